This design comes from an exercise in tuning for small area, a short achievable clock period and few clock cycles per item on the open sky130 flow, not from production work. RTL that was checked went through simulation tests only; none was proved equivalent to the original. Runs are listed by start time; runs that overlapped did not see each other's results, and the first one shown may already differ from the original design. The series may have gaps, and a smaller design here may also do less where the tests do not look. No functional check of the RTL was part of runs 2 to 6, 9, 10, 12 to 14, 17 to 19, 21, 22 and 31 to 33.

<file path="flow/design.v">
module basc_element
	(
		input wire aj,
		input wire bj,
		input wire t_i1_j1,
		input wire t_i1_m1,
		input wire b_m1,
		input wire gj,
		output wire out_t_i1_m1,
		output wire out_b_m1,
		output wire out_aj,
		output wire out_bj,
	 	output wire t_i_j
		);
assign out_aj = aj;
assign out_bj = bj;
assign out_t_i1_m1 = t_i1_m1;
assign out_b_m1 = b_m1;
assign t_i_j = (b_m1&aj)^(t_i1_m1&gj)^t_i1_j1;
endmodule  
module one_bit
#(
	parameter DATA_WIDTH = 163
)(
	input wire b,
	input wire [DATA_WIDTH - 1 : 0] a,
	input wire [DATA_WIDTH - 1 : 0] g,
	input wire t_i1_m1,
	input wire [DATA_WIDTH - 1 : 0] t_i1_j1,
	output wire [DATA_WIDTH - 1 : 0] t_i_j,
	output wire [DATA_WIDTH - 1 : 0] out_a,
	output wire [DATA_WIDTH - 1 : 0] out_b
);
generate
	genvar i;
	for(i = DATA_WIDTH - 1; i >= 0; i = i - 1)
	begin: basic
		basc_element inst(
			.aj(a[i]),
			.bj(b),
			.t_i1_j1(t_i1_j1[i]),
			.t_i1_m1(t_i1_m1),
			.b_m1(b),
			.gj(g[i]),
			.out_t_i1_m1(),
			.out_b_m1(),
			.out_aj(out_a[i]),
			.out_bj(out_b[i]),
	 		.t_i_j(t_i_j[i])
			);
	end
endgenerate
endmodule
module serial
#(
    parameter DATA_WIDTH = 163,
	parameter DIGITAL = 32
)(
	input wire [DIGITAL - 1:0] b,
	input wire [DATA_WIDTH - 1 : 0] a,
	input wire [DATA_WIDTH - 1 : 0] g,
	input wire [DATA_WIDTH - 1 : 0] t_i1_j1,
	output wire [DATA_WIDTH - 1 : 0] t_i_j
);
generate
	genvar j;
	for(j = 0; j< DIGITAL + 1; j = j + 1)
	begin : inter_wire
		wire [DATA_WIDTH - 1 : 0] t_wire_i_j;
	end
endgenerate
assign t_i_j = inter_wire[DIGITAL].t_wire_i_j;
assign inter_wire[0].t_wire_i_j = t_i1_j1;
generate
	genvar i;
	for(i = 0; i < DIGITAL; i = i + 1)
	begin: array
		one_bit
		#(
		  .DATA_WIDTH(DATA_WIDTH)
		) instone_bit(
			.b(b[DIGITAL - i - 1]),
			.a(a),
			.g(g),
			.t_i1_m1(inter_wire[i].t_wire_i_j[DATA_WIDTH - 1]),
			.t_i1_j1({inter_wire[i].t_wire_i_j[DATA_WIDTH - 2:0], 1'b0}),
			.t_i_j(inter_wire[i + 1].t_wire_i_j)
			);
	end
endgenerate
endmodule  
module gf2m
#(
	parameter DIGITAL = 32,
	parameter DATA_WIDTH = 163
)(
	input wire rst,
	input wire clk,
	input wire start,
	input wire [DATA_WIDTH - 1 : 0] a,
	input wire [DATA_WIDTH - 1 : 0] g,
	input wire [DIGITAL - 1:0] b,
	output reg [DATA_WIDTH - 1 : 0] t_i_j,
	output reg done
);
parameter ITERATION_NUMBER = DATA_WIDTH / DIGITAL;
parameter IDLE = 1'b0;
parameter CAL  = 1'b1;
reg state;
reg [12:0] counter;
wire [DATA_WIDTH - 1 : 0] wire_t_i_j;
serial #(
    .DATA_WIDTH(DATA_WIDTH),
    .DIGITAL(DIGITAL)
)serial_8_bit(
	.b(b),
	.a(a),
	.g(g),
	.t_i1_j1(t_i_j),
	.t_i_j(wire_t_i_j)
);
always @(posedge clk or negedge rst) begin : proc_counter
	if(~rst) begin
		counter <= 0;
	end else begin
		case (state)
			IDLE: begin  
				counter <= 6'd0;
			end
			CAL: begin 
				if( counter < ITERATION_NUMBER) 
					counter <= counter + 1;
				else 
					counter <= 6'd0;
			end
			default :  ;
		endcase
	end
end
always @(posedge clk or negedge rst) begin : proc_t_i_j
	if(~rst) begin
		t_i_j <= 0;
	end else begin
		case (state)
			IDLE : t_i_j <= 0;
			CAL : t_i_j <= wire_t_i_j;
			default : t_i_j <= 0;
		endcase
	end
end
always @(posedge clk or negedge rst) begin : proc_done
	if(~rst) begin
		done <= 0;
	end else begin
		case (state)
			IDLE : done <= 0;
			CAL : begin 
				if( counter < ITERATION_NUMBER) 
					done <= 0;
				else 
					done <= 1'b1;
			end	
			default : done <= 0;
		endcase
	end
end
always @(posedge clk or negedge rst) begin : proc_state
	if(~rst) begin
		state <= IDLE;
	end else begin
		case (state)
			IDLE: begin : IDLE_STATE
				if (start)
					state <= CAL;
				else
					state <= state;
			end
			CAL: begin  : CAL_STATE
				if ( counter < ITERATION_NUMBER)
					state <= CAL;
				else
					state <= IDLE;
			end
			default : state <= IDLE;
		endcase
	end
end
endmodule
module fpga_gf2m
#(
	parameter DIGITAL = 32,
	parameter DATA_WIDTH = 163
)(
	input clk,     
	input rst,   
	input wire start,
	input wire [DATA_WIDTH - 1 : 0] a,
	input wire [DATA_WIDTH - 1 : 0] g,
	input wire [BWIDTH - 1:0] b,
	output reg [DATA_WIDTH - 1 : 0] t_i_j,
	output reg done
);
parameter ITERATION_NUMBER = DATA_WIDTH / DIGITAL;
parameter BWIDTH = (ITERATION_NUMBER + 1)*DIGITAL;
parameter IDLE = 2'b00;
parameter CAL  = 2'b01;
parameter DONE = 2'b10;
reg state;
reg [12:0] counter;
reg [DATA_WIDTH - 1 : 0] reg_a;
reg [DATA_WIDTH - 1 : 0] reg_g;
reg [BWIDTH - 1:0] reg_b;
wire [DIGITAL - 1:0] b_in;
wire [DATA_WIDTH - 1 : 0] out_t_i_j;
wire wire_done;
gf2m #(
    .DATA_WIDTH(DATA_WIDTH),
    .DIGITAL(DIGITAL)
)fpgainst(
	.rst(rst),
	.clk(clk),
	.start(start),
	.a(reg_a),
	.g(reg_g),
	.b(b_in),
	.t_i_j(out_t_i_j),
	.done(wire_done)
);
always @(posedge clk or negedge rst) begin : proc_done
	if(~rst) begin
		done <= 0;
	end else begin
		case (wire_done)
			1'b0: done <= (start && state == IDLE) ? 1'b0 : done;
			1'b1: done <= 1'b1;	
			default : done <= done;
		endcase
	end
end
always @(posedge clk or negedge rst) begin : proc_t_i_j
	if(~rst) begin
		t_i_j <= 0;
	end else begin
		case (wire_done)
			1'b0: t_i_j <= t_i_j;
			1'b1: t_i_j <= out_t_i_j;
			default : t_i_j <= t_i_j;
		endcase
	end
end
always @(posedge clk or negedge rst) begin : proc_counter
	if(~rst) begin
		counter <= 0;
	end else begin
		case (state)
			IDLE: begin 
				counter <= 12'd0;
			end
			CAL: begin 
				if(counter < ITERATION_NUMBER)
					counter <= counter + 1;
				else
					counter <= 12'd0;
			end
			default : counter <= 12'd0;
		endcase
	end
end
assign b_in = reg_b[(ITERATION_NUMBER + 1)*DIGITAL - 1  : (ITERATION_NUMBER )*DIGITAL];
always @(posedge clk or negedge rst) begin : reg_a34
	if(~rst) begin
		reg_a <= 0;
	end else begin
		case (state)
			IDLE: begin 
				if(start)
					reg_a <= a;
				else
					reg_a <= 0;
			end		
			default : reg_a <= reg_a;
		endcase
	end
end
always @(posedge clk or negedge rst) begin : reg_b24
	if(~rst) begin
		reg_b <= 0;
	end else begin
		case (state)
			IDLE: begin 
				if(start)
					reg_b <= b;
				else
					reg_b <= 0;
			end
			CAL:begin
			     reg_b <= reg_b <<< DIGITAL;
			end
			default : reg_b <= reg_b;
		endcase
	end
end
always @(posedge clk or negedge rst) begin : proc_reg_g32
	if(~rst) begin
		reg_g <= 0;
	end else begin
		case (state)
			IDLE: begin 
				if(start)
					reg_g <= g;
				else
					reg_g <= 0;
			end	 
		 	default : reg_g <= reg_g;
		 endcase 
	end
end
always @(posedge clk or negedge rst) begin : proc_state_machine
	if(~rst) begin
		state <= IDLE;
	end else begin
		 case (state)
		 	IDLE: begin 
		 		if(start) begin
		 			state <= CAL;
		 		end
		 		else begin 
		 			state <= state;
		 		end
		 	end
		 	CAL: begin 
		 		if (counter < ITERATION_NUMBER)
		 			state <= CAL;
		 		else 
		 			state <= DONE;
		 	end
		 	DONE: begin
		 		state <= DONE;
		 	end 
		 	default : state <= IDLE;
		 endcase
	end
end
endmodule
</file>
<file path="flow/run.sh">
#!/bin/bash
# synth_recipe.tcl (not shown) runs the flow's synth.tcl, then flattens the netlist and writes it again
# the make line also repeats each setting of config.mk as NAME=value (left out here)
make -C /OpenROAD-flow-scripts/flow DESIGN_CONFIG=/design/flow/config.mk WORK_HOME=/design/flow/orfs CLKGATE_MAP_FILE= SYNTH_SCRIPT=/design/flow/synth_recipe.tcl finish
</file>
<file path="flow/config.mk">
export PLATFORM = sky130hd
export DESIGN_NAME = fpga_gf2m
export DESIGN_NICKNAME = fpga_gf2m
export VERILOG_FILES = /design/flow/design.v
export SDC_FILE = /design/flow/constraint.sdc
export NUM_CORES = 8
export LEC_CHECK = 0
export CAP_MARGIN = 20
export CORE_MARGIN = 2
export CORE_UTILIZATION = 40
export SLEW_MARGIN = 20
</file>
<file path="flow/constraint.sdc">
create_clock -name core_clock -period 14.5 [get_ports {clk}]
set_input_delay 2.9000 -clock core_clock [delete_from_list [all_inputs] [get_ports {clk}]]
set_output_delay 2.9000 -clock core_clock [all_outputs]
set_load 0.01 [all_outputs]
</file>
==> results.txt, run 1 <==
- Fillers: 45150
- Setup crit end kind: flip-flop
- Worst path most repeated cell: buf_4
- Pin count of the biggest net entering global routing: 155
- Final setup viols: 0
- Clk sinks: 874
- Hold WS: 0.4583 ns
- Final Max Slew Viols: 0
- Max-cap violations: 0
- Final Cycle Share: 97.30%
- Slew Limit Headroom: 8.199%
- Synth Area per Inst: 6.806 um2
- Die footprint: 0.4509 mm2
- Slowest Stage Delay on Critical Path: 0.55 ns
- Root Driver: clkbuf_16
- Initial antenna violation count: 108
- Fin. Hold Viols: 0
- Crit Path Class: flip-flop to flip-flop
- Required time of the critical path: 15.37 ns
- Final nets: 25777
- Ys flop type: dfrtp_1
- Cts bufs inserted: 121
- Number of global-route vias before repair: 168321
- Via density per instance: 5.779
- Global-route wire length before repair: 1274 mm
- P&R area growth vs syn: 9.434%
- Area of the mapped netlist: 0.1782 mm2
- Post-Synthesis Cells: 26186
- Worst-Margin Slew: 1.377 ns
- Routability congestion estimate from global placement: 1.033
- Part of the Yosys area used for sequential elements: 12.27%
- Hold/Removal Path Class: flip-flop to flip-flop
- Asr flop ratio synth: 100.0%
- Most common cell after layout, fill and taps aside: nand2_1
- R2R setup slack: 0.39 ns
- DRC errors left: 0
- Core Footprint: 0.4445 mm2
- Clock Skews: 0.1264 ns
- Yosys cell types: 102
- Buffers on Ports: 684
- Fin cells: 31324
- Most frequent cells in the layout: nand2_1, xnor2_1, xor2_1
- Congestion Overflow GR: 0
- CTS H-tree depth: 3
- Max frequency: 0.07088 GHz
- DIE WIDTH: 671.5 um
- Yosys Warn Count: 2
- CP Max Fanout: 12
- CTS clk-pin slew, worst paths: 0.06 ns
- Layout cell share with drive strength beyond 1: 5.771%
- Post-synth EDFFs: 0
- DIE HEIGHT: 671.5 um
- Crit path DAT: 14.98 ns
- Routed vias: 181015
- Post-DR wirelength/cell: 28.66 um
- Min cycle time layout: 14.11 ns
- Antenna-violating nets left: 0
- Slowest CP cell: nor3_4
- Total track usage: 38.19%
- First drt pass iteration count: 10
- WL final: 897.9 mm
- DP HPWL: 587.7 mm
- Clock latency (worst-skew pair): 1.00 ns
- Placed cell count: 31018
- Register bit total from synthesis: 874
- Post-CTS Hold Fix Bufs: 0
- Number of DRC markers in iteration 0: 27223
- CP startpoint kind: flip-flop
- CTS tree: yes
- Max Root-Sink Buffers: 4
- Status: no timing/DRC/antenna violations
- FP Rows: 245
- IO Count: 685
- Initial core utilization: 40.09%
cell families (layout without fill, tap and decap cells):
group                      after synthesis  count (layout)  share of synthesized area [%]
and+or+nand+nor                      10639           10641                          23.24
xor gates and xnor gates              9813            9813                          49.70
buffers and inverters                 2739            1883                          5.823
AOI/OAI and AO/OA                     1938            1938                          7.814
DFF                                    874             874                          12.27
muxes                                  180             180                          1.132
adders and majority gates                2               2                        0.01404
other                                    1              65                       0.002104
final cells by class:
type                       count  area (um2)  area share [%]
antenna                       45       112.6         0.05774
timing repair buffer        1540       14070           7.214
clock buffer                 157        3416           1.751
multi-input combinational  22594      146900           75.30
clock inverter                63       643.1          0.3298
inverter                     123       471.7          0.2419
sequential                   874       22040           11.30
tap                         5928        7417           3.803
metrics by stage:
stage / area (um2) / TNS [ns] / setup WS [ns] / utilization (%)
4_1_cts: 194300 / 0 / 0.05678 / 43.70
3_3_place_gp: 190100 / -27.56 / -0.2972 / 42.76
3_5_place_dp: 190100 / -36.48 / -0.3545 / 42.76
2_1_floorplan: 178300 / 0 / 2.027 / -
5_1_grt: 194900 / -0.08372 / -0.02822 / 43.86
6_report: 195000 / 0 / 0.3922 / 43.88
flip-flops by register name, summed over array words and instances, names as in the netlist:
signal,count
counter,13
done,1
fpgainst.counter,13
fpgainst.done,1
fpgainst.state,1
fpgainst.t_i_j,163
reg_a,163
reg_b,192
reg_g,163
state,1
t_i_j,163
what timing repair did:
action	CTS	global route
endpoints found under the setup margin	160	163
buffers inserted	8	30
hold endpoints to repair	0	0
cloned	1	1
resized for setup	14	69
pin swaps	3	27
worst max-delay path, delay by kind of cell (launching register included):
| family | cells | cell delay (ns) |
|---|---|---|
| simple gates | 16 | 3.75 |
| mux | 2 | 0.76 |
| xor+xnor | 9 | 2.83 |
| buf+inv | 9 | 1.83 |
| flops | 1 | 0.53 |
| compound gates | 17 | 4.32 |
path summary, 6_finish.rpt:
kind	startpoint	to	cells past startpoint
worst min register to register	fpgainst.counter[0]	fpgainst.counter[0]	1
worst max-delay path	reg_b[191]	fpgainst.t_i_j[36]	53
worst min-delay path	fpgainst.counter[0]	fpgainst.counter[0]	1
worst max register to register	reg_b[191]	fpgainst.t_i_j[36]	53
min in group asynchronous	rst	reg_g[28]	1
max in group asynchronous	rst	fpgainst.t_i_j[162]	4
routing by layer:
metal / GRT usage, % / vias to the layer above / share of wire (%)
li1: - / 78681 / -
met4: 29.45 / 88 / 9.5
met5: 0.07440 / - / 0.072
met1: 47.11 / 85136 / 37
met2: 54.60 / 13470 / 40
met3: 12.59 / 3640 / 14
cell usage after synthesis (all sizes together) (118+ instances only):
| library cell | count | area share, % |
|---|---|---|
| a22oi | 124 | 0.52 |
| clkbuf | 1915 | 4.0 |
| mux2 | 169 | 1.1 |
| buf | 701 | 1.5 |
| xnor2 | 8253 | 41 |
| a32oi | 125 | 0.62 |
| nand2 | 9497 | 20 |
| dfrtp | 874 | 12 |
| a221oi | 118 | 0.60 |
| a22o | 512 | 2.5 |
| nor2 | 517 | 1.1 |
| o21ai | 235 | 0.66 |
| xor2 | 1379 | 6.8 |
| nor3 | 270 | 0.82 |
| a21oi | 475 | 1.3 |
| xnor3 | 180 | 2.3 |
Testbench counts, summed over its fixed seeds: cycles 6,144, items 768.
Power of run 1 is not shown: default switching activity piles up to over one toggle a cycle in this logic, so the estimate is an artifact.
==> run 2: changes to the inputs <==
==> flow/design.v (replaced) <==
module digit_step
#(
	parameter W = 163,
	parameter D = 18
)(
	input wire [W-1:0] t,
	input wire [W-1:0] a,
	input wire [W-1:0] g,
	input wire [D-1:0] bd,
	output wire [W-1:0] v
);
wire [D-1:0] m;
genvar i, k, j;
generate
	for (i = 0; i < D; i = i + 1) begin : q
		wire [2*i:0] early;
		assign early[0] = t[W-1-i];
		for (k = 0; k < i; k = k + 1) begin : pa
			assign early[1+k] = bd[D-1-k] & a[W-i+k];
		end
		for (k = 0; k < i; k = k + 1) begin : pg
			if (k < i - 1)
				assign early[1+i+k] = m[k] & g[W-i+k];
			else
				assign early[1+i+k] = 1'b0;
		end
		if (i == 0)
			assign m[i] = early[0];
		else
			assign m[i] = (^early) ^ (m[i-1] & g[W-1]);
	end
	for (j = 0; j < W; j = j + 1) begin : col
		wire [2*D:0] terms;
		if (j >= D)
			assign terms[2*D] = t[j-D];
		else
			assign terms[2*D] = 1'b0;
		for (k = 0; k < D; k = k + 1) begin : tk
			if (j - D + 1 + k >= 0 && j - D + 1 + k < W) begin : in
				assign terms[2*k]   = bd[D-1-k] & a[j-D+1+k];
				assign terms[2*k+1] = m[k] & g[j-D+1+k];
			end else begin : out
				assign terms[2*k]   = 1'b0;
				assign terms[2*k+1] = 1'b0;
			end
		end
		assign v[j] = ^terms;
	end
endgenerate
endmodule
module fpga_gf2m
#(
	parameter DIGITAL = 18,
	parameter DATA_WIDTH = 163
)(
	input clk,     
	input rst,   
	input wire start,
	input wire [DATA_WIDTH - 1 : 0] a,
	input wire [DATA_WIDTH - 1 : 0] g,
	input wire [191:0] b,
	output reg [DATA_WIDTH - 1 : 0] t_i_j,
	output reg done
);
localparam W = DATA_WIDTH;
localparam D = DIGITAL;
localparam K = (W - 1) / D;    
localparam CW = $clog2(K);
reg busy;
reg [CW-1:0] counter;
reg [W-1:0] reg_a;
reg [W-1:0] reg_g;
reg [W-2:0] reg_b;
wire accept = start & ~busy;
wire [W-1:0] next_t;
digit_step #(.W(W), .D(D)) step (
	.t(t_i_j),
	.a(reg_a),
	.g(reg_g),
	.bd(reg_b[W-2 -: D]),
	.v(next_t)
);
always @(posedge clk or negedge rst) begin : proc_ctrl
	if (~rst) begin
		busy <= 1'b0;
		done <= 1'b0;
		counter <= 0;
	end else if (accept) begin
		busy <= 1'b1;
		done <= 1'b0;
		counter <= 0;
	end else if (busy) begin
		counter <= counter + 1'b1;
		if (counter == K - 1) begin
			busy <= 1'b0;
			done <= 1'b1;
		end
	end
end
always @(posedge clk) begin : proc_operands
	if (~busy) begin
		reg_a <= a;
		reg_g <= g;
		reg_b <= b[W-2:0];
	end else begin
		reg_b <= reg_b << D;
	end
end
always @(posedge clk) begin : proc_t_i_j
	if (accept)
		t_i_j <= a & {W{b[W-1]}};
	else if (busy)
		t_i_j <= next_t;
end
endmodule
==> results.txt, run 2 <==
- First drt pass iteration count: 6
- Crit Path Class: flip-flop to flip-flop
- Fraction of synthesized area in multiplexers: 1.655%
- Post-Synthesis Cells: 15341
- Final setup viols: 0
- Slowest Stage Delay on Critical Path: 0.86 ns
- Post-CTS setup repair buffer count: 0
- Die footprint: 0.2711 mm2
- Total track usage: 27.20%
- Most frequent cells in the layout: nand2_1, xnor2_1, xor2_1
- Clock Skews: 0.03930 ns
- Setup TNS: 0 ns
- Slowest CP cell: edfxtp_1
- Yosys cell types: 67
- Asr flop ratio synth: 0.9132%
- Hold/Removal Path Class: flip-flop to flip-flop
- Most common library cells after synthesis: nand2_1, xnor2_1, clkbuf_1
- Post-synthesis compound-gate area fraction: 5.891%
- Hold endpoint: reg_b[18]
- Layout cell share with drive strength beyond 1: 4.393%
- Initial antenna violation count: 11
- P&R area growth vs syn: 10.24%
- Clock latency (worst-skew pair): 0.74 ns
- Fin. Hold Viols: 0
- Ys flop type: edfxtp_1
- CP Max Fanout: 66
- Number of DRC markers in iteration 0: 10282
- Setup crit end kind: flip-flop
- Min cycle time layout: 11.62 ns
- Cts bufs inserted: 87
- WL final: 382.6 mm
- Post-CTS Hold Fix Bufs: 0
- Biggest regs: reg_a: 163 flops, reg_g: 163 flops, t_i_j: 163 flops
- Yosys Warn Count: 1
- Final Max Slew Viols: 0
- Design area: 0.1177 mm2
- Max Root-Sink Buffers: 3
- Post-synth EDFFs: 489
- Max-cap violations: 0
- Core Footprint: 0.2653 mm2
- Routed vias: 97469
- R2r startpoint: reg_a[162]
- CTS clk-pin slew, worst paths: 0.06 ns
- Required time of the critical path: 14.94 ns
- Post-Synth XOR/XNOR Area: 47.02%
- Simple-gate share of the synthesized area: 23.01%
- Initial core utilization: 40.24%
- Most common cell after layout, fill and taps aside: nand2_1
- Crit path DAT: 12.06 ns
- Congestion Overflow GR: 0
- Routability congestion estimate from global placement: 0.8435
- DIE WIDTH: 520.6 um
- FP Rows: 189
- Clk sinks: 657
- Reg2Reg Depth: 30
- Global-route wire length before repair: 582.3 mm
- Part of the Yosys area used for sequential elements: 16.93%
- Hold Path Cell Cnt: 1
- RSZ-0062 raised after global routing: false
- Antenna-violating nets left: 0
- CP startpoint kind: flip-flop
- Most frequent cell after synthesis: nand2_1
- Largest family of logic cells by synthesized area: XOR/XNOR gates
- Final Cycle Share: 80.14%
- IO Count: 685
- CTS resizes: 0
- DIE HEIGHT: 520.6 um
- Worst reg2reg endpoint: t_i_j[64]
- Synth Area per Inst: 6.959 um2
- Number of global-route vias before repair: 90890
- R2R setup slack: 2.88 ns
- DP HPWL: 242.3 mm
- Area leader, netlist: xnor2_1
- Via density per instance: 5.271
- Post-DR wirelength/cell: 20.69 um
- DRC errors left: 0
- Buffers on Ports: 655
- CP delay by family, top: XOR/XNOR gates
- Root Driver: clkbuf_16
- Hold Startpoint: reg_b[0]
- Slew Limit Headroom: 18.95%
- Worst-Margin Slew: 1.216 ns
- CTS H-tree depth: 3
- Area share of fa/ha/maj cells after synthesis: 0.02344%
- Status: no timing/DRC/antenna violations
- Critical path buffer and inverter count: 3
- Pin count of the biggest net entering global routing: 140
- Post-synth top area share: 39.83%
- CTS tree: yes
- DP Area: 0.1149 mm2
- Final nets: 15417
- Area of the mapped netlist: 0.1068 mm2
- Max frequency: 0.08606 GHz
- Area contributors post-synth: xnor2_1, nand2_1, edfxtp_1, xor2_1, clkbuf_1
- Register bit total from synthesis: 657
run 2: cell types whose count changed after synthesis, sizes merged, moves of 288 or more:
cell | before | now
dfrtp | 874 | 6
xor2 | 1379 | 813
a21oi | 475 | 187
nand2 | 9497 | 5686
clkbuf | 1915 | 1091
xnor2 | 8253 | 4864
nor2b | 5 | 316
a22o | 512 | 4
edfxtp | 0 | 489
nor2 | 517 | 34
run 2: metal layers:
layer / vias to the layer above / track usage (%) / share of wire, %
met5: - / 0 / 0.0071
met4: 4 / 7.777 / 2.7
met3: 672 / 3.325 / 8.3
met2: 4452 / 43.96 / 45
met1: 46125 / 37.81 / 44
li1: 46216 / - / -
run 2: how the worst max path moves through the flow:
stage                           from        end  depth (start not counted)
final                     reg_a[162]  t_i_j[64]                         30
after global routing      reg_a[162]  t_i_j[65]                         30
after CTS                 reg_a[162]  t_i_j[21]                         30
after detailed placement  reg_a[162]  t_i_j[21]                         30
after global placement    reg_a[162]  t_i_j[21]                         30
after floorplan                 busy  t_i_j[11]                          6
run 2: cells by family after synthesis:
kind of cell    Yosys count
flops                   657
buf+inv                1525
xor+xnor               5692
compound gates         1059
mux                     158
fa+ha+maj                 2
simple gates           6248
run 2: layout make-up:
type                       count  area [um2]
antenna                        3       7.507
tap                         3533        4420
inverter                      19       86.33
clock inverter                37       401.6
multi-input combinational  13159       83040
timing repair buffer         970        9193
sequential                   657       18150
clock buffer                 115        2396
fill                       26695      147600
run 2: stage by stage:
step | setup slack, ns | instances | hold WS [ns] | utilization [%]
after global routing | 2.283 | 18491 | 0.4424 | 44.36
final | 2.880 | 18493 | 0.4430 | 44.36
after floorplan | 5.974 | 15341 | 0.4329 | -
after detailed placement | 2.993 | 18337 | 0.4389 | 43.29
after CTS | 2.970 | 18489 | 0.4442 | 44.34
after global placement | 2.809 | 18337 | 0.4354 | 43.29
Power of run 2 is left out for the same reason.
==> run 3: changes to the inputs <==
--- a/flow/design.v
+++ b/flow/design.v
@@ -50,7 +50,7 @@
 endmodule
 module fpga_gf2m
 #(
-	parameter DIGITAL = 18,
+	parameter DIGITAL = 9,
 	parameter DATA_WIDTH = 163
 )(
 	input clk,     
==> results.txt, run 3 <==
- Reg2Reg Depth: 17
- Hold Path Cell Cnt: 1
- Slew Limit Headroom: 17.00%
- CTS clk-pin slew, worst paths: 0.06 ns
- Most common cell after layout, fill and taps aside: nand2_1
- Die footprint: 0.1772 mm2
- Area of the mapped netlist: 0.06954 mm2
- DP HPWL: 164.8 mm
- Most frequent cell after synthesis: nand2_1
- Max frequency: 0.1193 GHz
- IO Count: 685
- Final setup viols: 0
- Final Max Slew Viols: 0
- Post-CTS setup repair buffer count: 0
- Total track usage: 26.77%
- Post-DR wirelength/cell: 22.77 um
- P&R area growth vs syn: 14.09%
- Clk sinks: 658
- Part of the Yosys area used for sequential elements: 26.03%
- Area contributors post-synth: edfxtp_1, xnor2_1, nand2_1, xor2_1, xor3_1
- Area of the multi-input gates: 0.04731 mm2
- Post-synth EDFFs: 489
- DIE HEIGHT: 420.9 um
- Crit Path Class: flip-flop to flip-flop
- Max-cap violations: 0
- Buffers on Ports: 655
- Fillers: 16511
- Crit path DAT: 8.86 ns
- Register area: 0.01814 mm2
- DP Area: 0.07613 mm2
- Post-CTS Hold Fix Bufs: 0
- Design area: 0.07933 mm2
- Layout cell share with drive strength beyond 1: 6.311%
- Register bit total from synthesis: 658
- Max Root-Sink Buffers: 3
- Yosys Warn Count: 1
- Number of DRC markers in iteration 0: 6772
- DRC errors left: 0
- Status: no timing/DRC/antenna violations
- Fin. Hold Viols: 0
- Area leader, netlist: edfxtp_1
- Required time of the critical path: 14.97 ns
- Post-Synthesis Cells: 8476
- Most common library cells after synthesis: nand2_1, xnor2_1, clkbuf_1
- Final Cycle Share: 57.81%
- Pin count of the biggest net entering global routing: 193
- FP Rows: 153
- Min cycle time layout: 8.383 ns
- Antenna-violating nets left: 0
- Clock Skews: 0.07471 ns
- Setup crit end kind: flip-flop
- RSZ-0062 raised after global routing: false
- Via density per instance: 5.771
- Yosys cell types: 64
- CTS H-tree depth: 3
- Congestion Overflow GR: 0
- Ys flop type: edfxtp_1
- CTS tree: yes
- Core Footprint: 0.1732 mm2
- Final nets: 8898
- Post-synth top area share: 21.12%
- Synth Area per Inst: 8.204 um2
- Most frequent cells in the layout: nand2_1, xnor2_1, clkdlybuf4s50_1
- Clock latency (worst-skew pair): 0.78 ns
- Global-route wire length before repair: 374.4 mm
- Routability congestion estimate from global placement: 0.8729
- Worst-Margin Slew: 1.245 ns
- CTS resizes: 0
- Initial antenna violation count: 22
- CP Max Fanout: 165
- Routed vias: 62277
- Asr flop ratio synth: 1.064%
- CP startpoint kind: flip-flop
- DIE WIDTH: 420.9 um
- First drt pass iteration count: 6
- Biggest regs: reg_a: 163 flops, reg_g: 163 flops, t_i_j: 163 flops
- Initial core utilization: 40.14%
- Setup TNS: 0 ns
- Root Driver: clkbuf_16
- Number of global-route vias before repair: 58816
- Hold/Removal Path Class: flip-flop to flip-flop
- Cts bufs inserted: 87
- WL final: 245.8 mm
-- run 3: cell types whose count changed after synthesis, moves of 304 or more --
cell      change
xnor2_1    -3238
a211oi_1    +307
nand2_1    -3556
nor2b_1     -304
xor2_1      -316
clkbuf_1    -432
-- run 3: logic make-up (layout without fill, tap and decap cells) --
family                     Yosys count  after routing  synth area share, %
AOI/OAI and AO/OA                 1480           1480                15.86
buffers and inverters             1075           1045                6.078
xor gates and xnor gates          2280           2280                32.36
adders and majority gates            2              2              0.03598
muxes                              158            158                2.555
and+or+nand+nor                   2823           2823                17.08
other                                0             21                    0
DFF                                658            658                26.03
-- run 3: final cells by class --
type                       instances  area share [%]
clock inverter                    57          0.9747
sequential                       658           22.86
timing repair buffer             724           9.048
inverter                         161          0.7870
multi-input combinational       6743           59.64
tap                             2325           3.667
clock buffer                     103           2.957
antenna                           21         0.06624
-- run 3: path summary, 6_finish.rpt --
path                            slack (ns)        from         end
max in group asynchronous            11.86         rst        busy
worst max register to register        6.12  reg_b[160]   t_i_j[61]
min in group asynchronous             2.38         rst        done
worst min-delay path                  0.45  reg_b[142]  reg_b[151]
worst min register to register        0.45  reg_b[142]  reg_b[151]
worst max-delay path                  6.12  reg_b[160]   t_i_j[61]
-- run 3: worst max-delay path: stages (launching register included) --
cell      delay, ns
dfxtp_4        0.75
buf_4          0.75
nand2_1        0.14
xor2_1         0.21
xnor2_1        0.26
xnor2_2        0.18
buf_12         0.64
a21oi_1        0.42
o211ai_2       0.49
nand2_2        0.23
xnor3_1        0.42
and3_4         0.22
nor3_4         0.57
buf_4          0.73
buf_4          0.93
nor4_1         0.18
o211a_1        0.27
o31ai_1        0.48
-- run 3: through the flow --
stage | setup slack (ns) | hold slack, ns | util [%] | instances
2_1_floorplan | 5.488 | 0.4329 | - | 8476
6_report | 6.117 | 0.4545 | 45.79 | 10792
5_1_grt | 5.709 | 0.4598 | 45.79 | 10792
3_5_place_dp | 5.795 | 0.4384 | 43.94 | 10610
4_1_cts | 5.677 | 0.4556 | 45.74 | 10770
3_3_place_gp | 5.862 | 0.4354 | 43.94 | 10610
-- run 3: layer usage --
metal  part of all wire, %  global-route usage, %  vias up
met3                   7.5                  3.488      536
met4                   5.9                  15.34        0
met5                     0                      0        -
li1                      -                      -    28527
met2                    46                  42.89     3196
met1                    40                  34.66    30018
Power of run 3 is left out for the same reason.
==> run 4: changes to the inputs <==
==> flow/flow/run.sh (new file) <==
#!/bin/bash
# Standard ORFS layout, with repair_timing aiming for extra setup slack.
cp standard.sh standard_sh.txt
cp config.mk config_orig.txt
echo "export SETUP_SLACK_MARGIN = 9" >> config.mk
bash standard.sh > standard.log 2>&1
==> flow/standard.sh (new file) <==
#!/bin/bash
# synth_recipe.tcl (not shown) runs the flow's synth.tcl, then flattens the netlist and writes it again
# the make line also repeats each setting of config.mk as NAME=value (left out here)
make -C /OpenROAD-flow-scripts/flow DESIGN_CONFIG=/design/flow/config.mk WORK_HOME=/design/flow/orfs CLKGATE_MAP_FILE= SYNTH_SCRIPT=/design/flow/synth_recipe.tcl "${@:-finish}"
--- a/flow/config.mk
+++ b/flow/config.mk
@@ -9,3 +9,4 @@
 export CORE_MARGIN = 2
 export CORE_UTILIZATION = 40
 export SLEW_MARGIN = 20
+export SETUP_SLACK_MARGIN = 9
removed: flow/run.sh
==> results.txt, run 4 <==
- Slowest Stage Delay on Critical Path: 0.61 ns
- Yosys Warn Count: 1
- Buffers on Ports: 655
- Max frequency: 0.1828 GHz
- Reg2Reg Depth: 17
- Setup crit end kind: flip-flop
- Via density per instance: 5.913
- Global-route wire length before repair: 407.1 mm
- Final Max Slew Viols: 0
- Layout cell share with drive strength beyond 1: 7.799%
- Register bit total from synthesis: 658
- Initial antenna violation count: 27
- CP Max Fanout: 87
- Area of the mapped netlist: 0.06954 mm2
- Crit Path Class: flip-flop to flip-flop
- Hold/Removal Path Class: flip-flop to flip-flop
- Clock Skews: 0.04970 ns
- R2R setup slack: 9.03 ns
- Most frequent cell after synthesis: nand2_1
- Area leader, netlist: edfxtp_1
- Post-DR wirelength/cell: 25.46 um
- Initial core utilization: 40.14%
- P&R area growth vs syn: 16.91%
- Status: no timing/DRC/antenna violations
- Worst reg2reg endpoint: t_i_j[86]
- Fin. Hold Viols: 0
- Post-CTS Hold Fix Bufs: 0
- Number of global-route vias before repair: 61637
- Required time of the critical path: 14.95 ns
- CTS clk-pin slew, worst paths: 0.07 ns
- Most common library cells after synthesis: nand2_1, xnor2_1, clkbuf_1
- First drt pass iteration count: 6
- Ys flop type: edfxtp_1
- Area of the multi-input gates: 0.04796 mm2
- Setup TNS: 0 ns
- Die footprint: 0.1772 mm2
- Slowest CP cell: nor4_1
- Max Root-Sink Buffers: 3
- Hold endpoint: reg_b[145]
- Most common cell after layout, fill and taps aside: nand2_1
- CTS tree: yes
- Register area: 0.01814 mm2
- Final setup viols: 0
- Final nets: 8992
- Post-synth top area share: 21.12%
- Fillers: 16492
- Asr flop ratio synth: 1.064%
- Routed vias: 64379
- Slew Limit Headroom: 17.69%
- Worst-Margin Slew: 1.235 ns
- Part of the Yosys area used for sequential elements: 26.03%
- IO Count: 685
- DRC errors left: 0
- Yosys cell types: 64
- Total track usage: 29.82%
- Number of DRC markers in iteration 0: 7433
- Crit path DAT: 5.92 ns
- DIE HEIGHT: 420.9 um
- Synth Area per Inst: 8.204 um2
- WL final: 277.2 mm
- Congestion Overflow GR: 0
- Routability congestion estimate from global placement: 0.8819
- Hold Path Cell Cnt: 1
- RSZ-0062 raised after global routing: false
- Pin count of the biggest net entering global routing: 150
- Post-Synthesis Cells: 8476
- CTS H-tree depth: 3
- Hold Startpoint: reg_b[136]
- Post-synth EDFFs: 489
- DP HPWL: 167.1 mm
- DIE WIDTH: 420.9 um
- R2r startpoint: t_i_j[162]
- Core Footprint: 0.1732 mm2
- Max-cap violations: 0
- Most frequent cells in the layout: nand2_1, xnor2_1, clkdlybuf4s50_1
- Min cycle time layout: 5.470 ns
- Final Cycle Share: 37.72%
- Area contributors post-synth: edfxtp_1, xnor2_1, nand2_1, xor2_1, xor3_1
- Clock latency (worst-skew pair): 0.76 ns
- CP startpoint kind: flip-flop
- Cts bufs inserted: 87
- FP Rows: 153
- Biggest regs: reg_a: 163 flops, reg_g: 163 flops, t_i_j: 163 flops
- Clk sinks: 658
- Root Driver: clkbuf_16
- Crit-path cells: buf_4, buf_12, nand2_1, xor2_2, xor3_1, nand2b_4, xor2_4, clkbuf_16, a211o_4, nand2_2, xnor3_1, and3_4, o21a_4, buf_16, nor4_1, o211a_1, o31ai_2
- Antenna-violating nets left: 0
[run 4: cell families after synthesis]
logic type	count (synthesis)	synth area share, %
adders and majority gates	2	0.03598
and+or+nand+nor	2823	17.08
DFF	658	26.03
AOI/OAI and AO/OA	1480	15.86
muxes	158	2.555
xor gates and xnor gates	2280	32.36
buffers and inverters	1075	6.078
[run 4: how the worst max path moves through the flow]
stage,slack [ns],end,start
2_1_floorplan,8.08,t_i_j[0],busy
3_3_place_gp,5.52,t_i_j[61],reg_b[161]
3_5_place_dp,5.58,t_i_j[61],reg_b[161]
4_1_cts,9.00,t_i_j[157],reg_b[160]
5_1_grt,8.97,t_i_j[100],t_i_j[162]
6_report,9.03,t_i_j[86],t_i_j[162]
[run 4: worst max-delay path, delay by kind of cell (launching register included)]
kind,cells,cell delay [ns]
xor+xnor,4,1.36
compound gates,4,0.93
buf+inv,4,0.80
simple gates,5,1.42
flops,1,0.35
[run 4: metrics by stage]
stage	setup WS, ns	hold WS, ns	cell area [um2]	utilization (%)	cells
final	9.030	0.4418	81300	46.93	10888
after global placement	5.525	0.4362	76160	43.96	10614
after detailed placement	5.581	0.4384	76160	43.96	10614
after CTS	9.001	0.4536	80840	46.66	10847
after floorplan	8.085	0.4329	69550	-	8476
after global routing	8.974	0.4565	81290	46.92	10886
[run 4: area by class of cell]
class                      count  area share, %
antenna                       23        0.07080
inverter                     161         0.7587
sequential                   658          22.31
tap                         2325          3.578
timing repair buffer         801          10.61
clock buffer                 112          2.950
multi-input combinational   6760          59.00
clock inverter                48         0.7203
[run 4: per-layer routing]
layer,vias to the layer above,track usage [%],share of wire (%)
met3,781,5.606,9.0
met2,3721,47.12,45
li1,28805,-,-
met4,4,19.18,6.9
met1,31068,37.27,39
met5,-,0,0.0069
[run 4: what timing repair did]
action | 4_1_cts | 5_1_grt
setup buffers | 41 | 15
resized for setup | 116 | 42
pin swaps | 14 | 2
setup endpoints to repair | 163 | 163
cloned | 32 | 3
Power of run 4 is left out for the same reason.
==> run 5: changes to the inputs <==
--- a/flow/design.v
+++ b/flow/design.v
@@ -50,7 +50,7 @@
 endmodule
 module fpga_gf2m
 #(
-	parameter DIGITAL = 9,
+	parameter DIGITAL = 18,
 	parameter DATA_WIDTH = 163
 )(
 	input clk,     
==> flow/run.sh (new file) <==
#!/bin/bash
# synth_recipe.tcl (not shown) runs the flow's synth.tcl, then flattens the netlist and writes it again
# the make line also repeats each setting of config.mk as NAME=value (left out here)
make -C /OpenROAD-flow-scripts/flow DESIGN_CONFIG=/design/flow/config.mk WORK_HOME=/design/flow/orfs CLKGATE_MAP_FILE= SYNTH_SCRIPT=/design/flow/synth_recipe.tcl finish
--- a/flow/config.mk
+++ b/flow/config.mk
@@ -8,5 +8,5 @@
 export CAP_MARGIN = 20
 export CORE_MARGIN = 2
 export CORE_UTILIZATION = 40
+export SETUP_SLACK_MARGIN = 5
 export SLEW_MARGIN = 20
-export SETUP_SLACK_MARGIN = 9
removed: flow/flow/run.sh
removed: flow/standard.sh
==> results.txt, run 5 <==
- Met2 wire length: 177.5 mm
- FP Rows: 189
- Global-route wire length before repair: 589.6 mm
- Crit Path Class: flip-flop to flip-flop
- Part of the Yosys area used for sequential elements: 16.93%
- CP startpoint kind: flip-flop
- DRC errors left: 0
- Congestion Overflow GR: 0
- Status: no timing/DRC/antenna violations
- Asr flop ratio synth: 0.9132%
- Most common cell after layout, fill and taps aside: nand2_1
- CTS H-tree depth: 3
- Total track usage: 27.67%
- Worst reg2reg endpoint: t_i_j[71]
- P&R area growth vs syn: 11.09%
- Max-cap violations: 0
- Initial antenna violation count: 13
- Clock Skews: 0.04127 ns
- Antenna-violating nets left: 0
- Simple-gate share of the synthesized area: 23.01%
- Number of global-route vias before repair: 91230
- Core Footprint: 0.2653 mm2
- Yosys Warn Count: 1
- WL final: 393.7 mm
- Area contributors post-synth: xnor2_1, nand2_1, edfxtp_1, xor2_1, clkbuf_1
- Fin cells: 18539
- R2r startpoint: reg_g[162]
- Pin count of the biggest net entering global routing: 135
- Most frequent cells in the layout: nand2_1, xnor2_1, xor2_1
- CTS clk-pin slew, worst paths: 0.06 ns
- Place WS: 2.993 ns
- DP Area: 0.1149 mm2
- IO Count: 685
- Ys flop type: edfxtp_1
- RSZ-0062 raised after global routing: false
- Number of DRC markers in iteration 0: 10793
- Routability congestion estimate from global placement: 0.8435
- Area leader, netlist: xnor2_1
- Final worst setup slack: 5.354 ns
- Max frequency: 0.1093 GHz
- Met1 wire length: 169.4 mm
- Slowest CP cell: xnor3_1
- Fraction of synthesized area in multiplexers: 1.655%
- Cts bufs inserted: 87
- Post-synthesis compound-gate area fraction: 5.891%
- DIE HEIGHT: 520.6 um
- Slowest Stage Delay on Critical Path: 0.47 ns
- Setup crit end: t_i_j[71]
- CP Max Fanout: 43
- Max Root-Sink Buffers: 3
- Post-synth EDFFs: 489
- Final Max Slew Viols: 0
- Highest routing layer actually used: met5
- Met3 WL: 34.58 mm
- R2R setup slack: 5.35 ns
- First drt pass iteration count: 8
- Most common library cells after synthesis: nand2_1, xnor2_1, clkbuf_1
- Buffers on Ports: 655
- Area share of fa/ha/maj cells after synthesis: 0.02344%
- CTS tree: yes
- Die footprint: 0.2711 mm2
- Min cycle time layout: 9.146 ns
- Fin. Hold Viols: 0
- Final Cycle Share: 63.08%
- Via density per instance: 5.283
- Biggest regs: reg_a: 163 flops, reg_g: 163 flops, t_i_j: 163 flops
- Largest family of logic cells by synthesized area: XOR/XNOR gates
- Yosys cell types: 67
- DP HPWL: 242.3 mm
- Layout cell share with drive strength beyond 1: 4.792%
- Crit path DAT: 9.60 ns
- Post-Synth XOR/XNOR Area: 47.02%
- Final setup viols: 0
- Register bit total from synthesis: 657
- Required time of the critical path: 14.96 ns
- Design area: 0.1186 mm2
- Hold/Removal Path Class: flip-flop to flip-flop
- Most frequent cell after synthesis: nand2_1
- Root Driver: clkbuf_16
- Reg2Reg Depth: 33
- Post-synth top area share: 39.83%
- Placed cell count: 18337
- Slew Limit Headroom: 19.74%
- Setup crit end kind: flip-flop
- CP startpoint: reg_g[162]
- Post-DR wirelength/cell: 21.24 um
- Setup TNS: 0 ns
- Worst-Margin Slew: 1.204 ns
- DIE WIDTH: 520.6 um
- Synth Area per Inst: 6.959 um2
- Area of the mapped netlist: 0.1068 mm2
- Final nets: 15463
- Clock latency (worst-skew pair): 0.75 ns
- Clk sinks: 657
- Routed vias: 97942
- Post-Synthesis Cells: 15341
- Initial core utilization: 40.24%
-- run 5: changes by cell type after synthesis, moves of 156 or more --
cell	change
a211oi_1	-307
buf_1	+201
clkbuf_1	+432
nand2_1	+3556
nor2b_1	+304
o211a_1	-156
o21ai_0	-190
o21ai_1	+232
xnor2_1	+3238
xor2_1	+316
-- run 5: final cells by class --
type	count	area, um2
antenna	3	7.507
fill	26606	146700
inverter	19	86.33
multi-input combinational	13165	83330
timing repair buffer	1010	9812
clock buffer	115	2396
clock inverter	37	401.6
sequential	657	18150
tap	3533	4420
-- run 5: metal layers --
| layer | up-vias | track usage, % |
|---|---|---|
| met1 | 46312 | 38.39 |
| met2 | 4637 | 44.32 |
| met5 | - | 0 |
| li1 | 46326 | - |
| met4 | 4 | 8.790 |
| met3 | 663 | 3.460 |
-- run 5: what timing repair did --
| item | 4_1_cts | 5_1_grt |
|---|---|---|
| buffers inserted | 23 | 9 |
| endpoints found under the setup margin | 163 | 163 |
| hold buffers | 0 | 0 |
| resized for setup | 30 | 30 |
| gates cloned | 9 | 4 |
| pin swaps | 6 | 4 |
-- run 5: worst min path at each step --
stage / from / end / slack [ns] / cells past startpoint
2_1_floorplan: reg_b[136] / reg_b[154] / 0.43 / 1
3_3_place_gp: reg_b[46] / reg_b[64] / 0.44 / 1
3_5_place_dp: reg_b[72] / reg_b[90] / 0.44 / 1
4_1_cts: reg_b[54] / reg_b[72] / 0.44 / 1
5_1_grt: reg_b[54] / reg_b[72] / 0.44 / 1
6_report: reg_b[54] / reg_b[72] / 0.44 / 1
-- run 5: worst max-delay path: cells and delay by family (launching register included) --
family	cells	cell delay (ns)
AOI/OAI and AO/OA	6	1.32
and+or+nand+nor	7	1.64
buffers and inverters	6	1.53
xor gates and xnor gates	13	3.45
muxes	1	0.33
DFF	1	0.45
-- run 5: logic make-up after synthesis --
| logic type | Yosys count |
|---|---|
| buf+inv | 1525 |
| simple gates | 6248 |
| flops | 657 |
| mux | 158 |
| fa+ha+maj | 2 |
| xor+xnor | 5692 |
| compound gates | 1059 |
-- run 5: metrics by stage --
| stage | hold slack [ns] | util, % |
|---|---|---|
| 2_1_floorplan | 0.4329 | - |
| 3_3_place_gp | 0.4354 | 43.29 |
| 3_5_place_dp | 0.4389 | 43.29 |
| 4_1_cts | 0.4442 | 44.58 |
| 5_1_grt | 0.4424 | 44.70 |
| 6_report | 0.4407 | 44.70 |
Power of run 5 is left out for the same reason.
==> run 6: changes to the inputs <==
==> flow/flow/run.sh (new file) <==
#!/bin/bash
# Standard ORFS layout, with repair_timing aiming for extra setup slack.
echo "export SETUP_SLACK_MARGIN = 10" >> config.mk
bash standard.sh > standard.log 2>&1
==> flow/standard.sh (new file) <==
#!/bin/bash
# synth_recipe.tcl (not shown) runs the flow's synth.tcl, then flattens the netlist and writes it again
# the make line also repeats each setting of config.mk as NAME=value (left out here)
make -C /OpenROAD-flow-scripts/flow DESIGN_CONFIG=/design/flow/config.mk WORK_HOME=/design/flow/orfs CLKGATE_MAP_FILE= SYNTH_SCRIPT=/design/flow/synth_recipe.tcl "${@:-finish}"
--- a/flow/config.mk
+++ b/flow/config.mk
@@ -8,5 +8,5 @@
 export CAP_MARGIN = 20
 export CORE_MARGIN = 2
 export CORE_UTILIZATION = 40
-export SETUP_SLACK_MARGIN = 5
 export SLEW_MARGIN = 20
+export SETUP_SLACK_MARGIN = 10
removed: flow/run.sh
==> results.txt, run 6 <==
- Status: no timing/DRC/antenna violations
- Area of the mapped netlist: 0.1068 mm2
- Post-CTS Hold Fix Bufs: 0
- Routed vias: 100463
- Cts bufs inserted: 88
- Via density per instance: 5.305
- Congestion Overflow GR: 0
- Min cycle time layout: 8.190 ns
- Final nets: 15853
- CTS clk-pin slew, worst paths: 0.06 ns
- Slew Limit Headroom: 23.31%
- Final setup viols: 0
- IO Count: 685
- Ys flop type: edfxtp_1
- Most common cell after layout, fill and taps aside: nand2_1
- Most common library cells after synthesis: nand2_1, xnor2_1, clkbuf_1
- Clock latency (worst-skew pair): 0.84 ns
- Antenna-violating nets left: 0
- Most frequent cells in the layout: nand2_1, xnor2_1, xor2_1
- R2R setup slack: 6.31 ns
- Number of global-route vias before repair: 92782
- Slowest Stage Delay on Critical Path: 0.50 ns
- Area leader, netlist: xnor2_1
- Biggest regs: reg_a: 163 flops, reg_g: 163 flops, t_i_j: 163 flops
- Final Max Slew Viols: 0
- Post-DR wirelength/cell: 22.09 um
- CP startpoint kind: flip-flop
- CP Max Fanout: 58
- Yosys cell types: 67
- Die footprint: 0.2711 mm2
- Yosys Warn Count: 1
- Part of the Yosys area used for sequential elements: 16.93%
- Initial core utilization: 40.24%
- Fin. Hold Viols: 0
- Required time of the critical path: 14.97 ns
- Setup crit end kind: flip-flop
- Fillers: 26078
- Setup TNS: 0 ns
- Post-synth top area share: 39.83%
- Final Cycle Share: 56.48%
- Post-Synthesis Cells: 15341
- Core Footprint: 0.2653 mm2
- Area contributors post-synth: xnor2_1, nand2_1, edfxtp_1, xor2_1, clkbuf_1
- Buffers on Ports: 655
- RSZ-0062 raised after global routing: true
- DIE HEIGHT: 520.6 um
- Max Root-Sink Buffers: 4
- CTS tree: yes
- Crit path DAT: 8.66 ns
- WL final: 418.4 mm
- CTS H-tree depth: 3
- Worst-Margin Slew: 1.150 ns
- First drt pass iteration count: 6
- Layout cell share with drive strength beyond 1: 8.760%
- Most frequent cell after synthesis: nand2_1
- Root Driver: clkbuf_16
- Slowest CP cell: xnor3_4
- Post-synth EDFFs: 489
- Synth Area per Inst: 6.959 um2
- Max frequency: 0.1221 GHz
- Register bit total from synthesis: 657
- Pin count of the biggest net entering global routing: 135
- DP HPWL: 241.1 mm
- Initial antenna violation count: 22
- Total track usage: 29.11%
- Asr flop ratio synth: 0.9132%
- P&R area growth vs syn: 16.90%
- Hold/Removal Path Class: flip-flop to flip-flop
- Global-route wire length before repair: 614.1 mm
- DRC errors left: 0
- Routability congestion estimate from global placement: 0.8423
- DIE WIDTH: 520.6 um
- Max-cap violations: 0
- FP Rows: 189
- Clk sinks: 657
- Crit Path Class: flip-flop to flip-flop
- Number of DRC markers in iteration 0: 11420
- Clock Skews: 0.08709 ns
run 6: changes by cell type in the layout (fill, tap and decap cells not counted), sizes merged, moves of 12 or more:
| cell | before | now |
|---|---|---|
| buf | 347 | 737 |
| bufbuf | 4 | 16 |
| clkdlybuf4s15 | 0 | 56 |
| clkdlybuf4s50 | 654 | 490 |
| diode | 3 | 16 |
| dlygate4sd2 | 0 | 78 |
run 6: routing by layer:
layer  GRT usage (%)  vias up  part of all wire, %
met5               0        -                0.014
met4           10.22       10                  3.9
met3           4.764      802                  9.9
met2           46.21     5072                   44
met1           39.68    47431                   42
li1                -    47148                    -
run 6: timing repair:
item                                   4_1_cts  5_1_grt
gates resized for setup                    569      223
cloned                                      57       21
pin swaps                                  114      202
setup endpoints to repair                  438      264
setup buffers                              318       38
endpoints found under the hold margin        0        0
run 6: metrics by stage:
step	worst slack (ns)	utilization (%)	std cells	hold WS (ns)	area [um2]
floorplan	7.325	-	15341	0.4329	107100
global placement	3.093	43.33	18339	0.4345	115000
detailed placement	2.892	43.33	18339	0.4395	115000
CTS	6.539	46.32	18862	0.4544	122900
global route	6.084	47.03	18929	0.4607	124800
finish	6.310	47.04	18937	0.4538	124800
run 6: cell type report:
type,instances,area [um2],share of cell area (%)
multi-input cells,13166,84670,67.84
diodes,16,40.04,0.03208
flip-flops and latches,657,18150,14.54
clock buffers,108,2422,1.941
well taps,3533,4420,3.542
repair buffers,1397,14630,11.72
inverters,19,78.83,0.06316
clock inverters,40,381.6,0.3058
repair inverters,1,7.507,0.006015
run 6: cell families (layout without fill, tap and decap cells):
group | Yosys count | count (layout) | synth area share, %
flip-flops | 657 | 657 | 16.93
XOR/XNOR | 5692 | 5695 | 47.02
AND/OR/NAND/NOR | 6248 | 6252 | 23.01
buffers and inverters | 1525 | 1565 | 5.473
AO/OA/AOI/OAI | 1059 | 1059 | 5.891
other | 0 | 16 | 0
adder cells (fa/ha/maj) | 2 | 2 | 0.02343
multiplexers | 158 | 158 | 1.655
run 6: critical path, delay by kind of cell, from the launching register on:
| family | cells | cell delay (ns) |
|---|---|---|
| compound gates | 8 | 2.00 |
| xor+xnor | 11 | 2.70 |
| buf+inv | 8 | 1.21 |
| flops | 1 | 0.44 |
| mux | 2 | 0.40 |
| simple gates | 4 | 0.84 |
run 6: final timing paths:
| check | startpoint | endpoint | depth (start not counted) |
|---|---|---|---|
| worst max-delay path | reg_a[162] | t_i_j[55] | 33 |
| worst min-delay path | reg_b[20] | reg_b[38] | 1 |
| worst max register to register | reg_a[162] | t_i_j[55] | 33 |
| worst min register to register | reg_b[20] | reg_b[38] | 1 |
| max in group asynchronous | rst | busy | 1 |
| min in group asynchronous | rst | busy | 1 |
Power of run 6 is left out for the same reason.
==> run 7: changes to the inputs <==
--- a/flow/design.v
+++ b/flow/design.v
@@ -50,7 +50,7 @@
 endmodule
 module fpga_gf2m
 #(
-	parameter DIGITAL = 18,
+	parameter DIGITAL = 9,
 	parameter DATA_WIDTH = 163
 )(
 	input clk,     
@@ -65,7 +65,7 @@
 localparam W = DATA_WIDTH;
 localparam D = DIGITAL;
 localparam K = (W - 1) / D;    
-localparam CW = $clog2(K);
+localparam CW = 6;
 reg busy;
 reg [CW-1:0] counter;
 reg [W-1:0] reg_a;
==> flow/flow/run.sh (replaced) <==
#!/bin/bash
# Standard ORFS layout, with repair_timing aiming for extra setup slack.
cp standard.sh standard_sh.txt
cp config.mk config_orig.txt
echo "export SETUP_SLACK_MARGIN = 9" >> config.mk
bash standard.sh > standard.log 2>&1
--- a/flow/config.mk
+++ b/flow/config.mk
@@ -9,4 +9,4 @@
 export CORE_MARGIN = 2
 export CORE_UTILIZATION = 40
 export SLEW_MARGIN = 20
-export SETUP_SLACK_MARGIN = 10
+export SETUP_SLACK_MARGIN = 9
==> results.txt, run 7 <==
- Most frequent cells in the layout: nand2_1, xnor2_1, clkdlybuf4s50_1
- Fin. Hold Viols: 0
- Simple-gate share of the synthesized area: 16.76%
- Placed cell count: 10598
- Number of global-route vias before repair: 61884
- Post-synth EDFFs: 489
- Worst-Margin Slew: 1.193 ns
- Setup TNS: 0 ns
- Max-cap violations: 0
- Buffers on Ports: 655
- Routability congestion estimate from global placement: 0.8756
- Part of the Yosys area used for sequential elements: 26.31%
- Setup crit end kind: flip-flop
- Area contributors post-synth: edfxtp_1, xnor2_1, nand2_1, xor2_1, xnor3_1
- Post-synth top area share: 21.32%
- Congestion Overflow GR: 0
- Layout cell share with drive strength beyond 1: 7.374%
- Initial core utilization: 40.20%
- FP Rows: 152
- Post-Synth XOR/XNOR Area: 32.38%
- DIE HEIGHT: 419 um
- Max frequency: 0.1830 GHz
- Post-Synthesis Cells: 8478
- Clock latency (worst-skew pair): 0.77 ns
- CTS tree: yes
- Register bit total from synthesis: 659
- Most common cell after layout, fill and taps aside: nand2_1
- Slew Limit Headroom: 20.50%
- Slowest Stage Delay on Critical Path: 0.44 ns
- CP delay by family, top: buffers and inverters
- Final setup viols: 0
- Total track usage: 30.95%
- Final worst setup slack: 9.036 ns
- Most frequent cell after synthesis: nand2_1
- Core Util, Final: 47.43%
- First drt pass iteration count: 8
- Register area: 0.01816 mm2
- Crit Path Class: flip-flop to flip-flop
- Status: no timing/DRC/antenna violations
- Final Max Slew Viols: 0
- Biggest regs: reg_a: 163 flops, reg_g: 163 flops, t_i_j: 163 flops
- Area leader, netlist: edfxtp_1
- CP Max Fanout: 70
- Final Cycle Share: 37.68%
- Yosys Warn Count: 1
- Antenna-violating nets left: 0
- DIE WIDTH: 419 um
- Worst path most repeated cell: buf_12
- Min cycle time layout: 5.464 ns
- Fin cells: 10890
- Ys flop type: edfxtp_1
- Critical path buffer and inverter count: 5
- Routed vias: 65155
- Final nets: 9003
- CTS clk-pin slew, worst paths: 0.07 ns
- IO Count: 685
- Post-synthesis compound-gate area fraction: 15.90%
- Fraction of synthesized area in multiplexers: 2.579%
- Synth Area per Inst: 8.126 um2
- Clock Skews: 0.03555 ns
- Largest family of logic cells by synthesized area: XOR/XNOR gates
- Hold/Removal Path Class: flip-flop to flip-flop
- DP HPWL: 164.1 mm
- Required time of the critical path: 15.04 ns
- Number of DRC markers in iteration 0: 8632
- CP startpoint kind: flip-flop
- Area share of fa/ha/maj cells after synthesis: 0.03632%
- Area of the mapped netlist: 0.06889 mm2
- RSZ-0062 raised after global routing: false
- Via density per instance: 5.983
- Initial antenna violation count: 39
- Die footprint: 0.1756 mm2
- Place WS: 5.473 ns
- Yosys cell types: 66
- Global-route wire length before repair: 412.6 mm
- Clk sinks: 659
- Asr flop ratio synth: 1.214%
- Crit path DAT: 6.00 ns
- Most common library cells after synthesis: nand2_1, xnor2_1, clkbuf_1
- WL final: 285.6 mm
- Cts bufs inserted: 89
- Post-DR wirelength/cell: 26.22 um
- Crit-path cells: buf_12, nand2_4, xnor3_4, buf_4, nand2_1, xor2_4, xor3_1, buf_12, mux2i_4, a21oi_4, buf_12, bufbuf_16, or3b_1, xnor2_1, and4_1, a211o_1, a31oi_1
- CTS H-tree depth: 3
- Root Driver: clkbuf_16
- Max Root-Sink Buffers: 3
- Slowest CP cell: xor3_1
- Core Footprint: 0.1714 mm2
- P&R area growth vs syn: 17.99%
- DRC errors left: 0
- Pin count of the biggest net entering global routing: 156
- Area of the multi-input gates: 0.04740 mm2
- Fillers: 16124
==> run 7: stage by stage <==
stage,cell area (um2),hold WS [ns]
2_1_floorplan,68910,0.4329
3_3_place_gp,75570,0.4349
3_5_place_dp,75570,0.4384
4_1_cts,80500,0.4535
5_1_grt,81280,0.4593
6_report,81280,0.4472
==> run 7: path summary, 6_finish.rpt <==
check	from	cells after the start	to	slack [ns]
setup / recovery	reg_g[162]	17	t_i_j[6]	9.04
hold / removal	reg_b[90]	1	reg_b[99]	0.45
setup reg to reg	reg_g[162]	17	t_i_j[6]	9.04
hold reg to reg	reg_b[90]	1	reg_b[99]	0.45
max in group asynchronous	rst	1	busy	11.76
min in group asynchronous	rst	1	counter[5]	2.43
==> run 7: cells by family after synthesis <==
kind of cell	count (synthesis)
xor+xnor	2278
compound gates	1485
simple gates	2820
buf+inv	1076
mux	158
flops	659
fa+ha+maj	2
==> run 7: repair_timing <==
| action | in CTS | in global routing |
|---|---|---|
| resized for setup | 97 | 75 |
| gates cloned | 38 | 11 |
| hold buffers | 0 | 0 |
| buffers inserted | 43 | 8 |
| pin swaps | 15 | 5 |
| endpoints found under the setup margin | 164 | 163 |
==> run 7: area by class of cell <==
class                      instances  area share [%]
clock buffer                     108           2.968
multi-input combinational       6758           58.31
tap                             2310           3.556
sequential                       659           22.35
clock inverter                    60          0.8805
timing repair buffer             811           11.10
inverter                         161          0.7589
antenna                           23         0.07081
==> run 7: layer usage <==
metal	vias to the layer above	GRT usage, %	part of all wire [%]
li1	28824	-	-
met1	31442	38.69	39
met2	3962	47.82	44
met3	913	6.571	9.8
met4	14	20.96	7.5
met5	-	0	0.023
Testbench counts for the RTL of run 7, summed over its fixed seeds: cycles 14,592, items 768.
Power of run 7 is left out for the same reason.
==> run 8: changes to the inputs <==
==> flow/design.v (replaced) <==
module mu_calc
#(
	parameter W = 163,
	parameter D = 20
)(
	input wire [W-1:0] g,
	output wire [D:0] mu
);
localparam N = D + 1;            
localparam integer STEPS = (N > 1 ? 1 : 0) + (N > 2 ? 1 : 0) + (N > 4 ? 1 : 0) + (N > 8 ? 1 : 0) + (N > 16 ? 1 : 0) + (N > 32 ? 1 : 0) + (N > 64 ? 1 : 0) + (N > 128 ? 1 : 0);
wire [N-1:0] fx;                 
assign fx[0] = 1'b1;
genvar i, k, st;
generate
	for (i = 1; i < N; i = i + 1) begin : fc
		assign fx[i] = g[W-i];
	end
	for (st = 0; st <= STEPS; st = st + 1) begin : nw
		wire [N-1:0] s;
		if (st == 0) begin : init
			assign s = {{(N-1){1'b0}}, 1'b1};
		end else begin : step
			for (k = 0; k < N; k = k + 1) begin : sk
				if (k < (1 << st)) begin : ex
					wire [k/2:0] terms;
					for (i = 0; i <= k / 2; i = i + 1) begin : ti
						if (i == 0)
							assign terms[i] = fx[k];
						else
							assign terms[i] = nw[st-1].s[i] & fx[k-2*i];
					end
					assign s[k] = ^terms;
				end else begin : nx
					assign s[k] = 1'b0;
				end
			end
		end
	end
	for (k = 0; k <= D; k = k + 1) begin : mb
		assign mu[D-k] = nw[STEPS].s[k];
	end
endgenerate
endmodule
module barrett_step
#(
	parameter W = 163,
	parameter D = 20
)(
	input wire [W-1:0] t,
	input wire [W-1:0] a,
	input wire [W-1:0] g,
	input wire [D-1:0] bd,
	input wire [D-1:0] pre_h,
	input wire [D:0] mu,
	output wire [W-1:0] v
);
wire [D-1:0] uh = t[W-1 -: D] ^ pre_h;
wire [D-1:0] q;
genvar i, k, j;
generate
	for (i = 0; i < D; i = i + 1) begin : qbit
		wire [D-1-i:0] terms;
		for (k = i; k < D; k = k + 1) begin : tk
			assign terms[k-i] = uh[k] & mu[D+i-k];
		end
		assign q[i] = ^terms;
	end
	for (j = 0; j < W; j = j + 1) begin : col
		wire [D:0] early;
		wire [D-1:0] late;
		if (j >= D)
			assign early[D] = t[j-D];
		else
			assign early[D] = 1'b0;
		for (k = 0; k < D; k = k + 1) begin : tk
			if (j - k >= 0) begin : in
				assign early[k] = bd[k] & a[j-k];
				assign late[k]  = q[k] & g[j-k];
			end else begin : out
				assign early[k] = 1'b0;
				assign late[k]  = 1'b0;
			end
		end
		assign v[j] = (^early) ^ (^late);
	end
endgenerate
endmodule
module digit_high
#(
	parameter W = 163,
	parameter D = 20
)(
	input wire [W-1:0] a,
	input wire [D-1:0] bd,
	output wire [D-1:0] h
);
genvar i, k;
generate
	for (i = 0; i < D; i = i + 1) begin : hb
		if (i == D - 1) begin : top
			assign h[i] = 1'b0;
		end else begin : mid
			wire [D-2-i:0] terms;
			for (k = i + 1; k < D; k = k + 1) begin : tk
				assign terms[k-i-1] = bd[k] & a[W+i-k];
			end
			assign h[i] = ^terms;
		end
	end
endgenerate
endmodule
module fpga_gf2m
#(
	parameter DIGITAL = 20,
	parameter DATA_WIDTH = 163
)(
	input clk,     
	input rst,   
	input wire start,
	input wire [DATA_WIDTH - 1 : 0] a,
	input wire [DATA_WIDTH - 1 : 0] g,
	input wire [191:0] b,
	output reg [DATA_WIDTH - 1 : 0] t_i_j,
	output reg done
);
localparam W = DATA_WIDTH;
localparam D = DIGITAL;
localparam K = (W - 1) / D + 1;              
localparam F = W - (K - 1) * D;              
localparam BW = K * D;                       
reg busy;
reg first;
reg [5:0] counter;
reg [W-1:0] reg_a;
reg [W-1:0] reg_g;
reg [BW-1:0] reg_b;
reg [D-1:0] pre_h;       
reg [D:0] mu;
wire accept = start & ~busy;
wire [D-1:0] cur_digit = reg_b[BW-1 -: D];
wire [D-1:0] nxt_digit = reg_b[BW-1-D -: D];
wire [D-1:0] first_digit = {{(D-F){1'b0}}, b[W-1 -: F]};
wire [W-1:0] next_t;
wire [D-1:0] nxt_pre_h;
wire [D-1:0] first_pre_h;
wire [D:0] mu_full;
wire [D:0] mu_first;
barrett_step #(.W(W), .D(D)) step (
	.t(t_i_j),
	.a(reg_a),
	.g(reg_g),
	.bd(cur_digit),
	.pre_h(pre_h),
	.mu(mu),
	.v(next_t)
);
digit_high #(.W(W), .D(D)) hi_next (
	.a(reg_a),
	.bd(nxt_digit),
	.h(nxt_pre_h)
);
digit_high #(.W(W), .D(D)) hi_first (
	.a(a),
	.bd(first_digit),
	.h(first_pre_h)
);
mu_calc #(.W(W), .D(D)) mu_now (
	.g(reg_g),
	.mu(mu_full)
);
mu_calc #(.W(W), .D(F)) mu_in (
	.g(g),
	.mu(mu_first[D:D-F])
);
assign mu_first[D-F-1:0] = {(D-F){1'b0}};
always @(posedge clk or negedge rst) begin : proc_ctrl
	if (~rst) begin
		busy <= 1'b0;
		first <= 1'b0;
		done <= 1'b0;
		counter <= 6'd0;
	end else if (accept) begin
		busy <= 1'b1;
		first <= 1'b1;
		done <= 1'b0;
		counter <= 6'd0;
	end else if (busy) begin
		first <= 1'b0;
		counter <= counter + 1'b1;
		if (counter == K - 1) begin
			busy <= 1'b0;
			done <= 1'b1;
		end
	end
end
always @(posedge clk) begin : proc_operands
	if (~busy) begin
		reg_a <= a;
		reg_g <= g;
		reg_b <= {{(BW-W){1'b0}}, b[W-1:0]};
		pre_h <= first_pre_h;
		mu <= mu_first;
	end else begin
		reg_b <= reg_b << D;
		pre_h <= nxt_pre_h;
		if (first)
			mu <= mu_full;
	end
end
always @(posedge clk) begin : proc_t_i_j
	if (accept)
		t_i_j <= {W{1'b0}};
	else if (busy)
		t_i_j <= next_t;
end
endmodule
==> flow/flow/run.sh (replaced) <==
#!/bin/bash
# Standard ORFS layout (standard.sh), with repair_timing asked to
# aim for extra setup slack.
echo "export SETUP_SLACK_MARGIN = 10" >> config.mk
bash standard.sh > standard.log 2>&1
--- a/flow/config.mk
+++ b/flow/config.mk
@@ -9,4 +9,4 @@
 export CORE_MARGIN = 2
 export CORE_UTILIZATION = 40
 export SLEW_MARGIN = 20
-export SETUP_SLACK_MARGIN = 9
+export SETUP_SLACK_MARGIN = 10
==> results.txt, run 8 <==
- Crit-path cells: buf_4
- Yosys Warn Count: 1
- Post-Synthesis Cells: 15693
- Max reg flops: 180
- Post-synth EDFFs: 329
- Most frequent cells in the layout: nand2_1, xnor2_1, xor2_1
- Hold Startpoint: reg_b[93]
- Most common library cells after synthesis: nand2_1, xnor2_1, xor2_1
- Post-synth top area share: 40.03%
- IO Count: 685
- Crit Path Class: flip-flop to primary output
- FP Rows: 193
- Number of global-route vias before repair: 94836
- DIE HEIGHT: 531.1 um
- CTS H-tree depth: 3
- Hold Path Cell Cnt: 1
- Register bit total from synthesis: 716
- Worst reg2reg endpoint: t_i_j[88]
- Area leader, netlist: xnor2_1
- Slowest Stage Delay on Critical Path: 0.50 ns
- CP Max Fanout: 3
- Asr flop ratio synth: 1.257%
- Buffers on Ports: 655
- Routability congestion estimate from global placement: 0.9220
- Final setup viols: 0
- DRC errors left: 0
- Pin count of the biggest net entering global routing: 150
- Most common cell after layout, fill and taps aside: nand2_1
- R2R setup slack: 10.00 ns
- Root Driver: clkbuf_16
- Worst-Margin Slew: 1.241 ns
- Hold endpoint: reg_b[113]
- Congestion Overflow GR: 0
- CP startpoint kind: flip-flop
- Max-cap violations: 0
- First drt pass iteration count: 6
- Die footprint: 0.2820 mm2
- Crit path DAT: 1.61 ns
- Total track usage: 33.56%
- Max frequency: 0.2217 GHz
- Reg2Reg Depth: 13
- Initial core utilization: 40.19%
- Clock latency (worst-skew pair): 0.90 ns
- Routed vias: 105087
- RSZ-0062 raised after global routing: false
- Hold/Removal Path Class: flip-flop to flip-flop
- DP HPWL: 291.6 mm
- Core Footprint: 0.2765 mm2
- Final nets: 15951
- Final Cycle Share: 31.11%
- Place WS: 8.800 ns
- DIE WIDTH: 531.1 um
- CP delay by family, top: flip-flops
- Most frequent cell after synthesis: nand2_1
- Area contributors post-synth: xnor2_1, nand2_1, xor2_1, edfxtp_1, dfxtp_1
- Initial antenna violation count: 29
- Via density per instance: 5.463
- Synth Area per Inst: 7.081 um2
- CTS tree: yes
- Critical path buffer and inverter count: 1
- Clk sinks: 716
- Number of DRC markers in iteration 0: 15255
- Final worst setup slack: 9.989 ns
- Fin cells: 19235
- Placed cell count: 18935
- Cts bufs inserted: 102
- CTS clk-pin slew, worst paths: 0.06 ns
- Min cycle time layout: 4.511 ns
- Slew Limit Headroom: 17.26%
- Setup crit end kind: primary output
- Max Root-Sink Buffers: 4
- Post-DR wirelength/cell: 26.05 um
- Part of the Yosys area used for sequential elements: 15.90%
- R2r startpoint: reg_b[167]
- WL final: 501.1 mm
- Ys flop type: dfxtp_1
- Fin. Hold Viols: 0
- Final Max Slew Viols: 0
- Antenna-violating nets left: 0
- Status: no timing/DRC/antenna violations
- Yosys cell types: 43
- Core Util, Final: 45.20%
- Clock Skews: 0.09240 ns
- Slowest CP cell: dfxtp_2
- Fillers: 27626
- Setup TNS: 0 ns
- Post-CTS Hold Fix Bufs: 0
- Reg with most FFs: reg_b
- Required time of the critical path: 11.60 ns
- Layout cell share with drive strength beyond 1: 6.540%
- Global-route wire length before repair: 701.4 mm
- Area of the mapped netlist: 0.1111 mm2
- P&R area growth vs syn: 12.46%
[run 8: changes by cell type after synthesis, moves of 302 or more]
cell and change:
nand2_1 +4459, xnor2_1 +3614, xor2_1 +515, clkbuf_1 +433
o21ai_0 -311, a211oi_1 -302
[run 8: routing by layer]
metal  global-route usage (%)  vias to the layer above  wire (um)
li1                         -                    46367          -
met1                    44.00                    49380     189800
met2                    49.30                     7736     206600
met3                    8.715                     1586      69980
met4                    19.76                       18      34600
met5                        0                        -        130
[run 8: cell type report]
type | count | area, um2 | area share (%)
Antenna cell | 25 | 62.56 | 0.05006
Clock buffer | 133 | 2793 | 2.235
Clock inverter | 53 | 570.5 | 0.4566
Inverter | 8 | 37.54 | 0.03004
Multi-Input combinational cell | 13542 | 88450 | 70.78
Sequential cell | 716 | 18200 | 14.57
Tap cell | 3705 | 4636 | 3.710
Timing Repair Buffer | 1053 | 10220 | 8.176
[run 8: cells by family (layout without fill, tap and decap cells)]
logic type / count (synthesis) / in the layout / share of synthesized area, %
compound gates: 194 / 194 / 1.366
xor+xnor: 6417 / 6428 / 52.77
fa+ha+maj: 7 / 7 / 0.07881
buf+inv: 1446 / 1247 / 5.156
flops: 716 / 716 / 15.90
mux: 151 / 151 / 1.521
other cells: 0 / 25 / 0
simple gates: 6762 / 6762 / 23.21
[run 8: worst max path at each step]
| stage | from | endpoint | slack, ns | cells past startpoint |
|---|---|---|---|---|
| global route | mu[12] | t_i_j[42] | 9.99 | 13 |
| CTS | mu[14] | t_i_j[70] | 10.0 | 13 |
| global placement | t_i_j[158] | t_i_j[70] | 8.79 | 13 |
| finish | t_i_j[94] | t_i_j[94] | 9.99 | 1 |
| floorplan | start | t_i_j[75] | 10.53 | 5 |
| detailed placement | t_i_j[158] | t_i_j[70] | 8.80 | 13 |
[run 8: metrics by stage]
step	instance area, um2	hold slack, ns
after floorplan	111100	0.4329
after global placement	119500	0.4368
after detailed placement	119500	0.4384
after CTS	124200	0.4511
after global routing	124900	0.4575
final	125000	0.4467
[run 8: repair_timing]
action / CTS / global route
setup buffers: 50 / 13
gates resized for setup: 747 / 59
gates cloned: 13 / 9
pin swaps: 6 / 8
endpoints found under the setup margin: 326 / 141
Testbench counts for the RTL of run 8, summed over its fixed seeds: cycles 7,680, items 768.
Power of run 8 is left out for the same reason.
==> run 9: changes to the inputs <==
--- a/flow/design.v
+++ b/flow/design.v
@@ -130,6 +130,8 @@
 localparam BW = K * D;                       
 reg busy;
 reg first;
+reg last;                
+reg [W-1:0] acc;         
 reg [5:0] counter;
 reg [W-1:0] reg_a;
 reg [W-1:0] reg_g;
@@ -146,7 +148,7 @@
 wire [D:0] mu_full;
 wire [D:0] mu_first;
 barrett_step #(.W(W), .D(D)) step (
-	.t(t_i_j),
+	.t(acc),
 	.a(reg_a),
 	.g(reg_g),
 	.bd(cur_digit),
@@ -177,15 +179,18 @@
 	if (~rst) begin
 		busy <= 1'b0;
 		first <= 1'b0;
+		last <= 1'b0;
 		done <= 1'b0;
 		counter <= 6'd0;
 	end else if (accept) begin
 		busy <= 1'b1;
 		first <= 1'b1;
+		last <= (K == 1);
 		done <= 1'b0;
 		counter <= 6'd0;
 	end else if (busy) begin
 		first <= 1'b0;
+		last <= (counter == K - 2);
 		counter <= counter + 1'b1;
 		if (counter == K - 1) begin
 			busy <= 1'b0;
@@ -207,10 +212,14 @@
 			mu <= mu_full;
 	end
 end
+always @(posedge clk) begin : proc_acc
+	if (busy)
+		acc <= next_t;
+	else
+		acc <= {W{1'b0}};
+end
 always @(posedge clk) begin : proc_t_i_j
-	if (accept)
-		t_i_j <= {W{1'b0}};
-	else if (busy)
+	if (last)
 		t_i_j <= next_t;
 end
 endmodule
==> flow/flow/run.sh (replaced) <==
#!/bin/bash
# Standard ORFS layout (standard.sh), with repair_timing asked to
# aim for extra setup slack and smaller port buffers.
cat >> config.mk <<'EOC'
export SETUP_SLACK_MARGIN = 10
export BUFFER_PORTS_ARGS = -buffer_cell sky130_fd_sc_hd__buf_2
EOC
bash standard.sh > standard.log 2>&1
--- a/flow/config.mk
+++ b/flow/config.mk
@@ -10,3 +10,4 @@
 export CORE_UTILIZATION = 40
 export SLEW_MARGIN = 20
 export SETUP_SLACK_MARGIN = 10
+export BUFFER_PORTS_ARGS = -buffer_cell sky130_fd_sc_hd__buf_2
==> results.txt, run 9 <==
- CP delay by family, top: flip-flops
- Setup crit end kind: primary output
- Slew Limit Headroom: 18.35%
- Fillers: 28337
- Reg with most FFs: reg_b
- Most frequent cell after synthesis: nand2_1
- Max Root-Sink Buffers: 3
- CTS H-tree depth: 3
- Final nets: 16031
- DP HPWL: 295.8 mm
- Initial core utilization: 40.10%
- Hold/Removal Path Class: flip-flop to flip-flop
- Setup crit end: t_i_j[91]
- Post-DR wirelength/cell: 25.21 um
- First drt pass iteration count: 6
- Pin count of the biggest net entering global routing: 122
- Number of DRC markers in iteration 0: 15276
- Max-cap violations: 0
- Number of global-route vias before repair: 95648
- Cts bufs inserted: 107
- Worst-Margin Slew: 1.225 ns
- Reg2Reg Depth: 11
- Setup TNS: 0 ns
- Buffers on Ports: 655
- CTS clk-pin slew, worst paths: 0.06 ns
- CP startpoint: t_i_j[91]
- Yosys Warn Count: 1
- Yosys cell types: 41
- Post-synth top area share: 38.61%
- Die footprint: 0.2922 mm2
- Slowest Stage Delay on Critical Path: 0.77 ns
- Most frequent cells in the layout: nand2_1, xnor2_1, xor2_1
- Initial antenna violation count: 83
- Part of the Yosys area used for sequential elements: 19.62%
- Most common library cells after synthesis: nand2_1, xnor2_1, xor2_1
- Critical path buffer and inverter count: 1
- IO Count: 685
- Max frequency: 0.2102 GHz
- Status: no timing/DRC/antenna violations
- DRC errors left: 0
- Congestion Overflow GR: 0
- Max reg flops: 180
- Crit Path Class: flip-flop to primary output
- Final setup viols: 0
- DIE HEIGHT: 540.6 um
- Asr flop ratio synth: 1.136%
- Final Max Slew Viols: 0
- Area leader, netlist: xnor2_1
- Post-CTS Hold Fix Bufs: 0
- Via density per instance: 5.380
- Required time of the critical path: 11.60 ns
- Register bit total from synthesis: 880
- DIE WIDTH: 540.6 um
- Min cycle time layout: 4.758 ns
- Clock Skews: 0.09142 ns
- Final Cycle Share: 32.81%
- Most common cell after layout, fill and taps aside: nand2_1
- Synth Area per Inst: 7.308 um2
- Worst reg2reg endpoint: t_i_j[160]
- Routed vias: 104412
- FP Rows: 197
- Slowest CP cell: edfxtp_1
- CTS tree: yes
- R2r startpoint: reg_b[171]
- Worst path depth: 1
- Core Footprint: 0.2872 mm2
- WL final: 489.2 mm
- Routability congestion estimate from global placement: 0.9074
- P&R area growth vs syn: 10.28%
- Layout cell share with drive strength beyond 1: 9.895%
- Fin. Hold Viols: 0
- Ys flop type: edfxtp_1
- Area of the mapped netlist: 0.1152 mm2
- Clk sinks: 880
- Total track usage: 32.16%
- Post-Synthesis Cells: 15757
- Area contributors post-synth: xnor2_1, nand2_1, edfxtp_1, xor2_1, dfxtp_1
- Antenna-violating nets left: 0
- Crit path DAT: 1.86 ns
- Post-synth EDFFs: 492
- R2R setup slack: 9.92 ns
- RSZ-0062 raised after global routing: true
- CP Max Fanout: 1
- CP startpoint kind: flip-flop
- Global-route wire length before repair: 699.0 mm
- Root Driver: clkbuf_16
- Crit-path cells: buf_2
- Clock latency (worst-skew pair): 0.84 ns
-- run 9: cell types whose count changed in the layout (fill, tap and decap cells not counted), moves of 84 or more --
| cell | previous run | this run |
|---|---|---|
| buf_2 | 12 | 655 |
| clkdlybuf4s50_1 | 490 | 0 |
| edfxtp_1 | 329 | 492 |
| and2_1 | 17 | 177 |
| dfxtp_1 | 207 | 352 |
| dfxtp_4 | 125 | 21 |
| xnor2_1 | 5058 | 4964 |
| buf_4 | 351 | 262 |
| xnor2_2 | 14 | 98 |
-- run 9: what timing repair did --
item | 4_1_cts | 5_1_grt
cloned | 14 | 0
setup endpoints to repair | 343 | 241
pin swaps | 7 | 6
buffers inserted | 31 | 18
resized for setup | 215 | 119
endpoints found under the hold margin | 0 | 0
-- run 9: layout make-up --
| type | count | area [um2] | share of cell area, % |
|---|---|---|---|
| multi-input cells | 13466 | 88450 | 69.65 |
| flip-flops and latches | 880 | 22680 | 17.86 |
| repair buffers | 1037 | 7420 | 5.842 |
| well taps | 3781 | 4731 | 3.725 |
| clock buffers | 131 | 2872 | 2.261 |
| clock inverters | 68 | 709.4 | 0.5586 |
| diodes | 32 | 80.08 | 0.06305 |
| inverters | 11 | 48.80 | 0.03842 |
-- run 9: through the flow --
stage               hold WS (ns)  setup WS [ns]  utilization (%)  instances  cell area, um2
CTS                       0.4147          9.856            43.85      19356          125900
global route              0.4413          9.761            44.21      19387          126900
floorplan                 0.4329          10.32                -      15757          115200
global placement          0.4371          8.298            41.94      19112          120400
detailed placement        0.4383          8.255            41.94      19112          120400
finish                    0.4131          9.742            44.23      19406          127000
-- run 9: logic make-up (layout without fill, tap and decap cells) --
| family | Yosys count | in the layout | synth area share [%] |
|---|---|---|---|
| muxes | 151 | 151 | 1.468 |
| buffers and inverters | 1421 | 1247 | 4.884 |
| and+or+nand+nor | 6849 | 6849 | 22.82 |
| DFF | 880 | 880 | 19.62 |
| adders and majority gates | 7 | 7 | 0.07605 |
| other | 0 | 32 | 0 |
| AOI/OAI and AO/OA | 31 | 31 | 0.1804 |
| xor gates and xnor gates | 6418 | 6428 | 50.96 |
-- run 9: worst min path at each step --
stage               start  cells past startpoint  slack (ns)    endpoint
6_report       reg_b[103]                      1        0.41  reg_b[123]
5_1_grt        reg_b[103]                      1        0.44  reg_b[123]
4_1_cts        reg_b[103]                      1        0.41  reg_b[123]
3_5_place_dp    reg_b[99]                      1        0.44  reg_b[119]
3_3_place_gp    reg_b[88]                      1        0.44  reg_b[108]
2_1_floorplan    reg_b[0]                      1        0.43   reg_b[20]
-- run 9: layer usage --
layer	global-route usage (%)	wire, um	vias up
li1	-	-	46486
met2	45.11	195300	7244
met5	0	579	-
met3	10.43	72040	1477
met4	17.09	29210	92
met1	43.32	192000	49113
Power of run 9 is left out for the same reason.
==> run 10: changes to the inputs <==
--- a/flow/design.v
+++ b/flow/design.v
@@ -219,7 +219,9 @@
 		acc <= {W{1'b0}};
 end
 always @(posedge clk) begin : proc_t_i_j
-	if (last)
+	if (accept)
+		t_i_j <= {W{1'b0}};
+	else if (last)
 		t_i_j <= next_t;
 end
 endmodule
==> results.txt, run 10 <==
- IO Count: 685
- Fillers: 28718
- Place WS: 8.462 ns
- Most common cell after layout, fill and taps aside: nand2_1
- Die footprint: 0.2938 mm2
- Min cycle time layout: 4.529 ns
- Area of the mapped netlist: 0.1158 mm2
- Number of DRC markers in iteration 0: 14951
- Root Driver: clkbuf_16
- Register bit total from synthesis: 880
- Number of global-route vias before repair: 95177
- DRC errors left: 0
- First drt pass iteration count: 6
- Final Max Slew Viols: 0
- Layout cell share with drive strength beyond 1: 9.644%
- Setup crit end kind: flip-flop
- Yosys cell types: 41
- Fin. Hold Viols: 0
- Crit path DAT: 5.24 ns
- Clk sinks: 880
- DP HPWL: 299.0 mm
- Routed vias: 105479
- Routability congestion estimate from global placement: 0.9770
- Hold/Removal Path Class: flip-flop to flip-flop
- Most frequent cells in the layout: nand2_1, xnor2_1, xor2_1
- DIE WIDTH: 542.0 um
- Max reg flops: 180
- Initial antenna violation count: 66
- Most common library cells after synthesis: nand2_1, xnor2_1, xor2_1
- Buffers on Ports: 655
- Crit Path Class: flip-flop to flip-flop
- Area contributors post-synth: xnor2_1, nand2_1, xor2_1, dfxtp_1, edfxtp_1
- Initial core utilization: 40.21%
- Asr flop ratio synth: 1.136%
- Max frequency: 0.2208 GHz
- Global-route wire length before repair: 703.2 mm
- CTS tree: yes
- CTS clk-pin slew, worst paths: 0.06 ns
- Worst-Margin Slew: 1.191 ns
- Required time of the critical path: 15.21 ns
- Final worst setup slack: 9.971 ns
- Core Util, Final: 44.19%
- Yosys Warn Count: 1
- Post-CTS Hold Fix Bufs: 0
- Post-synth EDFFs: 329
- Congestion Overflow GR: 0
- Synth Area per Inst: 7.178 um2
- Post-synth top area share: 37.89%
- Cts bufs inserted: 105
- DIE HEIGHT: 542.0 um
- Antenna-violating nets left: 0
- Final Cycle Share: 31.24%
- WL final: 493.2 mm
- Reg with most FFs: reg_b
- Clock latency (worst-skew pair): 0.83 ns
- Most frequent cell after synthesis: nand2_1
- Max Root-Sink Buffers: 3
- Part of the Yosys area used for sequential elements: 18.10%
- Status: no timing/DRC/antenna violations
- Core Footprint: 0.2879 mm2
- Clock Skews: 0.05739 ns
- CP startpoint kind: flip-flop
- Final nets: 16365
- CP Max Fanout: 52
- CTS H-tree depth: 3
- Register area: 0.02106 mm2
- Setup TNS: 0 ns
- Post-Synthesis Cells: 16128
- Ys flop type: dfxtp_1
- Max-cap violations: 0
- Total track usage: 32.08%
- Via density per instance: 5.347
- FP Rows: 197
- RSZ-0062 raised after global routing: true
- P&R area growth vs syn: 9.897%
- Pin count of the biggest net entering global routing: 184
- Final setup viols: 0
- Area leader, netlist: xnor2_1
- Post-DR wirelength/cell: 25.00 um
- Slew Limit Headroom: 20.62%
- Area of the multi-input gates: 0.09048 mm2
[run 10: path summary, 6_finish.rpt]
check | start | endpoint | slack [ns] | cells after the start
worst max-delay path | acc[151] | t_i_j[57] | 9.97 | 14
worst min-delay path | reg_b[15] | reg_b[35] | 0.45 | 1
worst max register to register | acc[151] | t_i_j[57] | 9.97 | 14
worst min register to register | reg_b[15] | reg_b[35] | 0.45 | 1
max in group asynchronous | rst | last | 12.32 | 1
min in group asynchronous | rst | counter[2] | 1.97 | 1
[run 10: stage by stage]
stage | hold slack, ns | instance area [um2] | cells
after floorplan | 0.4329 | 115800 | 16128
after global routing | 0.4578 | 127200 | 19716
after CTS | 0.4527 | 126300 | 19693
final | 0.4535 | 127200 | 19726
after detailed placement | 0.4389 | 120900 | 19448
after global placement | 0.4367 | 120900 | 19448
[run 10: cell type report]
type	instances	area share, %
Antenna cell	18	0.03540
Clock buffer	126	2.169
Clock inverter	71	0.6136
Inverter	8	0.02950
Multi-Input combinational cell	13805	71.11
Sequential cell	880	16.55
Tap cell	3781	3.718
Timing Repair Buffer	1037	5.770
[run 10: kinds of logic (layout without fill, tap and decap cells)]
| kind of cell | Yosys count | in the layout | synth area share (%) |
|---|---|---|---|
| and+or+nand+nor | 7014 | 7014 | 23.21 |
| buffers and inverters | 1455 | 1242 | 4.978 |
| other | 0 | 18 | 0 |
| xor gates and xnor gates | 6427 | 6439 | 50.61 |
| muxes | 301 | 301 | 2.757 |
| DFF | 880 | 880 | 18.10 |
| adders and majority gates | 7 | 7 | 0.07565 |
| AOI/OAI and AO/OA | 44 | 44 | 0.2605 |
[run 10: what timing repair did]
action / in CTS / in global routing
endpoints found under the hold margin: 0 / 0
setup buffers: 35 / 13
setup endpoints to repair: 321 / 225
pin swaps: 11 / 10
gates cloned: 13 / 2
resized for setup: 212 / 125
[run 10: critical path, stage by stage (launching register included)]
cell,delay [ns]
dfxtp_1,0.41
xor2_4,0.31
buf_4,0.19
nand2_1,0.06
xor2_1,0.16
xnor2_2,0.53
xnor3_4,0.77
buf_12,0.25
nand2_1,0.18
xor2_1,0.19
xnor2_1,0.16
xnor3_1,0.34
xnor2_1,0.50
mux2i_1,0.15
nor2_1,0.11
[run 10: metal layers]
metal  track usage [%]  part of all wire, %
met1             42.53                   39
met2             46.30                   41
met3             9.198                   14
met4             17.97                  6.3
met5                 0                0.082
Power of run 10 is left out for the same reason.
==> run 11: changes to the inputs <==
--- a/flow/design.v
+++ b/flow/design.v
@@ -130,8 +130,6 @@
 localparam BW = K * D;                       
 reg busy;
 reg first;
-reg last;                
-reg [W-1:0] acc;         
 reg [5:0] counter;
 reg [W-1:0] reg_a;
 reg [W-1:0] reg_g;
@@ -148,7 +146,7 @@
 wire [D:0] mu_full;
 wire [D:0] mu_first;
 barrett_step #(.W(W), .D(D)) step (
-	.t(acc),
+	.t(t_i_j),
 	.a(reg_a),
 	.g(reg_g),
 	.bd(cur_digit),
@@ -179,18 +177,15 @@
 	if (~rst) begin
 		busy <= 1'b0;
 		first <= 1'b0;
-		last <= 1'b0;
 		done <= 1'b0;
 		counter <= 6'd0;
 	end else if (accept) begin
 		busy <= 1'b1;
 		first <= 1'b1;
-		last <= (K == 1);
 		done <= 1'b0;
 		counter <= 6'd0;
 	end else if (busy) begin
 		first <= 1'b0;
-		last <= (counter == K - 2);
 		counter <= counter + 1'b1;
 		if (counter == K - 1) begin
 			busy <= 1'b0;
@@ -212,16 +207,10 @@
 			mu <= mu_full;
 	end
 end
-always @(posedge clk) begin : proc_acc
-	if (busy)
-		acc <= next_t;
-	else
-		acc <= {W{1'b0}};
-end
 always @(posedge clk) begin : proc_t_i_j
 	if (accept)
 		t_i_j <= {W{1'b0}};
-	else if (last)
+	else if (busy)
 		t_i_j <= next_t;
 end
 endmodule
==> results.txt, run 11 <==
- Clock latency (worst-skew pair): 0.93 ns
- Antenna-violating nets left: 0
- Worst path most repeated cell: xnor2_1
- CTS tree: yes
- Pin count of the biggest net entering global routing: 141
- Most common cell after layout, fill and taps aside: nand2_1
- Final nets: 15931
- Final Max Slew Viols: 0
- CP delay by family, top: XOR/XNOR gates
- Worst-Margin Slew: 1.241 ns
- Layout cell share with drive strength beyond 1: 9.753%
- Required time of the critical path: 15.27 ns
- Cts bufs inserted: 100
- Placed cell count: 18947
- Post-Synthesis Cells: 15693
- Crit-path cells: buf_4, buf_6, nand2_1, xnor2_1, xnor2_1, xnor2_1, xnor2_1, xnor2_1, xnor2_1, xnor2_1, xnor2_1, xnor2_1, a22o_1
- Fin. Hold Viols: 0
- DIE WIDTH: 531.1 um
- Congestion Overflow GR: 0
- Most frequent cells in the layout: nand2_1, xnor2_1, xor2_1
- Buffers on Ports: 655
- Slowest Stage Delay on Critical Path: 0.69 ns
- Slew Limit Headroom: 17.30%
- P&R area growth vs syn: 9.432%
- Area leader, netlist: xnor2_1
- Global-route wire length before repair: 703.5 mm
- Total track usage: 33.76%
- First drt pass iteration count: 6
- Crit path DAT: 5.33 ns
- Setup TNS: 0 ns
- Via density per instance: 5.474
- Crit Path Class: flip-flop to flip-flop
- Area contributors post-synth: xnor2_1, nand2_1, xor2_1, edfxtp_1, dfxtp_1
- Max reg flops: 180
- DRC errors left: 0
- Core Util, Final: 43.98%
- Synth Area per Inst: 7.081 um2
- Met3 Use GR: 9.652%
- Hold WS: 0.4493 ns
- Routability congestion estimate from global placement: 0.9319
- Fin cells: 19206
- CTS H-tree depth: 3
- FP Rows: 193
- Status: no timing/DRC/antenna violations
- Part of the Yosys area used for sequential elements: 15.90%
- Die footprint: 0.2820 mm2
- Core Footprint: 0.2765 mm2
- Initial antenna violation count: 39
- IO Count: 685
- Register bit total from synthesis: 716
- CTS clk-pin slew, worst paths: 0.06 ns
- Asr flop ratio synth: 1.257%
- CP startpoint kind: flip-flop
- Hold/Removal Path Class: flip-flop to flip-flop
- DIE HEIGHT: 531.1 um
- Met2 track demand over resource: 48.86%
- Max frequency: 0.2195 GHz
- Most Crowded Layer GR: met2
- Post-synth top area share: 40.03%
- Routed vias: 105139
- CP Max Fanout: 47
- Final setup viols: 0
- Max-cap violations: 0
- Setup crit end kind: flip-flop
- Fillers: 27743
- Register area: 0.01793 mm2
- Area of the multi-input gates: 0.08860 mm2
- Yosys cell types: 43
- Critical path buffer and inverter count: 2
- Root Driver: clkbuf_16
- RSZ-0062 raised after global routing: false
- Yosys Warn Count: 1
- Ys flop type: dfxtp_1
- Slowest CP cell: buf_4
- Most common library cells after synthesis: nand2_1, xnor2_1, xor2_1
- Area of the mapped netlist: 0.1111 mm2
- Most frequent cell after synthesis: nand2_1
- Post-synth EDFFs: 329
- Post-DR wirelength/cell: 26.13 um
- Final Cycle Share: 31.42%
- Initial core utilization: 40.19%
- DP HPWL: 289.2 mm
- Number of DRC markers in iteration 0: 16182
- Clk sinks: 716
- Max Root-Sink Buffers: 4
- Number of global-route vias before repair: 94828
- WL final: 501.9 mm
- Reg with most FFs: reg_b
- Min cycle time layout: 4.555 ns
- Clock Skews: 0.1008 ns
- Met1 track utilization from global routing: 44.42%
- Post-CTS Hold Fix Bufs: 0
run 11: kinds of logic after synthesis:
kind of cell / count (synthesis) / synth area share (%)
compound gates: 194 / 1.366
xor+xnor: 6417 / 52.77
fa+ha+maj: 7 / 0.07881
buf+inv: 1446 / 5.156
flops: 716 / 15.90
mux: 151 / 1.521
simple gates: 6762 / 23.21
run 11: metal layers:
layer	routed length [um]	vias up
li1	-	46317
met1	190700	49430
met2	204200	7729
met3	72170	1639
met4	34590	24
met5	263	-
run 11: area by class of cell:
type | count | share of cell area, %
multi-input combinational | 13547 | 72.86
sequential | 716 | 14.74
timing repair buffer | 1030 | 5.851
tap | 3705 | 3.812
clock buffer | 128 | 2.220
clock inverter | 53 | 0.4476
antenna | 19 | 0.03910
inverter | 8 | 0.03087
run 11: worst paths after layout:
| path | start | cells after the start | end | slack, ns |
|---|---|---|---|---|
| max | reg_b[171] | 13 | t_i_j[91] | 9.94 |
| min | reg_b[55] | 1 | reg_b[75] | 0.45 |
| max reg2reg | reg_b[171] | 13 | t_i_j[91] | 9.94 |
| min reg2reg | reg_b[55] | 1 | reg_b[75] | 0.45 |
| max in group asynchronous | rst | 1 | busy | 12.36 |
| min in group asynchronous | rst | 1 | first | 1.87 |
run 11: metrics by stage:
stage	setup slack [ns]	cell area, um2
3_5_place_dp	8.756	116300
2_1_floorplan	10.53	111100
5_1_grt	9.994	121600
3_3_place_gp	8.729	116200
6_report	9.945	121600
4_1_cts	9.964	120900
run 11: repair_timing:
item                       CTS  global route
pin swaps                    7             6
setup buffers               20             7
gates resized for setup    210            58
gates cloned                20             8
setup endpoints to repair  226           130
Testbench counts for the RTL of run 11, summed over its fixed seeds: cycles 7,680, items 768.
Power of run 11 is left out for the same reason.
==> run 12: changes to the inputs <==
--- a/flow/design.v
+++ b/flow/design.v
@@ -130,6 +130,8 @@
 localparam BW = K * D;                       
 reg busy;
 reg first;
+reg last;                
+reg [W-1:0] acc;         
 reg [5:0] counter;
 reg [W-1:0] reg_a;
 reg [W-1:0] reg_g;
@@ -146,7 +148,7 @@
 wire [D:0] mu_full;
 wire [D:0] mu_first;
 barrett_step #(.W(W), .D(D)) step (
-	.t(t_i_j),
+	.t(acc),
 	.a(reg_a),
 	.g(reg_g),
 	.bd(cur_digit),
@@ -177,15 +179,18 @@
 	if (~rst) begin
 		busy <= 1'b0;
 		first <= 1'b0;
+		last <= 1'b0;
 		done <= 1'b0;
 		counter <= 6'd0;
 	end else if (accept) begin
 		busy <= 1'b1;
 		first <= 1'b1;
+		last <= (K == 1);
 		done <= 1'b0;
 		counter <= 6'd0;
 	end else if (busy) begin
 		first <= 1'b0;
+		last <= (counter == K - 2);
 		counter <= counter + 1'b1;
 		if (counter == K - 1) begin
 			busy <= 1'b0;
@@ -207,10 +212,16 @@
 			mu <= mu_full;
 	end
 end
+always @(posedge clk) begin : proc_acc
+	if (busy)
+		acc <= next_t;
+	else
+		acc <= {W{1'b0}};
+end
 always @(posedge clk) begin : proc_t_i_j
 	if (accept)
 		t_i_j <= {W{1'b0}};
-	else if (busy)
+	else if (last)
 		t_i_j <= next_t;
 end
 endmodule
==> flow/flow/run.sh (replaced) <==
#!/bin/bash
# Standard ORFS layout (standard.sh), with repair_timing asked to
# aim for extra setup slack and smaller port buffers.
cat >> config.mk <<'EOC'
export SETUP_SLACK_MARGIN = 10.3
export BUFFER_PORTS_ARGS = -buffer_cell sky130_fd_sc_hd__buf_2
EOC
bash standard.sh > standard.log 2>&1
--- a/flow/config.mk
+++ b/flow/config.mk
@@ -9,5 +9,5 @@
 export CORE_MARGIN = 2
 export CORE_UTILIZATION = 40
 export SLEW_MARGIN = 20
-export SETUP_SLACK_MARGIN = 10
+export SETUP_SLACK_MARGIN = 10.3
 export BUFFER_PORTS_ARGS = -buffer_cell sky130_fd_sc_hd__buf_2
==> results.txt, run 12 <==
- Status: no timing/DRC/antenna violations
- Hold/Removal Path Class: flip-flop to flip-flop
- R2R setup slack: 10.16 ns
- Max reg flops: 180
- DP Area: 0.1209 mm2
- Clock latency (worst-skew pair): 0.83 ns
- Total track usage: 32.75%
- CP startpoint: reg_b[174]
- DRC errors left: 0
- DIE WIDTH: 542.0 um
- Design area: 0.1312 mm2
- Global-route wire length before repair: 715.3 mm
- IO Count: 685
- Antenna-violating nets left: 0
- First drt pass iteration count: 6
- Post-CTS Hold Fix Bufs: 0
- Number of DRC markers in iteration 0: 16355
- CP Max Fanout: 43
- DP HPWL: 299.0 mm
- Slowest CP cell: dfxtp_4
- Clock Skews: 0.06298 ns
- Core Footprint: 0.2879 mm2
- Reg with most FFs: reg_b
- Worst reg2reg endpoint: t_i_j[113]
- Setup crit end kind: flip-flop
- Hold Path Cell Cnt: 1
- Final nets: 16476
- Area contributors post-synth: xnor2_1, nand2_1, xor2_1, dfxtp_1, edfxtp_1
- RSZ-0062 raised after global routing: true
- Slowest Stage Delay on Critical Path: 0.69 ns
- Cts bufs inserted: 105
- Buffers on Ports: 655
- R2r startpoint: reg_b[174]
- Hold endpoint: reg_b[132]
- Final setup viols: 0
- Post-synth top area share: 37.89%
- FP Rows: 197
- DIE HEIGHT: 542.0 um
- CP delay by family, top: XOR/XNOR gates
- Initial antenna violation count: 71
- Number of global-route vias before repair: 96452
- WL final: 523.1 mm
- CP startpoint kind: flip-flop
- Setup TNS: 0 ns
- Area leader, netlist: xnor2_1
- Yosys cell types: 41
- Reg2Reg Depth: 13
- Hold WS: 0.4442 ns
- Area of the mapped netlist: 0.1158 mm2
- Critical path buffer and inverter count: 1
- Final worst setup slack: 10.16 ns
- Min cycle time layout: 4.341 ns
- Crit path DAT: 5.06 ns
- Required time of the critical path: 15.21 ns
- Clk sinks: 880
- Post-Synthesis Cells: 16128
- Register bit total from synthesis: 880
- Most frequent cells in the layout: nand2_1, xnor2_1, xor2_1
- Initial core utilization: 40.21%
- Max Root-Sink Buffers: 3
- Asr flop ratio synth: 1.136%
- Via density per instance: 5.452
- Hold Startpoint: reg_b[112]
- CTS tree: yes
- Worst-Margin Slew: 1.205 ns
- Crit-path cells: clkbuf_8, nand2_1, xor2_1, xnor2_1, xnor2_1, xnor2_1, xnor2_1, xnor2_1, xnor2_1, xnor3_1, xnor2_4, mux2i_1, nor2_1
- Die footprint: 0.2938 mm2
- CTS clk-pin slew, worst paths: 0.08 ns
- Most common cell after layout, fill and taps aside: nand2_1
- Crit Path Class: flip-flop to flip-flop
- Post-synth EDFFs: 329
- Post-DR wirelength/cell: 26.36 um
- Routed vias: 108194
- Final Max Slew Viols: 0
- Max frequency: 0.2304 GHz
- Ys flop type: dfxtp_1
- Most frequent cell after synthesis: nand2_1
- Yosys Warn Count: 1
- Place WS: 8.462 ns
- Layout cell share with drive strength beyond 1: 11.35%
- P&R area growth vs syn: 13.29%
- Most common library cells after synthesis: nand2_1, xnor2_1, xor2_1
- Max-cap violations: 0
- Synth Area per Inst: 7.178 um2
- Slew Limit Headroom: 19.65%
- Root Driver: clkbuf_16
- Routability congestion estimate from global placement: 0.9770
- Final Cycle Share: 29.94%
- Pin count of the biggest net entering global routing: 184
- Congestion Overflow GR: 0
- Part of the Yosys area used for sequential elements: 18.10%
- Fin. Hold Viols: 0
- CTS H-tree depth: 3
- Worst path most repeated cell: xnor2_1
[run 12: cell types whose count changed in the layout (fill, tap and decap cells not counted), moves of 76 or more]
cell     delta
xnor2_2   +106
dfxtp_1   +139
a22o_1     -82
mux2i_1   +150
buf_6      +76
and2_1    +149
xor2_1     +84
nor2_1    +177
xnor2_1   -201
[run 12: worst max path at each step]
stage                  to  slack, ns  depth (start not counted)
3_5_place_dp   t_i_j[107]       8.46                         14
2_1_floorplan  t_i_j[100]      10.48                          5
6_report       t_i_j[113]      10.16                         13
4_1_cts         t_i_j[97]      10.21                          1
3_3_place_gp   t_i_j[107]       8.49                         14
5_1_grt         t_i_j[53]      10.18                         14
[run 12: logic make-up after synthesis]
| family | synth area share, % |
|---|---|
| AO/OA/AOI/OAI | 0.2605 |
| XOR/XNOR | 50.61 |
| adder cells (fa/ha/maj) | 0.07565 |
| buffers and inverters | 4.978 |
| flip-flops | 18.10 |
| multiplexers | 2.757 |
| AND/OR/NAND/NOR | 23.21 |
[run 12: final cells by class]
| cell class | count | area (um2) |
|---|---|---|
| inverters | 8 | 37.54 |
| multi-input cells | 13805 | 91160 |
| flip-flops and latches | 880 | 21290 |
| repair buffers | 1148 | 10330 |
| clock inverters | 71 | 780.7 |
| fillers | 28240 | 156700 |
| clock buffers | 126 | 2760 |
| well taps | 3781 | 4731 |
| diodes | 26 | 65.06 |
[run 12: what timing repair did]
action,CTS,global route
cloned,24,37
setup endpoints to repair,431,319
gates resized for setup,637,161
buffers inserted,64,49
pin swaps,29,57
[run 12: worst register-to-register path: stages (launching register included)]
cell      delay (ns)
dfxtp_4         0.69
clkbuf_8        0.54
nand2_1         0.13
xor2_1          0.19
xnor2_1         0.15
xnor2_1         0.39
xnor2_1         0.18
xnor2_1         0.42
xnor2_1         0.15
xnor2_1         0.25
xnor3_1         0.52
xnor2_4         0.41
mux2i_1         0.14
nor2_1          0.11
[run 12: per-layer routing]
layer | up-vias | GRT usage [%] | routed length (um)
li1 | 47744 | - | -
met1 | 50528 | 42.83 | 194800
met2 | 8061 | 46.99 | 211600
met3 | 1791 | 9.882 | 78080
met4 | 70 | 19.70 | 38230
met5 | - | 0 | 454
[run 12: metrics by stage]
stage | util, % | std cells
6_report | 45.56 | 19845
4_1_cts | 44.72 | 19733
3_3_place_gp | 42.01 | 19448
3_5_place_dp | 42.01 | 19448
5_1_grt | 45.54 | 19828
2_1_floorplan | - | 16128
Power of run 12 is left out for the same reason.
==> run 13: changes to the inputs <==
--- a/flow/design.v
+++ b/flow/design.v
@@ -56,6 +56,7 @@
 );
 wire [D-1:0] uh = t[W-1 -: D] ^ pre_h;
 wire [D-1:0] q;
+localparam P = (D + 1) / 2;              
 genvar i, k, j;
 generate
 	for (i = 0; i < D; i = i + 1) begin : qbit
@@ -65,20 +66,51 @@
 		end
 		assign q[i] = ^terms;
 	end
+	wire [W:0] a_e = {a, 1'b0};            
+	wire [W:0] g_e = {g, 1'b0};
+	wire [W-1:0] ax = a ^ a_e[W-1:0];       
+	wire [W-1:0] gx = g ^ g_e[W-1:0];
+	wire [P-1:0] b_lo, b_hi, b_both;        
+	wire [P-1:0] q_lo, q_hi, q_both;
+	for (k = 0; k < P; k = k + 1) begin : sel
+		wire b0 = bd[2*k];
+		wire b1 = (2*k+1 < D) ? bd[2*k+1] : 1'b0;
+		wire q0 = q[2*k];
+		wire q1 = (2*k+1 < D) ? q[2*k+1] : 1'b0;
+		assign b_lo[k] = b0 & ~b1;
+		assign b_hi[k] = b1 & ~b0;
+		assign b_both[k] = b0 & b1;
+		assign q_lo[k] = q0 & ~q1;
+		assign q_hi[k] = q1 & ~q0;
+		assign q_both[k] = q0 & q1;
+	end
 	for (j = 0; j < W; j = j + 1) begin : col
-		wire [D:0] early;
-		wire [D-1:0] late;
+		wire [P:0] early;
+		wire [P-1:0] late;
+		wire [P-1:0] early_n;
+		wire [P-1:0] late_n;
 		if (j >= D)
-			assign early[D] = t[j-D];
+			assign early[P] = t[j-D];
 		else
-			assign early[D] = 1'b0;
-		for (k = 0; k < D; k = k + 1) begin : tk
-			if (j - k >= 0) begin : in
-				assign early[k] = bd[k] & a[j-k];
-				assign late[k]  = q[k] & g[j-k];
+			assign early[P] = 1'b0;
+		for (k = 0; k < P; k = k + 1) begin : tk
+			if (j - 2*k >= 0 && 2*k + 1 == D) begin : single
+				assign early[k] = bd[2*k] & a[j-2*k];
+				assign late[k]  = q[2*k] & g[j-2*k];
+				assign early_n[k] = 1'b0;
+				assign late_n[k]  = 1'b0;
+			end else if (j - 2*k >= 0) begin : in
+				sel3n sa (.s0(b_lo[k]), .s1(b_hi[k]), .s2(b_both[k]),
+					.x0(a[j-2*k]), .x1(a_e[j-2*k]), .x2(ax[j-2*k]), .y(early_n[k]));
+				sel3n sg (.s0(q_lo[k]), .s1(q_hi[k]), .s2(q_both[k]),
+					.x0(g[j-2*k]), .x1(g_e[j-2*k]), .x2(gx[j-2*k]), .y(late_n[k]));
+				assign early[k] = ~early_n[k];
+				assign late[k]  = ~late_n[k];
 			end else begin : out
 				assign early[k] = 1'b0;
 				assign late[k]  = 1'b0;
+				assign early_n[k] = 1'b0;
+				assign late_n[k]  = 1'b0;
 			end
 		end
 		assign v[j] = (^early) ^ (^late);
@@ -109,6 +141,18 @@
 	end
 endgenerate
 endmodule
+module sel3n
+(
+	input wire s0,
+	input wire s1,
+	input wire s2,
+	input wire x0,
+	input wire x1,
+	input wire x2,
+	output wire y
+);
+assign y = ~((s0 & x0) | (s1 & x1) | (s2 & x2));
+endmodule
 module fpga_gf2m
 #(
 	parameter DIGITAL = 20,
@@ -130,8 +174,6 @@
 localparam BW = K * D;                       
 reg busy;
 reg first;
-reg last;                
-reg [W-1:0] acc;         
 reg [5:0] counter;
 reg [W-1:0] reg_a;
 reg [W-1:0] reg_g;
@@ -148,7 +190,7 @@
 wire [D:0] mu_full;
 wire [D:0] mu_first;
 barrett_step #(.W(W), .D(D)) step (
-	.t(acc),
+	.t(t_i_j),
 	.a(reg_a),
 	.g(reg_g),
 	.bd(cur_digit),
@@ -179,18 +221,15 @@
 	if (~rst) begin
 		busy <= 1'b0;
 		first <= 1'b0;
-		last <= 1'b0;
 		done <= 1'b0;
 		counter <= 6'd0;
 	end else if (accept) begin
 		busy <= 1'b1;
 		first <= 1'b1;
-		last <= (K == 1);
 		done <= 1'b0;
 		counter <= 6'd0;
 	end else if (busy) begin
 		first <= 1'b0;
-		last <= (counter == K - 2);
 		counter <= counter + 1'b1;
 		if (counter == K - 1) begin
 			busy <= 1'b0;
@@ -212,16 +251,10 @@
 			mu <= mu_full;
 	end
 end
-always @(posedge clk) begin : proc_acc
-	if (busy)
-		acc <= next_t;
-	else
-		acc <= {W{1'b0}};
-end
 always @(posedge clk) begin : proc_t_i_j
 	if (accept)
 		t_i_j <= {W{1'b0}};
-	else if (last)
+	else if (busy)
 		t_i_j <= next_t;
 end
 endmodule
==> flow/flow/run.sh (replaced) <==
#!/bin/bash
# Standard ORFS layout (standard.sh), with repair_timing asked to
# aim for extra setup slack and smaller port buffers.
cat >> config.mk <<'EOC'
export SETUP_SLACK_MARGIN = 10
export BUFFER_PORTS_ARGS = -buffer_cell sky130_fd_sc_hd__buf_2
EOC
bash standard.sh > standard.log 2>&1
--- a/flow/config.mk
+++ b/flow/config.mk
@@ -8,6 +8,8 @@
 export CAP_MARGIN = 20
 export CORE_MARGIN = 2
 export CORE_UTILIZATION = 40
+export MIN_ROUTING_LAYER = met2
 export SLEW_MARGIN = 20
-export SETUP_SLACK_MARGIN = 10.3
+export SYNTH_HIERARCHICAL = 1
+export SETUP_SLACK_MARGIN = 10
 export BUFFER_PORTS_ARGS = -buffer_cell sky130_fd_sc_hd__buf_2
==> results.txt, run 13 <==
- Status: stopped before the end
- Exit stage: global routing
- First Err: [ERROR GRT-0116] Global routing finished with congestion. Check the congestion regions in the DRC Viewer.
- Routability congestion estimate from global placement: 1.055
- Synth Area per Inst: 9.747 um2
- FP Rows: 176
- DIE WIDTH: 485.5 um
- Global-route wire length before repair: 896.6 mm
- Area of the mapped netlist: 0.09274 mm2
- Pin count of the biggest net entering global routing: 182
- IO Count: 685
- Number of global-route vias before repair: 167203
- Buffers on Ports: 655
- Cts bufs inserted: 93
- Max Root-Sink Buffers: 3
- Root Driver: clkbuf_16
- DIE HEIGHT: 485.5 um
- Total track usage: 76.23%
- Congestion Overflow GR: 201
- Placed cell count: 13455
- Post-Synthesis Cells: 9514
- CTS H-tree depth: 3
- DP HPWL: 301.9 mm
- Yosys Warn Count: 7
- Initial core utilization: 40.26%
[run 13: per-stage QoR]
| stage | hold slack [ns] | util [%] | setup WS [ns] | cell area [um2] |
|---|---|---|---|---|
| global placement | 0.4349 | 44.54 | 8.024 | 102600 |
| CTS | 0.4546 | 46.96 | 10.00 | 108200 |
| detailed placement | 0.4396 | 44.57 | 8.018 | 102700 |
| floorplan | 0.4295 | - | 9.523 | 93470 |
[run 13: worst max path at each step]
| stage | slack, ns | start | endpoint |
|---|---|---|---|
| 3_3_place_gp | 8.02 | mu[19] | t_i_j[54] |
| 4_1_cts | 10.00 | t_i_j[157] | t_i_j[88] |
| 2_1_floorplan | 9.52 | t_i_j[160] | t_i_j[162] |
| 3_5_place_dp | 8.02 | mu[19] | t_i_j[57] |
[run 13: what timing repair did]
| action | 4_1_cts |
|---|---|
| buffers inserted | 61 |
| resized for setup | 239 |
| hold buffers | 0 |
| gates cloned | 25 |
| setup endpoints to repair | 204 |
| pin swaps | 22 |
[run 13: per-layer routing]
metal	overflow	track usage, %
met5	29	59.60
met4	20	60.11
met3	141	83.14
met2	11	80.04
met1	-	-
==> run 14: changes to the inputs <==
--- a/flow/design.v
+++ b/flow/design.v
@@ -56,7 +56,6 @@
 );
 wire [D-1:0] uh = t[W-1 -: D] ^ pre_h;
 wire [D-1:0] q;
-localparam P = (D + 1) / 2;              
 genvar i, k, j;
 generate
 	for (i = 0; i < D; i = i + 1) begin : qbit
@@ -66,54 +65,34 @@
 		end
 		assign q[i] = ^terms;
 	end
-	wire [W:0] a_e = {a, 1'b0};            
-	wire [W:0] g_e = {g, 1'b0};
-	wire [W-1:0] ax = a ^ a_e[W-1:0];       
-	wire [W-1:0] gx = g ^ g_e[W-1:0];
-	wire [P-1:0] b_lo, b_hi, b_both;        
-	wire [P-1:0] q_lo, q_hi, q_both;
-	for (k = 0; k < P; k = k + 1) begin : sel
-		wire b0 = bd[2*k];
-		wire b1 = (2*k+1 < D) ? bd[2*k+1] : 1'b0;
-		wire q0 = q[2*k];
-		wire q1 = (2*k+1 < D) ? q[2*k+1] : 1'b0;
-		assign b_lo[k] = b0 & ~b1;
-		assign b_hi[k] = b1 & ~b0;
-		assign b_both[k] = b0 & b1;
-		assign q_lo[k] = q0 & ~q1;
-		assign q_hi[k] = q1 & ~q0;
-		assign q_both[k] = q0 & q1;
-	end
+	localparam NB = (W + D - 1) / D;
+	wire [NB*D-1:0] a_pad = {{(NB*D-W){1'b0}}, a};
+	wire [(NB+1)*D-1:0] ab_part [0:NB-1];
+	for (k = 0; k < NB; k = k + 1) begin : blk
+		wire [2*D-2:0] p;
+		kmul #(.N(D)) km (.x(a_pad[k*D +: D]), .y(bd), .p(p));
+		if (k == 0) begin : first
+			assign ab_part[k] = {{(NB*D-2*D+D+1){1'b0}}, p};
+		end else begin : next
+			assign ab_part[k] = ab_part[k-1] ^ ({{((NB+1)*D-2*D+1){1'b0}}, p} << (k*D));
+		end
+	end
+	wire [(NB+1)*D-1:0] ab = ab_part[NB-1];
 	for (j = 0; j < W; j = j + 1) begin : col
-		wire [P:0] early;
-		wire [P-1:0] late;
-		wire [P-1:0] early_n;
-		wire [P-1:0] late_n;
+		wire early;
+		wire [D-1:0] late;
 		if (j >= D)
-			assign early[P] = t[j-D];
+			assign early = t[j-D] ^ ab[j];
 		else
-			assign early[P] = 1'b0;
-		for (k = 0; k < P; k = k + 1) begin : tk
-			if (j - 2*k >= 0 && 2*k + 1 == D) begin : single
-				assign early[k] = bd[2*k] & a[j-2*k];
-				assign late[k]  = q[2*k] & g[j-2*k];
-				assign early_n[k] = 1'b0;
-				assign late_n[k]  = 1'b0;
-			end else if (j - 2*k >= 0) begin : in
-				sel3n sa (.s0(b_lo[k]), .s1(b_hi[k]), .s2(b_both[k]),
-					.x0(a[j-2*k]), .x1(a_e[j-2*k]), .x2(ax[j-2*k]), .y(early_n[k]));
-				sel3n sg (.s0(q_lo[k]), .s1(q_hi[k]), .s2(q_both[k]),
-					.x0(g[j-2*k]), .x1(g_e[j-2*k]), .x2(gx[j-2*k]), .y(late_n[k]));
-				assign early[k] = ~early_n[k];
-				assign late[k]  = ~late_n[k];
+			assign early = ab[j];
+		for (k = 0; k < D; k = k + 1) begin : tk
+			if (j - k >= 0) begin : in
+				assign late[k] = q[k] & g[j-k];
 			end else begin : out
-				assign early[k] = 1'b0;
-				assign late[k]  = 1'b0;
-				assign early_n[k] = 1'b0;
-				assign late_n[k]  = 1'b0;
-			end
-		end
-		assign v[j] = (^early) ^ (^late);
+				assign late[k] = 1'b0;
+			end
+		end
+		assign v[j] = early ^ (^late);
 	end
 endgenerate
 endmodule
@@ -141,21 +120,40 @@
 	end
 endgenerate
 endmodule
-module sel3n
-(
-	input wire s0,
-	input wire s1,
-	input wire s2,
-	input wire x0,
-	input wire x1,
-	input wire x2,
-	output wire y
-);
-assign y = ~((s0 & x0) | (s1 & x1) | (s2 & x2));
+module kmul
+#(
+	parameter N = 20
+)(
+	input wire [N-1:0] x,
+	input wire [N-1:0] y,
+	output wire [2*N-2:0] p
+);
+genvar i, k;
+generate
+	if (N <= 5 || N % 2) begin : school
+		for (k = 0; k < 2 * N - 1; k = k + 1) begin : pk
+			localparam LO = (k < N) ? 0 : k - N + 1;
+			localparam HI = (k < N) ? k : N - 1;
+			wire [HI-LO:0] terms;
+			for (i = LO; i <= HI; i = i + 1) begin : ti
+				assign terms[i-LO] = x[i] & y[k-i];
+			end
+			assign p[k] = ^terms;
+		end
+	end else begin : kara
+		localparam H = N / 2;
+		wire [2*H-2:0] pl, ph, pm;
+		kmul #(.N(H)) ml (.x(x[H-1:0]), .y(y[H-1:0]), .p(pl));
+		kmul #(.N(H)) mh (.x(x[N-1:H]), .y(y[N-1:H]), .p(ph));
+		kmul #(.N(H)) mm (.x(x[H-1:0] ^ x[N-1:H]), .y(y[H-1:0] ^ y[N-1:H]), .p(pm));
+		wire [2*H-2:0] mid = pm ^ pl ^ ph;
+		assign p = {ph, 1'b0, pl} ^ ({{(2*N-1-(2*H-1)){1'b0}}, mid} << H);
+	end
+endgenerate
 endmodule
 module fpga_gf2m
 #(
-	parameter DIGITAL = 20,
+	parameter DIGITAL = 22,
 	parameter DATA_WIDTH = 163
 )(
 	input clk,     
@@ -174,6 +172,8 @@
 localparam BW = K * D;                       
 reg busy;
 reg first;
+reg last;                
+reg [W-1:0] acc;         
 reg [5:0] counter;
 reg [W-1:0] reg_a;
 reg [W-1:0] reg_g;
@@ -190,7 +190,7 @@
 wire [D:0] mu_full;
 wire [D:0] mu_first;
 barrett_step #(.W(W), .D(D)) step (
-	.t(t_i_j),
+	.t(acc),
 	.a(reg_a),
 	.g(reg_g),
 	.bd(cur_digit),
@@ -221,15 +221,18 @@
 	if (~rst) begin
 		busy <= 1'b0;
 		first <= 1'b0;
+		last <= 1'b0;
 		done <= 1'b0;
 		counter <= 6'd0;
 	end else if (accept) begin
 		busy <= 1'b1;
 		first <= 1'b1;
+		last <= (K == 1);
 		done <= 1'b0;
 		counter <= 6'd0;
 	end else if (busy) begin
 		first <= 1'b0;
+		last <= (counter == K - 2);
 		counter <= counter + 1'b1;
 		if (counter == K - 1) begin
 			busy <= 1'b0;
@@ -251,10 +254,16 @@
 			mu <= mu_full;
 	end
 end
+always @(posedge clk) begin : proc_acc
+	if (busy)
+		acc <= next_t;
+	else
+		acc <= {W{1'b0}};
+end
 always @(posedge clk) begin : proc_t_i_j
 	if (accept)
 		t_i_j <= {W{1'b0}};
-	else if (busy)
+	else if (last)
 		t_i_j <= next_t;
 end
 endmodule
==> flow/flow/run.sh (replaced) <==
#!/bin/bash
# Standard ORFS layout (standard.sh), with repair_timing asked to
# aim for extra setup slack and smaller port buffers.
cat >> config.mk <<'EOC'
export SETUP_SLACK_MARGIN = 10.3
export BUFFER_PORTS_ARGS = -buffer_cell sky130_fd_sc_hd__buf_2
EOC
bash standard.sh > standard.log 2>&1
--- a/flow/config.mk
+++ b/flow/config.mk
@@ -8,8 +8,6 @@
 export CAP_MARGIN = 20
 export CORE_MARGIN = 2
 export CORE_UTILIZATION = 40
-export MIN_ROUTING_LAYER = met2
 export SLEW_MARGIN = 20
-export SYNTH_HIERARCHICAL = 1
-export SETUP_SLACK_MARGIN = 10
+export SETUP_SLACK_MARGIN = 10.3
 export BUFFER_PORTS_ARGS = -buffer_cell sky130_fd_sc_hd__buf_2
==> results.txt, run 14 <==
- Crit path DAT: 5.14 ns
- Die footprint: 0.2984 mm2
- Design area: 0.1389 mm2
- Routability congestion estimate from global placement: 0.9679
- CTS tree: yes
- Number of DRC markers in iteration 0: 20240
- CP startpoint kind: flip-flop
- Fillers: 28349
- Post-DR wirelength/cell: 28.58 um
- Routed vias: 117211
- Hold/Removal Path Class: flip-flop to flip-flop
- Max reg flops: 176
- Via density per instance: 5.710
- DP Area: 0.1236 mm2
- WL final: 586.6 mm
- Part of the Yosys area used for sequential elements: 17.87%
- FP Rows: 199
- Final nets: 16993
- Root Driver: clkbuf_16
- P&R area growth vs syn: 18.14%
- Final Cycle Share: 30.82%
- Cts bufs inserted: 102
- Antenna-violating nets left: 0
- Post-Synthesis Cells: 16166
- Max Root-Sink Buffers: 3
- Final setup viols: 0
- DIE WIDTH: 546.2 um
- Congestion Overflow GR: 0
- Crit Path Class: flip-flop to flip-flop
- Hold WS: 0.4517 ns
- DIE HEIGHT: 546.2 um
- Post-synth top area share: 39.08%
- DRC errors left: 0
- Area leader, netlist: xnor2_1
- Setup crit end kind: flip-flop
- Status: no timing/DRC/antenna violations
- Crit-path cells: xor2_2, buf_2, xor2_1, xnor3_1, xnor2_4, clkbuf_16, clkbuf_16, nand2_1, xnor2_1, xnor2_1, xnor3_1, xnor3_2, mux2i_1, nor2_1
- Total track usage: 34.96%
- Buffers on Ports: 655
- Initial core utilization: 40.09%
- Ys flop type: dfxtp_1
- Slowest Stage Delay on Critical Path: 0.63 ns
- Area contributors post-synth: xnor2_1, nand2_1, dfxtp_1, edfxtp_1, xor2_1
- Initial antenna violation count: 67
- Most frequent cell after synthesis: nand2_1
- Post-CTS Hold Fix Bufs: 0
- Worst-Margin Slew: 1.347 ns
- Max frequency: 0.2238 GHz
- Critical path buffer and inverter count: 3
- Required time of the critical path: 15.17 ns
- Min cycle time layout: 4.469 ns
- Slew Limit Headroom: 9.576%
- Clock latency (worst-skew pair): 0.84 ns
- Area of the mapped netlist: 0.1176 mm2
- Post-synth EDFFs: 335
- Fin cells: 20526
- Fin. Hold Viols: 0
- Number of global-route vias before repair: 101790
- Placed cell count: 19757
- Clock Skews: 0.08774 ns
- CP Max Fanout: 26
- Layout cell share with drive strength beyond 1: 14.50%
- Asr flop ratio synth: 1.136%
- Most common cell after layout, fill and taps aside: nand2_1
- CTS clk-pin slew, worst paths: 0.07 ns
- Final Max Slew Viols: 0
- RSZ-0062 raised after global routing: true
- Synth Area per Inst: 7.275 um2
- Slowest CP cell: xnor3_2
- Pin count of the biggest net entering global routing: 125
- Setup TNS: 0 ns
- Most frequent cells in the layout: nand2_1, xnor2_1, nor2_1
- Clk sinks: 880
- Yosys cell types: 40
- DP HPWL: 318.8 mm
- Reg with most FFs: reg_b
- CP delay by family, top: XOR/XNOR gates
- CTS H-tree depth: 3
- IO Count: 685
- Yosys Warn Count: 2
- Global-route wire length before repair: 764.1 mm
- Register bit total from synthesis: 880
- Max-cap violations: 0
- Most common library cells after synthesis: nand2_1, xnor2_1, nor2_1
- Core Footprint: 0.2933 mm2
- First drt pass iteration count: 10
run 14: logic make-up after synthesis:
group	Yosys count	share of synthesized area, %
and+or+nand+nor	6958	22.58
xor gates and xnor gates	6566	51.47
buffers and inverters	1379	4.986
DFF	880	17.87
muxes	240	2.197
AOI/OAI and AO/OA	131	0.7597
adders and majority gates	12	0.1277
run 14: routing by layer:
metal / GRT usage, % / wire, um
met3: 14.89 / 104200
met1: 44.68 / 207200
met5: 0 / 1173
met2: 48.07 / 219800
met4: 21.33 / 54300
run 14: per-stage QoR:
| step | util (%) | worst slack, ns |
|---|---|---|
| global placement | 42.14 | 8.553 |
| detailed placement | 42.15 | 8.543 |
| floorplan | - | 10.43 |
| finish | 47.37 | 10.03 |
| CTS | 45.51 | 10.22 |
| global route | 47.33 | 10.15 |
run 14: worst register-to-register path, stage by stage (launching register included):
cell and delay, ns:
dfxtp_1 0.40, xor2_2 0.28, buf_2 0.32, xor2_1 0.19, xnor3_1 0.51, xnor2_4 0.23, clkbuf_16 0.28, clkbuf_16 0.38
nand2_1 0.12, xnor2_1 0.24, xnor2_1 0.17, xnor3_1 0.26, xnor3_2 0.63, mux2i_1 0.25, nor2_1 0.05
run 14: timing repair:
| action | in CTS | in global routing |
|---|---|---|
| cloned | 55 | 67 |
| endpoints found under the setup margin | 561 | 458 |
| pin swaps | 55 | 105 |
| setup buffers | 155 | 241 |
| resized for setup | 754 | 294 |
| hold endpoints to repair | 0 | 0 |
run 14: area by class of cell:
type	count	area, um2	share of cell area [%]
well taps	3919	4903	3.529
inverters	12	52.55	0.03783
diodes	60	150.1	0.1081
multi-input cells	13924	93650	67.41
clock inverters	56	645.6	0.4647
flip-flops and latches	880	21360	15.37
clock buffers	135	2954	2.126
repair buffers	1540	15210	10.95
run 14: final timing paths:
check / from / endpoint / slack [ns] / cells after the start
setup / recovery: pre_h[12] / t_i_j[21] / 10.03 / 14
hold / removal: reg_b[90] / reg_b[112] / 0.45 / 1
setup reg to reg: pre_h[12] / t_i_j[21] / 10.03 / 14
hold reg to reg: reg_b[90] / reg_b[112] / 0.45 / 1
max in group asynchronous: rst / last / 12.36 / 1
min in group asynchronous: rst / done / 1.92 / 1
Power of run 14 is left out for the same reason.
==> run 15: changes to the inputs <==
--- a/flow/design.v
+++ b/flow/design.v
@@ -153,7 +153,7 @@
 endmodule
 module fpga_gf2m
 #(
-	parameter DIGITAL = 22,
+	parameter DIGITAL = 20,
 	parameter DATA_WIDTH = 163
 )(
 	input clk,     
==> results.txt, run 15 <==
- Status: no timing/DRC/antenna violations
- Die footprint: 0.2687 mm2
- Congestion Overflow GR: 0
- Hold WS: 0.4461 ns
- Post-Synthesis Cells: 14150
- FP Rows: 188
- CP Max Fanout: 51
- Antenna-violating nets left: 0
- Met3 Use GR: 15.79%
- Post-DR wirelength/cell: 27.66 um
- Initial antenna violation count: 82
- DP HPWL: 309.3 mm
- Met2 track demand over resource: 46.28%
- Yosys Warn Count: 2
- WL final: 497.2 mm
- Fillers: 25367
- DP Area: 0.1116 mm2
- CTS clk-pin slew, worst paths: 0.07 ns
- Asr flop ratio synth: 1.136%
- Fin. Hold Viols: 0
- Core Footprint: 0.2627 mm2
- Most common library cells after synthesis: xnor2_1, nand2_1, nor2_1
- Max reg flops: 180
- Clock latency (worst-skew pair): 0.82 ns
- Part of the Yosys area used for sequential elements: 19.80%
- Clk sinks: 880
- First drt pass iteration count: 10
- Pin count of the biggest net entering global routing: 186
- CTS tree: yes
- Number of DRC markers in iteration 0: 16310
- Most frequent cell after synthesis: xnor2_1
- Ys flop type: dfxtp_1
- Via density per instance: 5.512
- Hold/Removal Path Class: flip-flop to flip-flop
- Max Root-Sink Buffers: 3
- Max-cap violations: 0
- Area contributors post-synth: xnor2_1, nand2_1, dfxtp_1, edfxtp_1, xor2_1
- Synth Area per Inst: 7.480 um2
- Reg with most FFs: reg_b
- Final Cycle Share: 29.57%
- Root Driver: clkbuf_16
- DIE WIDTH: 518.4 um
- Slew Limit Headroom: 12.16%
- Most Crowded Layer GR: met2
- Area leader, netlist: xnor2_1
- Clock Skews: 0.06858 ns
- Post-synth top area share: 37.57%
- Initial core utilization: 40.29%
- Final Max Slew Viols: 0
- Setup crit end kind: flip-flop
- CP startpoint kind: flip-flop
- Crit Path Class: flip-flop to flip-flop
- Cts bufs inserted: 103
- Crit path DAT: 4.92 ns
- DIE HEIGHT: 518.4 um
- Most common cell after layout, fill and taps aside: nand2_1
- Global-route wire length before repair: 667.6 mm
- Routability congestion estimate from global placement: 1.010
- Layout cell share with drive strength beyond 1: 14.98%
- Final nets: 14868
- Final setup viols: 0
- Buffers on Ports: 655
- Core Util, Final: 47.37%
- Setup TNS: 0 ns
- Post-CTS Hold Fix Bufs: 0
- CTS H-tree depth: 3
- IO Count: 685
- Min cycle time layout: 4.288 ns
- Max frequency: 0.2332 GHz
- Most frequent cells in the layout: nand2_1, xnor2_1, nor2_1
- DRC errors left: 0
- Yosys cell types: 47
- Worst-Margin Slew: 1.308 ns
- Design area: 0.1245 mm2
- Number of global-route vias before repair: 87634
- Area of the mapped netlist: 0.1058 mm2
- Total track usage: 34.04%
- P&R area growth vs syn: 17.59%
- Register bit total from synthesis: 880
- Met1 track utilization from global routing: 43.46%
- Post-synth EDFFs: 329
- Routed vias: 99065
- Required time of the critical path: 15.13 ns
- RSZ-0062 raised after global routing: true
[run 15: cell types whose count changed in the layout (fill, tap and decap cells not counted), moves of 29 or more]
cell	before	now
nand2_1	5671	4454
buf_4	589	382
diode_2	60	29
clkbuf_16	167	137
xnor2_1	5024	4269
buf_12	102	73
xnor3_1	154	125
nor2_1	1107	1152
buf_16	75	41
[run 15: cell type report]
type / count / area [um2] / share of cell area [%]
diodes: 29 / 72.57 / 0.05830
clock buffers: 132 / 2879 / 2.313
clock inverters: 62 / 769.5 / 0.6182
inverters: 25 / 101.3 / 0.08142
multi-input cells: 12086 / 83420 / 67.02
flip-flops and latches: 880 / 21250 / 17.07
well taps: 3515 / 4398 / 3.533
repair buffers: 1244 / 11580 / 9.304
[run 15: kinds of logic after synthesis]
group / after synthesis / share of synthesized area (%)
AOI/OAI and AO/OA: 188 / 1.240
xor gates and xnor gates: 5835 / 50.60
adders and majority gates: 7 / 0.08274
buffers and inverters: 1198 / 4.740
DFF: 880 / 19.80
muxes: 251 / 2.564
and+or+nand+nor: 5791 / 20.98
[run 15: path summary, 6_finish.rpt]
check                      startpoint    endpoint  slack, ns  cells after the start
max                         pre_h[15]     acc[84]      10.21                     14
min                        reg_b[136]  reg_b[156]       0.45                      1
max reg2reg                 pre_h[15]     acc[84]      10.21                     14
min reg2reg                reg_b[136]  reg_b[156]       0.45                      1
max in group asynchronous         rst        busy      12.27                      1
min in group asynchronous         rst        done       1.97                      1
[run 15: per-stage QoR]
step | setup WS, ns | instances
4_1_cts | 10.20 | 17787
5_1_grt | 10.19 | 17960
3_3_place_gp | 8.408 | 17467
2_1_floorplan | 10.50 | 14150
3_5_place_dp | 8.402 | 17467
6_report | 10.21 | 17973
[run 15: per-layer routing]
metal | vias up | share of wire, %
li1 | 43056 | -
met1 | 46329 | 37
met2 | 7524 | 38
met3 | 2042 | 16
met4 | 114 | 8.1
met5 | - | 0.25
[run 15: critical path, stage by stage (launching register included)]
cell	delay (ns)
dfxtp_1	0.41
xor2_4	0.19
buf_12	0.17
nand2_1	0.08
xor2_1	0.20
xnor2_4	0.40
xnor3_4	0.72
buf_16	0.30
nand2_1	0.17
xnor2_1	0.15
xnor2_1	0.17
xnor2_1	0.18
xnor2_1	0.12
xnor2_1	0.63
nor2_1	0.17
[run 15: what timing repair did]
item                                    CTS  global route
pin swaps                                47            59
resized for setup                       837           233
endpoints found under the setup margin  478           277
buffers inserted                         86           124
hold endpoints to repair                  0             0
cloned                                   40            33
Testbench counts for the RTL of run 15, summed over its fixed seeds: cycles 7,680, items 768.
Power of run 15 is left out for the same reason.
==> run 16: changes to the inputs <==
--- a/flow/config.mk
+++ b/flow/config.mk
@@ -7,7 +7,7 @@
 export LEC_CHECK = 0
 export CAP_MARGIN = 20
 export CORE_MARGIN = 2
-export CORE_UTILIZATION = 40
+export CORE_UTILIZATION = 50
 export SLEW_MARGIN = 20
 export SETUP_SLACK_MARGIN = 10.3
 export BUFFER_PORTS_ARGS = -buffer_cell sky130_fd_sc_hd__buf_2
==> results.txt, run 16 <==
- Slowest CP cell: xnor2_1
- Most common cell after layout, fill and taps aside: nand2_1
- Antenna-violating nets left: 0
- Synth Area per Inst: 7.480 um2
- Max reg flops: 180
- Ys flop type: dfxtp_1
- Worst path depth: 11
- Clock Skews: 0.05958 ns
- Post-Synthesis Cells: 14150
- Crit path DAT: 4.99 ns
- Initial antenna violation count: 20
- Reg with most FFs: reg_b
- Final nets: 14874
- Final Cycle Share: 29.93%
- Final Max Slew Viols: 0
- Core Footprint: 0.2100 mm2
- Most frequent cells in the layout: nand2_1, xnor2_1, nor2_1
- Crit-path cells: buf_12, nand2_1, xnor3_1, xnor2_1, xnor2_1, xnor2_1, xnor2_1, xnor2_1, xnor2_1, xnor2_2, a211oi_1
- Most frequent cell after synthesis: xnor2_1
- Post-synth EDFFs: 329
- Max frequency: 0.2304 GHz
- Critical path buffer and inverter count: 1
- Layout cell share with drive strength beyond 1: 15.24%
- Max-cap violations: 0
- Setup TNS: 0 ns
- CP delay by family, top: XOR/XNOR gates
- Clk sinks: 880
- Hold/Removal Path Class: flip-flop to flip-flop
- Routed vias: 100891
- Area leader, netlist: xnor2_1
- RSZ-0062 raised after global routing: true
- Status: no timing/DRC/antenna violations
- Min cycle time layout: 4.339 ns
- P&R area growth vs syn: 16.96%
- Cts bufs inserted: 105
- Worst path most repeated cell: xnor2_1
- Max Root-Sink Buffers: 3
- Clock latency (worst-skew pair): 0.83 ns
- Placed cell count: 16756
- CP startpoint: reg_b[161]
- CTS clk-pin slew, worst paths: 0.06 ns
- Post-synth top area share: 37.57%
- IO Count: 685
- Setup crit end kind: flip-flop
- Crit Path Class: flip-flop to flip-flop
- Global-route wire length before repair: 676.3 mm
- Fin cells: 17257
- First drt pass iteration count: 8
- Buffers on Ports: 655
- Worst-Margin Slew: 1.262 ns
- CTS tree: yes
- R2R setup slack: 10.16 ns
- Congestion Overflow GR: 0
- Area contributors post-synth: xnor2_1, nand2_1, dfxtp_1, edfxtp_1, xor2_1
- Via density per instance: 5.846
- Reg2Reg Depth: 11
- CP startpoint kind: flip-flop
- Met2 track demand over resource: 57.94%
- Pin count of the biggest net entering global routing: 186
- CP Max Fanout: 39
- WL final: 499.4 mm
- Routability congestion estimate from global placement: 1.015
- Worst reg2reg endpoint: t_i_j[97]
- Post-DR wirelength/cell: 28.94 um
- FP Rows: 168
- Die footprint: 0.2154 mm2
- Yosys Warn Count: 2
- Slew Limit Headroom: 15.29%
- DIE HEIGHT: 464.1 um
- Most common library cells after synthesis: xnor2_1, nand2_1, nor2_1
- Area of the mapped netlist: 0.1058 mm2
- Root Driver: clkbuf_16
- Fin. Hold Viols: 0
- Final setup viols: 0
- Most Crowded Layer GR: met2
- Slowest Stage Delay on Critical Path: 0.71 ns
- DRC errors left: 0
- Asr flop ratio synth: 1.136%
- Yosys cell types: 47
- Number of global-route vias before repair: 92526
- Required time of the critical path: 15.15 ns
- Total track usage: 43.09%
- Number of DRC markers in iteration 0: 16784
- Initial core utilization: 50.41%
- Register bit total from synthesis: 880
- Part of the Yosys area used for sequential elements: 19.80%
- DP HPWL: 320.4 mm
- CTS H-tree depth: 3
- DIE WIDTH: 464.1 um
- Post-CTS Hold Fix Bufs: 0
- Setup crit end: t_i_j[97]
- Met3 Use GR: 20.65%
- R2r startpoint: reg_b[161]
- Met1 track utilization from global routing: 55.95%
[run 16: worst reg2reg max path, delay by kind of cell (launching register included)]
| kind | cells | cell delay, ns |
|---|---|---|
| XOR/XNOR | 8 | 3.06 |
| flip-flops | 1 | 0.49 |
| buffers and inverters | 1 | 0.29 |
| AND/OR/NAND/NOR | 1 | 0.17 |
| AO/OA/AOI/OAI | 1 | 0.14 |
[run 16: through the flow]
stage	setup WS [ns]	hold slack (ns)	util (%)	area, um2
after floorplan	10.50	0.4329	-	105900
after global placement	8.270	0.4343	52.68	110600
after detailed placement	8.310	0.4401	52.70	110700
after CTS	10.19	0.4527	57.09	119900
after global routing	10.23	0.4638	58.94	123800
final	10.16	0.4514	58.95	123800
[run 16: per-layer routing]
layer  vias to the layer above  share of wire (%)
li1                      43035                  -
met1                     47888                 37
met2                      8135                 38
met3                      1821                 17
met4                        12                7.0
met5                         -               0.11
[run 16: logic make-up (layout without fill, tap and decap cells)]
logic type / after synthesis / after routing / synth area share [%]
AOI/OAI and AO/OA: 188 / 188 / 1.240
xor gates and xnor gates: 5835 / 5847 / 50.60
adders and majority gates: 7 / 7 / 0.08274
buffers and inverters: 1198 / 1471 / 4.740
DFF: 880 / 880 / 19.80
muxes: 251 / 251 / 2.564
other: 0 / 16 / 0
and+or+nand+nor: 5791 / 5792 / 20.98
[run 16: layout make-up]
| type | count | area (um2) |
|---|---|---|
| tap | 2805 | 3510 |
| clock buffer | 135 | 2844 |
| antenna | 16 | 40.04 |
| inverter | 25 | 101.3 |
| multi-input combinational | 12085 | 84080 |
| timing repair buffer | 1249 | 11170 |
| clock inverter | 62 | 780.7 |
| sequential | 880 | 21270 |
| fill | 18978 | 86200 |
[run 16: worst min path at each step]
stage | depth (start not counted) | end | slack [ns] | from
floorplan | 1 | reg_b[147] | 0.43 | reg_b[127]
global placement | 1 | reg_b[31] | 0.43 | reg_b[11]
detailed placement | 1 | reg_b[33] | 0.44 | reg_b[13]
CTS | 1 | reg_b[126] | 0.45 | reg_b[106]
global route | 1 | reg_b[68] | 0.46 | reg_b[48]
finish | 1 | reg_b[60] | 0.45 | reg_b[40]
[run 16: what timing repair did]
item,in CTS,in global routing
buffers inserted,85,139
setup endpoints to repair,449,287
gates cloned,36,26
resized for setup,747,304
pin swaps,44,71
Power of run 16 is left out for the same reason.
==> run 17: changes to the inputs <==
--- a/flow/design.v
+++ b/flow/design.v
@@ -172,8 +172,6 @@
 localparam BW = K * D;                       
 reg busy;
 reg first;
-reg last;                
-reg [W-1:0] acc;         
 reg [5:0] counter;
 reg [W-1:0] reg_a;
 reg [W-1:0] reg_g;
@@ -190,7 +188,7 @@
 wire [D:0] mu_full;
 wire [D:0] mu_first;
 barrett_step #(.W(W), .D(D)) step (
-	.t(acc),
+	.t(t_i_j),
 	.a(reg_a),
 	.g(reg_g),
 	.bd(cur_digit),
@@ -221,18 +219,15 @@
 	if (~rst) begin
 		busy <= 1'b0;
 		first <= 1'b0;
-		last <= 1'b0;
 		done <= 1'b0;
 		counter <= 6'd0;
 	end else if (accept) begin
 		busy <= 1'b1;
 		first <= 1'b1;
-		last <= (K == 1);
 		done <= 1'b0;
 		counter <= 6'd0;
 	end else if (busy) begin
 		first <= 1'b0;
-		last <= (counter == K - 2);
 		counter <= counter + 1'b1;
 		if (counter == K - 1) begin
 			busy <= 1'b0;
@@ -254,16 +249,10 @@
 			mu <= mu_full;
 	end
 end
-always @(posedge clk) begin : proc_acc
-	if (busy)
-		acc <= next_t;
-	else
-		acc <= {W{1'b0}};
-end
 always @(posedge clk) begin : proc_t_i_j
 	if (accept)
 		t_i_j <= {W{1'b0}};
-	else if (last)
+	else if (busy)
 		t_i_j <= next_t;
 end
 endmodule
--- a/flow/config.mk
+++ b/flow/config.mk
@@ -7,7 +7,7 @@
 export LEC_CHECK = 0
 export CAP_MARGIN = 20
 export CORE_MARGIN = 2
-export CORE_UTILIZATION = 50
+export CORE_UTILIZATION = 40
 export SLEW_MARGIN = 20
 export SETUP_SLACK_MARGIN = 10.3
 export BUFFER_PORTS_ARGS = -buffer_cell sky130_fd_sc_hd__buf_2
==> results.txt, run 17 <==
- Ys flop type: dfxtp_1
- P&R area growth vs syn: 15.90%
- Status: no timing/DRC/antenna violations
- Buffers on Ports: 655
- Cts bufs inserted: 87
- Fin cells: 17356
- Most common library cells after synthesis: xnor2_1, nand2_1, nor2_1
- Die footprint: 0.2590 mm2
- DP HPWL: 312.8 mm
- Initial antenna violation count: 24
- Slowest Stage Delay on Critical Path: 0.68 ns
- Crit path DAT: 5.13 ns
- Place WS: 8.718 ns
- Number of DRC markers in iteration 0: 15887
- Final setup viols: 0
- Yosys Warn Count: 2
- Layout cell share with drive strength beyond 1: 14.49%
- Crit-path cells: xnor2_4, buf_12, buf_6, xor2_2, buf_4, nand2_1, xnor2_1, xnor2_1, xnor2_2, xnor3_2, xnor3_1, xnor3_1, xnor2_4, a21o_1
- Congestion Overflow GR: 0
- Crit Path Class: flip-flop to flip-flop
- Critical path buffer and inverter count: 3
- Pin count of the biggest net entering global routing: 151
- Post-DR wirelength/cell: 28.17 um
- Max reg flops: 180
- Clock latency (worst-skew pair): 0.81 ns
- Root Driver: clkbuf_16
- Slew Limit Headroom: 14.59%
- Final nets: 14440
- Max frequency: 0.2249 GHz
- Slowest CP cell: dfxtp_2
- Setup TNS: 0 ns
- Worst-Margin Slew: 1.272 ns
- Hold/Removal Path Class: flip-flop to flip-flop
- CTS H-tree depth: 3
- Final Cycle Share: 30.67%
- Core Footprint: 0.2537 mm2
- Via density per instance: 5.562
- Post-synth top area share: 39.58%
- Min cycle time layout: 4.447 ns
- CP delay by family, top: XOR/XNOR gates
- Initial core utilization: 40.19%
- Synth Area per Inst: 7.426 um2
- Total track usage: 35.64%
- DIE HEIGHT: 508.9 um
- Global-route wire length before repair: 664.1 mm
- Required time of the critical path: 15.18 ns
- IO Count: 685
- Max-cap violations: 0
- Routed vias: 96529
- Area leader, netlist: xnor2_1
- Most common cell after layout, fill and taps aside: nand2_1
- CP Max Fanout: 26
- Asr flop ratio synth: 1.257%
- Clk sinks: 716
- CP startpoint kind: flip-flop
- Clock Skews: 0.08037 ns
- Final Max Slew Viols: 0
- Part of the Yosys area used for sequential elements: 17.33%
- Post-Synthesis Cells: 13731
- FP Rows: 185
- Routability congestion estimate from global placement: 1.035
- CTS tree: yes
- Setup crit end kind: flip-flop
- CTS clk-pin slew, worst paths: 0.07 ns
- RSZ-0062 raised after global routing: true
- Register bit total from synthesis: 716
- Yosys cell types: 47
- Antenna-violating nets left: 0
- Most frequent cell after synthesis: xnor2_1
- Max Root-Sink Buffers: 3
- Placed cell count: 16906
- Post-synth EDFFs: 329
- Core Util, Final: 46.59%
- First drt pass iteration count: 10
- Area contributors post-synth: xnor2_1, nand2_1, edfxtp_1, xor2_1, dfxtp_1
- WL final: 488.9 mm
- Final worst setup slack: 10.05 ns
- Most frequent cells in the layout: nand2_1, xnor2_1, nor2_1
- DIE WIDTH: 508.9 um
- Fin. Hold Viols: 0
- Area of the mapped netlist: 0.1020 mm2
- DRC errors left: 0
- Number of global-route vias before repair: 85530
- Reg with most FFs: reg_b
-- run 17: per-layer routing --
layer / GRT usage, % / share of wire [%]
met1: 45.91 / 37
met4: 24.06 / 9.0
met2: 48.74 / 39
met3: 13.53 / 16
met5: 0.3148 / 0.099
-- run 17: cell families (layout without fill, tap and decap cells) --
| family | count (synthesis) | after routing | share of synthesized area (%) |
|---|---|---|---|
| buffers and inverters | 1180 | 1423 | 4.982 |
| XOR/XNOR | 5788 | 5800 | 52.90 |
| AND/OR/NAND/NOR | 5639 | 5639 | 21.35 |
| flip-flops | 716 | 716 | 17.33 |
| other | 0 | 4 | 0 |
| multiplexers | 163 | 163 | 1.783 |
| adder cells (fa/ha/maj) | 7 | 7 | 0.08589 |
| AO/OA/AOI/OAI | 238 | 238 | 1.577 |
-- run 17: per-stage QoR --
step                      hold slack (ns)  instance area (um2)
after CTS                          0.4298               116000
final                              0.4314               118200
after global routing               0.4585               118200
after global placement             0.4352               107300
after detailed placement           0.4395               107300
after floorplan                    0.4329               102000
-- run 17: final timing paths --
path,from,end,slack (ns),depth (start not counted)
worst max-delay path,reg_b[163],t_i_j[79],10.05,14
worst min-delay path,reg_b[62],reg_b[82],0.43,1
worst max register to register,reg_b[163],t_i_j[79],10.05,14
worst min register to register,reg_b[62],reg_b[82],0.43,1
max in group asynchronous,rst,busy,12.35,1
min in group asynchronous,rst,done,1.94,1
-- run 17: timing repair --
item / 4_1_cts / 5_1_grt
resized for setup: 875 / 219
setup endpoints to repair: 325 / 208
buffers inserted: 182 / 55
hold buffers: 0 / 0
pin swaps: 36 / 48
gates cloned: 28 / 17
-- run 17: cell type report --
cell class	instances	area, um2
Inverter	18	75.07
Clock inverter	44	584.3
Tap cell	3366	4212
Antenna cell	4	10.01
Multi-Input combinational cell	11847	81870
Timing Repair Buffer	1242	10760
Sequential cell	716	18220
Fill cell	25061	135500
Clock buffer	119	2459
Power of run 17 is left out for the same reason.
==> run 18: changes to the inputs <==
--- a/flow/design.v
+++ b/flow/design.v
@@ -78,21 +78,51 @@
 		end
 	end
 	wire [(NB+1)*D-1:0] ab = ab_part[NB-1];
+	localparam HD = D / 2;                  
+	localparam HW = (W + 1) / 2;            
+	wire [HD-1:0] q0, q1, qs;
+	wire [HW-1:0] g0, g1, gs;
+	for (k = 0; k < HD; k = k + 1) begin : qh
+		assign q0[k] = q[2*k];
+		assign q1[k] = q[2*k+1];
+		assign qs[k] = q[2*k] ^ q[2*k+1];
+	end
+	for (k = 0; k < HW; k = k + 1) begin : gh
+		assign g0[k] = g[2*k];
+		if (2 * k + 1 < W) begin : odd
+			assign g1[k] = g[2*k+1];
+		end else begin : none
+			assign g1[k] = 1'b0;
+		end
+		assign gs[k] = g0[k] ^ g1[k];
+	end
+	wire [HW-1:0] pa, pb, pm;
+	for (j = 0; j < HW; j = j + 1) begin : ffa
+		localparam N = (j + 1 < HD) ? j + 1 : HD;
+		wire [N-1:0] ta, tb, tm;
+		for (k = 0; k < N; k = k + 1) begin : tk
+			assign ta[k] = q0[k] & g0[j-k];
+			assign tb[k] = q1[k] & g1[j-k];
+			assign tm[k] = qs[k] & gs[j-k];
+		end
+		assign pa[j] = ^ta;
+		assign pb[j] = ^tb;
+		assign pm[j] = ^tm;
+	end
 	for (j = 0; j < W; j = j + 1) begin : col
 		wire early;
-		wire [D-1:0] late;
 		if (j >= D)
 			assign early = t[j-D] ^ ab[j];
 		else
 			assign early = ab[j];
-		for (k = 0; k < D; k = k + 1) begin : tk
-			if (j - k >= 0) begin : in
-				assign late[k] = q[k] & g[j-k];
-			end else begin : out
-				assign late[k] = 1'b0;
-			end
-		end
-		assign v[j] = early ^ (^late);
+		if (j % 2 == 0) begin : ev
+			if (j == 0)
+				assign v[j] = early ^ pa[0];
+			else
+				assign v[j] = (early ^ pb[j/2-1]) ^ pa[j/2];
+		end else begin : od
+			assign v[j] = (early ^ pa[j/2] ^ pb[j/2]) ^ pm[j/2];
+		end
 	end
 endgenerate
 endmodule
@@ -172,6 +202,8 @@
 localparam BW = K * D;                       
 reg busy;
 reg first;
+reg last;                
+reg [W-1:0] acc;         
 reg [5:0] counter;
 reg [W-1:0] reg_a;
 reg [W-1:0] reg_g;
@@ -188,7 +220,7 @@
 wire [D:0] mu_full;
 wire [D:0] mu_first;
 barrett_step #(.W(W), .D(D)) step (
-	.t(t_i_j),
+	.t(acc),
 	.a(reg_a),
 	.g(reg_g),
 	.bd(cur_digit),
@@ -219,15 +251,18 @@
 	if (~rst) begin
 		busy <= 1'b0;
 		first <= 1'b0;
+		last <= 1'b0;
 		done <= 1'b0;
 		counter <= 6'd0;
 	end else if (accept) begin
 		busy <= 1'b1;
 		first <= 1'b1;
+		last <= (K == 1);
 		done <= 1'b0;
 		counter <= 6'd0;
 	end else if (busy) begin
 		first <= 1'b0;
+		last <= (counter == K - 2);
 		counter <= counter + 1'b1;
 		if (counter == K - 1) begin
 			busy <= 1'b0;
@@ -249,10 +284,16 @@
 			mu <= mu_full;
 	end
 end
+always @(posedge clk) begin : proc_acc
+	if (busy)
+		acc <= next_t;
+	else
+		acc <= {W{1'b0}};
+end
 always @(posedge clk) begin : proc_t_i_j
 	if (accept)
 		t_i_j <= {W{1'b0}};
-	else if (busy)
+	else if (last)
 		t_i_j <= next_t;
 end
 endmodule
==> results.txt, run 18 <==
- Buffers on Ports: 655
- IO Count: 685
- Core Footprint: 0.2410 mm2
- Most frequent cells in the layout: xnor2_1, nand2_1, nor2_1
- Antenna-violating nets left: 0
- Hold/Removal Path Class: flip-flop to flip-flop
- Part of the Yosys area used for sequential elements: 21.57%
- Initial antenna violation count: 35
- Ys flop type: dfxtp_1
- Global-route wire length before repair: 582.0 mm
- Core Util, Final: 49.81%
- CTS tree: yes
- Most common library cells after synthesis: xnor2_1, nand2_1, nor2_1
- Post-DR wirelength/cell: 26.54 um
- Asr flop ratio synth: 1.136%
- WL final: 437.7 mm
- Initial core utilization: 40.33%
- Yosys Warn Count: 2
- Slowest Stage Delay on Critical Path: 0.54 ns
- Post-synth top area share: 39.86%
- Crit-path cells: xor2_4, buf_4, clkbuf_16, nand2_1, xnor2_1, xnor2_1, xnor2_2, xnor2_4, buf_12, buf_16, nand2_1, xor2_2, xnor3_2, xnor2_1, xnor3_2, mux2i_1, nor2_1
- Min cycle time layout: 4.443 ns
- Yosys cell types: 46
- CTS H-tree depth: 3
- CP Max Fanout: 30
- Fillers: 22642
- Most common cell after layout, fill and taps aside: xnor2_1
- Status: no timing/DRC/antenna violations
- Max Root-Sink Buffers: 3
- Design area: 0.1200 mm2
- Most frequent cell after synthesis: xnor2_1
- Setup TNS: 0 ns
- DP HPWL: 278.9 mm
- Synth Area per Inst: 7.701 um2
- Number of global-route vias before repair: 79147
- Pin count of the biggest net entering global routing: 136
- Area of the mapped netlist: 0.09719 mm2
- Layout cell share with drive strength beyond 1: 19.58%
- CTS clk-pin slew, worst paths: 0.06 ns
- Routability congestion estimate from global placement: 0.9651
- Required time of the critical path: 15.17 ns
- Max-cap violations: 0
- Reg with most FFs: reg_b
- First drt pass iteration count: 8
- Clk sinks: 880
- Area leader, netlist: xnor2_1
- Setup crit end kind: flip-flop
- Worst-Margin Slew: 1.140 ns
- Final setup viols: 0
- Max frequency: 0.2251 GHz
- Final Max Slew Viols: 0
- Total track usage: 32.03%
- CP startpoint kind: flip-flop
- Slew Limit Headroom: 23.64%
- Routed vias: 90180
- Final Cycle Share: 30.64%
- Met3 Use GR: 9.053%
- Register bit total from synthesis: 880
- Clock Skews: 0.09834 ns
- Root Driver: clkbuf_16
- Slowest CP cell: xnor3_2
- Worst path most repeated cell: xnor2_1
- Area contributors post-synth: xnor2_1, nand2_1, dfxtp_1, edfxtp_1, nor2_1
- FP Rows: 180
- Number of DRC markers in iteration 0: 14481
- Congestion Overflow GR: 0
- Clock latency (worst-skew pair): 0.86 ns
- Final nets: 13728
- Met1 track utilization from global routing: 45.32%
- Met2 track demand over resource: 43.71%
- Die footprint: 0.2469 mm2
- DP Area: 0.1027 mm2
- Post-Synthesis Cells: 12620
- DIE WIDTH: 496.9 um
- Fin cells: 16492
- Crit path DAT: 5.12 ns
- Via density per instance: 5.468
- Post-CTS Hold Fix Bufs: 0
- Cts bufs inserted: 108
- Fin. Hold Viols: 0
- RSZ-0062 raised after global routing: true
- DIE HEIGHT: 496.9 um
- Post-synth EDFFs: 329
- Crit Path Class: flip-flop to flip-flop
- P&R area growth vs syn: 23.50%
- Most Crowded Layer GR: met1
- Max reg flops: 180
- Placed cell count: 15727
- DRC errors left: 0
run 18: cells by family (layout without fill, tap and decap cells):
kind of cell	Yosys count	after routing	synth area share [%]
xor gates and xnor gates	5320	5331	50.54
adders and majority gates	7	7	0.09011
muxes	234	234	2.598
other	0	14	0
and+or+nand+nor	5049	5049	19.93
buffers and inverters	945	1607	3.965
DFF	880	880	21.57
AOI/OAI and AO/OA	185	185	1.312
run 18: worst max-delay path: cells and delay by family (launching register included):
family / cells / cell delay [ns]
xor gates and xnor gates: 9 / 2.55
muxes: 1 / 0.16
buffers and inverters: 4 / 0.80
and+or+nand+nor: 3 / 0.30
DFF: 1 / 0.36
run 18: per-stage QoR:
| step | worst slack (ns) | hold slack [ns] |
|---|---|---|
| after floorplan | 10.50 | 0.4329 |
| after global placement | 8.504 | 0.4361 |
| after detailed placement | 8.497 | 0.4383 |
| after CTS | 10.17 | 0.4512 |
| after global routing | 10.04 | 0.4506 |
| final | 10.06 | 0.4478 |
run 18: area by class of cell:
class / instances / area, um2 / area share, %
Antenna cell: 14 / 35.03 / 0.02919
Clock buffer: 137 / 2944 / 2.453
Clock inverter: 66 / 680.7 / 0.5670
Inverter: 12 / 52.55 / 0.04378
Multi-Input combinational cell: 10806 / 77540 / 64.60
Sequential cell: 880 / 21280 / 17.73
Tap cell: 3185 / 3985 / 3.320
Timing Repair Buffer: 1392 / 13520 / 11.26
run 18: worst paths after layout:
| check | startpoint | endpoint | slack [ns] | cells after the start |
|---|---|---|---|---|
| max | acc[158] | t_i_j[103] | 10.06 | 17 |
| min | reg_b[28] | reg_b[48] | 0.45 | 1 |
| max reg2reg | acc[158] | t_i_j[103] | 10.06 | 17 |
| min reg2reg | reg_b[28] | reg_b[48] | 0.45 | 1 |
| max in group asynchronous | rst | last | 12.32 | 1 |
| min in group asynchronous | rst | busy | 1.93 | 1 |
run 18: per-layer routing:
layer	up-vias	wire, um
met1	42489	171600
met3	1566	63570
met2	6686	168300
met5	-	189
met4	30	34020
li1	39409	-
run 18: what timing repair did:
action	in CTS	in global routing
resized for setup	948	451
setup endpoints to repair	473	311
cloned	50	50
setup buffers	216	232
pin swaps	189	356
Power of run 18 is left out for the same reason.
==> run 19: changes to the inputs <==
==> flow/design.v: back to that of run 17 <==
==> flow/flow/run.sh (replaced) <==
#!/bin/bash
# Standard ORFS layout (standard.sh), with repair_timing asked to
# aim for extra setup slack and smaller port buffers.
cat >> config.mk <<'EOC'
export SETUP_SLACK_MARGIN = 10.0
export BUFFER_PORTS_ARGS = -buffer_cell sky130_fd_sc_hd__buf_2
EOC
bash standard.sh > standard.log 2>&1
--- a/flow/config.mk
+++ b/flow/config.mk
@@ -9,5 +9,5 @@
 export CORE_MARGIN = 2
 export CORE_UTILIZATION = 40
 export SLEW_MARGIN = 20
-export SETUP_SLACK_MARGIN = 10.3
+export SETUP_SLACK_MARGIN = 10.0
 export BUFFER_PORTS_ARGS = -buffer_cell sky130_fd_sc_hd__buf_2
==> results.txt, run 19 <==
- Max frequency: 0.2077 GHz
- Post-synth top area share: 39.58%
- Most frequent cells in the layout: nand2_1, xnor2_1, nor2_1
- Initial core utilization: 40.19%
- Slew Limit Headroom: 9.208%
- Max Root-Sink Buffers: 3
- DRC errors left: 0
- IO Count: 685
- Area of the mapped netlist: 0.1020 mm2
- Final Max Slew Viols: 0
- Number of DRC markers in iteration 0: 14977
- Routability congestion estimate from global placement: 1.035
- Most frequent cell after synthesis: xnor2_1
- Post-CTS Hold Fix Bufs: 0
- R2r startpoint: reg_b[168]
- Min cycle time layout: 4.816 ns
- First drt pass iteration count: 6
- Part of the Yosys area used for sequential elements: 17.33%
- Most common library cells after synthesis: xnor2_1, nand2_1, nor2_1
- Routed vias: 93946
- Clock Skews: 0.09147 ns
- Final setup viols: 0
- RSZ-0062 raised after global routing: true
- Clk sinks: 716
- CP startpoint kind: flip-flop
- Reg2Reg Depth: 13
- Setup crit end: t_i_j[79]
- Number of global-route vias before repair: 83734
- Initial antenna violation count: 25
- Required time of the critical path: 15.20 ns
- CP startpoint: reg_b[168]
- DP HPWL: 312.8 mm
- Worst reg2reg endpoint: t_i_j[79]
- Crit path DAT: 5.51 ns
- Ys flop type: dfxtp_1
- Setup TNS: 0 ns
- Max reg flops: 180
- Crit Path Class: flip-flop to flip-flop
- Buffers on Ports: 655
- Area contributors post-synth: xnor2_1, nand2_1, edfxtp_1, xor2_1, dfxtp_1
- Total track usage: 34.47%
- Pin count of the biggest net entering global routing: 151
- Fin. Hold Viols: 0
- Post-DR wirelength/cell: 27.18 um
- CTS clk-pin slew, worst paths: 0.07 ns
- Worst-Margin Slew: 1.352 ns
- FP Rows: 185
- Hold/Removal Path Class: flip-flop to flip-flop
- Max-cap violations: 0
- DIE HEIGHT: 508.9 um
- Clock latency (worst-skew pair): 0.83 ns
- Die footprint: 0.2590 mm2
- R2R setup slack: 9.68 ns
- Most common cell after layout, fill and taps aside: nand2_1
- CTS tree: yes
- Post-Synthesis Cells: 13731
- Setup crit end kind: flip-flop
- Status: no timing/DRC/antenna violations
- Reg with most FFs: reg_b
- Layout cell share with drive strength beyond 1: 11.57%
- Post-synth EDFFs: 329
- CP Max Fanout: 40
- Final nets: 14234
- Root Driver: clkbuf_16
- P&R area growth vs syn: 11.14%
- Core Footprint: 0.2537 mm2
- Yosys cell types: 47
- Yosys Warn Count: 2
- CTS H-tree depth: 3
- WL final: 466.2 mm
- Register bit total from synthesis: 716
- Synth Area per Inst: 7.426 um2
- Cts bufs inserted: 87
- Final Cycle Share: 33.21%
- Global-route wire length before repair: 644.9 mm
- DIE WIDTH: 508.9 um
- Via density per instance: 5.477
- Asr flop ratio synth: 1.257%
- Area leader, netlist: xnor2_1
- Antenna-violating nets left: 0
- Congestion Overflow GR: 0
run 19: changes by cell type in the layout (fill, tap and decap cells not counted), moves of 107 or more:
| cell | before | now |
|---|---|---|
| buf_2 | 545 | 652 |
| xnor2_2 | 369 | 135 |
| nor2_1 | 1945 | 946 |
| xnor3_1 | 68 | 206 |
| nand2_1 | 2866 | 4499 |
| dfxtp_2 | 174 | 41 |
| xnor2_1 | 4008 | 4467 |
| buf_6 | 170 | 32 |
| xor2_1 | 652 | 915 |
| buf_4 | 426 | 283 |
run 19: metal layers:
metal | GRT usage (%) | wire (um) | up-vias
li1 | - | - | 41340
met2 | 47.27 | 183000 | 6642
met5 | 0 | 507 | -
met3 | 11.81 | 67900 | 1381
met1 | 45.32 | 177000 | 44553
met4 | 22.64 | 37830 | 30
run 19: critical path, cell delays in order (launching register included):
cell and delay, ns:
dfxtp_4 0.49, buf_8 0.31, xnor2_2 0.16, buf_4 0.50, nor2_1 0.10, xnor3_1 0.42
xnor2_2 0.65, xnor2_1 0.19, xnor2_1 0.20, xnor3_1 0.33, xnor3_1 0.44, xnor3_1 0.30
xnor2_4 0.37, a21o_1 0.17
run 19: what timing repair did:
item | in CTS | in global routing
gates resized for setup | 208 | 149
cloned | 16 | 4
pin swaps | 19 | 17
endpoints found under the hold margin | 0 | 0
buffers inserted | 33 | 24
setup endpoints to repair | 182 | 110
run 19: final cells by class:
type                            count  area (um2)
Fill cell                       25592      140400
Multi-Input combinational cell  11846       81040
Sequential cell                   716       17760
Timing Repair Buffer             1037        7177
Tap cell                         3366        4212
Clock buffer                      119        2459
Clock inverter                     44       584.3
Inverter                           18       75.07
Antenna cell                        8       20.02
run 19: worst min path at each step:
stage          cells past startpoint  slack [ns]    endpoint  startpoint
6_report                           1        0.43   reg_b[55]   reg_b[35]
5_1_grt                            1        0.46   reg_b[55]   reg_b[35]
4_1_cts                            1        0.43   reg_b[55]   reg_b[35]
3_5_place_dp                       1        0.44   reg_b[50]   reg_b[30]
3_3_place_gp                       1        0.44  reg_b[102]   reg_b[82]
2_1_floorplan                      1        0.43   reg_b[90]   reg_b[70]
run 19: metrics by stage:
step	instances	util (%)	worst slack (ns)	hold slack, ns	area [um2]
after floorplan	13731	-	10.73	0.4329	102000
after global placement	16906	42.30	8.735	0.4352	107300
after detailed placement	16906	42.31	8.718	0.4395	107300
after CTS	17118	44.21	9.826	0.4298	112100
after global routing	17147	44.66	9.731	0.4589	113300
final	17154	44.67	9.684	0.4316	113300
run 19: logic make-up (layout without fill, tap and decap cells):
logic type | after synthesis | count (layout) | share of synthesized area [%]
and+or+nand+nor | 5639 | 5639 | 21.35
adders and majority gates | 7 | 7 | 0.08589
buffers and inverters | 1180 | 1218 | 4.982
AOI/OAI and AO/OA | 238 | 238 | 1.577
other | 0 | 8 | 0
muxes | 163 | 163 | 1.783
DFF | 716 | 716 | 17.33
xor gates and xnor gates | 5788 | 5799 | 52.90
Power of run 19 is left out for the same reason.
==> run 20: changes to the inputs <==
--- a/flow/design.v
+++ b/flow/design.v
@@ -78,21 +78,51 @@
 		end
 	end
 	wire [(NB+1)*D-1:0] ab = ab_part[NB-1];
+	localparam HD = D / 2;                  
+	localparam HW = (W + 1) / 2;            
+	wire [HD-1:0] q0, q1, qs;
+	wire [HW-1:0] g0, g1, gs;
+	for (k = 0; k < HD; k = k + 1) begin : qh
+		assign q0[k] = q[2*k];
+		assign q1[k] = q[2*k+1];
+		assign qs[k] = q[2*k] ^ q[2*k+1];
+	end
+	for (k = 0; k < HW; k = k + 1) begin : gh
+		assign g0[k] = g[2*k];
+		if (2 * k + 1 < W) begin : odd
+			assign g1[k] = g[2*k+1];
+		end else begin : none
+			assign g1[k] = 1'b0;
+		end
+		assign gs[k] = g0[k] ^ g1[k];
+	end
+	wire [HW-1:0] pa, pb, pm;
+	for (j = 0; j < HW; j = j + 1) begin : ffa
+		localparam N = (j + 1 < HD) ? j + 1 : HD;
+		wire [N-1:0] ta, tb, tm;
+		for (k = 0; k < N; k = k + 1) begin : tk
+			assign ta[k] = q0[k] & g0[j-k];
+			assign tb[k] = q1[k] & g1[j-k];
+			assign tm[k] = qs[k] & gs[j-k];
+		end
+		assign pa[j] = ^ta;
+		assign pb[j] = ^tb;
+		assign pm[j] = ^tm;
+	end
 	for (j = 0; j < W; j = j + 1) begin : col
 		wire early;
-		wire [D-1:0] late;
 		if (j >= D)
 			assign early = t[j-D] ^ ab[j];
 		else
 			assign early = ab[j];
-		for (k = 0; k < D; k = k + 1) begin : tk
-			if (j - k >= 0) begin : in
-				assign late[k] = q[k] & g[j-k];
-			end else begin : out
-				assign late[k] = 1'b0;
-			end
-		end
-		assign v[j] = early ^ (^late);
+		if (j % 2 == 0) begin : ev
+			if (j == 0)
+				assign v[j] = early ^ pa[0];
+			else
+				assign v[j] = (early ^ pb[j/2-1]) ^ pa[j/2];
+		end else begin : od
+			assign v[j] = (early ^ pa[j/2] ^ pb[j/2]) ^ pm[j/2];
+		end
 	end
 endgenerate
 endmodule
==> flow/flow/run.sh (replaced) <==
#!/bin/bash
# Standard ORFS layout (standard.sh), with repair_timing asked to
# aim for extra setup slack and smaller port buffers.
cat >> config.mk <<'EOC'
export SETUP_SLACK_MARGIN = 10.3
export BUFFER_PORTS_ARGS = -buffer_cell sky130_fd_sc_hd__buf_2
EOC
bash standard.sh > standard.log 2>&1
--- a/flow/config.mk
+++ b/flow/config.mk
@@ -9,5 +9,5 @@
 export CORE_MARGIN = 2
 export CORE_UTILIZATION = 40
 export SLEW_MARGIN = 20
-export SETUP_SLACK_MARGIN = 10.0
+export SETUP_SLACK_MARGIN = 10.3
 export BUFFER_PORTS_ARGS = -buffer_cell sky130_fd_sc_hd__buf_2
==> results.txt, run 20 <==
- Fillers: 22540
- Crit Path Class: flip-flop to primary output
- Fin cells: 15623
- Most common cell after layout, fill and taps aside: xnor2_1
- Most frequent cells in the layout: xnor2_1, nand2_1, nor2_1
- CP Max Fanout: 2
- Routed vias: 83330
- Clk sinks: 716
- Root Driver: clkbuf_16
- Layout cell share with drive strength beyond 1: 15.64%
- Required time of the critical path: 11.60 ns
- Slowest Stage Delay on Critical Path: 0.39 ns
- Number of global-route vias before repair: 73367
- Max frequency: 0.2356 GHz
- Yosys cell types: 48
- Most common library cells after synthesis: xnor2_1, nand2_1, nor2_1
- Core Util, Final: 46.99%
- Final nets: 13006
- Setup crit end kind: primary output
- CTS tree: yes
- Yosys Warn Count: 2
- Pin count of the biggest net entering global routing: 113
- CTS H-tree depth: 3
- Initial antenna violation count: 83
- Area leader, netlist: xnor2_1
- Number of DRC markers in iteration 0: 11983
- DRC errors left: 0
- Hold/Removal Path Class: flip-flop to flip-flop
- Max Root-Sink Buffers: 3
- Reg with most FFs: reg_b
- First drt pass iteration count: 6
- Via density per instance: 5.334
- Clock latency (worst-skew pair): 0.81 ns
- Total track usage: 30.64%
- Max reg flops: 180
- Congestion Overflow GR: 0
- Routability congestion estimate from global placement: 0.9801
- CP startpoint kind: flip-flop
- Buffers on Ports: 655
- Most frequent cell after synthesis: xnor2_1
- Final Max Slew Viols: 0
- Ys flop type: dfxtp_1
- IO Count: 685
- DIE WIDTH: 486.6 um
- Asr flop ratio synth: 1.257%
- Post-DR wirelength/cell: 25.01 um
- Core Footprint: 0.2321 mm2
- Area of the mapped netlist: 0.09317 mm2
- Final setup viols: 0
- Post-synth EDFFs: 329
- Setup TNS: 0 ns
- CP delay by family, top: flip-flops
- Critical path buffer and inverter count: 1
- Placed cell count: 15081
- Fin. Hold Viols: 0
- Die footprint: 0.2368 mm2
- Clock Skews: 0.06884 ns
- DP Area: 0.09844 mm2
- RSZ-0062 raised after global routing: true
- WL final: 390.7 mm
- DIE HEIGHT: 486.6 um
- Final Cycle Share: 29.28%
- Part of the Yosys area used for sequential elements: 18.97%
- Crit path DAT: 1.34 ns
- Cts bufs inserted: 85
- Register bit total from synthesis: 716
- Status: no timing/DRC/antenna violations
- CTS clk-pin slew, worst paths: 0.06 ns
- Design area: 0.1091 mm2
- Worst-Margin Slew: 1.097 ns
- Area contributors post-synth: xnor2_1, nand2_1, edfxtp_1, dfxtp_1, nor2_1
- Crit-path cells: buf_6
- Post-synth top area share: 40.04%
- Synth Area per Inst: 7.712 um2
- Min cycle time layout: 4.245 ns
- Post-Synthesis Cells: 12082
- Slew Limit Headroom: 26.35%
- P&R area growth vs syn: 17.04%
- Initial core utilization: 40.15%
- Slowest CP cell: dfxtp_4
- DP HPWL: 268.0 mm
- FP Rows: 177
- Global-route wire length before repair: 535.4 mm
- Max-cap violations: 0
- Antenna-violating nets left: 0
[run 20: cell types whose count changed in the layout (fill, tap and decap cells not counted), moves of 98 or more]
cell | before | now
a21o_1 | 100 | 2
buf_2 | 652 | 525
buf_4 | 283 | 391
buf_6 | 32 | 138
dfxtp_1 | 328 | 181
dfxtp_4 | 9 | 130
nand2_1 | 4499 | 2919
nor2_1 | 946 | 1738
nor3b_1 | 101 | 2
xnor2_1 | 4467 | 4086
xor2_1 | 915 | 640
[run 20: repair_timing]
action                                  4_1_cts  5_1_grt
hold buffers                                  0        0
buffers inserted                            215       94
resized for setup                           841      211
cloned                                       16       27
endpoints found under the setup margin      388      234
pin swaps                                    66       76
[run 20: final cells by class]
class,instances,area [um2],area share [%]
multi-input cells,10460,73680,67.57
clock buffers,105,2263,2.076
repair buffers,1207,10300,9.443
flip-flops and latches,716,18250,16.73
clock inverters,52,634.4,0.5817
inverters,8,37.54,0.03442
diodes,32,80.08,0.07343
well taps,3043,3807,3.491
[run 20: worst paths after layout]
kind                              end  depth (start not counted)        from  slack (ns)
max in group asynchronous        busy                          1         rst       12.31
min in group asynchronous  counter[0]                          1         rst        1.96
max reg2reg                t_i_j[139]                         15   pre_h[12]       10.29
max                         t_i_j[15]                          1   t_i_j[15]       10.26
min reg2reg                reg_b[160]                          1  reg_b[140]        0.45
min                        reg_b[160]                          1  reg_b[140]        0.45
[run 20: per-layer routing]
layer | GRT usage (%) | up-vias | share of wire [%]
met5 | 0 | - | 0.15
met4 | 13.10 | 100 | 6.2
met3 | 7.175 | 889 | 13
met2 | 42.95 | 5229 | 40
met1 | 44.29 | 39667 | 41
li1 | - | 37445 | -
[run 20: stage by stage]
stage | hold slack [ns] | worst slack [ns]
global route | 0.4625 | 10.21
floorplan | 0.4329 | 10.64
CTS | 0.4507 | 10.17
finish | 0.4521 | 10.26
detailed placement | 0.4397 | 8.679
global placement | 0.4359 | 8.717
[run 20: logic make-up after synthesis]
kind of cell             synth area share, %
XOR/XNOR                               53.47
AND/OR/NAND/NOR                        19.96
buffers and inverters                  4.085
flip-flops                             18.97
AO/OA/AOI/OAI                          1.485
multiplexers                           1.942
adder cells (fa/ha/maj)              0.09400
Testbench counts for the RTL of run 20, summed over its fixed seeds: cycles 7,680, items 768.
Power of run 20 is left out for the same reason.
==> run 21: changes to the inputs <==
--- a/flow/design.v
+++ b/flow/design.v
@@ -183,7 +183,7 @@
 endmodule
 module fpga_gf2m
 #(
-	parameter DIGITAL = 20,
+	parameter DIGITAL = 22,
 	parameter DATA_WIDTH = 163
 )(
 	input clk,     
==> results.txt, run 21 <==
- Synth Area per Inst: 7.416 um2
- Setup crit end kind: primary output
- Root Driver: clkbuf_16
- Post-DR wirelength/cell: 24.24 um
- Final nets: 14917
- Setup TNS: 0 ns
- Core Footprint: 0.2595 mm2
- Final worst setup slack: 10.21 ns
- Initial core utilization: 40.17%
- Crit path DAT: 1.39 ns
- Area contributors post-synth: xnor2_1, nand2_1, edfxtp_1, xor2_1, dfxtp_1
- Fin. Hold Viols: 0
- Design area: 0.1223 mm2
- Asr flop ratio synth: 1.257%
- Clock latency (worst-skew pair): 0.81 ns
- Min cycle time layout: 4.294 ns
- Most common cell after layout, fill and taps aside: xnor2_1
- Final Max Slew Viols: 0
- Ys flop type: dfxtp_1
- Most frequent cell after synthesis: xnor2_1
- Required time of the critical path: 11.60 ns
- Routed vias: 95474
- DIE WIDTH: 514.5 um
- Register area: 0.01836 mm2
- Most frequent cells in the layout: xnor2_1, nand2_1, nor2_1
- Die footprint: 0.2647 mm2
- Worst-Margin Slew: 1.218 ns
- WL final: 433.8 mm
- Area leader, netlist: xnor2_1
- CP Max Fanout: 3
- Place WS: 8.744 ns
- Yosys Warn Count: 2
- Post-Synthesis Cells: 14056
- CTS H-tree depth: 3
- Status: no timing/DRC/antenna violations
- Cts bufs inserted: 90
- Most common library cells after synthesis: xnor2_1, nand2_1, nor2_1
- IO Count: 685
- DRC errors left: 0
- Congestion Overflow GR: 0
- Max frequency: 0.2329 GHz
- Hold/Removal Path Class: flip-flop to flip-flop
- Global-route wire length before repair: 602.8 mm
- Max Root-Sink Buffers: 3
- Max-cap violations: 0
- RSZ-0062 raised after global routing: true
- Crit-path cells: buf_4, buf_6
- Reg with most FFs: reg_b
- DP Area: 0.1098 mm2
- CP startpoint kind: flip-flop
- P&R area growth vs syn: 17.31%
- Pin count of the biggest net entering global routing: 196
- Final Cycle Share: 29.61%
- CTS tree: yes
- Routability congestion estimate from global placement: 0.9697
- Buffers on Ports: 655
- Clk sinks: 716
- FP Rows: 187
- Post-synth EDFFs: 335
- Fillers: 24924
- Slowest CP cell: dfxtp_4
- Register bit total from synthesis: 716
- Part of the Yosys area used for sequential elements: 17.01%
- Final setup viols: 0
- Area of the mapped netlist: 0.1042 mm2
- Crit Path Class: flip-flop to primary output
- Total track usage: 30.35%
- Number of DRC markers in iteration 0: 14339
- Number of global-route vias before repair: 83763
- Slowest Stage Delay on Critical Path: 0.35 ns
- First drt pass iteration count: 6
- Slew Limit Headroom: 18.20%
- Initial antenna violation count: 110
- Max reg flops: 176
- Clock Skews: 0.09333 ns
- Core Util, Final: 47.12%
- CP delay by family, top: flip-flops
- Yosys cell types: 45
- Antenna-violating nets left: 0
- Layout cell share with drive strength beyond 1: 15.02%
- Critical path buffer and inverter count: 2
- Post-synth top area share: 38.94%
- Area of the multi-input gates: 0.08373 mm2
- Via density per instance: 5.335
- Post-CTS Hold Fix Bufs: 0
- DP HPWL: 276.9 mm
- DIE HEIGHT: 514.5 um
- CTS clk-pin slew, worst paths: 0.07 ns
==> run 21: cell count changes in the layout (fill, tap and decap cells not counted), moves of 48 or more <==
cell | before | now
nand2_1 | 2919 | 4055
xnor2_1 | 4086 | 4526
xor2_1 | 640 | 909
buf_4 | 391 | 529
xnor2_2 | 186 | 102
nor2b_1 | 123 | 43
xnor3_2 | 27 | 101
o21ai_0 | 82 | 30
o21ai_1 | 50 | 2
==> run 21: area by class of cell <==
| class | count | area share [%] |
|---|---|---|
| Sequential cell | 716 | 15.01 |
| Clock inverter | 65 | 0.7572 |
| Tap cell | 3402 | 3.481 |
| Multi-Input combinational cell | 12179 | 68.48 |
| Timing Repair Buffer | 1388 | 10.25 |
| Antenna cell | 30 | 0.06140 |
| Clock buffer | 105 | 1.922 |
| Inverter | 10 | 0.03684 |
==> run 21: stage by stage <==
step	hold WS [ns]	instances
global route	0.4655	17885
finish	0.4466	17895
global placement	0.4359	17251
floorplan	0.4329	14056
CTS	0.4497	17672
detailed placement	0.4384	17251
==> run 21: final timing paths <==
kind / start / end / slack, ns / cells after the start
min in group asynchronous: rst / done / 1.97 / 1
hold / removal: reg_b[118] / reg_b[140] / 0.45 / 1
setup reg to reg: pre_h[18] / t_i_j[91] / 10.23 / 16
hold reg to reg: reg_b[118] / reg_b[140] / 0.45 / 1
max in group asynchronous: rst / busy / 12.33 / 1
setup / recovery: t_i_j[162] / t_i_j[162] / 10.21 / 2
==> run 21: timing repair <==
item | 4_1_cts | 5_1_grt
endpoints found under the hold margin | 0 | 0
gates resized for setup | 893 | 329
endpoints found under the setup margin | 326 | 311
cloned | 22 | 36
setup buffers | 229 | 157
pin swaps | 28 | 149
==> run 21: cell families (layout without fill, tap and decap cells) <==
logic type               after synthesis  in the layout  share of synthesized area (%)
AND/OR/NAND/NOR                     5897           5897                          21.58
XOR/XNOR                            5894           5906                          53.64
buffers and inverters               1173           1568                          4.543
flip-flops                           716            716                          17.01
AO/OA/AOI/OAI                        214            214                          1.472
multiplexers                         151            151                          1.622
adder cells (fa/ha/maj)               11             11                         0.1320
other                                  0             30                              0
==> run 21: layer usage <==
layer | share of wire [%] | routed length, um | up-vias | GRT usage (%)
li1 | - | - | 43086 | -
met1 | 41 | 178900 | 45107 | 44.01
met2 | 40 | 171900 | 6086 | 41.63
met3 | 13 | 54900 | 1047 | 7.584
met4 | 6.3 | 27280 | 148 | 13.56
met5 | 0.20 | 864 | - | 0
Power of run 21 is left out for the same reason.
==> run 22: changes to the inputs <==
--- a/flow/design.v
+++ b/flow/design.v
@@ -56,6 +56,7 @@
 );
 wire [D-1:0] uh = t[W-1 -: D] ^ pre_h;
 wire [D-1:0] q;
+wire [D/2-1:0] qs;
 genvar i, k, j;
 generate
 	for (i = 0; i < D; i = i + 1) begin : qbit
@@ -64,6 +65,14 @@
 			assign terms[k-i] = uh[k] & mu[D+i-k];
 		end
 		assign q[i] = ^terms;
+	end
+	wire [D:0] mu2 = mu ^ {1'b0, mu[D:1]};
+	for (i = 0; i < D / 2; i = i + 1) begin : qsbit
+		wire [D-1-2*i:0] terms;
+		for (k = 2 * i; k < D; k = k + 1) begin : tk
+			assign terms[k-2*i] = uh[k] & mu2[D+2*i-k];
+		end
+		assign qs[i] = ^terms;
 	end
 	localparam NB = (W + D - 1) / D;
 	wire [NB*D-1:0] a_pad = {{(NB*D-W){1'b0}}, a};
@@ -80,12 +89,11 @@
 	wire [(NB+1)*D-1:0] ab = ab_part[NB-1];
 	localparam HD = D / 2;                  
 	localparam HW = (W + 1) / 2;            
-	wire [HD-1:0] q0, q1, qs;
+	wire [HD-1:0] q0, q1;
 	wire [HW-1:0] g0, g1, gs;
 	for (k = 0; k < HD; k = k + 1) begin : qh
 		assign q0[k] = q[2*k];
 		assign q1[k] = q[2*k+1];
-		assign qs[k] = q[2*k] ^ q[2*k+1];
 	end
 	for (k = 0; k < HW; k = k + 1) begin : gh
 		assign g0[k] = g[2*k];
@@ -183,7 +191,7 @@
 endmodule
 module fpga_gf2m
 #(
-	parameter DIGITAL = 22,
+	parameter DIGITAL = 20,
 	parameter DATA_WIDTH = 163
 )(
 	input clk,     
==> results.txt, run 22 <==
- Status: no timing/DRC/antenna violations
- R2r startpoint: mu[17]
- Required time of the critical path: 11.60 ns
- Ys flop type: dfxtp_1
- Final setup viols: 0
- Max-cap violations: 0
- Yosys Warn Count: 2
- IO Count: 685
- Pin count of the biggest net entering global routing: 184
- Crit Path Class: flip-flop to primary output
- Fillers: 23395
- Routed vias: 85816
- Final nets: 12824
- Area leader, netlist: xnor2_1
- Total track usage: 31.37%
- Worst-Margin Slew: 1.294 ns
- Congestion Overflow GR: 0
- Core Footprint: 0.2425 mm2
- Hold/Removal Path Class: flip-flop to flip-flop
- Most frequent cell after synthesis: xnor2_1
- Global-route wire length before repair: 569.6 mm
- CP startpoint kind: flip-flop
- Area of the mapped netlist: 0.09729 mm2
- Clock Skews: 0.07480 ns
- Max reg flops: 180
- Reg with most FFs: reg_b
- Post-synth EDFFs: 329
- Fin cells: 15580
- DIE WIDTH: 497.2 um
- Hold endpoint: reg_b[136]
- Clk sinks: 716
- CP Max Fanout: 3
- Area contributors post-synth: xnor2_1, xnor3_1, nand2_1, edfxtp_1, dfxtp_1
- Placed cell count: 15097
- Most common library cells after synthesis: xnor2_1, nand2_1, nor2_1
- Setup crit end kind: primary output
- Synth Area per Inst: 8.131 um2
- Worst reg2reg endpoint: t_i_j[19]
- Initial core utilization: 40.11%
- Area of the multi-input gates: 0.07777 mm2
- Fin. Hold Viols: 0
- Reg2Reg Depth: 13
- Hold Startpoint: reg_b[116]
- Min cycle time layout: 4.339 ns
- Most common cell after layout, fill and taps aside: xnor2_1
- Setup TNS: 0 ns
- Crit-path cells: buf_12, buf_8
- First drt pass iteration count: 7
- Max Root-Sink Buffers: 3
- Most frequent cells in the layout: xnor2_1, nand2_1, nor2_1
- R2R setup slack: 10.27 ns
- DIE HEIGHT: 497.2 um
- Number of global-route vias before repair: 76015
- Die footprint: 0.2472 mm2
- Register bit total from synthesis: 716
- Asr flop ratio synth: 1.257%
- Number of DRC markers in iteration 0: 12567
- Clock latency (worst-skew pair): 0.84 ns
- Final Cycle Share: 29.93%
- Slew Limit Headroom: 13.13%
- DP HPWL: 287.2 mm
- Final Max Slew Viols: 0
- Crit path DAT: 1.44 ns
- Antenna-violating nets left: 0
- WL final: 419.3 mm
- Initial antenna violation count: 31
- Post-Synthesis Cells: 11965
- P&R area growth vs syn: 16.95%
- Slowest Stage Delay on Critical Path: 0.33 ns
- Max frequency: 0.2304 GHz
- Via density per instance: 5.508
- Yosys cell types: 56
- Register area: 0.01831 mm2
- Layout cell share with drive strength beyond 1: 16.22%
- Slowest CP cell: dfxtp_2
- CTS tree: yes
- Post-CTS Hold Fix Bufs: 0
- Routability congestion estimate from global placement: 0.9733
- CTS H-tree depth: 3
- Cts bufs inserted: 91
- DRC errors left: 0
- Post-synth top area share: 32.51%
- Post-DR wirelength/cell: 26.91 um
- Core Util, Final: 46.91%
- RSZ-0062 raised after global routing: true
- Root Driver: clkbuf_16
- CTS clk-pin slew, worst paths: 0.06 ns
- Part of the Yosys area used for sequential elements: 18.16%
- Buffers on Ports: 655
- FP Rows: 181
- Hold Path Cell Cnt: 1
==> run 22: changes by cell type in the layout (fill, tap and decap cells not counted), sizes merged, moves of 27 or more <==
cell | previous run | this run
xnor3 | 308 | 661
xor3 | 0 | 27
a22o | 71 | 33
xnor2 | 4651 | 3619
buf | 1347 | 1140
xor2 | 947 | 602
nor2 | 1702 | 1661
nand2 | 4067 | 2978
a21oi | 11 | 62
nor3 | 0 | 76
==> run 22: worst max path at each step <==
stage / start / end / slack, ns / cells after the start
2_1_floorplan: start / t_i_j[14] / 10.56 / 4
3_3_place_gp: mu[14] / t_i_j[99] / 8.76 / 13
3_5_place_dp: mu[14] / t_i_j[99] / 8.68 / 13
4_1_cts: t_i_j[138] / t_i_j[138] / 10.12 / 2
5_1_grt: t_i_j[138] / t_i_j[138] / 10.16 / 2
6_report: t_i_j[138] / t_i_j[138] / 10.16 / 2
==> run 22: through the flow <==
stage               hold WS [ns]  worst slack, ns  instance area (um2)
floorplan                 0.4329            10.56                97300
global placement          0.4359            8.755               102800
detailed placement        0.4394            8.679               102800
CTS                       0.4383            10.12               110900
global route              0.4428            10.16               113800
finish                    0.4422            10.16               113800
==> run 22: critical path: cells and delay by family (launching register included) <==
kind,cells,cell delay (ns)
buf+inv,2,0.27
flops,1,0.33
==> run 22: per-layer routing <==
metal | wire length [um] | global-route usage [%]
met2 | 169100 | 44.23
met5 | 195 | 0
met4 | 27070 | 14.00
met3 | 52510 | 6.974
met1 | 170400 | 45.29
==> run 22: logic make-up after synthesis <==
group / Yosys count / share of synthesized area [%]
multiplexers: 161 / 1.844
buffers and inverters: 961 / 4.128
adder cells (fa/ha/maj): 7 / 0.09002
flip-flops: 716 / 18.16
AND/OR/NAND/NOR: 4868 / 19.34
AO/OA/AOI/OAI: 349 / 2.474
XOR/XNOR: 4903 / 53.96
==> run 22: final cells by class <==
class                           instances  share of cell area, %
Antenna cell                           10                0.02199
Clock buffer                          109                  2.123
Clock inverter                         56                 0.6488
Inverter                               12                0.04618
Multi-Input combinational cell      10295                  68.35
Sequential cell                       716                  16.09
Tap cell                             3202                  3.521
Timing Repair Buffer                 1180                  9.201
==> run 22: timing repair <==
item,4_1_cts,5_1_grt
setup buffers,181,76
gates resized for setup,933,310
gates cloned,12,39
hold endpoints to repair,0,0
endpoints found under the setup margin,326,204
pin swaps,12,69
Power of run 22 is left out for the same reason.
==> run 23: changes to the inputs <==
--- a/flow/design.v
+++ b/flow/design.v
@@ -56,7 +56,6 @@
 );
 wire [D-1:0] uh = t[W-1 -: D] ^ pre_h;
 wire [D-1:0] q;
-wire [D/2-1:0] qs;
 genvar i, k, j;
 generate
 	for (i = 0; i < D; i = i + 1) begin : qbit
@@ -65,14 +64,6 @@
 			assign terms[k-i] = uh[k] & mu[D+i-k];
 		end
 		assign q[i] = ^terms;
-	end
-	wire [D:0] mu2 = mu ^ {1'b0, mu[D:1]};
-	for (i = 0; i < D / 2; i = i + 1) begin : qsbit
-		wire [D-1-2*i:0] terms;
-		for (k = 2 * i; k < D; k = k + 1) begin : tk
-			assign terms[k-2*i] = uh[k] & mu2[D+2*i-k];
-		end
-		assign qs[i] = ^terms;
 	end
 	localparam NB = (W + D - 1) / D;
 	wire [NB*D-1:0] a_pad = {{(NB*D-W){1'b0}}, a};
@@ -89,11 +80,12 @@
 	wire [(NB+1)*D-1:0] ab = ab_part[NB-1];
 	localparam HD = D / 2;                  
 	localparam HW = (W + 1) / 2;            
-	wire [HD-1:0] q0, q1;
+	wire [HD-1:0] q0, q1, qs;
 	wire [HW-1:0] g0, g1, gs;
 	for (k = 0; k < HD; k = k + 1) begin : qh
 		assign q0[k] = q[2*k];
 		assign q1[k] = q[2*k+1];
+		assign qs[k] = q[2*k] ^ q[2*k+1];
 	end
 	for (k = 0; k < HW; k = k + 1) begin : gh
 		assign g0[k] = g[2*k];
==> flow/flow/run.sh (replaced) <==
#!/bin/bash
# Standard ORFS layout (standard.sh), with repair_timing asked to
# aim for extra setup slack and smaller port buffers.
cat >> config.mk <<'EOC'
export SETUP_SLACK_MARGIN = 10.3
export BUFFER_PORTS_ARGS = -buffer_cell sky130_fd_sc_hd__buf_1
EOC
bash standard.sh > standard.log 2>&1
--- a/flow/config.mk
+++ b/flow/config.mk
@@ -8,6 +8,7 @@
 export CAP_MARGIN = 20
 export CORE_MARGIN = 2
 export CORE_UTILIZATION = 40
+export CTS_BUF_LIST = sky130_fd_sc_hd__clkbuf_8
 export SLEW_MARGIN = 20
 export SETUP_SLACK_MARGIN = 10.3
-export BUFFER_PORTS_ARGS = -buffer_cell sky130_fd_sc_hd__buf_2
+export BUFFER_PORTS_ARGS = -buffer_cell sky130_fd_sc_hd__buf_1
==> results.txt, run 23 <==
- Synth Area per Inst: 7.712 um2
- Asr flop ratio synth: 1.257%
- R2r startpoint: t_i_j[158]
- Hold Startpoint: reg_b[79]
- Global-route wire length before repair: 540.3 mm
- Post-Synthesis Cells: 12082
- P&R area growth vs syn: 17.92%
- Hold WS: 0.4389 ns
- CP startpoint kind: flip-flop
- Post-synth EDFFs: 329
- Crit Path Class: flip-flop to primary output
- Congestion Overflow GR: 0
- Final Cycle Share: 30.77%
- Most frequent cell after synthesis: xnor2_1
- Initial antenna violation count: 80
- Setup crit end kind: primary output
- Required time of the critical path: 11.60 ns
- Max-cap violations: 0
- Number of global-route vias before repair: 74370
- Pin count of the biggest net entering global routing: 196
- CP delay by family, top: flip-flops
- Antenna-violating nets left: 0
- Slew Limit Headroom: 20.26%
- Setup TNS: 0 ns
- Fin. Hold Viols: 0
- First drt pass iteration count: 7
- Via density per instance: 5.366
- Initial core utilization: 40.15%
- Die footprint: 0.2368 mm2
- IO Count: 685
- Slowest CP cell: dfxtp_4
- CP Max Fanout: 2
- Yosys Warn Count: 2
- Final nets: 13117
- FP Rows: 177
- Part of the Yosys area used for sequential elements: 18.97%
- DIE WIDTH: 486.6 um
- Max frequency: 0.2241 GHz
- Core Footprint: 0.2321 mm2
- Yosys cell types: 48
- Clock latency (worst-skew pair): 1.01 ns
- DP HPWL: 268.5 mm
- Status: no timing/DRC/antenna violations
- Area of the mapped netlist: 0.09317 mm2
- CTS clk-pin slew, worst paths: 0.06 ns
- Post-synth top area share: 40.04%
- Design area: 0.1099 mm2
- Post-DR wirelength/cell: 25.44 um
- Clock Skews: 0.05838 ns
- Min cycle time layout: 4.461 ns
- Cts bufs inserted: 135
- Area leader, netlist: xnor2_1
- Most common library cells after synthesis: xnor2_1, nand2_1, nor2_1
- Crit path DAT: 1.56 ns
- Layout cell share with drive strength beyond 1: 12.86%
- Max reg flops: 180
- Most frequent cells in the layout: xnor2_1, nand2_1, nor2_1
- Place WS: 8.762 ns
- CP startpoint: t_i_j[139]
- DRC errors left: 0
- Buffers on Ports: 655
- CTS tree: yes
- Area contributors post-synth: xnor2_1, nand2_1, edfxtp_1, dfxtp_1, nor2_1
- Most common cell after layout, fill and taps aside: xnor2_1
- Crit-path cells: buf_6
- DP Area: 0.09763 mm2
- Register bit total from synthesis: 716
- Total track usage: 30.95%
- Number of DRC markers in iteration 0: 12170
- Worst-Margin Slew: 1.188 ns
- Max Root-Sink Buffers: 3
- DIE HEIGHT: 486.6 um
- Hold/Removal Path Class: flip-flop to flip-flop
- Routability congestion estimate from global placement: 0.9775
- Critical path buffer and inverter count: 1
- Final setup viols: 0
- Ys flop type: dfxtp_1
- Final Max Slew Viols: 0
- WL final: 401.0 mm
- CTS H-tree depth: 4
- RSZ-0062 raised after global routing: true
- Routed vias: 84592
- Reg with most FFs: reg_b
- Root Driver: clkbuf_8
- Final worst setup slack: 10.04 ns
- Clk sinks: 716
- Slowest Stage Delay on Critical Path: 0.43 ns
run 23: changes by cell type in the layout (fill, tap and decap cells not counted), moves of 61 or more:
cell / previous run / this run
xnor2_1: 3460 / 4048
buf_2: 502 / 1
buf_1: 0 / 491
xnor3_1: 536 / 236
clkbuf_8: 8 / 157
xnor3_2: 118 / 25
clkbuf_16: 121 / 31
nor2b_1: 41 / 123
xnor2_2: 131 / 210
nor2_1: 1659 / 1734
nor3_1: 76 / 5
nand2_1: 2978 / 2917
run 23: worst paths after layout:
kind / end / slack (ns) / depth (start not counted)
worst max-delay path: t_i_j[139] / 10.04 / 1
worst min-delay path: reg_b[99] / 0.44 / 1
worst max register to register: t_i_j[79] / 10.08 / 15
worst min register to register: reg_b[99] / 0.44 / 1
max in group asynchronous: busy / 12.26 / 1
min in group asynchronous: counter[0] / 1.87 / 1
run 23: cell type report:
class                           instances  area, um2
Fill cell                           22422     122200
Multi-Input combinational cell      10464      74290
Sequential cell                       716      18270
Timing Repair Buffer                 1264      10500
Tap cell                             3043       3807
Clock buffer                          147       2023
Clock inverter                         97      890.9
Antenna cell                           26      65.06
Inverter                                8      37.54
run 23: metrics by stage:
step | util (%) | instances
5_1_grt | 47.33 | 15755
3_3_place_gp | 42.06 | 15073
6_report | 47.34 | 15765
3_5_place_dp | 42.07 | 15073
4_1_cts | 45.68 | 15554
2_1_floorplan | - | 12082
run 23: routing by layer:
| metal | vias to the layer above | track usage, % | routed length (um) | share of wire [%] |
|---|---|---|---|---|
| li1 | 37685 | - | - | - |
| met1 | 40157 | 44.34 | 162100 | 40 |
| met2 | 5456 | 43.39 | 158900 | 40 |
| met3 | 1176 | 7.905 | 51440 | 13 |
| met4 | 118 | 13.24 | 27880 | 7.0 |
| met5 | - | 0 | 729 | 0.18 |
run 23: timing repair:
item | CTS | global route
cloned | 13 | 38
setup buffers | 224 | 146
hold buffers | 0 | 0
endpoints found under the setup margin | 325 | 312
pin swaps | 32 | 106
resized for setup | 1028 | 316
run 23: logic make-up after synthesis:
group / Yosys count / share of synthesized area (%)
muxes: 162 / 1.942
AOI/OAI and AO/OA: 226 / 1.485
buffers and inverters: 913 / 4.085
adders and majority gates: 7 / 0.09400
DFF: 716 / 18.97
xor gates and xnor gates: 5222 / 53.47
and+or+nand+nor: 4836 / 19.96
Testbench counts for the RTL of run 23, summed over its fixed seeds: cycles 7,680, items 768.
Power of run 23 is left out for the same reason.
==> run 24: changes to the inputs <==
==> flow/flow/run.sh (replaced) <==
#!/bin/bash
# Standard ORFS layout (standard.sh), with repair_timing asked to
# aim for extra setup slack and smaller port buffers.
cat >> config.mk <<'EOC'
export SETUP_SLACK_MARGIN = 10.5
export BUFFER_PORTS_ARGS = -buffer_cell sky130_fd_sc_hd__buf_2
EOC
bash standard.sh > standard.log 2>&1
--- a/flow/config.mk
+++ b/flow/config.mk
@@ -8,7 +8,6 @@
 export CAP_MARGIN = 20
 export CORE_MARGIN = 2
 export CORE_UTILIZATION = 40
-export CTS_BUF_LIST = sky130_fd_sc_hd__clkbuf_8
 export SLEW_MARGIN = 20
-export SETUP_SLACK_MARGIN = 10.3
-export BUFFER_PORTS_ARGS = -buffer_cell sky130_fd_sc_hd__buf_1
+export SETUP_SLACK_MARGIN = 10.5
+export BUFFER_PORTS_ARGS = -buffer_cell sky130_fd_sc_hd__buf_2
==> results.txt, run 24 <==
- CP delay by family, top: XOR/XNOR gates
- Root Driver: clkbuf_16
- Routed vias: 87962
- Register bit total from synthesis: 716
- Ys flop type: dfxtp_1
- Total track usage: 32.37%
- CTS H-tree depth: 3
- Initial core utilization: 40.15%
- Initial antenna violation count: 87
- IO Count: 685
- Max frequency: 0.2330 GHz
- Final nets: 13361
- Number of global-route vias before repair: 75721
- First drt pass iteration count: 9
- Hold WS: 0.4505 ns
- CTS clk-pin slew, worst paths: 0.06 ns
- Via density per instance: 5.505
- Routability congestion estimate from global placement: 0.9801
- Buffers on Ports: 655
- Max-cap violations: 0
- CTS tree: yes
- Post-synth EDFFs: 329
- Clk sinks: 716
- Required time of the critical path: 15.16 ns
- Area contributors post-synth: xnor2_1, nand2_1, edfxtp_1, dfxtp_1, nor2_1
- RSZ-0062 raised after global routing: true
- Crit path DAT: 4.95 ns
- DRC errors left: 0
- Most common cell after layout, fill and taps aside: xnor2_1
- Yosys cell types: 48
- Met1 track utilization from global routing: 45.10%
- Slowest CP cell: xnor3_1
- DIE HEIGHT: 486.6 um
- Yosys Warn Count: 2
- Number of DRC markers in iteration 0: 13651
- Cts bufs inserted: 85
- Global-route wire length before repair: 561.2 mm
- Max reg flops: 180
- Antenna-violating nets left: 0
- Most frequent cells in the layout: xnor2_1, nand2_1, nor2_1
- Most frequent cell after synthesis: xnor2_1
- Crit Path Class: flip-flop to flip-flop
- DIE WIDTH: 486.6 um
- Worst path most repeated cell: buf_12
- Clock latency (worst-skew pair): 0.81 ns
- Post-CTS Hold Fix Bufs: 0
- Met2 track demand over resource: 45.30%
- Part of the Yosys area used for sequential elements: 18.97%
- Pin count of the biggest net entering global routing: 113
- WL final: 428.8 mm
- DP HPWL: 268.0 mm
- Most Crowded Layer GR: met2
- Most common library cells after synthesis: xnor2_1, nand2_1, nor2_1
- Fin. Hold Viols: 0
- Worst-Margin Slew: 1.114 ns
- Post-Synthesis Cells: 12082
- Asr flop ratio synth: 1.257%
- Post-DR wirelength/cell: 26.84 um
- Min cycle time layout: 4.291 ns
- Critical path buffer and inverter count: 7
- Final Max Slew Viols: 0
- P&R area growth vs syn: 25.72%
- Slowest Stage Delay on Critical Path: 0.47 ns
- Max Root-Sink Buffers: 3
- Area leader, netlist: xnor2_1
- Final Cycle Share: 29.59%
- Area of the mapped netlist: 0.09317 mm2
- Crit-path cells: xor2_4, buf_12, buf_16, buf_4, nand2_1, xor2_1, xnor2_1, xnor3_2, xnor2_4, buf_12, xnor2_4, buf_12, buf_12, clkbuf_16, nor2_1, xnor2_1, xnor2_1, xnor3_1, o21ai_1
- Reg with most FFs: reg_b
- Setup crit end kind: flip-flop
- CP Max Fanout: 9
- Slew Limit Headroom: 25.19%
- Fillers: 21188
- Hold/Removal Path Class: flip-flop to flip-flop
- Die footprint: 0.2368 mm2
- Core Footprint: 0.2321 mm2
- Setup TNS: 0 ns
- CP startpoint kind: flip-flop
- Congestion Overflow GR: 0
- Final setup viols: 0
- Status: no timing/DRC/antenna violations
- Synth Area per Inst: 7.712 um2
- Clock Skews: 0.06560 ns
- Met3 Use GR: 8.203%
- FP Rows: 177
- Layout cell share with drive strength beyond 1: 21.11%
- Post-synth top area share: 40.04%
- R2R setup slack: 10.21 ns
-- run 24: logic make-up after synthesis --
family,Yosys count,synth area share (%)
xor+xnor,5222,53.47
simple gates,4836,19.96
buf+inv,913,4.085
fa+ha+maj,7,0.09400
mux,162,1.942
flops,716,18.97
compound gates,226,1.485
-- run 24: timing repair --
action                      CTS  global route
buffers inserted            366           243
cloned                       55            44
gates resized for setup    1184           619
setup endpoints to repair   389           375
pin swaps                   349           453
-- run 24: worst reg2reg max path, cell delays in order, from the launching register on --
cell and delay (ns):
dfxtp_4 0.37, xor2_4 0.21, buf_12 0.16, buf_16 0.14
buf_4 0.14, nand2_1 0.06, xor2_1 0.16, xnor2_1 0.22
xnor3_2 0.42, xnor2_4 0.16, buf_12 0.17, xnor2_4 0.14
buf_12 0.16, buf_12 0.15, clkbuf_16 0.18, nor2_1 0.20
xnor2_1 0.13, xnor2_1 0.33, xnor3_1 0.48, o21ai_1 0.19
-- run 24: area by class of cell --
class	count	area, um2	share of cell area [%]
timing repair buffer	1561	15380	13.13
tap	3043	3807	3.250
inverter	8	37.54	0.03205
multi-input combinational	10461	76650	65.43
clock inverter	52	634.4	0.5416
antenna	34	85.08	0.07264
clock buffer	105	2263	1.932
sequential	716	18280	15.61
-- run 24: metrics by stage --
| step | util, % | cells | setup slack [ns] | instance area [um2] |
|---|---|---|---|---|
| final | 50.47 | 15980 | 10.21 | 117100 |
| after global routing | 50.46 | 15968 | 10.15 | 117100 |
| after CTS | 47.65 | 15659 | 10.20 | 110600 |
| after detailed placement | 42.42 | 15081 | 8.679 | 98440 |
| after global placement | 42.42 | 15081 | 8.717 | 98440 |
| after floorplan | - | 12082 | 10.64 | 93180 |
-- run 24: routing by layer --
| metal | wire length [um] | vias up | part of all wire (%) |
|---|---|---|---|
| met2 | 167000 | 6546 | 39 |
| met4 | 36890 | 106 | 8.6 |
| met1 | 163500 | 41524 | 38 |
| met3 | 60800 | 1624 | 14 |
| li1 | - | 38162 | - |
| met5 | 644 | - | 0.15 |
-- run 24: path summary, 6_finish.rpt --
kind | endpoint | start | cells after the start
setup / recovery | t_i_j[35] | pre_h[18] | 19
hold / removal | reg_b[67] | reg_b[47] | 1
setup reg to reg | t_i_j[35] | pre_h[18] | 19
hold reg to reg | reg_b[67] | reg_b[47] | 1
max in group asynchronous | busy | rst | 1
min in group asynchronous | counter[0] | rst | 1
Power of run 24 is left out for the same reason.
==> run 25: changes to the inputs <==
==> flow/flow/run.sh (replaced) <==
#!/bin/bash
# Standard ORFS layout (standard.sh), with repair_timing asked to
# aim for extra setup slack and smaller port buffers.
cat >> config.mk <<'EOC'
export SETUP_SLACK_MARGIN = 10.3
export BUFFER_PORTS_ARGS = -buffer_cell sky130_fd_sc_hd__buf_2
EOC
bash standard.sh > standard.log 2>&1
--- a/flow/config.mk
+++ b/flow/config.mk
@@ -7,7 +7,7 @@
 export LEC_CHECK = 0
 export CAP_MARGIN = 20
 export CORE_MARGIN = 2
-export CORE_UTILIZATION = 40
+export CORE_UTILIZATION = 35
 export SLEW_MARGIN = 20
-export SETUP_SLACK_MARGIN = 10.5
+export SETUP_SLACK_MARGIN = 10.3
 export BUFFER_PORTS_ARGS = -buffer_cell sky130_fd_sc_hd__buf_2
==> results.txt, run 25 <==
- Status: no timing/DRC/antenna violations
- DIE WIDTH: 520.0 um
- Most common cell after layout, fill and taps aside: xnor2_1
- DRC errors left: 0
- Die footprint: 0.2704 mm2
- Crit path DAT: 1.39 ns
- Pin count of the biggest net entering global routing: 153
- Met1 track utilization from global routing: 39.83%
- Synth Area per Inst: 7.712 um2
- Initial antenna violation count: 85
- CP Max Fanout: 4
- Core Footprint: 0.2649 mm2
- First drt pass iteration count: 7
- Clock Skews: 0.07905 ns
- Area contributors post-synth: xnor2_1, nand2_1, edfxtp_1, dfxtp_1, nor2_1
- Hold/Removal Path Class: flip-flop to flip-flop
- CP startpoint kind: flip-flop
- Part of the Yosys area used for sequential elements: 18.97%
- Worst-Margin Slew: 1.146 ns
- Met2 track demand over resource: 38.89%
- Final Max Slew Viols: 0
- Initial core utilization: 35.18%
- Number of DRC markers in iteration 0: 11711
- Setup crit end kind: primary output
- Final Cycle Share: 29.62%
- Root Driver: clkbuf_16
- Buffers on Ports: 655
- P&R area growth vs syn: 17.64%
- Final setup viols: 0
- Clk sinks: 716
- Slew Limit Headroom: 23.57%
- FP Rows: 189
- Post-synth EDFFs: 329
- CTS tree: yes
- Antenna-violating nets left: 0
- Post-DR wirelength/cell: 24.95 um
- Final nets: 12958
- Yosys Warn Count: 2
- CTS clk-pin slew, worst paths: 0.07 ns
- Global-route wire length before repair: 550.7 mm
- Reg with most FFs: reg_b
- CTS H-tree depth: 3
- Via density per instance: 5.184
- DIE HEIGHT: 520.0 um
- Layout cell share with drive strength beyond 1: 15.48%
- Routed vias: 83195
- Asr flop ratio synth: 1.257%
- Total track usage: 27.66%
- Most frequent cells in the layout: xnor2_1, nand2_1, nor2_1
- Routability congestion estimate from global placement: 0.9527
- Max reg flops: 180
- Most common library cells after synthesis: xnor2_1, nand2_1, nor2_1
- IO Count: 685
- Setup TNS: 0 ns
- Number of global-route vias before repair: 74206
- Crit Path Class: flip-flop to primary output
- Required time of the critical path: 11.60 ns
- Area leader, netlist: xnor2_1
- RSZ-0062 raised after global routing: true
- Most frequent cell after synthesis: xnor2_1
- Cts bufs inserted: 86
- Met3 Use GR: 6.043%
- Clock latency (worst-skew pair): 0.80 ns
- Register bit total from synthesis: 716
- Yosys cell types: 48
- Max-cap violations: 0
- Ys flop type: dfxtp_1
- Area of the mapped netlist: 0.09317 mm2
- Congestion Overflow GR: 0
- DP HPWL: 278.1 mm
- Post-Synthesis Cells: 12082
- Fin. Hold Viols: 0
- WL final: 400.4 mm
- Most Crowded Layer GR: met1
- Min cycle time layout: 4.294 ns
- Max frequency: 0.2329 GHz
- Max Root-Sink Buffers: 3
- Post-synth top area share: 40.04%
- Post-CTS Hold Fix Bufs: 0
## run 25: layer usage
layer / vias up / wire length (um)
met5: - / 722
met3: 942 / 46840
met4: 120 / 25110
met2: 5181 / 160700
li1: 37307 / -
met1: 39645 / 167000
## run 25: worst max-delay path, stage by stage (launching register included)
cell     delay (ns)
dfxtp_4        0.37
buf_16         0.13
buf_8          0.12
## run 25: layout make-up
| class | count | area, um2 |
|---|---|---|
| Fill cell | 26594 | 155200 |
| Timing Repair Buffer | 1159 | 9943 |
| Clock buffer | 98 | 2238 |
| Multi-Input combinational cell | 10459 | 74010 |
| Antenna cell | 14 | 35.03 |
| Tap cell | 3533 | 4420 |
| Inverter | 8 | 37.54 |
| Sequential cell | 716 | 18230 |
| Clock inverter | 60 | 689.4 |
## run 25: path summary, 6_finish.rpt
check | start | cells past startpoint | end | slack (ns)
max reg2reg | pre_h[17] | 15 | t_i_j[79] | 10.26
max in group asynchronous | rst | 1 | busy | 12.29
max | t_i_j[162] | 2 | t_i_j[162] | 10.21
min reg2reg | reg_b[89] | 1 | reg_b[109] | 0.45
min | reg_b[89] | 1 | reg_b[109] | 0.45
min in group asynchronous | rst | 1 | counter[1] | 1.95
## run 25: metrics by stage
stage	setup slack (ns)	hold WS, ns	util (%)	instance area [um2]	instances
floorplan	10.64	0.4329	-	93180	12082
global placement	8.845	0.4367	37.41	99070	15567
global route	10.11	0.4627	41.38	109600	16041
finish	10.21	0.4514	41.38	109600	16047
detailed placement	8.831	0.4384	37.41	99080	15567
CTS	10.17	0.4540	40.44	107100	15933
## run 25: timing repair
action                     CTS  global route
pin swaps                   61            68
setup endpoints to repair  326           177
resized for setup          837           214
buffers inserted           189            79
cloned                      19            21
## run 25: logic make-up (layout without fill, tap and decap cells)
group                    after synthesis  count (layout)  share of synthesized area, %
flip-flops                           716             716                         18.97
buffers and inverters                913            1325                         4.085
AO/OA/AOI/OAI                        226             226                         1.485
XOR/XNOR                            5222            5228                         53.47
AND/OR/NAND/NOR                     4836            4836                         19.96
adder cells (fa/ha/maj)                7               7                       0.09400
other                                  0              14                             0
multiplexers                         162             162                         1.942
Power of run 25 is left out for the same reason.
==> run 26: changes to the inputs <==
--- a/flow/design.v
+++ b/flow/design.v
@@ -50,11 +50,12 @@
 	input wire [W-1:0] a,
 	input wire [W-1:0] g,
 	input wire [D-1:0] bd,
-	input wire [D-1:0] pre_h,
+	input wire [D-1:0] uh,
+	input wire [D-1:0] nxt_h,
 	input wire [D:0] mu,
-	output wire [W-1:0] v
-);
-wire [D-1:0] uh = t[W-1 -: D] ^ pre_h;
+	output wire [W-1:0] v,
+	output wire [D-1:0] uh_nxt
+);
 wire [D-1:0] q;
 genvar i, k, j;
 generate
@@ -115,13 +116,18 @@
 			assign early = t[j-D] ^ ab[j];
 		else
 			assign early = ab[j];
+		wire late;
 		if (j % 2 == 0) begin : ev
 			if (j == 0)
-				assign v[j] = early ^ pa[0];
+				assign late = pa[0];
 			else
-				assign v[j] = (early ^ pb[j/2-1]) ^ pa[j/2];
+				assign late = pb[j/2-1] ^ pa[j/2];
 		end else begin : od
-			assign v[j] = (early ^ pa[j/2] ^ pb[j/2]) ^ pm[j/2];
+			assign late = pa[j/2] ^ pb[j/2] ^ pm[j/2];
+		end
+		assign v[j] = early ^ late;
+		if (j >= W - D) begin : top
+			assign uh_nxt[j-(W-D)] = (early ^ nxt_h[j-(W-D)]) ^ late;
 		end
 	end
 endgenerate
@@ -206,7 +212,7 @@
 reg [W-1:0] reg_a;
 reg [W-1:0] reg_g;
 reg [BW-1:0] reg_b;
-reg [D-1:0] pre_h;       
+reg [D-1:0] uh;          
 reg [D:0] mu;
 wire accept = start & ~busy;
 wire [D-1:0] cur_digit = reg_b[BW-1 -: D];
@@ -214,6 +220,7 @@
 wire [D-1:0] first_digit = {{(D-F){1'b0}}, b[W-1 -: F]};
 wire [W-1:0] next_t;
 wire [D-1:0] nxt_pre_h;
+wire [D-1:0] nxt_uh;
 wire [D-1:0] first_pre_h;
 wire [D:0] mu_full;
 wire [D:0] mu_first;
@@ -222,7 +229,9 @@
 	.a(reg_a),
 	.g(reg_g),
 	.bd(cur_digit),
-	.pre_h(pre_h),
+	.uh(uh),
+	.nxt_h(nxt_pre_h),
+	.uh_nxt(nxt_uh),
 	.mu(mu),
 	.v(next_t)
 );
@@ -270,11 +279,11 @@
 		reg_a <= a;
 		reg_g <= g;
 		reg_b <= {{(BW-W){1'b0}}, b[W-1:0]};
-		pre_h <= first_pre_h;
+		uh <= first_pre_h;
 		mu <= mu_first;
 	end else begin
 		reg_b <= reg_b << D;
-		pre_h <= nxt_pre_h;
+		uh <= nxt_uh;
 		if (first)
 			mu <= mu_full;
 	end
--- a/flow/config.mk
+++ b/flow/config.mk
@@ -7,7 +7,7 @@
 export LEC_CHECK = 0
 export CAP_MARGIN = 20
 export CORE_MARGIN = 2
-export CORE_UTILIZATION = 35
+export CORE_UTILIZATION = 40
 export SLEW_MARGIN = 20
 export SETUP_SLACK_MARGIN = 10.3
 export BUFFER_PORTS_ARGS = -buffer_cell sky130_fd_sc_hd__buf_2
==> results.txt, run 26 <==
- Status: no timing/DRC/antenna violations
- DIE WIDTH: 486.8 um
- Root Driver: clkbuf_16
- Buffers on Ports: 655
- Area leader, netlist: xnor2_1
- First drt pass iteration count: 6
- Register bit total from synthesis: 717
- Max frequency: 0.2349 GHz
- Max reg flops: 180
- Setup crit end kind: primary output
- CP Max Fanout: 3
- Synth Area per Inst: 7.628 um2
- Register area: 0.01827 mm2
- Final Max Slew Viols: 0
- Post-synth EDFFs: 329
- IO Count: 685
- Layout cell share with drive strength beyond 1: 14.48%
- P&R area growth vs syn: 15.10%
- DP HPWL: 271.0 mm
- Most frequent cell after synthesis: xnor2_1
- R2R setup slack: 10.27 ns
- WL final: 386.5 mm
- CTS H-tree depth: 3
- Slowest Stage Delay on Critical Path: 0.41 ns
- Crit path DAT: 1.36 ns
- Fillers: 23070
- Total track usage: 31.05%
- Number of DRC markers in iteration 0: 8817
- Crit Path Class: flip-flop to primary output
- Area of the multi-input gates: 0.07349 mm2
- Initial core utilization: 40.17%
- Most frequent cells in the layout: xnor2_1, nand2_1, nor2_1
- Clk sinks: 717
- CP startpoint kind: flip-flop
- Global-route wire length before repair: 544.2 mm
- Number of global-route vias before repair: 76566
- Post-CTS Hold Fix Bufs: 0
- Slew Limit Headroom: 16.93%
- Routed vias: 82173
- CTS clk-pin slew, worst paths: 0.07 ns
- Area contributors post-synth: xnor2_1, nand2_1, edfxtp_1, dfxtp_1, xor2_1
- Final worst setup slack: 10.24 ns
- Clock latency (worst-skew pair): 0.81 ns
- Routability congestion estimate from global placement: 0.9642
- Antenna-violating nets left: 0
- Core Footprint: 0.2321 mm2
- Congestion Overflow GR: 0
- Via density per instance: 5.262
- Critical path buffer and inverter count: 1
- Yosys cell types: 49
- Area of the mapped netlist: 0.09323 mm2
- Hold WS: 0.4396 ns
- Final Cycle Share: 29.36%
- Die footprint: 0.2369 mm2
- Max-cap violations: 0
- CTS tree: yes
- Core Util, Final: 46.23%
- Place WS: 9.057 ns
- Hold/Removal Path Class: flip-flop to flip-flop
- Setup TNS: 0 ns
- Part of the Yosys area used for sequential elements: 18.98%
- RSZ-0062 raised after global routing: true
- Worst-Margin Slew: 1.237 ns
- CP delay by family, top: flip-flops
- Post-synth top area share: 41.00%
- DRC errors left: 0
- Ys flop type: dfxtp_1
- Final nets: 13022
- Required time of the critical path: 11.60 ns
- Initial antenna violation count: 13
- FP Rows: 177
- Clock Skews: 0.06821 ns
- Max Root-Sink Buffers: 3
- Crit-path cells: buf_6
- Min cycle time layout: 4.257 ns
- Yosys Warn Count: 2
- Fin. Hold Viols: 0
- Asr flop ratio synth: 1.255%
- DIE HEIGHT: 486.8 um
- Most common library cells after synthesis: xnor2_1, nand2_1, nor2_1
- Final setup viols: 0
- Post-Synthesis Cells: 12222
- Cts bufs inserted: 88
- Post-DR wirelength/cell: 24.75 um
- Slowest CP cell: dfxtp_4
- Most common cell after layout, fill and taps aside: xnor2_1
- Pin count of the biggest net entering global routing: 112
- Reg with most FFs: reg_b
-- run 26: cell families after synthesis --
logic type | count (synthesis) | share of synthesized area, %
XOR/XNOR | 5304 | 52.89
AND/OR/NAND/NOR | 4836 | 20.00
buffers and inverters | 929 | 4.202
flip-flops | 717 | 18.98
AO/OA/AOI/OAI | 259 | 1.808
multiplexers | 170 | 2.031
adder cells (fa/ha/maj) | 7 | 0.09394
-- run 26: stage by stage --
step           instances  area, um2
6_report           15617     107300
2_1_floorplan      12222      93230
3_5_place_dp       15216      98470
4_1_cts            15545     105600
5_1_grt            15614     107300
3_3_place_gp       15216      98470
-- run 26: timing repair --
item                       4_1_cts  5_1_grt
cloned                           6       14
setup buffers                  158       53
hold endpoints to repair         0        0
pin swaps                       20       26
setup endpoints to repair      327      255
resized for setup              746      207
-- run 26: worst reg2reg max path: stages, from the launching register on --
cell     delay, ns
dfxtp_2       0.31
buf_4         0.39
buf_4         0.58
nand2_1       0.17
xnor2_1       0.17
xnor2_1       0.44
xnor2_1       0.18
xnor2_2       0.60
xnor3_1       0.54
xnor2_1       0.22
xnor2_1       0.16
xnor2_1       0.15
xnor2_1       0.09
a22o_1        0.17
-- run 26: final timing paths --
| kind | startpoint | end | depth (start not counted) |
|---|---|---|---|
| min in group asynchronous | rst | done | 1 |
| worst min-delay path | reg_b[10] | reg_b[30] | 1 |
| worst max register to register | reg_b[179] | t_i_j[87] | 13 |
| max in group asynchronous | rst | busy | 1 |
| worst min register to register | reg_b[10] | reg_b[30] | 1 |
| worst max-delay path | t_i_j[122] | t_i_j[122] | 1 |
-- run 26: layout make-up --
class                   instances  area share [%]
diodes                          5         0.01166
well taps                    3043           3.548
multi-input cells           10585           68.49
inverters                      10         0.04198
clock buffers                 106           2.212
flip-flops and latches        717           17.03
clock inverters                59          0.5994
repair buffers               1092           8.068
-- run 26: per-layer routing --
metal | GRT usage, % | vias to the layer above | part of all wire (%)
li1 | - | 37635 | -
met5 | 0 | - | 0.0028
met3 | 5.012 | 1153 | 9.0
met1 | 36.71 | 38978 | 37
met2 | 49.33 | 4405 | 44
met4 | 26.13 | 2 | 10
Testbench counts for the RTL of run 26, summed over its fixed seeds: cycles 7,680, items 768.
Power of run 26 is left out for the same reason.
==> run 27: changes to the inputs <==
==> flow/flow/run.sh (replaced) <==
#!/bin/bash
# Standard ORFS layout (standard.sh), with repair_timing asked to
# aim for extra setup slack and smaller port buffers.
cat >> config.mk <<'EOC'
export SETUP_SLACK_MARGIN = 10.15
export BUFFER_PORTS_ARGS = -buffer_cell sky130_fd_sc_hd__buf_2
EOC
bash standard.sh > standard.log 2>&1
--- a/flow/config.mk
+++ b/flow/config.mk
@@ -9,5 +9,5 @@
 export CORE_MARGIN = 2
 export CORE_UTILIZATION = 40
 export SLEW_MARGIN = 20
-export SETUP_SLACK_MARGIN = 10.3
+export SETUP_SLACK_MARGIN = 10.15
 export BUFFER_PORTS_ARGS = -buffer_cell sky130_fd_sc_hd__buf_2
==> results.txt, run 27 <==
- Status: no timing/DRC/antenna violations
- Max reg flops: 180
- Yosys cell types: 49
- Final worst setup slack: 10.15 ns
- CTS clk-pin slew, worst paths: 0.06 ns
- Most frequent cells in the layout: xnor2_1, nand2_1, nor2_1
- Buffers on Ports: 655
- Place WS: 9.057 ns
- Design area: 0.1042 mm2
- Part of the Yosys area used for sequential elements: 18.98%
- Slowest CP cell: dfxtp_2
- Register bit total from synthesis: 717
- IO Count: 685
- Final nets: 12849
- CTS tree: yes
- CP startpoint kind: flip-flop
- Crit-path cells: buf_2
- Number of global-route vias before repair: 75686
- Hold WS: 0.4369 ns
- Post-synth EDFFs: 329
- Post-Synthesis Cells: 12222
- Clock latency (worst-skew pair): 0.81 ns
- P&R area growth vs syn: 11.74%
- Crit Path Class: flip-flop to primary output
- Slew Limit Headroom: 17.56%
- FP Rows: 177
- Most common library cells after synthesis: xnor2_1, nand2_1, nor2_1
- Required time of the critical path: 11.60 ns
- Hold/Removal Path Class: flip-flop to flip-flop
- Antenna-violating nets left: 0
- Final setup viols: 0
- Worst-Margin Slew: 1.228 ns
- Number of DRC markers in iteration 0: 8257
- Max Root-Sink Buffers: 3
- Post-CTS Hold Fix Bufs: 0
- DRC errors left: 0
- Post-synth top area share: 41.00%
- First drt pass iteration count: 5
- Cts bufs inserted: 88
- Layout cell share with drive strength beyond 1: 12.50%
- Area leader, netlist: xnor2_1
- Routability congestion estimate from global placement: 0.9642
- Most common cell after layout, fill and taps aside: xnor2_1
- RSZ-0062 raised after global routing: true
- Hold Path Cell Cnt: 1
- Initial core utilization: 40.17%
- Via density per instance: 5.219
- DP HPWL: 271.0 mm
- Crit path DAT: 1.45 ns
- Final Max Slew Viols: 0
- Reg with most FFs: reg_b
- Yosys Warn Count: 2
- Total track usage: 30.56%
- Core Footprint: 0.2321 mm2
- Max-cap violations: 0
- WL final: 375.5 mm
- DIE HEIGHT: 486.8 um
- R2R setup slack: 10.17 ns
- Ys flop type: dfxtp_1
- Die footprint: 0.2369 mm2
- CP startpoint: t_i_j[115]
- Critical path buffer and inverter count: 1
- Routed vias: 80593
- DP Area: 0.09847 mm2
- CTS H-tree depth: 3
- Setup crit end kind: primary output
- Global-route wire length before repair: 536.7 mm
- Clk sinks: 717
- Hold Startpoint: reg_b[10]
- Pin count of the biggest net entering global routing: 112
- Clock Skews: 0.06769 ns
- DIE WIDTH: 486.8 um
- Slowest Stage Delay on Critical Path: 0.43 ns
- CP delay by family, top: flip-flops
- Post-DR wirelength/cell: 24.32 um
- Reg2Reg Depth: 13
- Asr flop ratio synth: 1.255%
- Hold endpoint: reg_b[30]
- Min cycle time layout: 4.355 ns
- R2r startpoint: reg_b[179]
- Most frequent cell after synthesis: xnor2_1
- Area contributors post-synth: xnor2_1, nand2_1, edfxtp_1, dfxtp_1, xor2_1
- Area of the mapped netlist: 0.09323 mm2
- Worst reg2reg endpoint: t_i_j[96]
- Fin. Hold Viols: 0
- Final Cycle Share: 30.03%
- Max frequency: 0.2296 GHz
- Setup TNS: 0 ns
- Synth Area per Inst: 7.628 um2
- Congestion Overflow GR: 0
- Initial antenna violation count: 12
- CP Max Fanout: 3
- Root Driver: clkbuf_16
## run 27: cell families (layout without fill, tap and decap cells)
logic type | count (synthesis) | after routing | synth area share [%]
compound gates | 259 | 259 | 1.808
flops | 717 | 717 | 18.98
mux | 170 | 170 | 2.031
buf+inv | 929 | 1095 | 4.202
fa+ha+maj | 7 | 7 | 0.09394
other cells | 0 | 4 | 0
simple gates | 4836 | 4836 | 20.00
xor+xnor | 5304 | 5312 | 52.89
## run 27: area by class of cell
| class | count | area, um2 |
|---|---|---|
| clock inverters | 59 | 643.1 |
| multi-input cells | 10584 | 73200 |
| repair buffers | 920 | 6171 |
| clock buffers | 106 | 2374 |
| fillers | 23476 | 127900 |
| well taps | 3043 | 3807 |
| inverters | 10 | 45.04 |
| flip-flops and latches | 717 | 17920 |
| diodes | 4 | 10.01 |
## run 27: metal layers
layer | vias up | share of wire [%] | wire length [um] | global-route usage, %
met5 | - | 0.0027 | 10 | 0
met4 | 2 | 10 | 38470 | 25.68
met3 | 1109 | 8.3 | 31020 | 4.758
met2 | 3940 | 45 | 167200 | 48.88
met1 | 38262 | 37 | 138800 | 35.99
li1 | 37280 | - | - | -
## run 27: how the worst max path moves through the flow
stage	end	slack, ns	cells after the start
2_1_floorplan	t_i_j[101]	10.33	6
3_3_place_gp	t_i_j[54]	9.05	5
3_5_place_dp	t_i_j[32]	9.06	13
4_1_cts	uh[0]	10.08	13
5_1_grt	uh[0]	10.07	15
6_report	t_i_j[115]	10.15	1
## run 27: per-stage QoR
| step | util, % | std cells |
|---|---|---|
| finish | 44.89 | 15443 |
| global route | 44.88 | 15441 |
| CTS | 44.36 | 15405 |
| detailed placement | 42.43 | 15216 |
| global placement | 42.43 | 15216 |
| floorplan | - | 12222 |
## run 27: what timing repair did
action / in CTS / in global routing
pin swaps: 4 / 18
setup endpoints to repair: 262 / 180
resized for setup: 300 / 183
setup buffers: 21 / 28
cloned: 3 / 6
Power of run 27 is left out for the same reason.
==> run 28: changes to the inputs <==
--- a/flow/config.mk
+++ b/flow/config.mk
@@ -8,6 +8,8 @@
 export CAP_MARGIN = 20
 export CORE_MARGIN = 2
 export CORE_UTILIZATION = 40
+export CTS_CLUSTER_DIAMETER = 80
+export CTS_CLUSTER_SIZE = 20
 export SLEW_MARGIN = 20
 export SETUP_SLACK_MARGIN = 10.15
 export BUFFER_PORTS_ARGS = -buffer_cell sky130_fd_sc_hd__buf_2
==> results.txt, run 28 <==
- CP startpoint kind: flip-flop
- Clock latency (worst-skew pair): 0.77 ns
- Root Driver: clkbuf_16
- Area leader, netlist: xnor2_1
- Core Util, Final: 44.68%
- DP HPWL: 271.0 mm
- Critical path buffer and inverter count: 1
- Ys flop type: dfxtp_1
- Routability congestion estimate from global placement: 0.9642
- Setup TNS: 0 ns
- Fin cells: 15415
- Post-synth EDFFs: 329
- Pin count of the biggest net entering global routing: 112
- DIE WIDTH: 486.8 um
- Reg2Reg Depth: 14
- Most common cell after layout, fill and taps aside: xnor2_1
- Slowest Stage Delay on Critical Path: 0.52 ns
- CTS clk-pin slew, worst paths: 0.08 ns
- FP Rows: 177
- Status: no timing/DRC/antenna violations
- Max reg flops: 180
- Required time of the critical path: 11.60 ns
- DRC errors left: 0
- Worst-Margin Slew: 1.240 ns
- Buffers on Ports: 655
- Crit Path Class: flip-flop to primary output
- Congestion Overflow GR: 0
- CTS H-tree depth: 3
- Clk sinks: 717
- Via density per instance: 5.217
- R2R setup slack: 10.18 ns
- Max-cap violations: 0
- Min cycle time layout: 4.356 ns
- Post-DR wirelength/cell: 24.26 um
- Most frequent cell after synthesis: xnor2_1
- Final Max Slew Viols: 0
- CP delay by family, top: flip-flops
- Hold/Removal Path Class: flip-flop to flip-flop
- Asr flop ratio synth: 1.255%
- Post-CTS Hold Fix Bufs: 0
- Max frequency: 0.2296 GHz
- CP Max Fanout: 3
- Register bit total from synthesis: 717
- Max Root-Sink Buffers: 3
- Hold endpoint: reg_b[124]
- Most frequent cells in the layout: xnor2_1, nand2_1, nor2_1
- Layout cell share with drive strength beyond 1: 12.19%
- Die footprint: 0.2369 mm2
- Slowest CP cell: dfxtp_1
- Yosys Warn Count: 2
- DIE HEIGHT: 486.8 um
- Antenna-violating nets left: 0
- Final setup viols: 0
- Final nets: 12838
- Cts bufs inserted: 73
- WL final: 374.0 mm
- Part of the Yosys area used for sequential elements: 18.98%
- Initial antenna violation count: 13
- Area of the mapped netlist: 0.09323 mm2
- Total track usage: 30.47%
- Global-route wire length before repair: 535.1 mm
- RSZ-0062 raised after global routing: true
- Hold Startpoint: reg_b[104]
- Post-Synthesis Cells: 12222
- Worst reg2reg endpoint: t_i_j[124]
- Setup crit end kind: primary output
- Routed vias: 80426
- Initial core utilization: 40.17%
- Slew Limit Headroom: 16.71%
- Area contributors post-synth: xnor2_1, nand2_1, edfxtp_1, dfxtp_1, xor2_1
- Crit-path cells: buf_2
- First drt pass iteration count: 6
- CTS tree: yes
- Final Cycle Share: 30.04%
- Placed cell count: 15216
- Reg with most FFs: reg_b
- IO Count: 685
- Number of global-route vias before repair: 75494
- Yosys cell types: 49
- Core Footprint: 0.2321 mm2
- Fillers: 23517
- Crit path DAT: 1.46 ns
- Hold Path Cell Cnt: 1
- Synth Area per Inst: 7.628 um2
- Post-synth top area share: 41.00%
- P&R area growth vs syn: 11.22%
- Clock Skews: 0.06058 ns
- R2r startpoint: mu[17]
- Number of DRC markers in iteration 0: 8104
- Fin. Hold Viols: 0
- Most common library cells after synthesis: xnor2_1, nand2_1, nor2_1
## run 28: cell counts after synthesis
No cell type changed its count.
## run 28: cells by family (layout without fill, tap and decap cells)
group	Yosys count	in the layout	synth area share, %
simple gates	4836	4836	20.00
compound gates	259	259	1.808
mux	170	170	2.031
other cells	0	6	0
buf+inv	929	1066	4.202
xor+xnor	5304	5311	52.89
flops	717	717	18.98
fa+ha+maj	7	7	0.09394
## run 28: how the worst max path moves through the flow
stage,endpoint,cells past startpoint,start
3_3_place_gp,t_i_j[54],5,start
6_report,t_i_j[30],1,t_i_j[30]
2_1_floorplan,t_i_j[101],6,start
4_1_cts,uh[0],13,uh[18]
5_1_grt,uh[6],15,mu[19]
3_5_place_dp,t_i_j[32],13,mu[16]
## run 28: what timing repair did
action                                  4_1_cts  5_1_grt
gates cloned                                  3        5
buffers inserted                             19       35
gates resized for setup                     277      144
pin swaps                                     4       23
endpoints found under the setup margin      253      156
## run 28: worst reg2reg max path: stages (launching register included)
cell,delay [ns]
edfxtp_1,0.48
buf_4,0.21
nand2_1,0.07
xor2_1,0.17
xnor2_2,0.40
xnor3_4,0.76
buf_12,0.28
nand2_1,0.23
xor2_1,0.19
xnor2_1,0.16
xnor2_1,0.12
xnor2_1,0.42
xnor2_1,0.15
xnor2_1,0.45
o22ai_1,0.13
## run 28: layer usage
| metal | global-route usage [%] | share of wire, % | up-vias |
|---|---|---|---|
| li1 | - | - | 37240 |
| met1 | 36.11 | 37 | 38263 |
| met2 | 48.67 | 45 | 3903 |
| met3 | 4.560 | 8.0 | 1018 |
| met4 | 25.40 | 10 | 2 |
| met5 | 0 | 0.0029 | - |
## run 28: layout make-up
| type | instances | area, um2 | area share (%) |
|---|---|---|---|
| multi-input combinational | 10583 | 73220 | 70.62 |
| sequential | 717 | 17880 | 17.24 |
| inverter | 10 | 45.04 | 0.04344 |
| clock inverter | 53 | 793.3 | 0.7650 |
| clock buffer | 78 | 1898 | 1.831 |
| tap | 3043 | 3807 | 3.672 |
| timing repair buffer | 925 | 6035 | 5.820 |
| antenna | 6 | 15.01 | 0.01448 |
## run 28: through the flow
stage	instance area [um2]	hold slack [ns]	setup WS (ns)
floorplan	93230	0.4329	10.33
finish	103700	0.4560	10.14
global route	103700	0.4578	10.10
detailed placement	98470	0.4394	9.057
CTS	102500	0.4509	10.10
global placement	98470	0.4358	9.048
Power of run 28 is left out for the same reason.
==> run 29: changes to the inputs <==
==> flow/flow/run.sh (replaced) <==
#!/bin/bash
# Standard ORFS layout (standard.sh), with repair_timing asked to
# aim for extra setup slack and smaller port buffers.
cat >> config.mk <<'EOC'
export SETUP_SLACK_MARGIN = 10.3
export BUFFER_PORTS_ARGS = -buffer_cell sky130_fd_sc_hd__buf_2
EOC
bash standard.sh > standard.log 2>&1
--- a/flow/config.mk
+++ b/flow/config.mk
@@ -11,5 +11,5 @@
 export CTS_CLUSTER_DIAMETER = 80
 export CTS_CLUSTER_SIZE = 20
 export SLEW_MARGIN = 20
-export SETUP_SLACK_MARGIN = 10.15
+export SETUP_SLACK_MARGIN = 10.3
 export BUFFER_PORTS_ARGS = -buffer_cell sky130_fd_sc_hd__buf_2
==> results.txt, run 29 <==
- Setup TNS: 0 ns
- Congestion Overflow GR: 0
- Synth Area per Inst: 7.628 um2
- Final Max Slew Viols: 0
- CTS tree: yes
- Area contributors post-synth: xnor2_1, nand2_1, edfxtp_1, dfxtp_1, xor2_1
- Layout cell share with drive strength beyond 1: 13.97%
- Pin count of the biggest net entering global routing: 112
- Worst path depth: 1
- CP startpoint: t_i_j[112]
- FP Rows: 177
- Final setup viols: 0
- Setup crit end: t_i_j[112]
- Final nets: 12954
- Part of the Yosys area used for sequential elements: 18.98%
- Fin. Hold Viols: 0
- CP Max Fanout: 2
- Status: no timing/DRC/antenna violations
- DIE HEIGHT: 486.8 um
- Crit Path Class: flip-flop to primary output
- Global-route wire length before repair: 541.7 mm
- Fillers: 23207
- WL final: 380.3 mm
- Post-synth EDFFs: 329
- Routability congestion estimate from global placement: 0.9642
- Register area: 0.01825 mm2
- Max-cap violations: 0
- CTS clk-pin slew, worst paths: 0.08 ns
- Max reg flops: 180
- CP delay by family, top: flip-flops
- CP startpoint kind: flip-flop
- Worst reg2reg endpoint: uh[0]
- Crit-path cells: buf_6
- Slew Limit Headroom: 19.96%
- Post-DR wirelength/cell: 24.48 um
- CTS H-tree depth: 3
- Buffers on Ports: 655
- Min cycle time layout: 4.246 ns
- Cts bufs inserted: 73
- Via density per instance: 5.226
- Worst-Margin Slew: 1.192 ns
- Number of global-route vias before repair: 76208
- Most frequent cell after synthesis: xnor2_1
- Hold/Removal Path Class: flip-flop to flip-flop
- Setup crit end kind: primary output
- Most common cell after layout, fill and taps aside: xnor2_1
- DP HPWL: 271.0 mm
- Slowest Stage Delay on Critical Path: 0.42 ns
- Most common library cells after synthesis: xnor2_1, nand2_1, nor2_1
- First drt pass iteration count: 7
- Required time of the critical path: 11.60 ns
- Asr flop ratio synth: 1.255%
- Core Footprint: 0.2321 mm2
- Area leader, netlist: xnor2_1
- Routed vias: 81170
- R2R setup slack: 10.31 ns
- Area of the multi-input gates: 0.07353 mm2
- Antenna-violating nets left: 0
- P&R area growth vs syn: 13.88%
- Clock latency (worst-skew pair): 0.79 ns
- Area of the mapped netlist: 0.09323 mm2
- Post-Synthesis Cells: 12222
- Ys flop type: dfxtp_1
- R2r startpoint: mu[16]
- DRC errors left: 0
- Number of DRC markers in iteration 0: 8399
- DIE WIDTH: 486.8 um
- Reg with most FFs: reg_b
- IO Count: 685
- Slowest CP cell: dfxtp_4
- Reg2Reg Depth: 13
- Crit path DAT: 1.35 ns
- Critical path buffer and inverter count: 1
- Total track usage: 30.88%
- Root Driver: clkbuf_16
- Clk sinks: 717
- Clock Skews: 0.06463 ns
- Yosys Warn Count: 2
- Yosys cell types: 49
- Final Cycle Share: 29.29%
- Post-synth top area share: 41.00%
- Max frequency: 0.2355 GHz
- RSZ-0062 raised after global routing: true
- Register bit total from synthesis: 717
- Initial antenna violation count: 16
- Most frequent cells in the layout: xnor2_1, nand2_1, nor2_1
- Initial core utilization: 40.17%
- Max Root-Sink Buffers: 3
- Die footprint: 0.2369 mm2
run 29: cell counts after synthesis:
No cell type changed its count.
run 29: how the worst min path moves through the flow:
stage                    start  depth (start not counted)    endpoint  slack [ns]
finish                reg_b[6]                          1   reg_b[26]        0.46
global route         reg_b[84]                          1  reg_b[104]        0.46
CTS                  reg_b[84]                          1  reg_b[104]        0.45
detailed placement   reg_b[80]                          1  reg_b[100]        0.44
global placement    reg_b[100]                          1  reg_b[120]        0.44
floorplan           reg_b[129]                          1  reg_b[149]        0.43
run 29: per-layer routing:
layer  wire length [um]  part of all wire [%]  GRT usage (%)  vias up
met1             139100                    37          36.22    38398
met3              32790                   8.6          5.253     1119
met2             169800                    45          49.27     4158
met4              38620                    10          25.88        2
li1                   -                     -              -    37493
met5                  9                0.0024              0        -
run 29: metrics by stage:
step | area (um2) | cells | utilization [%] | worst slack (ns) | hold WS (ns)
CTS | 104700 | 15474 | 45.13 | 10.26 | 0.4509
global route | 106200 | 15528 | 45.74 | 10.27 | 0.4581
finish | 106200 | 15531 | 45.74 | 10.25 | 0.4561
global placement | 98470 | 15216 | 42.43 | 9.048 | 0.4358
detailed placement | 98470 | 15216 | 42.43 | 9.057 | 0.4394
floorplan | 93230 | 12222 | - | 10.33 | 0.4329
run 29: kinds of logic after synthesis:
group	share of synthesized area [%]
xor gates and xnor gates	52.89
and+or+nand+nor	20.00
buffers and inverters	4.202
DFF	18.98
AOI/OAI and AO/OA	1.808
muxes	2.031
adders and majority gates	0.09394
run 29: layout make-up:
type                            count  share of cell area [%]
Timing Repair Buffer             1039                   7.372
Inverter                           10                 0.04243
Sequential cell                   717                   17.19
Multi-Input combinational cell  10585                   69.26
Antenna cell                        6                 0.01414
Clock inverter                     53                  0.7472
Tap cell                         3043                   3.586
Clock buffer                       78                   1.788
run 29: repair_timing:
action	4_1_cts	5_1_grt
endpoints found under the setup margin	324	182
gates cloned	6	7
resized for setup	704	171
hold buffers	0	0
setup buffers	121	44
pin swaps	16	24
Power of run 29 is left out for the same reason.
==> run 30: changes to the inputs <==
--- a/flow/config.mk
+++ b/flow/config.mk
@@ -7,7 +7,7 @@
 export LEC_CHECK = 0
 export CAP_MARGIN = 20
 export CORE_MARGIN = 2
-export CORE_UTILIZATION = 40
+export CORE_UTILIZATION = 45
 export CTS_CLUSTER_DIAMETER = 80
 export CTS_CLUSTER_SIZE = 20
 export SLEW_MARGIN = 20
==> results.txt, run 30 <==
- Status: no timing/DRC/antenna violations
- Worst reg2reg endpoint: t_i_j[55]
- CTS H-tree depth: 3
- Routed vias: 84208
- Root Driver: clkbuf_16
- Reg with most FFs: reg_b
- CP Max Fanout: 51
- IO Count: 685
- Hold endpoint: reg_b[118]
- Required time of the critical path: 15.20 ns
- Reg2Reg Depth: 14
- FP Rows: 167
- Min cycle time layout: 4.296 ns
- Fin. Hold Viols: 0
- Via density per instance: 5.524
- Total track usage: 35.26%
- Worst-Margin Slew: 1.135 ns
- Hold Startpoint: reg_b[98]
- Post-CTS Hold Fix Bufs: 0
- Crit path DAT: 4.99 ns
- Setup crit end kind: flip-flop
- CTS tree: yes
- Post-synth top area share: 41.00%
- Number of global-route vias before repair: 78100
- Pin count of the biggest net entering global routing: 185
- Clk sinks: 717
- Max reg flops: 180
- Post-DR wirelength/cell: 25.65 um
- R2R setup slack: 10.20 ns
- Most common library cells after synthesis: xnor2_1, nand2_1, nor2_1
- Final nets: 13017
- Register bit total from synthesis: 717
- RSZ-0062 raised after global routing: true
- Initial core utilization: 45.16%
- Met1 track utilization from global routing: 50.85%
- Area contributors post-synth: xnor2_1, nand2_1, edfxtp_1, dfxtp_1, xor2_1
- Hold Path Cell Cnt: 1
- Area leader, netlist: xnor2_1
- Met3 Use GR: 8.787%
- Number of DRC markers in iteration 0: 11548
- DP Area: 0.09804 mm2
- Post-Synthesis Cells: 12222
- Clock Skews: 0.03455 ns
- DIE WIDTH: 459.2 um
- Setup TNS: 0 ns
- Buffers on Ports: 655
- Most Crowded Layer GR: met1
- DIE HEIGHT: 459.2 um
- Yosys Warn Count: 2
- Congestion Overflow GR: 0
- Layout cell share with drive strength beyond 1: 14.75%
- Crit Path Class: flip-flop to flip-flop
- Slew Limit Headroom: 23.79%
- Design area: 0.1065 mm2
- Routability congestion estimate from global placement: 0.9916
- Max Root-Sink Buffers: 3
- Met2 track demand over resource: 50.68%
- DP HPWL: 277.1 mm
- Hold/Removal Path Class: flip-flop to flip-flop
- Final Max Slew Viols: 0
- Initial antenna violation count: 4
- Clock latency (worst-skew pair): 0.77 ns
- Most common cell after layout, fill and taps aside: xnor2_1
- Cts bufs inserted: 66
- Global-route wire length before repair: 551.3 mm
- Final setup viols: 0
- DRC errors left: 0
- Final Cycle Share: 29.63%
- Ys flop type: dfxtp_1
- Area of the mapped netlist: 0.09323 mm2
- Most frequent cell after synthesis: xnor2_1
- Max frequency: 0.2328 GHz
- Synth Area per Inst: 7.628 um2
- Yosys cell types: 49
- CTS clk-pin slew, worst paths: 0.08 ns
- Asr flop ratio synth: 1.255%
- Core Footprint: 0.2064 mm2
- CP startpoint kind: flip-flop
- Antenna-violating nets left: 0
- R2r startpoint: mu[17]
- Die footprint: 0.2108 mm2
- Most frequent cells in the layout: xnor2_1, nand2_1, nor2_1
- P&R area growth vs syn: 14.29%
- Part of the Yosys area used for sequential elements: 18.98%
- First drt pass iteration count: 8
- Max-cap violations: 0
- WL final: 390.9 mm
- Post-synth EDFFs: 329
==> run 30: routing by layer <==
layer / part of all wire (%) / wire [um]
met1: 42 / 163900
met2: 41 / 160400
met3: 13 / 49620
met4: 4.4 / 17020
met5: 0.0018 / 7
==> run 30: cell type report <==
class | instances | area (um2)
sequential | 717 | 18270
antenna | 3 | 7.507
multi-input combinational | 10586 | 73960
tap | 2704 | 3383
clock inverter | 44 | 590.6
inverter | 10 | 45.04
clock buffer | 72 | 1705
fill | 19591 | 99890
timing repair buffer | 1108 | 8583
==> run 30: metrics by stage <==
step / hold WS, ns / setup slack, ns / util [%] / cells
after floorplan: 0.4329 / 10.33 / - / 12222
after global placement: 0.4340 / 9.007 / 47.49 / 14875
after detailed placement: 0.4396 / 8.909 / 47.49 / 14875
after CTS: 0.4447 / 10.23 / 50.74 / 15176
after global routing: 0.4665 / 10.22 / 51.61 / 15241
final: 0.4460 / 10.20 / 51.61 / 15244
==> run 30: how the worst max path moves through the flow <==
stage | startpoint | slack [ns] | depth (start not counted) | to
3_3_place_gp | mu[18] | 9.01 | 15 | t_i_j[55]
5_1_grt | reg_b[172] | 10.22 | 13 | t_i_j[58]
4_1_cts | uh[18] | 10.23 | 15 | t_i_j[55]
3_5_place_dp | mu[16] | 8.91 | 13 | t_i_j[55]
6_report | mu[17] | 10.20 | 14 | t_i_j[55]
2_1_floorplan | start | 10.33 | 6 | t_i_j[101]
==> run 30: logic make-up (layout without fill, tap and decap cells) <==
| group | Yosys count | count (layout) | share of synthesized area (%) |
|---|---|---|---|
| compound gates | 259 | 259 | 1.808 |
| xor+xnor | 5304 | 5314 | 52.89 |
| fa+ha+maj | 7 | 7 | 0.09394 |
| buf+inv | 929 | 1234 | 4.202 |
| flops | 717 | 717 | 18.98 |
| mux | 170 | 170 | 2.031 |
| other cells | 0 | 3 | 0 |
| simple gates | 4836 | 4836 | 20.00 |
==> run 30: timing repair <==
action / in CTS / in global routing
endpoints found under the setup margin: 334 / 239
gates cloned: 6 / 15
pin swaps: 22 / 32
endpoints found under the hold margin: 0 / 0
buffers inserted: 179 / 50
resized for setup: 751 / 184
==> run 30: worst max-delay path, stage by stage (launching register included) <==
cell and delay, ns:
edfxtp_1 0.38, buf_12 0.15, nand2_1 0.07, xnor2_1 0.68, xnor3_4 0.58, buf_4 0.27, buf_8 0.39, nand2_1 0.12
xnor2_1 0.25, xnor2_1 0.20, xnor2_2 0.10, buf_4 0.17, xor2_1 0.18, xnor2_2 0.42, a22o_1 0.19
Power of run 30 is left out for the same reason.
==> run 31: changes to the inputs <==
--- a/flow/design.v
+++ b/flow/design.v
@@ -98,16 +98,17 @@
 		assign gs[k] = g0[k] ^ g1[k];
 	end
 	wire [HW-1:0] pa, pb, pm;
+	wire [HD+HW-2:0] pa_full, pb_full;
+	conv_ffa1 #(.NQ(HD), .NG(HW)) ca (.q(q0), .g(g0), .p(pa_full));
+	conv_ffa1 #(.NQ(HD), .NG(HW)) cb (.q(q1), .g(g1), .p(pb_full));
+	assign pa = pa_full[HW-1:0];
+	assign pb = pb_full[HW-1:0];
 	for (j = 0; j < HW; j = j + 1) begin : ffa
 		localparam N = (j + 1 < HD) ? j + 1 : HD;
-		wire [N-1:0] ta, tb, tm;
+		wire [N-1:0] tm;
 		for (k = 0; k < N; k = k + 1) begin : tk
-			assign ta[k] = q0[k] & g0[j-k];
-			assign tb[k] = q1[k] & g1[j-k];
 			assign tm[k] = qs[k] & gs[j-k];
 		end
-		assign pa[j] = ^ta;
-		assign pb[j] = ^tb;
 		assign pm[j] = ^tm;
 	end
 	for (j = 0; j < W; j = j + 1) begin : col
@@ -187,6 +188,76 @@
 	end
 endgenerate
 endmodule
+module conv_ffa1
+#(
+	parameter NQ = 10,
+	parameter NG = 82
+)(
+	input wire [NQ-1:0] q,
+	input wire [NG-1:0] g,
+	output wire [NQ+NG-2:0] p
+);
+localparam HQ = NQ / 2;
+localparam HG = (NG + 1) / 2;
+localparam NP = HQ + HG - 1;
+wire [HQ-1:0] qe, qo;
+wire [HG-1:0] ge, go;
+genvar i, m;
+generate
+	for (i = 0; i < HQ; i = i + 1) begin : qh
+		assign qe[i] = q[2*i];
+		assign qo[i] = q[2*i+1];
+	end
+	for (i = 0; i < HG; i = i + 1) begin : gh
+		assign ge[i] = g[2*i];
+		if (2 * i + 1 < NG) begin : odd
+			assign go[i] = g[2*i+1];
+		end else begin : none
+			assign go[i] = 1'b0;
+		end
+	end
+endgenerate
+wire [NP-1:0] pa, pb, pm;
+conv_sb #(.NQ(HQ), .NG(HG)) sa (.q(qe), .g(ge), .p(pa));
+conv_sb #(.NQ(HQ), .NG(HG)) sb (.q(qo), .g(go), .p(pb));
+conv_sb #(.NQ(HQ), .NG(HG)) sm (.q(qe ^ qo), .g(ge ^ go), .p(pm));
+generate
+	for (m = 0; 2 * m < NQ + NG - 1; m = m + 1) begin : ev
+		if (m == 0) begin : first
+			assign p[0] = pa[0];
+		end else if (m < NP) begin : mid
+			assign p[2*m] = pa[m] ^ pb[m-1];
+		end else begin : last
+			assign p[2*m] = pb[m-1];
+		end
+	end
+	for (m = 0; 2 * m + 1 < NQ + NG - 1; m = m + 1) begin : od
+		assign p[2*m+1] = pa[m] ^ pb[m] ^ pm[m];
+	end
+endgenerate
+endmodule
+module conv_sb
+#(
+	parameter NQ = 5,
+	parameter NG = 41
+)(
+	input wire [NQ-1:0] q,
+	input wire [NG-1:0] g,
+	output wire [NQ+NG-2:0] p
+);
+genvar i, k;
+generate
+	for (k = 0; k < NQ + NG - 1; k = k + 1) begin : pk
+		localparam LO = (k < NG) ? 0 : k - NG + 1;
+		localparam HI = (k < NQ) ? k : NQ - 1;
+		wire [HI-LO:0] terms;
+		for (i = LO; i <= HI; i = i + 1) begin : ti
+			assign terms[i-LO] = q[i] & g[k-i];
+		end
+		assign p[k] = ^terms;
+	end
+endgenerate
+endmodule
 module fpga_gf2m
 #(
 	parameter DIGITAL = 20,
--- a/flow/config.mk
+++ b/flow/config.mk
@@ -7,7 +7,7 @@
 export LEC_CHECK = 0
 export CAP_MARGIN = 20
 export CORE_MARGIN = 2
-export CORE_UTILIZATION = 45
+export CORE_UTILIZATION = 40
 export CTS_CLUSTER_DIAMETER = 80
 export CTS_CLUSTER_SIZE = 20
 export SLEW_MARGIN = 20
==> results.txt, run 31 <==
- Final setup viols: 0
- Area leader, netlist: xnor2_1
- WL final: 388.9 mm
- Area contributors post-synth: xnor2_1, edfxtp_1, nand2_1, nor2_1, dfxtp_1
- Fin. Hold Viols: 0
- DIE WIDTH: 479.7 um
- Cts bufs inserted: 68
- Reg2Reg Depth: 15
- Hold Startpoint: reg_b[102]
- RSZ-0062 raised after global routing: true
- Clk sinks: 717
- Final Cycle Share: 29.06%
- Pin count of the biggest net entering global routing: 152
- Area of the multi-input gates: 0.07177 mm2
- CTS clk-pin slew, worst paths: 0.08 ns
- Synth Area per Inst: 7.838 um2
- Slowest CP cell: dfxtp_4
- Critical path buffer and inverter count: 1
- R2R setup slack: 10.32 ns
- CP Max Fanout: 2
- Routed vias: 80646
- Worst reg2reg endpoint: t_i_j[102]
- Number of DRC markers in iteration 0: 12506
- Yosys Warn Count: 2
- Asr flop ratio synth: 1.255%
- Total track usage: 31.81%
- Crit-path cells: buf_6
- Buffers on Ports: 655
- Post-DR wirelength/cell: 26.01 um
- Highest routing layer actually used: met5
- Crit Path Class: flip-flop to primary output
- Slew Limit Headroom: 24.68%
- Min cycle time layout: 4.213 ns
- Most frequent cells in the layout: xnor2_1, nand2_1, nor2_1
- Setup crit end kind: primary output
- Layout cell share with drive strength beyond 1: 15.95%
- Global-route wire length before repair: 535.1 mm
- Final worst setup slack: 10.29 ns
- Post-synth top area share: 39.01%
- Initial core utilization: 40.25%
- DRC errors left: 0
- CTS tree: yes
- Root Driver: clkbuf_16
- Met1 wire length: 162.9 mm
- Max-cap violations: 0
- Hold endpoint: reg_b[122]
- CP startpoint kind: flip-flop
- Register bit total from synthesis: 717
- Status: no timing/DRC/antenna violations
- Most frequent cell after synthesis: xnor2_1
- Area of the mapped netlist: 0.09051 mm2
- Reg with most FFs: reg_b
- Setup TNS: 0 ns
- Initial antenna violation count: 41
- IO Count: 685
- Number of global-route vias before repair: 72319
- Post-synth EDFFs: 329
- Max Root-Sink Buffers: 3
- Post-Synthesis Cells: 11548
- Antenna-violating nets left: 0
- Core Footprint: 0.2249 mm2
- Most common cell after layout, fill and taps aside: xnor2_1
- FP Rows: 174
- Part of the Yosys area used for sequential elements: 19.55%
- Yosys cell types: 48
- Crit path DAT: 1.31 ns
- Met3 WL: 47.71 mm
- Routability congestion estimate from global placement: 0.9840
- Final nets: 12425
- Fin cells: 14954
- R2r startpoint: mu[18]
- Clock Skews: 0.03632 ns
- CTS H-tree depth: 3
- Max frequency: 0.2374 GHz
- Required time of the critical path: 11.60 ns
- Ys flop type: dfxtp_1
- Fillers: 21964
- DP HPWL: 274.2 mm
- Clock latency (worst-skew pair): 0.76 ns
- Place WS: 8.561 ns
- Worst-Margin Slew: 1.122 ns
- Register area: 0.01827 mm2
- First drt pass iteration count: 8
- Most common library cells after synthesis: xnor2_1, nand2_1, nor2_1
- Met2 wire length: 157.4 mm
- CP delay by family, top: flip-flops
- Placed cell count: 14532
- Final Max Slew Viols: 0
- Congestion Overflow GR: 0
- Slowest Stage Delay on Critical Path: 0.44 ns
- Hold Path Cell Cnt: 1
- DIE HEIGHT: 479.7 um
- P&R area growth vs syn: 17.06%
- Hold/Removal Path Class: flip-flop to flip-flop
- Max reg flops: 180
- Via density per instance: 5.393
- Die footprint: 0.2301 mm2
run 31: changes by cell type after synthesis, moves of 68 or more:
cell      previous run  this run
nand2_1           2993      2307
nor2_1            1648      2037
xnor2_1           4364      4031
xnor3_1            185       312
buf_2              221       133
clkbuf_1           477       549
nor2b_1            116        48
run 31: what timing repair did:
action | 4_1_cts | 5_1_grt
gates resized for setup | 811 | 243
cloned | 18 | 21
hold endpoints to repair | 0 | 0
pin swaps | 34 | 62
hold buffers | 0 | 0
endpoints found under the setup margin | 329 | 149
buffers inserted | 167 | 81
run 31: final cells by class:
class | instances | share of cell area [%]
inverter | 14 | 0.05668
clock inverter | 45 | 0.6188
clock buffer | 75 | 1.659
sequential | 717 | 17.24
timing repair buffer | 1151 | 9.126
antenna | 15 | 0.03543
tap | 2992 | 3.533
multi-input combinational | 9945 | 67.73
run 31: worst max path at each step:
| stage | start | to | cells past startpoint |
|---|---|---|---|
| CTS | uh[18] | t_i_j[111] | 16 |
| global placement | mu[16] | t_i_j[111] | 14 |
| floorplan | start | t_i_j[100] | 4 |
| detailed placement | mu[16] | t_i_j[111] | 14 |
| finish | t_i_j[141] | t_i_j[141] | 1 |
| global route | mu[19] | t_i_j[71] | 16 |
run 31: cell families (layout without fill, tap and decap cells):
family | count (synthesis) | count (layout) | share of synthesized area, %
AOI/OAI and AO/OA | 252 | 252 | 1.767
and+or+nand+nor | 4464 | 4464 | 18.85
adders and majority gates | 7 | 7 | 0.09676
DFF | 717 | 717 | 19.55
other | 0 | 15 | 0
buffers and inverters | 887 | 1285 | 3.887
xor gates and xnor gates | 5053 | 5054 | 53.78
muxes | 168 | 168 | 2.072
run 31: layer usage:
metal  vias up  GRT usage, %
met2      5113         44.51
met3       765         6.933
met4        42         13.06
met5         -             0
met1     38852         46.60
li1      35874             -
run 31: through the flow:
step | util [%] | cell area (um2) | hold WS, ns
after floorplan | - | 90520 | 0.4329
after global placement | 42.75 | 96130 | 0.4360
after detailed placement | 42.75 | 96130 | 0.4388
after CTS | 45.97 | 103400 | 0.4585
after global routing | 47.11 | 105900 | 0.4655
final | 47.11 | 106000 | 0.4555
Power of run 31 is left out for the same reason.
==> run 32: changes to the inputs <==
--- a/flow/design.v
+++ b/flow/design.v
@@ -103,14 +103,9 @@
 	conv_ffa1 #(.NQ(HD), .NG(HW)) cb (.q(q1), .g(g1), .p(pb_full));
 	assign pa = pa_full[HW-1:0];
 	assign pb = pb_full[HW-1:0];
-	for (j = 0; j < HW; j = j + 1) begin : ffa
-		localparam N = (j + 1 < HD) ? j + 1 : HD;
-		wire [N-1:0] tm;
-		for (k = 0; k < N; k = k + 1) begin : tk
-			assign tm[k] = qs[k] & gs[j-k];
-		end
-		assign pm[j] = ^tm;
-	end
+	wire [HD+HW-2:0] pm_full;
+	conv_ffa1 #(.NQ(HD), .NG(HW)) cm (.q(qs), .g(gs), .p(pm_full));
+	assign pm = pm_full[HW-1:0];
 	for (j = 0; j < W; j = j + 1) begin : col
 		wire early;
 		if (j >= D)
==> results.txt, run 32 <==
- Buffers on Ports: 655
- Met2 track demand over resource: 47.37%
- Reg with most FFs: reg_b
- Number of global-route vias before repair: 71504
- Initial core utilization: 40.31%
- CP Max Fanout: 7
- Crit path DAT: 4.97 ns
- Post-DR wirelength/cell: 27.32 um
- Hold endpoint: reg_b[152]
- Antenna-violating nets left: 0
- CP startpoint kind: flip-flop
- Routed vias: 82401
- Final Cycle Share: 29.65%
- Min cycle time layout: 4.300 ns
- Global-route wire length before repair: 537.9 mm
- Met1 track utilization from global routing: 45.61%
- Final setup viols: 0
- Area contributors post-synth: xnor2_1, edfxtp_1, nand2_1, dfxtp_1, xor2_1
- Most frequent cells in the layout: xnor2_1, nand2_1, nor2_1
- Max-cap violations: 0
- CTS tree: yes
- FP Rows: 172
- Layout cell share with drive strength beyond 1: 19.91%
- Final Max Slew Viols: 0
- Crit Path Class: flip-flop to flip-flop
- Worst reg2reg endpoint: uh[12]
- R2r startpoint: mu[17]
- First drt pass iteration count: 6
- Yosys Warn Count: 2
- Hold Path Cell Cnt: 1
- Total track usage: 33.04%
- Initial antenna violation count: 21
- Max Root-Sink Buffers: 3
- Yosys cell types: 55
- Hold/Removal Path Class: flip-flop to flip-flop
- Post-CTS Hold Fix Bufs: 0
- Root Driver: clkbuf_16
- R2R setup slack: 10.20 ns
- Met3 Use GR: 7.253%
- Hold Startpoint: reg_b[132]
- Reg2Reg Depth: 19
- Worst-Margin Slew: 1.299 ns
- Area leader, netlist: xnor2_1
- Register bit total from synthesis: 717
- RSZ-0062 raised after global routing: true
- P&R area growth vs syn: 22.93%
- DIE WIDTH: 474.8 um
- Core Footprint: 0.2199 mm2
- CTS clk-pin slew, worst paths: 0.08 ns
- Die footprint: 0.2254 mm2
- Post-Synthesis Cells: 11479
- Congestion Overflow GR: 0
- Clk sinks: 717
- Via density per instance: 5.476
- Max frequency: 0.2326 GHz
- Number of DRC markers in iteration 0: 12242
- Clock latency (worst-skew pair): 0.80 ns
- DIE HEIGHT: 474.8 um
- Most common cell after layout, fill and taps aside: xnor2_1
- Cts bufs inserted: 75
- Status: no timing/DRC/antenna violations
- Most frequent cell after synthesis: xnor2_1
- Fin. Hold Viols: 0
- Ys flop type: dfxtp_1
- IO Count: 685
- Post-synth top area share: 42.14%
- Part of the Yosys area used for sequential elements: 19.96%
- Most Crowded Layer GR: met2
- DP HPWL: 278.9 mm
- Clock Skews: 0.07718 ns
- Post-synth EDFFs: 329
- Final nets: 12557
- DRC errors left: 0
- Area of the mapped netlist: 0.08865 mm2
- Slew Limit Headroom: 12.77%
- Most common library cells after synthesis: xnor2_1, nand2_1, nor2_1
- WL final: 411.1 mm
- CTS H-tree depth: 3
- Max reg flops: 180
- Setup TNS: 0 ns
- Setup crit end kind: flip-flop
- Pin count of the biggest net entering global routing: 100
- Required time of the critical path: 15.17 ns
- Asr flop ratio synth: 1.255%
- Routability congestion estimate from global placement: 1.012
- Synth Area per Inst: 7.723 um2
run 32: per-layer routing:
metal / share of wire (%) / wire length, um
met1: 38 / 157900
met2: 40 / 164400
met3: 13 / 54150
met4: 8.4 / 34450
met5: 0.047 / 194
run 32: logic make-up after synthesis:
logic type,Yosys count,synth area share (%)
AO/OA/AOI/OAI,258,1.890
buffers and inverters,854,3.774
XOR/XNOR,5206,53.68
flip-flops,717,19.96
adder cells (fa/ha/maj),7,0.09879
AND/OR/NAND/NOR,4270,18.49
multiplexers,167,2.103
run 32: area by class of cell:
type	count	area [um2]
clock inverter	57	808.3
antenna	3	7.507
sequential	717	18240
timing repair buffer	1317	11950
multi-input combinational	9909	72330
clock buffer	79	1902
inverter	9	46.29
fill	20988	111000
tap	2958	3701
run 32: timing repair:
| item | 4_1_cts | 5_1_grt |
|---|---|---|
| setup buffers | 193 | 255 |
| gates cloned | 25 | 43 |
| gates resized for setup | 923 | 504 |
| pin swaps | 54 | 266 |
| endpoints found under the setup margin | 413 | 232 |
run 32: worst max path at each step:
stage	startpoint	end	slack [ns]
3_3_place_gp	uh[18]	t_i_j[75]	8.65
4_1_cts	mu[19]	uh[16]	10.21
5_1_grt	mu[17]	t_i_j[107]	10.13
3_5_place_dp	uh[18]	t_i_j[75]	8.63
2_1_floorplan	start	t_i_j[127]	10.35
6_report	mu[17]	uh[12]	10.20
run 32: critical path, cell delays in order, from the launching register on:
cell,delay [ns]
edfxtp_1,0.43
buf_12,0.17
buf_12,0.13
nand2_4,0.06
xor2_2,0.19
xnor2_1,0.15
xnor3_2,0.48
buf_12,0.17
buf_6,0.13
xor2_4,0.23
buf_12,0.15
clkbuf_16,0.17
nand2_1,0.07
xnor2_1,0.19
xnor2_1,0.16
xnor2_1,0.15
xnor2_2,0.36
xor3_2,0.55
xnor2_1,0.15
nor2_1,0.05
run 32: per-stage QoR:
| stage | cells | utilization, % | cell area, um2 | hold slack, ns | setup slack (ns) |
|---|---|---|---|---|---|
| 6_report | 15049 | 49.55 | 109000 | 0.4519 | 10.20 |
| 5_1_grt | 15049 | 49.55 | 109000 | 0.4581 | 10.13 |
| 4_1_cts | 14748 | 46.67 | 102700 | 0.4516 | 10.21 |
| 3_5_place_dp | 14394 | 42.73 | 93970 | 0.4374 | 8.628 |
| 3_3_place_gp | 14394 | 42.73 | 93970 | 0.4324 | 8.655 |
| 2_1_floorplan | 11479 | - | 88660 | 0.4329 | 10.35 |
Power of run 32 is left out for the same reason.
==> run 33: changes to the inputs <==
--- a/flow/design.v
+++ b/flow/design.v
@@ -98,14 +98,18 @@
 		assign gs[k] = g0[k] ^ g1[k];
 	end
 	wire [HW-1:0] pa, pb, pm;
-	wire [HD+HW-2:0] pa_full, pb_full;
-	conv_ffa1 #(.NQ(HD), .NG(HW)) ca (.q(q0), .g(g0), .p(pa_full));
-	conv_ffa1 #(.NQ(HD), .NG(HW)) cb (.q(q1), .g(g1), .p(pb_full));
-	assign pa = pa_full[HW-1:0];
-	assign pb = pb_full[HW-1:0];
-	wire [HD+HW-2:0] pm_full;
-	conv_ffa1 #(.NQ(HD), .NG(HW)) cm (.q(qs), .g(gs), .p(pm_full));
-	assign pm = pm_full[HW-1:0];
+	for (j = 0; j < HW; j = j + 1) begin : ffa
+		localparam N = (j + 1 < HD) ? j + 1 : HD;
+		wire [N-1:0] ta, tb, tm;
+		for (k = 0; k < N; k = k + 1) begin : tk
+			assign ta[k] = q0[k] & g0[j-k];
+			assign tb[k] = q1[k] & g1[j-k];
+			assign tm[k] = qs[k] & gs[j-k];
+		end
+		assign pa[j] = ^ta;
+		assign pb[j] = ^tb;
+		assign pm[j] = ^tm;
+	end
 	for (j = 0; j < W; j = j + 1) begin : col
 		wire early;
 		if (j >= D)
@@ -183,79 +187,9 @@
 	end
 endgenerate
 endmodule
-module conv_ffa1
-#(
-	parameter NQ = 10,
-	parameter NG = 82
-)(
-	input wire [NQ-1:0] q,
-	input wire [NG-1:0] g,
-	output wire [NQ+NG-2:0] p
-);
-localparam HQ = NQ / 2;
-localparam HG = (NG + 1) / 2;
-localparam NP = HQ + HG - 1;
-wire [HQ-1:0] qe, qo;
-wire [HG-1:0] ge, go;
-genvar i, m;
-generate
-	for (i = 0; i < HQ; i = i + 1) begin : qh
-		assign qe[i] = q[2*i];
-		assign qo[i] = q[2*i+1];
-	end
-	for (i = 0; i < HG; i = i + 1) begin : gh
-		assign ge[i] = g[2*i];
-		if (2 * i + 1 < NG) begin : odd
-			assign go[i] = g[2*i+1];
-		end else begin : none
-			assign go[i] = 1'b0;
-		end
-	end
-endgenerate
-wire [NP-1:0] pa, pb, pm;
-conv_sb #(.NQ(HQ), .NG(HG)) sa (.q(qe), .g(ge), .p(pa));
-conv_sb #(.NQ(HQ), .NG(HG)) sb (.q(qo), .g(go), .p(pb));
-conv_sb #(.NQ(HQ), .NG(HG)) sm (.q(qe ^ qo), .g(ge ^ go), .p(pm));
-generate
-	for (m = 0; 2 * m < NQ + NG - 1; m = m + 1) begin : ev
-		if (m == 0) begin : first
-			assign p[0] = pa[0];
-		end else if (m < NP) begin : mid
-			assign p[2*m] = pa[m] ^ pb[m-1];
-		end else begin : last
-			assign p[2*m] = pb[m-1];
-		end
-	end
-	for (m = 0; 2 * m + 1 < NQ + NG - 1; m = m + 1) begin : od
-		assign p[2*m+1] = pa[m] ^ pb[m] ^ pm[m];
-	end
-endgenerate
-endmodule
-module conv_sb
-#(
-	parameter NQ = 5,
-	parameter NG = 41
-)(
-	input wire [NQ-1:0] q,
-	input wire [NG-1:0] g,
-	output wire [NQ+NG-2:0] p
-);
-genvar i, k;
-generate
-	for (k = 0; k < NQ + NG - 1; k = k + 1) begin : pk
-		localparam LO = (k < NG) ? 0 : k - NG + 1;
-		localparam HI = (k < NQ) ? k : NQ - 1;
-		wire [HI-LO:0] terms;
-		for (i = LO; i <= HI; i = i + 1) begin : ti
-			assign terms[i-LO] = q[i] & g[k-i];
-		end
-		assign p[k] = ^terms;
-	end
-endgenerate
-endmodule
 module fpga_gf2m
 #(
-	parameter DIGITAL = 20,
+	parameter DIGITAL = 22,
 	parameter DATA_WIDTH = 163
 )(
 	input clk,     
==> results.txt, run 33 <==
- Hold Path Cell Cnt: 1
- RSZ-0062 raised after global routing: true
- Yosys Warn Count: 2
- Hold endpoint: reg_b[22]
- Hold Startpoint: reg_b[0]
- Clock Skews: 0.07020 ns
- Root Driver: clkbuf_16
- Crit path DAT: 4.90 ns
- Global-route wire length before repair: 604.8 mm
- DIE WIDTH: 511.6 um
- Hold/Removal Path Class: flip-flop to flip-flop
- Slew Limit Headroom: 24.12%
- Register bit total from synthesis: 717
- DIE HEIGHT: 511.6 um
- Final setup viols: 0
- Post-synth EDFFs: 335
- CTS H-tree depth: 3
- CP startpoint kind: flip-flop
- Met3 Use GR: 6.674%
- Initial antenna violation count: 49
- R2r startpoint: mu[20]
- Buffers on Ports: 655
- Max reg flops: 176
- Required time of the critical path: 15.12 ns
- Max frequency: 0.2335 GHz
- Area of the multi-input gates: 0.08270 mm2
- Post-DR wirelength/cell: 23.97 um
- FP Rows: 186
- Most Crowded Layer GR: met1
- Max-cap violations: 0
- Max Root-Sink Buffers: 3
- Fillers: 25302
- Initial core utilization: 40.19%
- CTS tree: yes
- Reg2Reg Depth: 16
- Status: no timing/DRC/antenna violations
- Yosys cell types: 41
- CTS clk-pin slew, worst paths: 0.08 ns
- Via density per instance: 5.282
- Area of the mapped netlist: 0.1031 mm2
- Routability congestion estimate from global placement: 0.9794
- Final Max Slew Viols: 0
- IO Count: 685
- Post-synth top area share: 40.83%
- Pin count of the biggest net entering global routing: 173
- Most common library cells after synthesis: xnor2_1, nand2_1, nor2_1
- Synth Area per Inst: 7.235 um2
- DRC errors left: 0
- Crit-path cells: buf_12, buf_4, nand2_1, xor2_1, xnor2_1, xnor2_2, xnor3_4, buf_12, buf_16, nand2_1, xor2_1, xnor2_1, xnor2_2, xnor2_1, xor2_1, o21ai_0
- Clk sinks: 717
- Total track usage: 30.75%
- Final Cycle Share: 29.54%
- Worst reg2reg endpoint: t_i_j[120]
- Final nets: 14905
- WL final: 427.4 mm
- Number of global-route vias before repair: 83285
- Crit Path Class: flip-flop to flip-flop
- Routed vias: 94179
- CP Max Fanout: 62
- Most frequent cells in the layout: xnor2_1, nand2_1, nor2_1
- Fin. Hold Viols: 0
- Worst-Margin Slew: 1.130 ns
- Register area: 0.01836 mm2
- Area contributors post-synth: xnor2_1, nand2_1, edfxtp_1, xor2_1, dfxtp_1
- Post-Synthesis Cells: 14245
- R2R setup slack: 10.22 ns
- Ys flop type: dfxtp_1
- Slowest Stage Delay on Critical Path: 0.59 ns
- Most frequent cell after synthesis: xnor2_1
- Setup crit end kind: flip-flop
- Layout cell share with drive strength beyond 1: 13.39%
- Area leader, netlist: xnor2_1
- Met2 track demand over resource: 43.41%
- Die footprint: 0.2617 mm2
- Congestion Overflow GR: 0
- First drt pass iteration count: 6
- Clock latency (worst-skew pair): 0.80 ns
- Part of the Yosys area used for sequential elements: 17.22%
- Setup TNS: 0 ns
- Asr flop ratio synth: 1.255%
- Min cycle time layout: 4.283 ns
- Most common cell after layout, fill and taps aside: xnor2_1
- Antenna-violating nets left: 0
- Number of DRC markers in iteration 0: 13374
- Reg with most FFs: reg_b
- P&R area growth vs syn: 14.54%
- Met1 track utilization from global routing: 44.45%
- DP HPWL: 285.2 mm
- Slowest CP cell: xnor3_4
- Cts bufs inserted: 75
- Core Footprint: 0.2565 mm2
## run 33: changes by cell type in the layout (fill, tap and decap cells not counted), moves of 22 or more
cell	change
clkbuf_16	-22
nand2b_1	-33
dfxtp_4	+27
xnor2_4	-23
dfxtp_2	-37
xnor3_1	+31
xor2_2	-62
buf_12	-57
xnor2_2	-209
a22o_1	-29
nor2_1	+137
xnor2_1	+764
xor2_1	+364
nand2_1	+1617
## run 33: metrics by stage
step	setup slack (ns)	util (%)	hold WS (ns)	instances	cell area, um2
6_report	10.22	46.03	0.4484	17830	118000
5_1_grt	10.20	46.02	0.4659	17822	118000
4_1_cts	10.16	45.18	0.4564	17732	115900
3_5_place_dp	8.740	42.34	0.4368	17410	108600
2_1_floorplan	10.43	-	0.4329	14245	103100
3_3_place_gp	8.762	42.34	0.4303	17410	108600
## run 33: logic make-up after synthesis
family,share of synthesized area (%)
buffers and inverters,4.494
multiplexers,1.691
adder cells (fa/ha/maj),0.1335
flip-flops,17.22
AND/OR/NAND/NOR,21.80
AO/OA/AOI/OAI,1.210
XOR/XNOR,53.45
## run 33: repair_timing
item                       in CTS  in global routing
setup endpoints to repair     341                188
gates resized for setup       810                201
pin swaps                      19                 51
hold buffers                    0                  0
buffers inserted              180                 67
gates cloned                    7                 16
## run 33: worst max path at each step
stage / startpoint / endpoint / slack (ns)
3_5_place_dp: uh[21] / uh[0] / 8.74
3_3_place_gp: uh[21] / uh[0] / 8.76
5_1_grt: mu[20] / t_i_j[120] / 10.20
6_report: mu[20] / t_i_j[120] / 10.22
2_1_floorplan: g[162] / mu[14] / 10.43
4_1_cts: reg_b[173] / uh[0] / 10.16
## run 33: routing by layer
metal | wire length (um) | vias to the layer above
met3 | 54040 | 870
met5 | 365 | -
met2 | 171700 | 5717
li1 | - | 42942
met1 | 177100 | 44588
met4 | 24230 | 62
## run 33: worst max-delay path, delay by kind of cell (launching register included)
kind	cells	cell delay, ns
and+or+nand+nor	2	0.25
AOI/OAI and AO/OA	1	0.14
buffers and inverters	4	0.73
DFF	1	0.40
xor gates and xnor gates	9	2.46
## run 33: layout make-up
cell class,count,share of cell area [%]
flip-flops and latches,717,15.55
diodes,15,0.03180
inverters,9,0.03498
multi-input cells,12357,70.05
clock buffers,80,1.614
repair buffers,1213,8.453
clock inverters,55,0.6773
well taps,3384,3.587
Power of run 33 is left out for the same reason.

-- port drivers added, routing unchanged --
How much do the figures lean on ideal ports? The routed layouts below were timed once more, with nothing changed but the port constraints.
Step 1, drivers: a clkbuf_16 drives clk and a buf_2 each remaining input, both assumed.
Step 2, shift: input delay + t, output delay - t, t = (earliest + latest rising clock arrival at the registers) / 2. This alone moves slack from input paths to output paths.
Three values: ideal ports, drivers, drivers and shift; two values: the first two.
run | t, ns | slack for setup (ns) | worst hold slack (ns) | worst register clock-pin slew, ns
run 1 | 1.064 | 0.392 / 0.392 / 0.392 | 0.458 / 0.458 / 0.458 | 0.08 / 0.08
run 2 | 0.820 | 2.880 / 2.880 / 2.880 | 0.443 / 0.443 / 0.443 | 0.07 / 0.07
run 3 | 0.839 | 6.117 / 6.117 / 6.117 | 0.454 / 0.454 / 0.454 | 0.08 / 0.08
run 4 | 0.821 | 9.030 / 9.030 / 8.444 | 0.442 / 0.442 / 0.442 | 0.07 / 0.07
run 5 | 0.818 | 5.354 / 5.354 / 5.354 | 0.441 / 0.441 / 0.441 | 0.07 / 0.07
run 6 | 0.889 | 6.310 / 6.310 / 6.310 | 0.454 / 0.454 / 0.454 | 0.07 / 0.07
run 7 | 0.833 | 9.036 / 9.036 / 8.464 | 0.447 / 0.447 / 0.447 | 0.07 / 0.07
run 8 | 0.952 | 9.989 / 9.893 / 9.132 | 0.447 / 0.447 / 0.447 | 0.08 / 0.08
run 9 | 0.893 | 9.742 / 9.642 / 9.920 | 0.413 / 0.413 / 0.413 | 0.08 / 0.08
run 10 | 0.902 | 9.971 / 9.893 / 9.463 | 0.454 / 0.454 / 0.454 | 0.08 / 0.08
run 11 | 0.976 | 9.945 / 9.873 / 8.937 | 0.449 / 0.449 / 0.449 | 0.08 / 0.08
run 12 | 0.902 | 10.159 / 10.106 / 9.839 | 0.444 / 0.444 / 0.444 | 0.08 / 0.08
run 14 | 0.904 | 10.031 / 10.031 / 9.574 | 0.452 / 0.452 / 0.452 | 0.08 / 0.08
run 15 | 0.883 | 10.212 / 10.140 / 9.612 | 0.446 / 0.446 / 0.446 | 0.08 / 0.08
run 16 | 0.899 | 10.161 / 10.113 / 9.664 | 0.451 / 0.451 / 0.451 | 0.07 / 0.07
run 17 | 0.861 | 10.053 / 10.053 / 9.506 | 0.431 / 0.431 / 0.431 | 0.07 / 0.07
run 18 | 0.904 | 10.057 / 10.057 / 9.561 | 0.448 / 0.448 / 0.448 | 0.08 / 0.08
run 19 | 0.881 | 9.684 / 9.684 / 9.537 | 0.432 / 0.432 / 0.432 | 0.07 / 0.07
run 20 | 0.869 | 10.255 / 10.165 / 9.714 | 0.452 / 0.452 / 0.452 | 0.07 / 0.07
run 21 | 0.856 | 10.206 / 10.115 / 9.700 | 0.447 / 0.447 / 0.447 | 0.07 / 0.07
run 22 | 0.903 | 10.161 / 10.059 / 9.612 | 0.442 / 0.442 / 0.442 | 0.07 / 0.07
run 23 | 1.071 | 10.039 / 9.950 / 9.403 | 0.439 / 0.439 / 0.439 | 0.08 / 0.08
run 24 | 0.866 | 10.209 / 10.150 / 9.738 | 0.451 / 0.451 / 0.451 | 0.07 / 0.07
run 25 | 0.857 | 10.206 / 10.108 / 9.904 | 0.451 / 0.451 / 0.451 | 0.07 / 0.07
run 26 | 0.880 | 10.243 / 10.141 / 9.591 | 0.440 / 0.440 / 0.440 | 0.08 / 0.08
run 27 | 0.873 | 10.145 / 10.044 / 9.502 | 0.437 / 0.437 / 0.437 | 0.08 / 0.08
run 28 | 0.841 | 10.144 / 10.044 / 9.488 | 0.456 / 0.456 / 0.456 | 0.09 / 0.09
run 29 | 0.845 | 10.254 / 10.168 / 9.643 | 0.456 / 0.456 / 0.456 | 0.09 / 0.09
run 30 | 0.843 | 10.204 / 10.170 / 9.525 | 0.446 / 0.446 / 0.446 | 0.09 / 0.09
run 31 | 0.838 | 10.287 / 10.191 / 9.984 | 0.455 / 0.455 / 0.455 | 0.09 / 0.09
run 32 | 0.860 | 10.200 / 10.138 / 9.572 | 0.452 / 0.452 / 0.452 | 0.09 / 0.09
run 33 | 0.868 | 10.217 / 10.131 / 9.642 | 0.448 / 0.448 / 0.448 | 0.09 / 0.09
After both steps every run listed still meets setup and hold. The setup slack of run 11, which loses most, moves by -0.072 ns with the drivers and by -1.008 ns with both steps.
